Background: an optimization exercise with open tools, aiming at small area. Do not read the settings as production practice. Function was checked by simulation only, so behaviour that the tests miss may differ from the original. The runs stand in the order in which they began. Some may have run side by side, so a run need not build on the results above it, and the first need not be the original design. The series may have gaps, and a smaller design here may also do less where the tests do not look. No driver is modelled on the clock port, so clocking that relies on it looks cheaper here than on a real chip.

$ cat flow/design.v
`timescale 1ns / 1ps
module DES_Core_Pipelined(
    input wire clk,
    input wire reset,  
    input wire [63:0] plaintext_i,
    input wire [63:0] key_i,
    output wire [63:0] ciphertext_o
    );
    reg [31:0] L [0:16];
    reg [31:0] R [0:16];
    reg [55:0] K [0:16];  
    wire [31:0] next_L [0:15];
    wire [31:0] next_R [0:15];
    wire [55:0] next_K [0:15];
    wire [47:0] subkey [0:15];
    wire [63:0] ip_out;
    function [63:0] func_ip;
        input [63:0] d;
        integer i;
        begin
            func_ip = {d[0], d[50], d[20], d[63:4]};  
            func_ip = d;  
        end
    endfunction
    assign ip_out = func_ip(plaintext_i);
    wire [55:0] key_pc1;
    assign key_pc1 = key_i[55:0]; 
    genvar i;
    generate
        for (i = 0; i < 16; i = i + 1) begin : STAGE
            wire [55:0] rotated_key;
            wire [47:0] round_subkey;
            assign rotated_key = {K[i][54:0], K[i][55]};  
            assign round_subkey = rotated_key[47:0];      
            wire [31:0] f_out;
            wire [47:0] e_expanded;
            wire [47:0] xor_out;
            assign e_expanded = {R[i][0], R[i], R[i][31], R[i][14:0]}; 
            assign xor_out = e_expanded ^ round_subkey;
            assign f_out = {xor_out[47:16] ^ xor_out[15:0]}; 
            assign next_L[i] = R[i];
            assign next_R[i] = L[i] ^ f_out;
            assign next_K[i] = rotated_key;
        end
    endgenerate
    integer j;
    always @(posedge clk) begin
        if (reset) begin
            for (j = 0; j <= 16; j = j + 1) begin
                L[j] <= 0;
                R[j] <= 0;
                K[j] <= 0;
            end
        end else begin
            L[0] <= ip_out[63:32];
            R[0] <= ip_out[31:0];
            K[0] <= key_pc1;
            for (j = 0; j < 16; j = j + 1) begin
                L[j+1] <= next_L[j];
                R[j+1] <= next_R[j];
                K[j+1] <= next_K[j];
            end
        end
    end
    wire [63:0] pre_fp;
    assign pre_fp = {R[16], L[16]};  
    function [63:0] func_fp;
        input [63:0] d;
        begin
            func_fp = d;  
        end
    endfunction
    assign ciphertext_o = func_fp(pre_fp);
endmodule
$ cat flow/constraint.sdc
create_clock -name core_clock -period 4.0 [get_ports {clk}]
set_input_delay 0.8000 -clock core_clock [delete_from_list [all_inputs] [get_ports {clk}]]
set_output_delay 0.8000 -clock core_clock [all_outputs]
set_load 0.01 [all_outputs]
$ cat flow/config.mk
export PLATFORM = sky130hd
export DESIGN_NAME = DES_Core_Pipelined
export DESIGN_NICKNAME = DES_Core_Pipelined
export VERILOG_FILES = /design/flow/design.v
export SDC_FILE = /design/flow/constraint.sdc
export NUM_CORES = 4
export LEC_CHECK = 0
export CAP_MARGIN = 20
export CORE_MARGIN = 2
export CORE_UTILIZATION = 40
export SLEW_MARGIN = 20
$ cat flow/run.sh
#!/bin/bash
# synth_recipe.tcl (not shown) runs the flow's synth.tcl, then flattens the netlist and writes it again
# the make line also repeats each setting of config.mk as NAME=value (left out here)
make -C /OpenROAD-flow-scripts/flow DESIGN_CONFIG=/design/flow/config.mk WORK_HOME=/design/flow/orfs CLKGATE_MAP_FILE= SYNTH_SCRIPT=/design/flow/synth_recipe.tcl finish
==> results of run 1 <==
-- path summary, 6_finish.rpt --
| kind | cells past startpoint | end | from |
|---|---|---|---|
| hold / removal | 1 | L[10][2] | R[9][2] |
| hold reg to reg | 1 | L[10][2] | R[9][2] |
| setup / recovery | 1 | ciphertext_o[33] | R[16][1] |
| setup reg to reg | 3 | R[9][15] | K[8][30] |
-- Yosys cell counts --
library cell	count	share of area, %
buf_2	76	0.63
xnor3_1	16	0.60
clkbuf_1	138	0.86
xor2_1	496	7.2
nor3_1	16	0.13
and2_1	16	0.17
buf_1	2	0.012
nor2b_1	1436	15
nor2_1	512	3.2
xnor2_1	512	7.5
dfxtp_1	1948	65
-- logic make-up after synthesis --
family / Yosys count / share of synthesized area (%)
simple gates: 1980 / 18.4
flops: 1948 / 64.8
xor+xnor: 1024 / 15.3
buf+inv: 216 / 1.51
-- per-layer routing --
layer	track usage [%]	routed length, µm	vias up
met3	2.72	3610	173
met2	16.5	34200	410
li1	-	-	15900
met5	0	0	-
met4	4.07	1980	0
met1	15.7	44100	12000
-- cell type report --
| type | count | share of cell area, % |
|---|---|---|
| clock inverter | 51 | 0.868 |
| timing repair buffer | 217 | 3.24 |
| multi-input combinational | 3004 | 28.8 |
| sequential | 1948 | 55.4 |
| tap | 2016 | 3.58 |
| clock buffer | 290 | 8.18 |
-- through the flow --
step	utilization, %	cell area (µm²)	std cells	setup WS, ns
final	47.1	70500	7526	1.57
after global routing	47.1	70500	7526	1.46
after CTS	47.1	70500	7526	1.47
after detailed placement	42.8	64100	7185	1.73
after global placement	42.8	64100	7185	1.74
after floorplan	-	60200	5168	2.37
-- registers in the layout (all words and copies together), names as in the netlist --
register	cells
K	860
L	544
R	544
-- cells in the final DEF (no fill, tap or decap) --
| cell | synthesis | routed |
|---|---|---|
| buf_16 | 0 | 1 |
| and2_1 | 16 | 16 |
| xnor3_1 | 16 | 16 |
| buf_4 | 0 | 18 |
| nor2_1 | 512 | 512 |
| clkbuf_1 | 138 | 40 |
| clkbuf_8 | 0 | 57 |
| dfxtp_1 | 1948 | 1948 |
| clkbuf_16 | 0 | 193 |
| clkinv_4 | 0 | 3 |
| xor2_1 | 496 | 496 |
| inv_6 | 0 | 6 |
| clkinv_8 | 0 | 2 |
| nor3_1 | 16 | 16 |
| xnor2_1 | 512 | 512 |
| clkinv_2 | 0 | 28 |
| clkdlybuf4s50_1 | 0 | 184 |
| nor2b_1 | 1436 | 1436 |
| buf_12 | 0 | 14 |
| bufinv_16 | 0 | 12 |
==> qor.yml, run 1 <==
status: "timing/DRC/antenna clean"
number_of_cts_inserted_buffers: 186
avgRoutedWirePerCell_um: 11.1
layout.area.seq_mm2: 0.0390
chipWidth_um: 392
holdWs_ns: 0.428
finalCriticalPeriod_ns: 2.43
dieArea_mm2: 0.154
rsz0062_at_grt: "false"
nNetsFinal: 5487
seq_total_area_yosys_pct: 64.8
core_region_area_mm2: 0.150
register_to_register_path_setup_slack_ns: 2.81
gr-total-overflow: 0
final_antenna_net_count: 0
cts-hold-fix-buffers: 0
drtIter0Drc: 963
timing.critical_path.arrival_ns: 1.63
hold_path.class: "register to register"
place_congestion: 0.711
postSynthRegisterBits: 1948
finalClockSkew_ns: 0.0228
io_port_bufs: 185
drive_above_1_share_pct: 6.06
grt_first_pass_wirelength_um: 142000
yosysUniqueCellTypes: 11
fp.dieH_um: 392
drv_cap: 0
synth_fp_nets: 5298
grt_pass1_vias: 28200
drt_wl_total_um: 83900
clk_pin_slew_ns: 0.06
max-clock-path-buffers: 3
post_cts_buffers: 0
setup_viol_count_final: 0
routed_vias: 28600
critPathLaunchType: "register"
clkSinkCount: 1948
worst_slew_margin_pct: 51.0
timing_worst_slew_pin_value_ns: 0.736
antenna_cells_inserted: 0
min_period_over_period_pct: 60.7
crit_family: "buffers and inverters"
dr.pass1.iters: 4
largest_net_degree_at_the_start_of_global_routing: 154
num_rows: 142
critical_path_cell_by_cell: "clkdlybuf4s50_1"
critPathCaptureType: "output pin"
syn-cell-area_mm2: 0.0602
slew_violations: 0
cts-htree-levels: 4
multiInputGateArea_mm2: 0.0203
finalSetupTns_ns: 0
critical_path_peak_fanout: 1
clock.fmax_mhz: 412
remaining_drc_errors: 0
post_cts_resize_count: 0
syn_to_final_growth_pct: 17.1
timing_hold_violations_final: 0
gr-usage-all-layers_pct: 11.1
tritoncts_clock_tree: "built"
syn_area_per_cell_um2: 11.6
criticalPathCategory: "register to output pin"
critical_path_required_ns: 3.20
num-fill-cells: 13800
ys_warn_count: 4
synthesis.instances: 5168
drt-vias-per-instance: 3.80
number_of_antenna_violations_at_the_first_check_in_global_routing: 0
detailed_place_hpwl_um: 57100
clk_latency_worst_skew_pair_ns: 0.78
worst_path_max_delay_cell: "clkdlybuf4s50_1"
critical_path.max_stage_delay_ns: 0.56
pin_count: 194
initial_core_util_pct: 40.2
worst_path_buffer_plus_inverter_count: 1
cts_root_buf: "clkbuf_16"
Power of run 1 is not shown: the default activity estimate is doubtful for this run.
==> run 2, diff against run 1 <==
==> flow/design.v (replaced) <==
`timescale 1ns / 1ps
module DES_Core_Pipelined(
    input wire clk,
    input wire reset,  
    input wire [63:0] plaintext_i,
    input wire [63:0] key_i,
    output wire [63:0] ciphertext_o
    );
    wire [63:0] c;
    wire x120 = key_i[6] ^ key_i[12];
    wire x121 = key_i[27] ^ key_i[30];
    wire x122 = key_i[3] ^ key_i[9];
    wire x123 = key_i[31] ^ key_i[34];
    wire x124 = key_i[29] ^ key_i[32];
    wire x125 = key_i[0] ^ x120;
    wire x126 = key_i[1] ^ x122;
    wire x127 = key_i[5] ^ key_i[55];
    wire x128 = key_i[7] ^ key_i[13];
    wire x129 = key_i[2] ^ x125;
    wire x130 = key_i[4] ^ key_i[10];
    wire x131 = key_i[14] ^ x129;
    wire x132 = key_i[11] ^ key_i[15];
    wire x133 = x126 ^ x128;
    wire x134 = key_i[8] ^ x131;
    wire x135 = x127 ^ x132;
    wire x136 = key_i[25] ^ key_i[28];
    wire x137 = key_i[16] ^ x130;
    wire x138 = x133 ^ x135;
    wire x139 = key_i[54] ^ x134;
    wire x140 = key_i[53] ^ x138;
    wire x141 = x137 ^ x139;
    wire x142 = key_i[33] ^ key_i[36];
    wire x143 = key_i[26] ^ x124;
    wire x144 = key_i[17] ^ key_i[19];
    wire x145 = key_i[24] ^ x121;
    wire x146 = key_i[37] ^ x123;
    wire x147 = key_i[18] ^ x141;
    wire x148 = key_i[35] ^ key_i[38];
    wire x149 = key_i[20] ^ key_i[22];
    wire x150 = key_i[51] ^ x140;
    wire x151 = key_i[21] ^ key_i[23];
    wire x152 = key_i[50] ^ key_i[52];
    wire x153 = key_i[49] ^ x150;
    wire x154 = key_i[39] ^ x142;
    wire x155 = key_i[48] ^ x152;
    wire x156 = key_i[40] ^ x146;
    wire x157 = x147 ^ x149;
    wire x158 = key_i[47] ^ x153;
    wire x159 = key_i[41] ^ x148;
    wire x160 = key_i[44] ^ key_i[46];
    wire x161 = key_i[22] ^ x136;
    wire x162 = x144 ^ x151;
    wire x163 = key_i[24] ^ x157;
    wire x164 = key_i[23] ^ x143;
    wire x165 = key_i[42] ^ x154;
    wire x166 = key_i[45] ^ x158;
    wire x167 = key_i[21] ^ x145;
    wire x168 = key_i[43] ^ x156;
    wire x169 = x155 ^ x160;
    wire x170 = key_i[25] ^ x162;
    wire x171 = x161 ^ x167;
    wire x172 = key_i[20] ^ x151;
    wire x173 = key_i[43] ^ x166;
    wire x174 = key_i[26] ^ x163;
    wire x175 = x136 ^ x149;
    wire x176 = x124 ^ x159;
    wire x177 = key_i[30] ^ x165;
    wire x178 = x145 ^ x172;
    wire x179 = x143 ^ x148;
    wire x180 = key_i[19] ^ key_i[31];
    wire x181 = key_i[26] ^ key_i[29];
    wire x182 = x143 ^ x178;
    wire x183 = key_i[27] ^ x170;
    wire x184 = key_i[28] ^ x156;
    wire x185 = key_i[18] ^ x171;
    wire x186 = key_i[32] ^ x159;
    wire x187 = x136 ^ x146;
    wire x188 = x142 ^ x145;
    wire x189 = key_i[42] ^ x169;
    wire x190 = x121 ^ x154;
    wire x191 = key_i[35] ^ x164;
    wire x192 = plaintext_i[29] ^ x177;
    wire x193 = plaintext_i[21] ^ x123;
    wire x194 = key_i[28] ^ x174;
    wire x195 = plaintext_i[26] ^ x190;
    wire x196 = x161 ^ x191;
    wire x197 = key_i[21] ^ x158;
    wire x198 = key_i[23] ^ x175;
    wire x199 = key_i[20] ^ x147;
    wire x200 = x147 ^ x169;
    wire x201 = plaintext_i[31] ^ key_i[45];
    wire x202 = x181 ^ x198;
    wire x203 = plaintext_i[25] ^ x179;
    wire x204 = plaintext_i[18] ^ x180;
    wire x205 = plaintext_i[20] ^ key_i[33];
    wire x206 = x144 ^ x197;
    wire x207 = x144 ^ x166;
    wire x208 = key_i[52] ^ x174;
    wire x209 = x155 ^ x199;
    wire x210 = x144 ^ x202;
    wire x211 = plaintext_i[28] ^ x176;
    wire x212 = key_i[41] ^ x173;
    wire x213 = key_i[17] ^ x173;
    wire x214 = plaintext_i[27] ^ x184;
    wire x215 = plaintext_i[30] ^ x168;
    wire x216 = key_i[46] ^ x209;
    wire x217 = x150 ^ x170;
    wire x218 = plaintext_i[63] ^ x160;
    wire x219 = key_i[17] ^ key_i[18];
    wire x220 = x141 ^ x189;
    wire x221 = plaintext_i[23] ^ x188;
    wire x222 = x152 ^ x163;
    wire x223 = x140 ^ x183;
    wire x224 = x153 ^ x162;
    wire x225 = key_i[44] ^ x186;
    wire x226 = plaintext_i[24] ^ x187;
    wire x227 = x155 ^ x157;
    wire x228 = x164 ^ x175;
    wire x229 = plaintext_i[32] ^ x212;
    wire x230 = plaintext_i[33] ^ x220;
    wire x231 = plaintext_i[34] ^ x213;
    wire x232 = plaintext_i[35] ^ x200;
    wire x233 = plaintext_i[36] ^ x207;
    wire x234 = plaintext_i[37] ^ x216;
    wire x235 = plaintext_i[38] ^ x206;
    wire x236 = plaintext_i[39] ^ x227;
    wire x237 = plaintext_i[40] ^ x224;
    wire x238 = plaintext_i[41] ^ x222;
    wire x239 = plaintext_i[42] ^ x217;
    wire x240 = plaintext_i[43] ^ x208;
    wire x241 = plaintext_i[44] ^ x223;
    wire x242 = plaintext_i[45] ^ x194;
    wire x243 = plaintext_i[46] ^ key_i[29];
    wire x244 = x138 ^ x183;
    wire x245 = x243 ^ x244;
    wire x246 = plaintext_i[15] ^ key_i[33];
    wire x247 = key_i[35] ^ key_i[39];
    wire x248 = key_i[41] ^ x125;
    wire x249 = x133 ^ x137;
    wire x250 = x201 ^ x210;
    wire x251 = x246 ^ x247;
    wire x252 = x248 ^ x249;
    wire x253 = x250 ^ x251;
    wire x254 = x252 ^ x253;
    wire x255 = plaintext_i[16] ^ x178;
    wire x256 = x181 ^ x219;
    wire x257 = x255 ^ x256;
    wire x258 = plaintext_i[17] ^ x180;
    wire x259 = x185 ^ x258;
    wire x260 = x204 ^ x228;
    wire x261 = plaintext_i[19] ^ key_i[33];
    wire x262 = x182 ^ x261;
    wire x263 = x123 ^ x171;
    wire x264 = x205 ^ x263;
    wire x265 = x193 ^ x196;
    wire x266 = plaintext_i[22] ^ x188;
    wire x267 = x191 ^ x266;
    wire x268 = x187 ^ x221;
    wire x269 = x179 ^ x226;
    wire x270 = x190 ^ x203;
    wire x271 = x184 ^ x195;
    wire x272 = x176 ^ x214;
    wire x273 = x177 ^ x211;
    wire x274 = x168 ^ x192;
    wire x275 = x215 ^ x225;
    wire x276 = x165 ^ x201;
    wire x277 = x225 ^ x276;
    wire x278 = plaintext_i[0] ^ key_i[40];
    wire x279 = x130 ^ x139;
    wire x280 = x189 ^ x278;
    wire x281 = x279 ^ x280;
    wire x282 = plaintext_i[1] ^ x212;
    wire x283 = plaintext_i[2] ^ x220;
    wire x284 = plaintext_i[3] ^ x213;
    wire x285 = plaintext_i[4] ^ x200;
    wire x286 = plaintext_i[5] ^ x207;
    wire x287 = plaintext_i[6] ^ x216;
    wire x288 = plaintext_i[7] ^ x206;
    wire x289 = plaintext_i[8] ^ x227;
    wire x290 = plaintext_i[9] ^ x224;
    wire x291 = plaintext_i[10] ^ x222;
    wire x292 = plaintext_i[11] ^ x217;
    wire x293 = plaintext_i[12] ^ x208;
    wire x294 = plaintext_i[13] ^ x223;
    wire x295 = plaintext_i[14] ^ x194;
    wire x296 = plaintext_i[15] ^ plaintext_i[47];
    wire x297 = key_i[16] ^ key_i[19];
    wire x298 = key_i[32] ^ key_i[34];
    wire x299 = key_i[38] ^ key_i[40];
    wire x300 = x122 ^ x134;
    wire x301 = x135 ^ x185;
    wire x302 = x218 ^ x296;
    wire x303 = x297 ^ x298;
    wire x304 = x299 ^ x300;
    wire x305 = x301 ^ x302;
    wire x306 = x303 ^ x304;
    wire x307 = x305 ^ x306;
    wire x308 = plaintext_i[16] ^ plaintext_i[48];
    wire x309 = key_i[16] ^ key_i[31];
    wire x310 = x210 ^ x308;
    wire x311 = x309 ^ x310;
    wire x312 = plaintext_i[17] ^ plaintext_i[49];
    wire x313 = x182 ^ x219;
    wire x314 = x312 ^ x313;
    wire x315 = plaintext_i[50] ^ key_i[33];
    wire x316 = x185 ^ x204;
    wire x317 = x315 ^ x316;
    wire x318 = plaintext_i[19] ^ plaintext_i[51];
    wire x319 = key_i[19] ^ x123;
    wire x320 = x228 ^ x318;
    wire x321 = x319 ^ x320;
    wire x322 = plaintext_i[52] ^ key_i[35];
    wire x323 = x182 ^ x205;
    wire x324 = x322 ^ x323;
    wire x325 = plaintext_i[53] ^ x142;
    wire x326 = x171 ^ x193;
    wire x327 = x325 ^ x326;
    wire x328 = plaintext_i[22] ^ plaintext_i[54];
    wire x329 = x146 ^ x196;
    wire x330 = x328 ^ x329;
    wire x331 = plaintext_i[55] ^ x148;
    wire x332 = x164 ^ x221;
    wire x333 = x331 ^ x332;
    wire x334 = plaintext_i[56] ^ x145;
    wire x335 = x154 ^ x226;
    wire x336 = x334 ^ x335;
    wire x337 = plaintext_i[57] ^ x136;
    wire x338 = x156 ^ x203;
    wire x339 = x337 ^ x338;
    wire x340 = plaintext_i[58] ^ x143;
    wire x341 = x159 ^ x195;
    wire x342 = x340 ^ x341;
    wire x343 = plaintext_i[59] ^ x121;
    wire x344 = x165 ^ x214;
    wire x345 = x343 ^ x344;
    wire x346 = plaintext_i[60] ^ key_i[28];
    wire x347 = x168 ^ x211;
    wire x348 = x346 ^ x347;
    wire x349 = plaintext_i[61] ^ key_i[44];
    wire x350 = x176 ^ x192;
    wire x351 = x349 ^ x350;
    wire x352 = plaintext_i[62] ^ key_i[45];
    wire x353 = x177 ^ x215;
    wire x354 = x352 ^ x353;
    wire x355 = plaintext_i[31] ^ x168;
    wire x356 = x186 ^ x218;
    wire x357 = x355 ^ x356;
    assign c = {x357, x354, x351, x348, x345, x342, x339, x336, x333, x330, x327, x324, x321, x317, x314, x311, x307, x295, x294, x293, x292, x291, x290, x289, x288, x287, x286, x285, x284, x283, x282, x281, x277, x275, x274, x273, x272, x271, x270, x269, x268, x267, x265, x264, x262, x260, x259, x257, x254, x245, x242, x241, x240, x239, x238, x237, x236, x235, x234, x233, x232, x231, x230, x229};
    reg [64*17-1:0] pipe_n;
    always @(posedge clk)
        pipe_n <= {pipe_n[64*16-1:0], ~c};
    reg [4:0] hold_cnt;
    always @(posedge clk) begin
        if (reset)
            hold_cnt <= 5'd17;
        else if (hold_cnt != 5'd0)
            hold_cnt <= hold_cnt - 5'd1;
    end
    wire flushed = (hold_cnt != 5'd0);
    assign ciphertext_o = ~(pipe_n[64*17-1:64*16] | {64{flushed}});
endmodule
==> run 2 against run 1 <==
Effect of this change: still clean; sequential share of layout area rose by 15 points; maximum frequency fell by 26%; core utilization rose by 3.6 points; global-route usage fell by 1.7 points; first-iteration DRC count fell by 62%; non-clock buffer count fell by 25; hold slack got worse by 0.11 ns; final cell count fell by 65%; highest routed layer unchanged.
==> qor.yml, run 2 <==
status: "timing/DRC/antenna clean"
finalClockSkew_ns: 0.0142
synth_fp_nets: 1560
post_cts_resize_count: 0
detailed_place_hpwl_um: 19700
avgRoutedWirePerCell_um: 11.5
criticalPathCategory: "register to output pin"
number_of_synthesized_flops_with_an_enable_pin: 0
final_antenna_net_count: 0
drt-vias-per-instance: 3.52
drive_above_1_share_pct: 9.65
ys_top_cells_by_count: "dfxtp_1 (1093), xnor2_1 (144), nor2_1 (67)"
pin_count: 194
tritoncts_clock_tree: "built"
post-synth-top-area-fraction_pct: 87.2
number_of_antenna_violations_at_the_first_check_in_global_routing: 0
max-clock-path-buffers: 3
synth_top_cells_by_area: "dfxtp_1 (87%), xnor2_1 (5.0%), xnor3_1 (2.6%), xor2_1 (1.6%), xor3_1 (1.0%)"
yosys.area.top_type: "dfxtp_1"
syn_to_final_growth_pct: 24.8
nNetsFinal: 1834
initial_core_util_pct: 40.6
timing_hold_violations_final: 0
yosys.cell_count.top_type: "dfxtp_1"
clk_pin_slew_ns: 0.06
largest_net_degree_at_the_start_of_global_routing: 38
top_register: "pipe_n"
finalSetupTns_ns: 0
registers_with_the_most_flip_flops: "pipe_n: 1088 flops, hold_cnt: 5 flops"
largest_register_ffs: 1088
io_port_bufs: 185
drt_wl_total_um: 30100
routed_vias: 9214
layout.cells.most_common: "dfxtp_1"
chipWidth_um: 254
core_region_area_mm2: 0.0618
number_of_cts_inserted_buffers: 96
drv_cap: 0
dieArea_mm2: 0.0648
slew_violations: 0
critPathCaptureType: "output pin"
min_period_over_period_pct: 81.6
remaining_drc_errors: 0
postSynth.asyncResetShare_pct: 0
gr-usage-all-layers_pct: 9.44
grt_first_pass_wirelength_um: 47700
clk_latency_worst_skew_pair_ns: 0.62
syn-cell-area_mm2: 0.0251
ys_warn_count: 1
drtIter0Drc: 368
cts_root_buf: "clkbuf_16"
cts-htree-levels: 3
fp.dieH_um: 254
timing.critical_path.arrival_ns: 2.46
seq_total_area_yosys_pct: 87.2
gr-total-overflow: 0
num-fill-cells: 5026
postSynthRegisterBits: 1093
grt_pass1_vias: 9223
setup_viol_count_final: 0
synth_top_flop_cell: "dfxtp_1"
yosysUniqueCellTypes: 23
critPathLaunchType: "register"
num_rows: 91
dr.pass1.iters: 4
critical_path_required_ns: 3.20
antenna_cells_inserted: 0
top_library_cells_by_usage_in_the_layout_fill_and_taps_aside: "dfxtp_1 (1093), clkdlybuf4s50_1 (185), xnor2_1 (144)"
finalCriticalPeriod_ns: 3.26
timing_worst_slew_pin_value_ns: 0.568
place_congestion: 0.804
worst_slew_margin_pct: 61.9
synthesis.instances: 1429
hold_path.class: "register to register"
clkSinkCount: 1093
post_cts_buffers: 0
cts-hold-fix-buffers: 0
rsz0062_at_grt: "false"
critical_path_peak_fanout: 37
syn_area_per_cell_um2: 17.6
clock.fmax_mhz: 306
## run 2: cell families after synthesis
| group | count (synthesis) | share of synthesized area, % |
|---|---|---|
| flops | 1093 | 87.2 |
| xor+xnor | 242 | 11.3 |
| simple gates | 73 | 1.13 |
| buf+inv | 18 | 0.294 |
| compound gates | 2 | 0.0599 |
| fa+ha+maj | 1 | 0.0498 |
## run 2: final timing paths
| kind | start | endpoint | slack, ns | cells past startpoint |
|---|---|---|---|---|
| min reg2reg | pipe_n[222] | pipe_n[286] | 0.31 | 0 |
| min | pipe_n[222] | pipe_n[286] | 0.31 | 0 |
| max | hold_cnt[0] | ciphertext_o[60] | 0.74 | 6 |
| max reg2reg | hold_cnt[0] | hold_cnt[1] | 2.43 | 6 |
## run 2: per-stage QoR
stage	hold slack (ns)	utilization [%]	setup WS [ns]	cells	area [µm²]
after floorplan	0.310	-	1.56	1429	25100
after global placement	0.310	45.3	0.805	2442	28000
after detailed placement	0.312	45.3	0.758	2442	28000
after CTS	0.315	50.7	0.636	2619	31300
after global routing	0.320	50.7	0.531	2619	31300
final	0.315	50.7	0.735	2619	31300
## run 2: routing by layer
| metal | up-vias | routed length [µm] | part of all wire [%] | global-route usage, % |
|---|---|---|---|---|
| met2 | 230 | 13600 | 45 | 14.9 |
| met4 | 0 | 1230 | 4.1 | 5.80 |
| li1 | 4982 | - | - | - |
| met3 | 84 | 1720 | 5.7 | 2.74 |
| met5 | - | 0 | 0 | 0 |
| met1 | 3918 | 13600 | 45 | 11.5 |
## run 2: cell type report
| type | count | area, µm² | area share [%] |
|---|---|---|---|
| multi-input combinational | 318 | 3140 | 10.0 |
| inverter | 2 | 7.51 | 0.0240 |
| tap | 837 | 1050 | 3.34 |
| timing repair buffer | 192 | 1900 | 6.08 |
| clock inverter | 30 | 430 | 1.37 |
| clock buffer | 147 | 2910 | 9.28 |
| sequential | 1093 | 21900 | 69.9 |
## run 2: worst max-delay path, cell delays in order, from the launching register on
cell and delay (ns):
dfxtp_1 0.37, inv_1 0.07, ha_1 0.24, nand3b_1 0.20, buf_4 0.37, nor2_1 0.09
clkdlybuf4s50_1 0.51
Power of run 2 is not shown: the default activity estimate is doubtful for this run.
==> run 3, diff against run 2 <==
--- a/flow/config.mk
+++ b/flow/config.mk
@@ -5,7 +5,10 @@
 export SDC_FILE = /design/flow/constraint.sdc
 export NUM_CORES = 4
 export LEC_CHECK = 0
+export ABC_AREA = 1
 export CAP_MARGIN = 20
 export CORE_MARGIN = 2
-export CORE_UTILIZATION = 40
+export CORE_UTILIZATION = 65
+export CTS_BUF_LIST = sky130_fd_sc_hd__clkbuf_2 sky130_fd_sc_hd__clkbuf_4 sky130_fd_sc_hd__clkbuf_8
+export CTS_CLUSTER_SIZE = 20
 export SLEW_MARGIN = 20
==> run 3 against run 2 <==
Effect of this change: synthesized cell count increased by 11%; clock skew increased by 0.011 ns; register-to-register slack got worse by 0.29 ns; routed wire length increased by 32%; still clean; first-iteration DRC count grew 31%; global-route usage rose by 11 points; via count is 20% higher; setup slack lost 0.53 ns; critical path depth grew 1; critical path type unchanged; core utilization is 30 points higher; maximum frequency is 14% lower; hold slack barely moved.
==> qor.yml, run 3 <==
status: "timing/DRC/antenna clean"
drive_above_1_share_pct: 14.8
rr_startpoint: "hold_cnt[0]"
synth_top_flop_cell: "dfxtp_1"
critical_path_required_ns: 3.20
drv_cap: 0
ff2ff_path_depth: 8
crit_path_end: "ciphertext_o[39]"
yosys.area.top_type: "dfxtp_1"
seq_total_area_yosys_pct: 87.2
syn-cell-area_mm2: 0.0251
place_congestion: 0.839
number_of_synthesized_flops_with_an_enable_pin: 0
io_port_bufs: 185
max-clock-path-buffers: 3
worst_setup_path_startpoint: "hold_cnt[0]"
finalCriticalPeriod_ns: 3.79
crit-reg2reg-capture: "hold_cnt[1]"
timing_hold_violations_final: 0
yosysUniqueCellTypes: 26
avgRoutedWirePerCell_um: 15.8
initial_core_util_pct: 66.3
routed_vias: 11000
hold_path.class: "register to register"
detailed_place_hpwl_um: 23500
remaining_drc_errors: 0
yosys.cell_count.top_type: "dfxtp_1"
grt_pass1_vias: 12300
top_register: "pipe_n"
register_to_register_path_setup_slack_ns: 2.14
slew_violations: 0
rsz0062_at_grt: "false"
routed.top_layer: "met5"
syn_to_final_growth_pct: 22.1
criticalPathCategory: "register to output pin"
core_region_area_mm2: 0.0378
critPathCaptureType: "output pin"
number_of_antenna_violations_at_the_first_check_in_global_routing: 1
clk_latency_worst_skew_pair_ns: 0.69
dieArea_mm2: 0.0402
syn_area_per_cell_um2: 15.9
final_antenna_net_count: 0
synth_top_cells_by_area: "dfxtp_1 (87%), xor2_1 (3.9%), xnor2_1 (2.4%), nand3_1 (1.3%), nand2_1 (1.0%)"
num-fill-cells: 1775
cts-htree-levels: 4
post-synth-top-area-fraction_pct: 87.2
gr-total-overflow: 0
number_of_cts_inserted_buffers: 146
layout.area.seq_mm2: 0.0219
critPathLaunchType: "register"
clk_pin_slew_ns: 0.06
routed-wl-met3_um: 2270
met1_layer_wirelength_in_the_final_routing_um: 16100
finalSetupTns_ns: 0
drt-vias-per-instance: 4.36
clock.fmax_mhz: 264
pin_count: 194
fp.dieH_um: 201
min_period_over_period_pct: 94.8
worst_slew_margin_pct: 59.7
timing.critical_path.arrival_ns: 2.99
synth_fp_nets: 1714
largest_net_degree_at_the_start_of_global_routing: 43
drt_wl_total_um: 39900
postSynth.asyncResetShare_pct: 0
dr.pass1.iters: 4
postSynthRegisterBits: 1093
num_rows: 71
critical_path_peak_fanout: 42
largest_register_ffs: 1088
registers_with_the_most_flip_flops: "pipe_n: 1088 flops, hold_cnt: 5 flops"
ys_warn_count: 1
multiInputGateArea_mm2: 0.00302
tritoncts_clock_tree: "built"
synthesis.instances: 1583
wl_met2_um: 20500
clkSinkCount: 1093
nNetsFinal: 2043
finalClockSkew_ns: 0.0254
cts_root_buf: "clkbuf_8"
drtIter0Drc: 481
timing_worst_slew_pin_value_ns: 0.603
layout.cells.most_common: "dfxtp_1"
gr-usage-all-layers_pct: 20.4
setup_viol_count_final: 0
top_library_cells_by_usage_in_the_layout_fill_and_taps_aside: "dfxtp_1 (1093), clkdlybuf4s50_1 (185), clkbuf_8 (176)"
chipWidth_um: 201
ys_top_cells_by_count: "dfxtp_1 (1093), xor2_1 (111), nand2_1 (70), nor2_1 (70), xnor2_1 (69)"
grt_first_pass_wirelength_um: 62500
-- run 3: cell types whose count changed after synthesis, moves of 29 or more --
cell     before  now
inv_1         2   42
nand2_1       1   70
nand3_1       0   64
xnor2_1     144   69
xnor3_1      29    0
xor2_1       47  111
-- run 3: cell families (layout without fill, tap and decap cells) --
kind of cell | Yosys count | in the layout | share of synthesized area (%)
other | 0 | 1 | 0
buffers and inverters | 55 | 486 | 0.842
xor gates and xnor gates | 199 | 199 | 7.69
and+or+nand+nor | 233 | 233 | 4.22
AOI/OAI and AO/OA | 2 | 2 | 0.0398
adders and majority gates | 1 | 1 | 0.0498
DFF | 1093 | 1093 | 87.2
-- run 3: worst min-delay path by stage --
| stage | to | slack, ns | cells after the start | from |
|---|---|---|---|---|
| after global placement | pipe_n[138] | 0.31 | 0 | pipe_n[74] |
| after CTS | pipe_n[782] | 0.31 | 0 | pipe_n[718] |
| after global routing | pipe_n[267] | 0.31 | 0 | pipe_n[203] |
| after detailed placement | pipe_n[1003] | 0.31 | 0 | pipe_n[939] |
| after floorplan | pipe_n[1000] | 0.31 | 0 | pipe_n[936] |
| final | pipe_n[158] | 0.31 | 0 | pipe_n[94] |
-- run 3: routing by layer --
metal / track usage (%) / vias up
li1: - / 5529
met1: 22.1 / 5120
met2: 36.4 / 298
met3: 6.62 / 76
met4: 8.99 / 2
met5: 0 / -
-- run 3: through the flow --
stage | util, % | instance area (µm²) | setup WS [ns] | std cells | hold WS [ns]
floorplan | - | 25100 | 1.61 | 1583 | 0.310
global placement | 72.9 | 27600 | 0.668 | 2275 | 0.310
detailed placement | 72.9 | 27600 | 0.590 | 2275 | 0.312
CTS | 81.0 | 30600 | 0.0722 | 2525 | 0.310
global route | 81.0 | 30600 | 0.0687 | 2525 | 0.306
finish | 81.0 | 30600 | 0.209 | 2526 | 0.315
-- run 3: layout make-up --
cell class / instances / share of cell area, %
clock buffer: 229 / 9.20
clock inverter: 21 / 0.731
sequential: 1093 / 71.4
timing repair buffer: 190 / 6.16
multi-input combinational: 435 / 9.84
antenna: 1 / 0.00816
tap: 511 / 2.09
inverter: 46 / 0.580
-- run 3: repair_timing --
action / CTS / global route
pin swaps: 0 / 0
setup endpoints to repair: 6 / 2
buffers inserted: 0 / 0
gates resized for setup: 1 / 2
hold buffers: 0 / 0
-- run 3: critical path, cell delays in order, from the launching register on --
cell,delay (ns)
dfxtp_1,0.34
inv_1,0.10
ha_1,0.23
nand2_1,0.13
nor2_2,0.24
inv_6,0.18
nor2_1,0.45
clkdlybuf4s50_1,0.64
Power of run 3 is not shown: the default activity estimate is doubtful for this run.
==> run 4, diff against run 3 <==
==> flow/design.v (replaced) <==
`timescale 1ns / 1ps
module DES_Core_Pipelined(
    input wire clk,
    input wire reset,  
    input wire [63:0] plaintext_i,
    input wire [63:0] key_i,
    output wire [63:0] ciphertext_o
    );
    wire [63:0] c_n;
    wire x120;
    fx_xor2 u120 (.a(key_i[32]), .b(key_i[35]), .y(x120));
    wire x121;
    fx_xor2 u121 (.a(key_i[27]), .b(key_i[30]), .y(x121));
    wire x122;
    fx_xor2 u122 (.a(key_i[2]), .b(key_i[14]), .y(x122));
    wire x123;
    fx_xor2 u123 (.a(key_i[6]), .b(key_i[12]), .y(x123));
    wire x124;
    fx_xor2 u124 (.a(key_i[3]), .b(key_i[9]), .y(x124));
    wire x125;
    fx_xor2 u125 (.a(key_i[31]), .b(key_i[34]), .y(x125));
    wire x126;
    fx_xor2 u126 (.a(key_i[0]), .b(x123), .y(x126));
    wire x127;
    fx_xor2 u127 (.a(key_i[11]), .b(key_i[55]), .y(x127));
    wire x128;
    fx_xor2 u128 (.a(key_i[8]), .b(x122), .y(x128));
    wire x129;
    fx_xor2 u129 (.a(key_i[15]), .b(x124), .y(x129));
    wire x130;
    fx_xor2 u130 (.a(key_i[1]), .b(key_i[7]), .y(x130));
    wire x131;
    fx_xor2 u131 (.a(key_i[13]), .b(x130), .y(x131));
    wire x132;
    fx_xor2 u132 (.a(key_i[4]), .b(key_i[10]), .y(x132));
    wire x133;
    fx_xor2 u133 (.a(x126), .b(x132), .y(x133));
    wire x134;
    fx_xor2 u134 (.a(key_i[26]), .b(key_i[29]), .y(x134));
    wire x135;
    fx_xor2 u135 (.a(key_i[5]), .b(x129), .y(x135));
    wire x136;
    fx_xor2 u136 (.a(x127), .b(x135), .y(x136));
    wire x137;
    fx_xor2 u137 (.a(x131), .b(x136), .y(x137));
    wire x138;
    fx_xor2 u138 (.a(key_i[16]), .b(x128), .y(x138));
    wire x139;
    fx_xor2 u139 (.a(key_i[25]), .b(key_i[28]), .y(x139));
    wire x140;
    fx_xor2 u140 (.a(key_i[54]), .b(x133), .y(x140));
    wire x141;
    fx_xor2 u141 (.a(key_i[33]), .b(key_i[36]), .y(x141));
    wire x142;
    fx_xor2 u142 (.a(key_i[53]), .b(x137), .y(x142));
    wire x143;
    fx_xor2 u143 (.a(x138), .b(x140), .y(x143));
    wire x144;
    fx_xor2 u144 (.a(key_i[17]), .b(key_i[19]), .y(x144));
    wire x145;
    fx_xor2 u145 (.a(key_i[24]), .b(x121), .y(x145));
    wire x146;
    fx_xor2 u146 (.a(key_i[37]), .b(x125), .y(x146));
    wire x147;
    fx_xor2 u147 (.a(key_i[23]), .b(x134), .y(x147));
    wire x148;
    fx_xor2 u148 (.a(key_i[38]), .b(x120), .y(x148));
    wire x149;
    fx_xor2 u149 (.a(key_i[20]), .b(key_i[22]), .y(x149));
    wire x150;
    fx_xor2 u150 (.a(key_i[18]), .b(x143), .y(x150));
    wire x151;
    fx_xor2 u151 (.a(key_i[51]), .b(x142), .y(x151));
    wire x152;
    fx_xor2 u152 (.a(key_i[50]), .b(key_i[52]), .y(x152));
    wire x153;
    fx_xor2 u153 (.a(key_i[39]), .b(x141), .y(x153));
    wire x154;
    fx_xor2 u154 (.a(key_i[49]), .b(x151), .y(x154));
    wire x155;
    fx_xor2 u155 (.a(key_i[21]), .b(x144), .y(x155));
    wire x156;
    fx_xor2 u156 (.a(key_i[21]), .b(x145), .y(x156));
    wire x157;
    fx_xor2 u157 (.a(key_i[48]), .b(x152), .y(x157));
    wire x158;
    fx_xor2 u158 (.a(key_i[40]), .b(x146), .y(x158));
    wire x159;
    fx_xor2 u159 (.a(key_i[41]), .b(x148), .y(x159));
    wire x160;
    fx_xor2 u160 (.a(x149), .b(x150), .y(x160));
    wire x161;
    fx_xor2 u161 (.a(key_i[47]), .b(x154), .y(x161));
    wire x162;
    fx_xor2 u162 (.a(key_i[46]), .b(x157), .y(x162));
    wire x163;
    fx_xor2 u163 (.a(key_i[22]), .b(x139), .y(x163));
    wire x164;
    fx_xor2 u164 (.a(key_i[42]), .b(x153), .y(x164));
    wire x165;
    fx_xor2 u165 (.a(key_i[23]), .b(x155), .y(x165));
    wire x166;
    fx_xor2 u166 (.a(key_i[24]), .b(x160), .y(x166));
    wire x167;
    fx_xor2 u167 (.a(key_i[45]), .b(x161), .y(x167));
    wire x168;
    fx_xor2 u168 (.a(key_i[25]), .b(x165), .y(x168));
    wire x169;
    fx_xor2 u169 (.a(key_i[18]), .b(x156), .y(x169));
    wire x170;
    fx_xor2 u170 (.a(key_i[44]), .b(x162), .y(x170));
    wire x171;
    fx_xor2 u171 (.a(key_i[43]), .b(x158), .y(x171));
    wire x172;
    fx_xor2 u172 (.a(key_i[44]), .b(x159), .y(x172));
    wire x173;
    fx_xor2 u173 (.a(x147), .b(x149), .y(x173));
    wire x174;
    fx_xor2 u174 (.a(key_i[20]), .b(x147), .y(x174));
    wire x175;
    fx_xor2 u175 (.a(key_i[43]), .b(x167), .y(x175));
    wire x176;
    fx_xor2 u176 (.a(key_i[30]), .b(x164), .y(x176));
    wire x177;
    fx_xor2 u177 (.a(x139), .b(x173), .y(x177));
    wire x178;
    fx_xor2 u178 (.a(key_i[26]), .b(x166), .y(x178));
    wire x179;
    fx_xor2 u179 (.a(x125), .b(x163), .y(x179));
    wire x180;
    fx_xor2 u180 (.a(key_i[33]), .b(x156), .y(x180));
    wire x181;
    fx_xor2 u181 (.a(key_i[27]), .b(x168), .y(x181));
    wire x182;
    fx_xor2 u182 (.a(x139), .b(x146), .y(x182));
    wire x183;
    fx_xor2 u183 (.a(key_i[19]), .b(x163), .y(x183));
    wire x184;
    fx_xor2 u184 (.a(key_i[42]), .b(x170), .y(x184));
    wire x185;
    fx_xor2 u185 (.a(x120), .b(x147), .y(x185));
    wire x186;
    fx_xor2 u186 (.a(x121), .b(x153), .y(x186));
    wire x187;
    fx_xor2 u187 (.a(key_i[29]), .b(x159), .y(x187));
    wire x188;
    fx_xor2 u188 (.a(x134), .b(x148), .y(x188));
    wire x189;
    fx_xor2 u189 (.a(x141), .b(x145), .y(x189));
    wire x190;
    fx_xor2 u190 (.a(key_i[28]), .b(x158), .y(x190));
    wire x191;
    fx_xor2 u191 (.a(x169), .b(x183), .y(x191));
    wire x192;
    fx_xor2 u192 (.a(x144), .b(x177), .y(x192));
    wire x193;
    fx_xor2 u193 (.a(key_i[28]), .b(x178), .y(x193));
    wire x194;
    fx_xor2 u194 (.a(key_i[41]), .b(x175), .y(x194));
    wire x195;
    fx_xor2 u195 (.a(x171), .b(x176), .y(x195));
    wire x196;
    fx_xor2 u196 (.a(x150), .b(x162), .y(x196));
    wire x197;
    fx_xor2 u197 (.a(key_i[17]), .b(x169), .y(x197));
    wire x198;
    fx_xor2 u198 (.a(plaintext_i[31]), .b(key_i[45]), .y(x198));
    wire x199;
    fx_xor2 u199 (.a(plaintext_i[24]), .b(x182), .y(x199));
    wire x200;
    fx_xor2 u200 (.a(plaintext_i[25]), .b(x188), .y(x200));
    wire x201;
    fx_xor2 u201 (.a(plaintext_i[27]), .b(x190), .y(x201));
    wire x202;
    fx_xor2 u202 (.a(plaintext_i[26]), .b(x186), .y(x202));
    wire x203;
    fx_xor2 u203 (.a(x152), .b(x166), .y(x203));
    wire x204;
    fx_xor2 u204 (.a(plaintext_i[22]), .b(x185), .y(x204));
    wire x205;
    fx_xor2 u205 (.a(key_i[32]), .b(x177), .y(x205));
    wire x206;
    fx_xor2 u206 (.a(key_i[16]), .b(x192), .y(x206));
    wire x207;
    fx_xor2 u207 (.a(x144), .b(x167), .y(x207));
    wire x208;
    fx_xor2 u208 (.a(x154), .b(x165), .y(x208));
    wire x209;
    fx_xor2 u209 (.a(x157), .b(x160), .y(x209));
    wire x210;
    fx_xor2 u210 (.a(x174), .b(x180), .y(x210));
    wire x211;
    fx_xor2 u211 (.a(x155), .b(x161), .y(x211));
    wire x212;
    fx_xor2 u212 (.a(plaintext_i[63]), .b(key_i[46]), .y(x212));
    wire x213;
    fx_xor2 u213 (.a(x142), .b(x181), .y(x213));
    wire x214;
    fx_xor2 u214 (.a(key_i[31]), .b(x191), .y(x214));
    wire x215;
    fx_xor2 u215 (.a(x151), .b(x168), .y(x215));
    wire x216;
    fx_xor2 u216 (.a(x174), .b(x197), .y(x216));
    wire x217;
    fx_xor2 u217 (.a(key_i[52]), .b(x178), .y(x217));
    wire x218;
    fx_xor2 u218 (.a(x143), .b(x184), .y(x218));
    wire x219;
    fx_xor2 u219 (.a(key_i[20]), .b(x196), .y(x219));
    wire x220;
    fx_xor2 u220 (.a(x150), .b(x170), .y(x220));
    wire x221;
    fx_xor2 u221 (.a(key_i[17]), .b(x175), .y(x221));
    wire x222;
    fx_xor2 u222 (.a(key_i[19]), .b(x205), .y(x222));
    wire x223;
    fx_xor2 u223 (.a(plaintext_i[21]), .b(x179), .y(x223));
    wire x224;
    fx_xor2 u224 (.a(x171), .b(x172), .y(x224));
    wire x225;
    fx_xor2 u225 (.a(plaintext_i[23]), .b(x189), .y(x225));
    wire x226;
    fx_xor2 u226 (.a(plaintext_i[28]), .b(x187), .y(x226));
    fx_xnor2 u227 (.a(plaintext_i[32]), .b(x194), .y(c_n[0]));
    fx_xnor2 u228 (.a(plaintext_i[33]), .b(x218), .y(c_n[1]));
    fx_xnor2 u229 (.a(plaintext_i[34]), .b(x221), .y(c_n[2]));
    fx_xnor2 u230 (.a(plaintext_i[35]), .b(x220), .y(c_n[3]));
    fx_xnor2 u231 (.a(plaintext_i[36]), .b(x207), .y(c_n[4]));
    fx_xnor2 u232 (.a(plaintext_i[37]), .b(x219), .y(c_n[5]));
    fx_xnor2 u233 (.a(plaintext_i[38]), .b(x211), .y(c_n[6]));
    fx_xnor2 u234 (.a(plaintext_i[39]), .b(x209), .y(c_n[7]));
    fx_xnor2 u235 (.a(plaintext_i[40]), .b(x208), .y(c_n[8]));
    fx_xnor2 u236 (.a(plaintext_i[41]), .b(x203), .y(c_n[9]));
    fx_xnor2 u237 (.a(plaintext_i[42]), .b(x215), .y(c_n[10]));
    fx_xnor2 u238 (.a(plaintext_i[43]), .b(x217), .y(c_n[11]));
    fx_xnor2 u239 (.a(plaintext_i[44]), .b(x213), .y(c_n[12]));
    fx_xnor2 u240 (.a(plaintext_i[45]), .b(x193), .y(c_n[13]));
    wire x241;
    fx_xor2 u241 (.a(plaintext_i[46]), .b(key_i[29]), .y(x241));
    wire x242;
    fx_xor2 u242 (.a(x137), .b(x181), .y(x242));
    fx_xnor2 u243 (.a(x241), .b(x242), .y(c_n[14]));
    wire x244;
    fx_xor2 u244 (.a(plaintext_i[15]), .b(key_i[33]), .y(x244));
    wire x245;
    fx_xor2 u245 (.a(key_i[35]), .b(key_i[39]), .y(x245));
    wire x246;
    fx_xor2 u246 (.a(key_i[41]), .b(x124), .y(x246));
    wire x247;
    fx_xor2 u247 (.a(x131), .b(x133), .y(x247));
    wire x248;
    fx_xor2 u248 (.a(x198), .b(x206), .y(x248));
    wire x249;
    fx_xor2 u249 (.a(x244), .b(x245), .y(x249));
    wire x250;
    fx_xor2 u250 (.a(x246), .b(x247), .y(x250));
    wire x251;
    fx_xor2 u251 (.a(x248), .b(x249), .y(x251));
    fx_xnor2 u252 (.a(x250), .b(x251), .y(c_n[15]));
    fx_xnor2 u253 (.a(plaintext_i[16]), .b(x216), .y(c_n[16]));
    fx_xnor2 u254 (.a(plaintext_i[17]), .b(x214), .y(c_n[17]));
    wire x255;
    fx_xor2 u255 (.a(plaintext_i[18]), .b(key_i[31]), .y(x255));
    fx_xnor2 u256 (.a(x222), .b(x255), .y(c_n[18]));
    wire x257;
    fx_xor2 u257 (.a(plaintext_i[19]), .b(key_i[32]), .y(x257));
    fx_xnor2 u258 (.a(x210), .b(x257), .y(c_n[19]));
    wire x259;
    fx_xor2 u259 (.a(plaintext_i[20]), .b(x179), .y(x259));
    fx_xnor2 u260 (.a(x180), .b(x259), .y(c_n[20]));
    fx_xnor2 u261 (.a(x185), .b(x223), .y(c_n[21]));
    fx_xnor2 u262 (.a(x189), .b(x204), .y(c_n[22]));
    fx_xnor2 u263 (.a(x182), .b(x225), .y(c_n[23]));
    fx_xnor2 u264 (.a(x188), .b(x199), .y(c_n[24]));
    fx_xnor2 u265 (.a(x186), .b(x200), .y(c_n[25]));
    fx_xnor2 u266 (.a(x190), .b(x202), .y(c_n[26]));
    fx_xnor2 u267 (.a(x187), .b(x201), .y(c_n[27]));
    fx_xnor2 u268 (.a(x176), .b(x226), .y(c_n[28]));
    fx_xnor2 u269 (.a(plaintext_i[29]), .b(x195), .y(c_n[29]));
    fx_xnor2 u270 (.a(plaintext_i[30]), .b(x224), .y(c_n[30]));
    wire x271;
    fx_xor2 u271 (.a(x164), .b(x172), .y(x271));
    fx_xnor2 u272 (.a(x198), .b(x271), .y(c_n[31]));
    wire x273;
    fx_xor2 u273 (.a(plaintext_i[0]), .b(key_i[40]), .y(x273));
    wire x274;
    fx_xor2 u274 (.a(x128), .b(x140), .y(x274));
    wire x275;
    fx_xor2 u275 (.a(x184), .b(x273), .y(x275));
    fx_xnor2 u276 (.a(x274), .b(x275), .y(c_n[32]));
    fx_xnor2 u277 (.a(plaintext_i[1]), .b(x194), .y(c_n[33]));
    fx_xnor2 u278 (.a(plaintext_i[2]), .b(x218), .y(c_n[34]));
    fx_xnor2 u279 (.a(plaintext_i[3]), .b(x221), .y(c_n[35]));
    fx_xnor2 u280 (.a(plaintext_i[4]), .b(x220), .y(c_n[36]));
    fx_xnor2 u281 (.a(plaintext_i[5]), .b(x207), .y(c_n[37]));
    fx_xnor2 u282 (.a(plaintext_i[6]), .b(x219), .y(c_n[38]));
    fx_xnor2 u283 (.a(plaintext_i[7]), .b(x211), .y(c_n[39]));
    fx_xnor2 u284 (.a(plaintext_i[8]), .b(x209), .y(c_n[40]));
    fx_xnor2 u285 (.a(plaintext_i[9]), .b(x208), .y(c_n[41]));
    fx_xnor2 u286 (.a(plaintext_i[10]), .b(x203), .y(c_n[42]));
    fx_xnor2 u287 (.a(plaintext_i[11]), .b(x215), .y(c_n[43]));
    fx_xnor2 u288 (.a(plaintext_i[12]), .b(x217), .y(c_n[44]));
    fx_xnor2 u289 (.a(plaintext_i[13]), .b(x213), .y(c_n[45]));
    fx_xnor2 u290 (.a(plaintext_i[14]), .b(x193), .y(c_n[46]));
    wire x291;
    fx_xor2 u291 (.a(plaintext_i[15]), .b(plaintext_i[47]), .y(x291));
    wire x292;
    fx_xor2 u292 (.a(key_i[32]), .b(key_i[34]), .y(x292));
    wire x293;
    fx_xor2 u293 (.a(key_i[38]), .b(key_i[40]), .y(x293));
    wire x294;
    fx_xor2 u294 (.a(key_i[44]), .b(x126), .y(x294));
    wire x295;
    fx_xor2 u295 (.a(x136), .b(x138), .y(x295));
    wire x296;
    fx_xor2 u296 (.a(x191), .b(x212), .y(x296));
    wire x297;
    fx_xor2 u297 (.a(x291), .b(x292), .y(x297));
    wire x298;
    fx_xor2 u298 (.a(x293), .b(x294), .y(x298));
    wire x299;
    fx_xor2 u299 (.a(x295), .b(x296), .y(x299));
    wire x300;
    fx_xor2 u300 (.a(x297), .b(x298), .y(x300));
    fx_xnor2 u301 (.a(x299), .b(x300), .y(c_n[47]));
    wire x302;
    fx_xor2 u302 (.a(plaintext_i[16]), .b(plaintext_i[48]), .y(x302));
    wire x303;
    fx_xor2 u303 (.a(key_i[31]), .b(x206), .y(x303));
    fx_xnor2 u304 (.a(x302), .b(x303), .y(c_n[48]));
    wire x305;
    fx_xor2 u305 (.a(plaintext_i[17]), .b(plaintext_i[49]), .y(x305));
    wire x306;
    fx_xor2 u306 (.a(key_i[32]), .b(x216), .y(x306));
    fx_xnor2 u307 (.a(x305), .b(x306), .y(c_n[49]));
    wire x308;
    fx_xor2 u308 (.a(plaintext_i[18]), .b(plaintext_i[50]), .y(x308));
    wire x309;
    fx_xor2 u309 (.a(key_i[33]), .b(x214), .y(x309));
    fx_xnor2 u310 (.a(x308), .b(x309), .y(c_n[50]));
    wire x311;
    fx_xor2 u311 (.a(plaintext_i[19]), .b(plaintext_i[51]), .y(x311));
    wire x312;
    fx_xor2 u312 (.a(x125), .b(x222), .y(x312));
    fx_xnor2 u313 (.a(x311), .b(x312), .y(c_n[51]));
    wire x314;
    fx_xor2 u314 (.a(plaintext_i[20]), .b(plaintext_i[52]), .y(x314));
    wire x315;
    fx_xor2 u315 (.a(x120), .b(x210), .y(x315));
    fx_xnor2 u316 (.a(x314), .b(x315), .y(c_n[52]));
    wire x317;
    fx_xor2 u317 (.a(plaintext_i[53]), .b(x141), .y(x317));
    wire x318;
    fx_xor2 u318 (.a(x156), .b(x223), .y(x318));
    fx_xnor2 u319 (.a(x317), .b(x318), .y(c_n[53]));
    wire x320;
    fx_xor2 u320 (.a(plaintext_i[54]), .b(x146), .y(x320));
    wire x321;
    fx_xor2 u321 (.a(x163), .b(x204), .y(x321));
    fx_xnor2 u322 (.a(x320), .b(x321), .y(c_n[54]));
    wire x323;
    fx_xor2 u323 (.a(plaintext_i[55]), .b(x147), .y(x323));
    wire x324;
    fx_xor2 u324 (.a(x148), .b(x225), .y(x324));
    fx_xnor2 u325 (.a(x323), .b(x324), .y(c_n[55]));
    wire x326;
    fx_xor2 u326 (.a(plaintext_i[56]), .b(x145), .y(x326));
    wire x327;
    fx_xor2 u327 (.a(x153), .b(x199), .y(x327));
    fx_xnor2 u328 (.a(x326), .b(x327), .y(c_n[56]));
    wire x329;
    fx_xor2 u329 (.a(plaintext_i[57]), .b(x139), .y(x329));
    wire x330;
    fx_xor2 u330 (.a(x158), .b(x200), .y(x330));
    fx_xnor2 u331 (.a(x329), .b(x330), .y(c_n[57]));
    wire x332;
    fx_xor2 u332 (.a(plaintext_i[58]), .b(x134), .y(x332));
    wire x333;
    fx_xor2 u333 (.a(x159), .b(x202), .y(x333));
    fx_xnor2 u334 (.a(x332), .b(x333), .y(c_n[58]));
    wire x335;
    fx_xor2 u335 (.a(plaintext_i[59]), .b(x121), .y(x335));
    wire x336;
    fx_xor2 u336 (.a(x164), .b(x201), .y(x336));
    fx_xnor2 u337 (.a(x335), .b(x336), .y(c_n[59]));
    wire x338;
    fx_xor2 u338 (.a(plaintext_i[60]), .b(key_i[28]), .y(x338));
    wire x339;
    fx_xor2 u339 (.a(x171), .b(x226), .y(x339));
    fx_xnor2 u340 (.a(x338), .b(x339), .y(c_n[60]));
    wire x341;
    fx_xor2 u341 (.a(plaintext_i[29]), .b(plaintext_i[61]), .y(x341));
    wire x342;
    fx_xor2 u342 (.a(key_i[29]), .b(x172), .y(x342));
    wire x343;
    fx_xor2 u343 (.a(x176), .b(x341), .y(x343));
    fx_xnor2 u344 (.a(x342), .b(x343), .y(c_n[61]));
    wire x345;
    fx_xor2 u345 (.a(plaintext_i[30]), .b(plaintext_i[62]), .y(x345));
    wire x346;
    fx_xor2 u346 (.a(key_i[45]), .b(x195), .y(x346));
    fx_xnor2 u347 (.a(x345), .b(x346), .y(c_n[62]));
    wire x348;
    fx_xor2 u348 (.a(plaintext_i[31]), .b(x212), .y(x348));
    fx_xnor2 u349 (.a(x224), .b(x348), .y(c_n[63]));
    reg [64*17-1:0] pipe_n;
    always @(posedge clk)
        pipe_n <= {pipe_n[64*16-1:0], c_n};
    reg [4:0] hold_cnt;
    always @(posedge clk) begin
        if (reset)
            hold_cnt <= 5'd17;
        else if (hold_cnt != 5'd0)
            hold_cnt <= hold_cnt - 5'd1;
    end
    wire flushed = (hold_cnt != 5'd0);
    genvar b;
    generate
        for (b = 0; b < 64; b = b + 1) begin : OUT
            fx_nor2 u_out (.a(pipe_n[64*16+b]), .b(flushed), .y(ciphertext_o[b]));
        end
    endgenerate
endmodule
module fx_xor2(input wire a, input wire b, output wire y);
    assign y = a ^ b;
endmodule
module fx_xnor2(input wire a, input wire b, output wire y);
    assign y = ~(a ^ b);
endmodule
module fx_nor2(input wire a, input wire b, output wire y);
    assign y = ~(a | b);
endmodule
==> flow/flow/run.sh (new file) <==
#!/bin/bash
# The standard layout (standard.sh: the standard flow's synthesis and ORFS steps), with two changes:
# ports get the smallest buffer cell, and the clock tree is built from clkbuf_8 sink
# clusters of at most 20 flip-flops, without dummy loads. All make output goes to
# standard_make.log; the ORFS step logs are under orfs/logs.
set -euo pipefail
CTS="-sink_clustering_enable -repair_clock_nets -dont_use_dummy_load"
CTS="$CTS -buf_list {sky130_fd_sc_hd__clkbuf_8}"
CTS="$CTS -sink_clustering_size 20 -sink_clustering_max_diameter 45"
bash standard.sh "BUFFER_PORTS_ARGS=-buffer_cell sky130_fd_sc_hd__buf_1" "CTS_ARGS=$CTS" finish > standard_make.log 2>&1
==> flow/standard.sh (new file) <==
#!/bin/bash
# synth_recipe.tcl (not shown) runs the flow's synth.tcl, then flattens the netlist and writes it again
# the make line also repeats each setting of config.mk as NAME=value (left out here)
make -C /OpenROAD-flow-scripts/flow DESIGN_CONFIG=/design/flow/config.mk WORK_HOME=/design/flow/orfs CLKGATE_MAP_FILE= SYNTH_SCRIPT=/design/flow/synth_recipe.tcl "${@:-finish}"
==> flow/config.mk (replaced) <==
export PLATFORM = sky130hd
export DESIGN_NAME = DES_Core_Pipelined
export DESIGN_NICKNAME = DES_Core_Pipelined
export VERILOG_FILES = /design/flow/design.v
export SDC_FILE = /design/flow/constraint.sdc
export NUM_CORES = 4
export LEC_CHECK = 0
export CAP_MARGIN = 20
export CORE_MARGIN = 2
export CORE_UTILIZATION = 65
export GPL_TIMING_DRIVEN = 0
export SLEW_MARGIN = 20
export SYNTH_HIERARCHICAL = 1
removed: flow/run.sh
==> run 4 against run 3 <==
Effect of this change: still clean on timing, DRC and antenna; via count is 17% lower; clock-buffer cell count down 161; routed wire length fell by 25%; setup slack improved by 0.021 ns; synthesized cell count fell by 11%; synthesized area is 3.1% lower; final area down 13%; critical path type is now input pin to register; critical endpoint is now pipe_n[2]; largest cell class unchanged.
==> qor.yml, run 4 <==
registers_with_the_most_flip_flops: "pipe_n: 1088 flops, hold_cnt: 5 flops"
place_congestion: 0.789
syn_to_final_growth_pct: 9.29
avgRoutedWirePerCell_um: 14.1
cts-hold-fix-buffers: 0
yosys.area.top_type: "dfxtp_1"
ys_top_cells_by_count: "dfxtp_1 (1093), xor2_1 (166), nor2_1 (67)"
worst_slew_margin_pct: 56.3
rsz0062_at_grt: "false"
layout.cells.most_common: "dfxtp_1"
postSynth.asyncResetShare_pct: 0
routed_vias: 9141
nNetsFinal: 1798
top_register: "pipe_n"
finalSetupTns_ns: 0
status: "timing/DRC/antenna clean"
post-synth-top-area-fraction_pct: 90.0
critical_path_required_ns: 4.49
detailed_place_hpwl_um: 19600
slew_violations: 0
finalCriticalPeriod_ns: 3.77
remaining_drc_errors: 0
tritoncts_clock_tree: "built"
syn-cell-area_mm2: 0.0243
holdPathStages: 0
critPathCaptureType: "register"
critical_path_peak_fanout: 2
clkSinkCount: 1093
top_library_cells_by_usage_in_the_layout_fill_and_taps_aside: "dfxtp_1 (1093), buf_1 (185), xor2_1 (165)"
yosysUniqueCellTypes: 17
gr-total-overflow: 0
timing_worst_slew_pin_value_ns: 0.654
max-clock-path-buffers: 3
dieArea_mm2: 0.0390
yosys.cell_count.top_type: "dfxtp_1"
cts-htree-levels: 3
holdWs_ns: 0.273
layout.cells.non_filler: 2132
dr.pass1.iters: 4
number_of_antenna_violations_at_the_first_check_in_global_routing: 2
criticalPathCategory: "input pin to register"
number_of_cts_inserted_buffers: 68
synthesis.instances: 1408
drt-vias-per-instance: 4.29
drtIter0Drc: 185
timing.critical_path.arrival_ns: 4.26
clk_pin_slew_ns: 0.10
synth_top_cells_by_area: "dfxtp_1 (90%), xor2_1 (6.0%), xnor2_1 (2.3%), nor2_1 (1.0%), ha_1 (0.10%)"
largest_register_ffs: 1088
chipWidth_um: 197
fp.dieH_um: 197
cts_root_buf: "clkbuf_8"
clock.fmax_mhz: 265
grt_pass1_vias: 9351
clk_latency_worst_skew_pair_ns: 0.61
dpl.cell_count: 2062
core_region_area_mm2: 0.0367
critPathLaunchType: "input pin"
antenna_cells_inserted: 0
finalClockSkew_ns: 0.0497
grt_first_pass_wirelength_um: 46500
ys_warn_count: 7
num-fill-cells: 2251
placedInstanceArea_mm2: 0.0256
largest_net_degree_at_the_start_of_global_routing: 46
drt_wl_total_um: 30000
setup_viol_count_final: 0
ff2ff_path_depth: 4
io_port_bufs: 185
min_period_over_period_pct: 94.3
number_of_synthesized_flops_with_an_enable_pin: 0
crit_path_frequent_cell: "xor2_1"
gr-usage-all-layers_pct: 15.9
critical_path_cell_by_cell: "buf_1 > xor2_2 > xor2_1 > xor2_1 > xor2_1 > xor2_1 > xor2_1 > xor2_1 > xor2_1 > xor2_1 > xor2_1 > xor2_1 > xor2_1 > xnor2_1"
final_antenna_net_count: 0
initial_core_util_pct: 66.3
drive_above_1_share_pct: 4.63
timing_hold_violations_final: 0
drv_cap: 0
post-route-cell-area_mm2: 0.0266
hold_path.class: "register to register"
syn_area_per_cell_um2: 17.3
pin_count: 194
synth_fp_nets: 1540
synth_top_flop_cell: "dfxtp_1"
critical_path.max_stage_delay_ns: 0.34
postSynthRegisterBits: 1093
worst_path_max_delay_cell: "xor2_1"
num_rows: 70
seq_total_area_yosys_pct: 90.0
[run 4: worst paths after layout]
check / startpoint / endpoint / slack (ns)
max: key_i[9] / pipe_n[2] / 0.23
min reg2reg: pipe_n[355] / pipe_n[419] / 0.27
max reg2reg: hold_cnt[0] / hold_cnt[1] / 2.51
min: pipe_n[355] / pipe_n[419] / 0.27
[run 4: logic make-up (layout without fill, tap and decap cells)]
logic type | Yosys count | count (layout) | share of synthesized area [%]
buf+inv | 3 | 259 | 0.0463
fa+ha+maj | 2 | 2 | 0.103
xor+xnor | 231 | 231 | 8.32
mux | 2 | 2 | 0.103
compound gates | 3 | 3 | 0.118
flops | 1093 | 1093 | 90.0
simple gates | 74 | 74 | 1.34
[run 4: critical path: cells and delay by family]
family                 cells  cell delay [ns]
buffers and inverters      1             0.12
XOR/XNOR                  13             3.31
[run 4: metal layers]
metal,track usage [%],wire (µm),vias to the layer above,share of wire [%]
li1,-,-,4772,-
met5,0,26,-,0.087
met2,27.1,14300,213,48
met3,4.40,1770,62,5.9
met1,19.0,13100,4090,44
met4,6.46,702,4,2.3
[run 4: layout make-up]
class | count | area (µm²) | area share [%]
sequential | 1093 | 21900 | 82.3
multi-input combinational | 312 | 2430 | 9.16
clock buffer | 68 | 936 | 3.52
timing repair buffer | 188 | 729 | 2.74
tap | 468 | 586 | 2.20
inverter | 3 | 11.3 | 0.0424
[run 4: modules after synthesis (local to each module, per instance)]
module / area [µm²] / cells inside / flops+latches
fx_xor2: 8.76 / 1 / 0
DES_Core_Pipelined: 22100 / 1114 / 1093
fx_nor2: 3.75 / 1 / 0
fx_xnor2: 8.76 / 1 / 0
[run 4: through the flow]
stage | utilization [%] | setup WS, ns
after floorplan | - | 0.165
final | 72.4 | 0.230
after global routing | 72.4 | 0.0105
after CTS | 72.4 | 0.147
after detailed placement | 69.8 | -0.530
after global placement | 69.8 | -0.557
[run 4: what timing repair did]
action,in CTS,in global routing
setup endpoints to repair,0,4
buffers inserted,0,2
hold endpoints to repair,0,0
gates resized for setup,0,1
Power of run 4 is not shown: the default activity estimate is doubtful for this run.
==> run 5, diff against run 4 <==
--- a/flow/design.v
+++ b/flow/design.v
@@ -406,14 +406,14 @@
     reg [64*17-1:0] pipe_n;
     always @(posedge clk)
         pipe_n <= {pipe_n[64*16-1:0], c_n};
-    reg [4:0] hold_cnt;
+    reg [4:0] flush_s;
     always @(posedge clk) begin
         if (reset)
-            hold_cnt <= 5'd17;
-        else if (hold_cnt != 5'd0)
-            hold_cnt <= hold_cnt - 5'd1;
+            flush_s <= 5'b01111;
+        else
+            flush_s <= {flush_s[3:0], flush_s[3] & flush_s[4]};
     end
-    wire flushed = (hold_cnt != 5'd0);
+    wire flushed = |flush_s;
     genvar b;
     generate
         for (b = 0; b < 64; b = b + 1) begin : OUT
--- a/flow/flow/run.sh
+++ b/flow/flow/run.sh
@@ -5,6 +5,6 @@
 # standard_make.log; the ORFS step logs are under orfs/logs.
 set -euo pipefail
 CTS="-sink_clustering_enable -repair_clock_nets -dont_use_dummy_load"
-CTS="$CTS -buf_list {sky130_fd_sc_hd__clkbuf_8}"
-CTS="$CTS -sink_clustering_size 20 -sink_clustering_max_diameter 45"
+CTS="$CTS -buf_list {sky130_fd_sc_hd__clkbuf_16}"
+CTS="$CTS -sink_clustering_size 32 -sink_clustering_max_diameter 50"
 bash standard.sh "BUFFER_PORTS_ARGS=-buffer_cell sky130_fd_sc_hd__buf_1" "CTS_ARGS=$CTS" finish > standard_make.log 2>&1
--- a/flow/config.mk
+++ b/flow/config.mk
@@ -7,7 +7,7 @@
 export LEC_CHECK = 0
 export CAP_MARGIN = 20
 export CORE_MARGIN = 2
-export CORE_UTILIZATION = 65
+export CORE_UTILIZATION = 75
 export GPL_TIMING_DRIVEN = 0
 export SLEW_MARGIN = 20
 export SYNTH_HIERARCHICAL = 1
==> run 5 against run 4 <==
Effect of this change: global-route usage up 11 points; hold slack better by 0.0056 ns; non-clock buffer count unchanged; setup slack worse by 0.061 ns; sequential share of layout area down 0.19 points; via count up 7.8%; final area up 0.24%; sequential cell count unchanged; largest cell class unchanged.
==> qor.yml, run 5 <==
grt_first_pass_wirelength_um: 65100
critPathCaptureType: "register"
crit_family: "XOR/XNOR gates"
clk_latency_worst_skew_pair_ns: 0.56
place_congestion: 0.793
synth_fp_nets: 1525
remaining_drc_errors: 0
yosys.area_share.simple_pct: 1.15
clk_pin_slew_ns: 0.11
min_period_over_period_pct: 95.8
top_library_cells_by_usage_in_the_layout_fill_and_taps_aside: "dfxtp_1 (1093), buf_1 (185), xor2_1 (154)"
holdWs_ns: 0.279
synth_top_flop_cell: "dfxtp_1"
ys_top_cells_by_count: "dfxtp_1 (1093), xor2_1 (166), nor2_1 (65)"
ys_warn_count: 7
max-clock-path-buffers: 3
critical_path_required_ns: 4.42
io_port_bufs: 185
worst_slew_margin_pct: 44.4
hold_path.class: "register to register"
avgRoutedWirePerCell_um: 21.8
number_of_antenna_violations_at_the_first_check_in_global_routing: 2
timing.critical_path.arrival_ns: 4.25
num-fill-cells: 1225
crit_path_frequent_cell: "xor2_2"
synth_top_cells_by_area: "dfxtp_1 (90%), xor2_1 (6.0%), xnor2_1 (2.3%), nor2_1 (1.0%), or2_1 (0.078%)"
layout.cells.most_common: "dfxtp_1"
gr-total-overflow: 0
drt_wl_total_um: 44400
routed_vias: 9852
xor_and_xnor_area_share_after_synthesis_pct: 8.33
critical_path_cell_by_cell: "buf_1 > xor2_1 > xor2_1 > xor2_1 > xor2_2 > xor2_2 > xor2_2 > xor2_2 > xor2_2 > xor2_2 > xor2_2 > xor2_2 > xor2_1 > xnor2_1"
final_core_utilization_pct: 84.2
drt-vias-per-instance: 4.85
finalClockSkew_ns: 0.0544
synth_top_family_by_area: "XOR/XNOR gates"
core_region_area_mm2: 0.0316
timing_worst_slew_pin_value_ns: 0.832
yosys.area.top_type: "dfxtp_1"
critical_path.max_stage_delay_ns: 0.31
detailed_place_hpwl_um: 25700
grt_pass1_vias: 11200
critical_path_peak_fanout: 2
largest_register_ffs: 1088
drive_above_1_share_pct: 3.81
final_antenna_net_count: 0
nNetsFinal: 1760
number_of_synthesized_flops_with_an_enable_pin: 0
worst_path_buffer_plus_inverter_count: 1
fp.dieH_um: 184
seq_total_area_yosys_pct: 90.5
pin_count: 194
status: "timing/DRC/antenna clean"
yosysUniqueCellTypes: 9
syn_area_per_cell_um2: 17.3
postSynthRegisterBits: 1093
gr-usage-all-layers_pct: 26.5
rsz0062_at_grt: "false"
top_register: "pipe_n"
chipWidth_um: 184
post-synth-top-area-fraction_pct: 90.5
cts_root_buf: "clkbuf_16"
finalCriticalPeriod_ns: 3.83
yosys.cell_count.top_type: "dfxtp_1"
drtIter0Drc: 477
placedInstanceArea_mm2: 0.0254
slew_violations: 0
antenna_cells_inserted: 0
criticalPathCategory: "input pin to register"
postSynth.asyncResetShare_pct: 0
met2_resource_use_gr_pct: 50.6
number_of_cts_inserted_buffers: 45
cts-htree-levels: 2
yosys.area_share.adder_pct: 0
clkSinkCount: 1093
num_rows: 65
dieArea_mm2: 0.0337
grt-busiest-layer: "met2"
critPathLaunchType: "input pin"
worst_path_max_delay_cell: "xor2_2"
setup_viol_count_final: 0
initial_core_util_pct: 76.4
dr.pass1.iters: 5
largest_net_degree_at_the_start_of_global_routing: 36
syn-cell-area_mm2: 0.0242
drv_cap: 0
use_met3_pct: 5.43
clock.fmax_mhz: 261
synthMuxAreaShare_pct: 0
syn_to_final_growth_pct: 10.2
post-route-cell-area_mm2: 0.0266
timing_hold_violations_final: 0
tritoncts_clock_tree: "built"
synthesis.instances: 1395
synth_compound_area_share_pct: 0.0362
registers_with_the_most_flip_flops: "pipe_n: 1088 flops, flush_s: 5 flops"
groute.layer.met1.usage_pct: 28.8
## run 5: cell count changes in the layout (fill, tap and decap cells not counted), sizes merged, moves of 2 or more
cell / before / now
nor2: 67 / 65
ha: 2 / 0
or2: 0 / 3
inv: 3 / 0
clkbuf: 68 / 45
## run 5: timing repair
item	CTS	global route
setup endpoints to repair	4	10
buffers inserted	1	1
resized for setup	3	9
hold buffers	0	0
pin swaps	1	3
## run 5: path summary, 6_finish.rpt
check | from | end | slack (ns) | cells past startpoint
setup / recovery | key_i[3] | pipe_n[2] | 0.17 | 14
hold / removal | pipe_n[170] | pipe_n[234] | 0.28 | 0
setup reg to reg | flush_s[2] | flush_s[3] | 3.33 | 1
hold reg to reg | pipe_n[170] | pipe_n[234] | 0.28 | 0
## run 5: area by class of cell
cell class                      count  area [µm²]  share of cell area [%]
Sequential cell                  1093       21900                    82.1
Multi-Input combinational cell    302        2390                    8.98
Clock buffer                       45        1130                    4.23
Timing Repair Buffer              188         737                    2.77
Tap cell                          402         503                    1.89
## run 5: logic make-up after synthesis
family / count (synthesis)
DFF: 1093
xor gates and xnor gates: 230
and+or+nand+nor: 71
AOI/OAI and AO/OA: 1
## run 5: layer usage
layer / wire length, µm / up-vias
met3: 2720 / 99
met1: 16200 / 4735
li1: - / 4664
met2: 23800 / 352
met4: 1650 / 2
met5: 13 / -
## run 5: through the flow
stage | std cells | setup TNS [ns] | setup WS (ns)
finish | 2030 | 0 | 0.169
floorplan | 1395 | 0 | 0.165
CTS | 2029 | 0 | 0.0467
global placement | 1982 | -4.47 | -0.509
detailed placement | 1983 | -5.60 | -0.644
global route | 2030 | 0 | 0.00551
## run 5: modules after synthesis (local to each module, per instance)
module              times used  flops+latches  area (µm²)
fx_xor2                    166              0        8.76
fx_xnor2                    64              0        8.76
fx_nor2                     64              0        3.75
DES_Core_Pipelined           1           1093       21900
Power of run 5 is not shown: the default activity estimate is doubtful for this run.
==> run 6, diff against run 5 <==
--- a/flow/flow/run.sh
+++ b/flow/flow/run.sh
@@ -5,6 +5,6 @@
 # standard_make.log; the ORFS step logs are under orfs/logs.
 set -euo pipefail
 CTS="-sink_clustering_enable -repair_clock_nets -dont_use_dummy_load"
-CTS="$CTS -buf_list {sky130_fd_sc_hd__clkbuf_16}"
-CTS="$CTS -sink_clustering_size 32 -sink_clustering_max_diameter 50"
+CTS="$CTS -buf_list {sky130_fd_sc_hd__clkbuf_8}"
+CTS="$CTS -sink_clustering_size 20 -sink_clustering_max_diameter 45"
 bash standard.sh "BUFFER_PORTS_ARGS=-buffer_cell sky130_fd_sc_hd__buf_1" "CTS_ARGS=$CTS" finish > standard_make.log 2>&1
==> run 6 against run 5 <==
Effect of this change: still clean; clock skew up 0.016 ns; synthesized cell count did not move; core utilization is 0.95 points lower; first-iteration DRC count decreased by 17%; synthesized area unchanged; clock-buffer cell count is 16 higher; sequential cell count is the same; critical endpoint is now pipe_n[0]; largest cell class unchanged.
==> qor.yml, run 6 <==
status: "timing/DRC/antenna clean"
worst_setup_path_startpoint: "key_i[3]"
synth_fp_nets: 1525
postSynthRegisterBits: 1093
critPathLaunchType: "input pin"
chipWidth_um: 184
gr-total-overflow: 0
grt_first_pass_wirelength_um: 59200
critPathCaptureType: "register"
slew_violations: 0
grt_pass1_vias: 10900
remaining_drc_errors: 0
seq_total_area_yosys_pct: 90.5
worstHoldStart: "pipe_n[114]"
synthesis.instances: 1395
tritoncts_clock_tree: "built"
ys_top_cells_by_count: "dfxtp_1 (1093), xor2_1 (166), nor2_1 (65)"
yosys.cell_count.top_type: "dfxtp_1"
yosys.area.top_type: "dfxtp_1"
min_period_over_period_pct: 95.3
post-synth-top-area-fraction_pct: 90.5
final_core_utilization_pct: 83.3
holdWs_ns: 0.295
routed_vias: 9601
finalSetupTns_ns: 0
registers_with_the_most_flip_flops: "pipe_n: 1088 flops, flush_s: 5 flops"
largest_net_degree_at_the_start_of_global_routing: 36
finalClockSkew_ns: 0.0704
num-fill-cells: 1290
pin_count: 194
syn_area_per_cell_um2: 17.3
synth_top_cells_by_area: "dfxtp_1 (90%), xor2_1 (6.0%), xnor2_1 (2.3%), nor2_1 (1.0%), or2_1 (0.078%)"
io_port_bufs: 185
antenna_cells_inserted: 0
worst_slew_margin_pct: 44.7
number_of_antenna_violations_at_the_first_check_in_global_routing: 1
place_congestion: 0.793
drt_wl_total_um: 40000
dpl.cell_count: 1983
finalCriticalPeriod_ns: 3.81
number_of_cts_inserted_buffers: 61
largest_register_ffs: 1088
timing.critical_path.arrival_ns: 4.34
top_register: "pipe_n"
postSynth.asyncResetShare_pct: 0
dr.pass1.iters: 6
ys_warn_count: 7
core_region_area_mm2: 0.0316
layout.cells.most_common: "dfxtp_1"
max-clock-path-buffers: 3
gr-usage-all-layers_pct: 24.0
timing_worst_slew_pin_value_ns: 0.827
synth_top_flop_cell: "dfxtp_1"
nNetsFinal: 1774
detailed_place_hpwl_um: 25700
clk_pin_slew_ns: 0.11
critical_path_peak_fanout: 2
rr_startpoint: "flush_s[0]"
drive_above_1_share_pct: 4.63
cts_root_buf: "clkbuf_8"
drv_cap: 0
timing_hold_violations_final: 0
drt-vias-per-instance: 4.70
dieArea_mm2: 0.0337
num_rows: 65
top_library_cells_by_usage_in_the_layout_fill_and_taps_aside: "dfxtp_1 (1093), buf_1 (185), xor2_1 (154)"
critical_path_required_ns: 4.53
syn_to_final_growth_pct: 8.92
avgRoutedWirePerCell_um: 19.6
post_cts_buffers: 0
criticalPathCategory: "input pin to register"
fp.dieH_um: 184
layout.cells.non_filler: 2044
number_of_synthesized_flops_with_an_enable_pin: 0
syn-cell-area_mm2: 0.0242
setup_viol_count_final: 0
clkSinkCount: 1093
initial_core_util_pct: 76.4
cts-htree-levels: 2
drtIter0Drc: 397
clock.fmax_mhz: 262
clk_latency_worst_skew_pair_ns: 0.64
final_antenna_net_count: 0
yosysUniqueCellTypes: 9
hold_path.class: "register to register"
## run 6: per-module statistics from Yosys (local to each module, per instance)
module              cells inside  area (µm²)  copies in the design
DES_Core_Pipelined          1101       21900                     1
fx_xnor2                       1        8.76                    64
fx_xor2                        1        8.76                   166
fx_nor2                        1        3.75                    64
## run 6: metal layers
layer  wire (µm)  part of all wire [%]  global-route usage, %
met4        1330                   3.3                   9.31
met2       21800                    54                   46.9
met1       14700                    37                   25.0
met3        2150                   5.4                   4.66
met5           0                     0                      0
## run 6: cell families after synthesis
kind of cell              Yosys count  share of synthesized area, %
DFF                              1093                          90.5
xor gates and xnor gates          230                          8.33
and+or+nand+nor                    71                          1.15
AOI/OAI and AO/OA                   1                        0.0362
## run 6: path summary, 6_finish.rpt
check,endpoint,slack [ns],depth (start not counted)
max,pipe_n[0],0.19,14
min,pipe_n[178],0.30,0
max reg2reg,flush_s[1],3.31,1
min reg2reg,pipe_n[178],0.30,0
## run 6: timing repair
action	in CTS	in global routing
hold endpoints to repair	0	0
hold buffers	0	0
resized for setup	2	10
pin swaps	2	4
endpoints found under the setup margin	4	10
## run 6: critical path, cell delays in order
cell and delay (ns):
buf_1 0.09, xor2_1 0.29, xor2_1 0.21, xor2_1 0.27, xor2_2 0.28, xor2_1 0.35
xor2_2 0.25, xor2_2 0.25, xor2_2 0.24, xor2_2 0.30, xor2_2 0.29, xor2_2 0.31
xor2_2 0.25, xnor2_1 0.15
## run 6: layout make-up
class	instances	area [µm²]	share of cell area, %
repair buffers	186	722	2.74
multi-input cells	302	2390	9.09
well taps	402	503	1.91
flip-flops and latches	1093	21900	83.1
clock buffers	61	840	3.19
## run 6: metrics by stage
stage               area (µm²)  worst slack, ns
floorplan                24200            0.165
finish                   26300            0.189
CTS                      26300           0.0270
detailed placement       25400           -0.644
global placement         25400           -0.509
global route             26300          -0.0170
Power of run 6 is not shown: the default activity estimate is doubtful for this run.
==> run 7, diff against run 6 <==
==> flow/design.v (replaced) <==
`timescale 1ns / 1ps
module DES_Core_Pipelined(
    input wire clk,
    input wire reset,  
    input wire [63:0] plaintext_i,
    input wire [63:0] key_i,
    output wire [63:0] ciphertext_o
    );
    wire [63:0] c_n;
    wire x120;
    fx_xor2 u120 (.a(key_i[0]), .b(key_i[12]), .y(x120));
    wire x121;
    fx_xor2 u121 (.a(key_i[29]), .b(key_i[32]), .y(x121));
    wire x122;
    fx_xor2 u122 (.a(key_i[6]), .b(x120), .y(x122));
    wire x123;
    fx_xor2 u123 (.a(key_i[27]), .b(key_i[30]), .y(x123));
    wire x124;
    fx_xor2 u124 (.a(key_i[31]), .b(key_i[34]), .y(x124));
    wire x125;
    fx_xor2 u125 (.a(key_i[3]), .b(key_i[9]), .y(x125));
    wire x126;
    fx_xor2 u126 (.a(key_i[5]), .b(key_i[55]), .y(x126));
    wire x127;
    fx_xor2 u127 (.a(key_i[1]), .b(key_i[7]), .y(x127));
    wire x128;
    fx_xor2 u128 (.a(key_i[11]), .b(key_i[15]), .y(x128));
    wire x129;
    fx_xor2 u129 (.a(key_i[16]), .b(x122), .y(x129));
    wire x130;
    fx_xor2 u130 (.a(x126), .b(x128), .y(x130));
    wire x131;
    fx_xor2 u131 (.a(x125), .b(x130), .y(x131));
    wire x132;
    fx_xor2 u132 (.a(key_i[2]), .b(key_i[14]), .y(x132));
    wire x133;
    fx_xor2 u133 (.a(key_i[8]), .b(x132), .y(x133));
    wire x134;
    fx_xor2 u134 (.a(key_i[13]), .b(x127), .y(x134));
    wire x135;
    fx_xor2 u135 (.a(key_i[4]), .b(key_i[10]), .y(x135));
    wire x136;
    fx_xor2 u136 (.a(x131), .b(x134), .y(x136));
    wire x137;
    fx_xor2 u137 (.a(key_i[54]), .b(x135), .y(x137));
    wire x138;
    fx_xor2 u138 (.a(key_i[25]), .b(key_i[28]), .y(x138));
    wire x139;
    fx_xor2 u139 (.a(key_i[53]), .b(x136), .y(x139));
    wire x140;
    fx_xor2 u140 (.a(x129), .b(x133), .y(x140));
    wire x141;
    fx_xor2 u141 (.a(x137), .b(x140), .y(x141));
    wire x142;
    fx_xor2 u142 (.a(key_i[33]), .b(key_i[36]), .y(x142));
    wire x143;
    fx_xor2 u143 (.a(key_i[35]), .b(x121), .y(x143));
    wire x144;
    fx_xor2 u144 (.a(key_i[17]), .b(key_i[19]), .y(x144));
    wire x145;
    fx_xor2 u145 (.a(key_i[37]), .b(x124), .y(x145));
    wire x146;
    fx_xor2 u146 (.a(key_i[24]), .b(x123), .y(x146));
    wire x147;
    fx_xor2 u147 (.a(key_i[51]), .b(x139), .y(x147));
    wire x148;
    fx_xor2 u148 (.a(key_i[23]), .b(key_i[26]), .y(x148));
    wire x149;
    fx_xor2 u149 (.a(key_i[18]), .b(x141), .y(x149));
    wire x150;
    fx_xor2 u150 (.a(key_i[22]), .b(x138), .y(x150));
    wire x151;
    fx_xor2 u151 (.a(key_i[50]), .b(key_i[52]), .y(x151));
    wire x152;
    fx_xor2 u152 (.a(key_i[49]), .b(x147), .y(x152));
    wire x153;
    fx_xor2 u153 (.a(key_i[20]), .b(x149), .y(x153));
    wire x154;
    fx_xor2 u154 (.a(key_i[39]), .b(x142), .y(x154));
    wire x155;
    fx_xor2 u155 (.a(key_i[21]), .b(x144), .y(x155));
    wire x156;
    fx_xor2 u156 (.a(key_i[40]), .b(x145), .y(x156));
    wire x157;
    fx_xor2 u157 (.a(key_i[38]), .b(x143), .y(x157));
    wire x158;
    fx_xor2 u158 (.a(key_i[21]), .b(x146), .y(x158));
    wire x159;
    fx_xor2 u159 (.a(key_i[48]), .b(x151), .y(x159));
    wire x160;
    fx_xor2 u160 (.a(key_i[47]), .b(x152), .y(x160));
    wire x161;
    fx_xor2 u161 (.a(key_i[20]), .b(x148), .y(x161));
    wire x162;
    fx_xor2 u162 (.a(key_i[22]), .b(x153), .y(x162));
    wire x163;
    fx_xor2 u163 (.a(key_i[46]), .b(x159), .y(x163));
    wire x164;
    fx_xor2 u164 (.a(key_i[23]), .b(x155), .y(x164));
    wire x165;
    fx_xor2 u165 (.a(key_i[45]), .b(x160), .y(x165));
    wire x166;
    fx_xor2 u166 (.a(key_i[42]), .b(x154), .y(x166));
    wire x167;
    fx_xor2 u167 (.a(key_i[24]), .b(x162), .y(x167));
    wire x168;
    fx_xor2 u168 (.a(key_i[41]), .b(key_i[43]), .y(x168));
    wire x169;
    fx_xor2 u169 (.a(key_i[44]), .b(x163), .y(x169));
    wire x170;
    fx_xor2 u170 (.a(key_i[19]), .b(x150), .y(x170));
    wire x171;
    fx_xor2 u171 (.a(x121), .b(x161), .y(x171));
    wire x172;
    fx_xor2 u172 (.a(key_i[25]), .b(x164), .y(x172));
    wire x173;
    fx_xor2 u173 (.a(key_i[18]), .b(x158), .y(x173));
    wire x174;
    fx_xor2 u174 (.a(key_i[41]), .b(x157), .y(x174));
    wire x175;
    fx_xor2 u175 (.a(key_i[30]), .b(x166), .y(x175));
    wire x176;
    fx_xor2 u176 (.a(key_i[28]), .b(x156), .y(x176));
    wire x177;
    fx_xor2 u177 (.a(key_i[32]), .b(key_i[44]), .y(x177));
    wire x178;
    fx_xor2 u178 (.a(key_i[38]), .b(x177), .y(x178));
    wire x179;
    fx_xor2 u179 (.a(key_i[26]), .b(x167), .y(x179));
    wire x180;
    fx_xor2 u180 (.a(key_i[33]), .b(x158), .y(x180));
    wire x181;
    fx_xor2 u181 (.a(x124), .b(x150), .y(x181));
    wire x182;
    fx_xor2 u182 (.a(key_i[31]), .b(x170), .y(x182));
    wire x183;
    fx_xor2 u183 (.a(x143), .b(x148), .y(x183));
    wire x184;
    fx_xor2 u184 (.a(key_i[35]), .b(x178), .y(x184));
    wire x185;
    fx_xor2 u185 (.a(key_i[29]), .b(x161), .y(x185));
    wire x186;
    fx_xor2 u186 (.a(key_i[26]), .b(x157), .y(x186));
    wire x187;
    fx_xor2 u187 (.a(x142), .b(x146), .y(x187));
    wire x188;
    fx_xor2 u188 (.a(key_i[27]), .b(x172), .y(x188));
    wire x189;
    fx_xor2 u189 (.a(key_i[42]), .b(x169), .y(x189));
    wire x190;
    fx_xor2 u190 (.a(x123), .b(x154), .y(x190));
    wire x191;
    fx_xor2 u191 (.a(x138), .b(x145), .y(x191));
    wire x192;
    fx_xor2 u192 (.a(x141), .b(x189), .y(x192));
    wire x193;
    fx_xor2 u193 (.a(plaintext_i[26]), .b(x190), .y(x193));
    wire x194;
    fx_xor2 u194 (.a(plaintext_i[20]), .b(x180), .y(x194));
    wire x195;
    fx_xor2 u195 (.a(plaintext_i[24]), .b(x191), .y(x195));
    wire x196;
    fx_xor2 u196 (.a(plaintext_i[31]), .b(key_i[41]), .y(x196));
    wire x197;
    fx_xor2 u197 (.a(x147), .b(x172), .y(x197));
    wire x198;
    fx_xor2 u198 (.a(plaintext_i[23]), .b(x187), .y(x198));
    wire x199;
    fx_xor2 u199 (.a(key_i[43]), .b(x175), .y(x199));
    wire x200;
    fx_xor2 u200 (.a(x155), .b(x160), .y(x200));
    wire x201;
    fx_xor2 u201 (.a(x156), .b(x199), .y(x201));
    wire x202;
    fx_xor2 u202 (.a(key_i[17]), .b(x173), .y(x202));
    wire x203;
    fx_xor2 u203 (.a(x144), .b(x185), .y(x203));
    wire x204;
    fx_xor2 u204 (.a(x165), .b(x168), .y(x204));
    wire x205;
    fx_xor2 u205 (.a(x150), .b(x203), .y(x205));
    wire x206;
    fx_xor2 u206 (.a(plaintext_i[18]), .b(x182), .y(x206));
    wire x207;
    fx_xor2 u207 (.a(key_i[17]), .b(key_i[43]), .y(x207));
    wire x208;
    fx_xor2 u208 (.a(plaintext_i[19]), .b(x171), .y(x208));
    wire x209;
    fx_xor2 u209 (.a(x174), .b(x175), .y(x209));
    wire x210;
    fx_xor2 u210 (.a(plaintext_i[21]), .b(x181), .y(x210));
    wire x211;
    fx_xor2 u211 (.a(x168), .b(x184), .y(x211));
    wire x212;
    fx_xor2 u212 (.a(x139), .b(x188), .y(x212));
    wire x213;
    fx_xor2 u213 (.a(x149), .b(x169), .y(x213));
    wire x214;
    fx_xor2 u214 (.a(x144), .b(x165), .y(x214));
    wire x215;
    fx_xor2 u215 (.a(plaintext_i[22]), .b(x183), .y(x215));
    wire x216;
    fx_xor2 u216 (.a(x165), .b(x207), .y(x216));
    wire x217;
    fx_xor2 u217 (.a(plaintext_i[25]), .b(x186), .y(x217));
    wire x218;
    fx_xor2 u218 (.a(x159), .b(x162), .y(x218));
    wire x219;
    fx_xor2 u219 (.a(x153), .b(x163), .y(x219));
    wire x220;
    fx_xor2 u220 (.a(x152), .b(x164), .y(x220));
    wire x221;
    fx_xor2 u221 (.a(x156), .b(x211), .y(x221));
    wire x222;
    fx_xor2 u222 (.a(plaintext_i[63]), .b(key_i[46]), .y(x222));
    wire x223;
    fx_xor2 u223 (.a(plaintext_i[27]), .b(x176), .y(x223));
    wire x224;
    fx_xor2 u224 (.a(x151), .b(x167), .y(x224));
    wire x225;
    fx_xor2 u225 (.a(key_i[45]), .b(x196), .y(x225));
    fx_xnor2 u226 (.a(plaintext_i[32]), .b(x204), .y(c_n[0]));
    fx_xnor2 u227 (.a(plaintext_i[33]), .b(x192), .y(c_n[1]));
    fx_xnor2 u228 (.a(plaintext_i[34]), .b(x216), .y(c_n[2]));
    fx_xnor2 u229 (.a(plaintext_i[35]), .b(x213), .y(c_n[3]));
    fx_xnor2 u230 (.a(plaintext_i[36]), .b(x214), .y(c_n[4]));
    fx_xnor2 u231 (.a(plaintext_i[37]), .b(x219), .y(c_n[5]));
    fx_xnor2 u232 (.a(plaintext_i[38]), .b(x200), .y(c_n[6]));
    fx_xnor2 u233 (.a(plaintext_i[39]), .b(x218), .y(c_n[7]));
    fx_xnor2 u234 (.a(plaintext_i[40]), .b(x220), .y(c_n[8]));
    fx_xnor2 u235 (.a(plaintext_i[41]), .b(x224), .y(c_n[9]));
    fx_xnor2 u236 (.a(plaintext_i[42]), .b(x197), .y(c_n[10]));
    wire x237;
    fx_xor2 u237 (.a(plaintext_i[43]), .b(key_i[52]), .y(x237));
    fx_xnor2 u238 (.a(x237), .b(x179), .y(c_n[11]));
    fx_xnor2 u239 (.a(plaintext_i[44]), .b(x212), .y(c_n[12]));
    wire x240;
    fx_xor2 u240 (.a(plaintext_i[45]), .b(key_i[28]), .y(x240));
    fx_xnor2 u241 (.a(x240), .b(x179), .y(c_n[13]));
    wire x242;
    fx_xor2 u242 (.a(plaintext_i[46]), .b(key_i[29]), .y(x242));
    wire x243;
    fx_xor2 u243 (.a(x242), .b(x136), .y(x243));
    fx_xnor2 u244 (.a(x188), .b(x243), .y(c_n[14]));
    wire x245;
    fx_xor2 u245 (.a(plaintext_i[15]), .b(key_i[33]), .y(x245));
    wire x246;
    fx_xor2 u246 (.a(key_i[35]), .b(key_i[39]), .y(x246));
    wire x247;
    fx_xor2 u247 (.a(x125), .b(x135), .y(x247));
    wire x248;
    fx_xor2 u248 (.a(x245), .b(x246), .y(x248));
    wire x249;
    fx_xor2 u249 (.a(x134), .b(x225), .y(x249));
    wire x250;
    fx_xor2 u250 (.a(x247), .b(x248), .y(x250));
    wire x251;
    fx_xor2 u251 (.a(x129), .b(x249), .y(x251));
    wire x252;
    fx_xor2 u252 (.a(x250), .b(x251), .y(x252));
    fx_xnor2 u253 (.a(x205), .b(x252), .y(c_n[15]));
    wire x254;
    fx_xor2 u254 (.a(plaintext_i[16]), .b(x185), .y(x254));
    fx_xnor2 u255 (.a(x254), .b(x202), .y(c_n[16]));
    wire x256;
    fx_xor2 u256 (.a(plaintext_i[17]), .b(x173), .y(x256));
    fx_xnor2 u257 (.a(x182), .b(x256), .y(c_n[17]));
    fx_xnor2 u258 (.a(x171), .b(x206), .y(c_n[18]));
    fx_xnor2 u259 (.a(x180), .b(x208), .y(c_n[19]));
    fx_xnor2 u260 (.a(x181), .b(x194), .y(c_n[20]));
    fx_xnor2 u261 (.a(x183), .b(x210), .y(c_n[21]));
    fx_xnor2 u262 (.a(x187), .b(x215), .y(c_n[22]));
    fx_xnor2 u263 (.a(x191), .b(x198), .y(c_n[23]));
    fx_xnor2 u264 (.a(x186), .b(x195), .y(c_n[24]));
    fx_xnor2 u265 (.a(x190), .b(x217), .y(c_n[25]));
    fx_xnor2 u266 (.a(x176), .b(x193), .y(c_n[26]));
    fx_xnor2 u267 (.a(x174), .b(x223), .y(c_n[27]));
    fx_xnor2 u268 (.a(plaintext_i[28]), .b(x209), .y(c_n[28]));
    fx_xnor2 u269 (.a(plaintext_i[29]), .b(x201), .y(c_n[29]));
    fx_xnor2 u270 (.a(plaintext_i[30]), .b(x221), .y(c_n[30]));
    wire x271;
    fx_xor2 u271 (.a(x225), .b(x166), .y(x271));
    fx_xnor2 u272 (.a(x184), .b(x271), .y(c_n[31]));
    wire x273;
    fx_xor2 u273 (.a(plaintext_i[0]), .b(key_i[40]), .y(x273));
    wire x274;
    fx_xor2 u274 (.a(x273), .b(x122), .y(x274));
    wire x275;
    fx_xor2 u275 (.a(x133), .b(x137), .y(x275));
    wire x276;
    fx_xor2 u276 (.a(x274), .b(x275), .y(x276));
    fx_xnor2 u277 (.a(x276), .b(x189), .y(c_n[32]));
    fx_xnor2 u278 (.a(plaintext_i[1]), .b(x204), .y(c_n[33]));
    fx_xnor2 u279 (.a(plaintext_i[2]), .b(x192), .y(c_n[34]));
    fx_xnor2 u280 (.a(plaintext_i[3]), .b(x216), .y(c_n[35]));
    fx_xnor2 u281 (.a(plaintext_i[4]), .b(x213), .y(c_n[36]));
    fx_xnor2 u282 (.a(plaintext_i[5]), .b(x214), .y(c_n[37]));
    fx_xnor2 u283 (.a(plaintext_i[6]), .b(x219), .y(c_n[38]));
    fx_xnor2 u284 (.a(plaintext_i[7]), .b(x200), .y(c_n[39]));
    fx_xnor2 u285 (.a(plaintext_i[8]), .b(x218), .y(c_n[40]));
    fx_xnor2 u286 (.a(plaintext_i[9]), .b(x220), .y(c_n[41]));
    fx_xnor2 u287 (.a(plaintext_i[10]), .b(x224), .y(c_n[42]));
    fx_xnor2 u288 (.a(plaintext_i[11]), .b(x197), .y(c_n[43]));
    wire x289;
    fx_xor2 u289 (.a(plaintext_i[12]), .b(key_i[52]), .y(x289));
    fx_xnor2 u290 (.a(x289), .b(x179), .y(c_n[44]));
    fx_xnor2 u291 (.a(plaintext_i[13]), .b(x212), .y(c_n[45]));
    wire x292;
    fx_xor2 u292 (.a(plaintext_i[14]), .b(key_i[28]), .y(x292));
    fx_xnor2 u293 (.a(x292), .b(x179), .y(c_n[46]));
    wire x294;
    fx_xor2 u294 (.a(plaintext_i[15]), .b(plaintext_i[47]), .y(x294));
    wire x295;
    fx_xor2 u295 (.a(key_i[34]), .b(key_i[40]), .y(x295));
    wire x296;
    fx_xor2 u296 (.a(x222), .b(x294), .y(x296));
    wire x297;
    fx_xor2 u297 (.a(x295), .b(x178), .y(x297));
    wire x298;
    fx_xor2 u298 (.a(x296), .b(x131), .y(x298));
    wire x299;
    fx_xor2 u299 (.a(x170), .b(x297), .y(x299));
    wire x300;
    fx_xor2 u300 (.a(x140), .b(x173), .y(x300));
    wire x301;
    fx_xor2 u301 (.a(x298), .b(x299), .y(x301));
    fx_xnor2 u302 (.a(x300), .b(x301), .y(c_n[47]));
    wire x303;
    fx_xor2 u303 (.a(plaintext_i[16]), .b(plaintext_i[48]), .y(x303));
    wire x304;
    fx_xor2 u304 (.a(key_i[16]), .b(key_i[31]), .y(x304));
    wire x305;
    fx_xor2 u305 (.a(x303), .b(x304), .y(x305));
    fx_xnor2 u306 (.a(x305), .b(x205), .y(c_n[48]));
    wire x307;
    fx_xor2 u307 (.a(plaintext_i[17]), .b(plaintext_i[49]), .y(x307));
    wire x308;
    fx_xor2 u308 (.a(x307), .b(x171), .y(x308));
    fx_xnor2 u309 (.a(x308), .b(x202), .y(c_n[49]));
    wire x310;
    fx_xor2 u310 (.a(plaintext_i[50]), .b(key_i[33]), .y(x310));
    wire x311;
    fx_xor2 u311 (.a(x310), .b(x173), .y(x311));
    fx_xnor2 u312 (.a(x206), .b(x311), .y(c_n[50]));
    wire x313;
    fx_xor2 u313 (.a(plaintext_i[51]), .b(x124), .y(x313));
    wire x314;
    fx_xor2 u314 (.a(x313), .b(x170), .y(x314));
    fx_xnor2 u315 (.a(x208), .b(x314), .y(c_n[51]));
    wire x316;
    fx_xor2 u316 (.a(plaintext_i[52]), .b(x143), .y(x316));
    wire x317;
    fx_xor2 u317 (.a(x161), .b(x316), .y(x317));
    fx_xnor2 u318 (.a(x317), .b(x194), .y(c_n[52]));
    wire x319;
    fx_xor2 u319 (.a(plaintext_i[53]), .b(x142), .y(x319));
    wire x320;
    fx_xor2 u320 (.a(x319), .b(x158), .y(x320));
    fx_xnor2 u321 (.a(x210), .b(x320), .y(c_n[53]));
    wire x322;
    fx_xor2 u322 (.a(plaintext_i[54]), .b(x145), .y(x322));
    wire x323;
    fx_xor2 u323 (.a(x150), .b(x322), .y(x323));
    fx_xnor2 u324 (.a(x215), .b(x323), .y(c_n[54]));
    wire x325;
    fx_xor2 u325 (.a(plaintext_i[55]), .b(x148), .y(x325));
    wire x326;
    fx_xor2 u326 (.a(x325), .b(x157), .y(x326));
    fx_xnor2 u327 (.a(x198), .b(x326), .y(c_n[55]));
    wire x328;
    fx_xor2 u328 (.a(plaintext_i[56]), .b(x146), .y(x328));
    wire x329;
    fx_xor2 u329 (.a(x154), .b(x328), .y(x329));
    fx_xnor2 u330 (.a(x195), .b(x329), .y(c_n[56]));
    wire x331;
    fx_xor2 u331 (.a(plaintext_i[57]), .b(x138), .y(x331));
    wire x332;
    fx_xor2 u332 (.a(x331), .b(x156), .y(x332));
    fx_xnor2 u333 (.a(x332), .b(x217), .y(c_n[57]));
    wire x334;
    fx_xor2 u334 (.a(plaintext_i[58]), .b(key_i[26]), .y(x334));
    wire x335;
    fx_xor2 u335 (.a(x334), .b(x174), .y(x335));
    fx_xnor2 u336 (.a(x193), .b(x335), .y(c_n[58]));
    wire x337;
    fx_xor2 u337 (.a(plaintext_i[59]), .b(x123), .y(x337));
    wire x338;
    fx_xor2 u338 (.a(x337), .b(x166), .y(x338));
    fx_xnor2 u339 (.a(x338), .b(x223), .y(c_n[59]));
    wire x340;
    fx_xor2 u340 (.a(plaintext_i[28]), .b(plaintext_i[60]), .y(x340));
    wire x341;
    fx_xor2 u341 (.a(x168), .b(x340), .y(x341));
    wire x342;
    fx_xor2 u342 (.a(x341), .b(x157), .y(x342));
    fx_xnor2 u343 (.a(x176), .b(x342), .y(c_n[60]));
    wire x344;
    fx_xor2 u344 (.a(plaintext_i[29]), .b(plaintext_i[61]), .y(x344));
    wire x345;
    fx_xor2 u345 (.a(key_i[44]), .b(x344), .y(x345));
    fx_xnor2 u346 (.a(x345), .b(x209), .y(c_n[61]));
    wire x347;
    fx_xor2 u347 (.a(plaintext_i[30]), .b(plaintext_i[62]), .y(x347));
    wire x348;
    fx_xor2 u348 (.a(key_i[45]), .b(x347), .y(x348));
    fx_xnor2 u349 (.a(x348), .b(x201), .y(c_n[62]));
    wire x350;
    fx_xor2 u350 (.a(plaintext_i[31]), .b(x222), .y(x350));
    fx_xnor2 u351 (.a(x350), .b(x221), .y(c_n[63]));
    reg [64*17-1:0] pipe_n;
    always @(posedge clk)
        pipe_n <= {pipe_n[64*16-1:0], c_n};
    reg [4:0] flush_s;
    always @(posedge clk) begin
        if (reset)
            flush_s <= 5'b01111;
        else
            flush_s <= {flush_s[3:0], flush_s[3] & flush_s[4]};
    end
    wire flushed = |flush_s;
    genvar b;
    generate
        for (b = 0; b < 64; b = b + 1) begin : OUT
            fx_nor2 u_out (.a(pipe_n[64*16+b]), .b(flushed), .y(ciphertext_o[b]));
        end
    endgenerate
endmodule
module fx_xor2(input wire a, input wire b, output wire y);
    assign y = a ^ b;
endmodule
module fx_xnor2(input wire a, input wire b, output wire y);
    assign y = ~(a ^ b);
endmodule
module fx_nor2(input wire a, input wire b, output wire y);
    assign y = ~(a | b);
endmodule
--- a/flow/flow/run.sh
+++ b/flow/flow/run.sh
@@ -6,5 +6,5 @@
 set -euo pipefail
 CTS="-sink_clustering_enable -repair_clock_nets -dont_use_dummy_load"
 CTS="$CTS -buf_list {sky130_fd_sc_hd__clkbuf_8}"
-CTS="$CTS -sink_clustering_size 20 -sink_clustering_max_diameter 45"
+CTS="$CTS -sink_clustering_size 21 -sink_clustering_max_diameter 55"
 bash standard.sh "BUFFER_PORTS_ARGS=-buffer_cell sky130_fd_sc_hd__buf_1" "CTS_ARGS=$CTS" finish > standard_make.log 2>&1
==> run 7 against run 6 <==
Effect of this change: still clean on timing, DRC and antenna; maximum frequency rose by 2.3%; synthesized cell count rose by 0.14%; via count fell by 0.41%; final area fell by 0.39%; die area barely moved; core utilization fell by 0.32 points; non-clock buffer count did not move; critical path type unchanged; critical endpoint is now pipe_n[13]; highest routed layer is now met5.
==> qor.yml, run 7 <==
status: "timing/DRC/antenna clean"
worst_slew_margin_pct: 48.6
syn-cell-area_mm2: 0.0242
timing_worst_slew_pin_value_ns: 0.768
post-route-cell-area_mm2: 0.0262
ys_warn_count: 7
top_library_cells_by_usage_in_the_layout_fill_and_taps_aside: "dfxtp_1 (1093), buf_1 (185), xor2_1 (168)"
placedInstanceArea_mm2: 0.0254
initial_core_util_pct: 76.5
hold_path.class: "register to register"
num-fill-cells: 1301
cts-hold-fix-buffers: 0
register_to_register_path_setup_slack_ns: 3.31
yosysUniqueCellTypes: 9
avgRoutedWirePerCell_um: 19.6
clk_latency_worst_skew_pair_ns: 0.63
yosys.cell_count.top_type: "dfxtp_1"
criticalPathCategory: "input pin to register"
setup_viol_count_final: 0
synth_top_cells_by_area: "dfxtp_1 (90%), xor2_1 (6.1%), xnor2_1 (2.3%), nor2_1 (1.0%), or2_1 (0.078%)"
critPathLaunchType: "input pin"
io_port_bufs: 185
layout.cells.most_common: "dfxtp_1"
dp_worst_setup_slack_ns: -0.270
post-synth-top-area-fraction_pct: 90.4
dieArea_mm2: 0.0337
tritoncts_clock_tree: "built"
timing.critical_path.arrival_ns: 4.18
final_antenna_net_count: 0
syn_area_per_cell_um2: 17.3
finalCriticalPeriod_ns: 3.73
slew_violations: 0
number_of_cts_inserted_buffers: 59
min_period_over_period_pct: 93.2
critical_path_peak_fanout: 4
drt_wl_total_um: 40000
chipWidth_um: 184
clock.fmax_mhz: 268
cts-htree-levels: 2
holdWs_ns: 0.251
largest_register_ffs: 1088
rsz0062_at_grt: "false"
number_of_synthesized_flops_with_an_enable_pin: 0
ys_top_cells_by_count: "dfxtp_1 (1093), xor2_1 (168), nor2_1 (65)"
detailed_place_hpwl_um: 25200
cts_root_buf: "clkbuf_8"
finalClockSkew_ns: 0.0831
synth_top_flop_cell: "dfxtp_1"
syn_to_final_growth_pct: 8.42
timing_hold_violations_final: 0
fp.dieH_um: 184
grt_pass1_vias: 10700
post_cts_resize_count: 0
nNetsFinal: 1774
drive_above_1_share_pct: 3.78
max-clock-path-buffers: 3
registers_with_the_most_flip_flops: "pipe_n: 1088 flops, flush_s: 5 flops"
postSynth.asyncResetShare_pct: 0
synthesis.instances: 1397
routed_vias: 9562
pin_count: 194
core_region_area_mm2: 0.0316
drt-vias-per-instance: 4.67
place_congestion: 0.798
drv_cap: 0
gr-total-overflow: 0
post_cts_buffers: 0
layout.area.seq_mm2: 0.0219
largest_net_degree_at_the_start_of_global_routing: 43
synth_fp_nets: 1527
remaining_drc_errors: 0
yosys.area.top_type: "dfxtp_1"
multiInputGateArea_mm2: 0.00232
critPathCaptureType: "register"
num_rows: 65
gr-usage-all-layers_pct: 24.0
clk_pin_slew_ns: 0.12
postSynthRegisterBits: 1093
grt_first_pass_wirelength_um: 59200
critical_path_required_ns: 4.45
drtIter0Drc: 396
dr.pass1.iters: 4
clkSinkCount: 1093
top_register: "pipe_n"
final_setup_slack_of_the_worst_path_ns: 0.273
seq_total_area_yosys_pct: 90.4
number_of_antenna_violations_at_the_first_check_in_global_routing: 4
-- run 7: cell types whose count changed in the layout (fill, tap and decap cells not counted), sizes merged --
cell / change
clkbuf: -2
diode: +2
xor2: +2
-- run 7: through the flow --
stage	util, %	setup TNS [ns]	cells
2_1_floorplan	-	0	1397
3_3_place_gp	80.3	-1.28	1984
3_5_place_dp	80.3	-1.67	1985
4_1_cts	82.9	0	2044
5_1_grt	82.9	0	2044
6_report	82.9	0	2046
-- run 7: layer usage --
metal | track usage (%) | part of all wire [%] | wire length (µm)
met1 | 25.6 | 37 | 15000
met3 | 4.87 | 5.7 | 2280
met2 | 47.6 | 55 | 21800
met4 | 6.72 | 2.3 | 932
met5 | 0 | 0.065 | 26
-- run 7: Yosys stat by module (local to each module, per instance) --
| module | flip-flops and latches | area [µm²] | times used | cells |
|---|---|---|---|---|
| DES_Core_Pipelined | 1093 | 21900 | 1 | 1101 |
| fx_xor2 | 0 | 8.76 | 168 | 1 |
| fx_xnor2 | 0 | 8.76 | 64 | 1 |
| fx_nor2 | 0 | 3.75 | 64 | 1 |
-- run 7: area by class of cell --
| cell class | count | share of cell area [%] |
|---|---|---|
| Clock buffer | 59 | 3.10 |
| Tap cell | 402 | 1.92 |
| Timing Repair Buffer | 186 | 2.72 |
| Sequential cell | 1093 | 83.4 |
| Multi-Input combinational cell | 304 | 8.85 |
| Antenna cell | 2 | 0.0191 |
-- run 7: cell families after synthesis --
| group | share of synthesized area (%) |
|---|---|
| xor gates and xnor gates | 8.40 |
| AOI/OAI and AO/OA | 0.0362 |
| DFF | 90.4 |
| and+or+nand+nor | 1.15 |
-- run 7: critical path, stage by stage --
cell and delay [ns]:
buf_1 0.10, xor2_1 0.22, xor2_1 0.29, xor2_1 0.28, xor2_1 0.33, xor2_1 0.29, xor2_1 0.31, xor2_1 0.34
xor2_1 0.34, xor2_1 0.29, xor2_1 0.44, xnor2_1 0.13
-- run 7: worst paths after layout --
check / start / cells after the start / to
worst max-delay path: key_i[0] / 12 / pipe_n[13]
worst min-delay path: pipe_n[52] / 0 / pipe_n[116]
worst max register to register: flush_s[1] / 1 / flush_s[2]
worst min register to register: pipe_n[52] / 0 / pipe_n[116]
Power of run 7 is not shown: the default activity estimate is doubtful for this run.
==> run 8, diff against run 7 <==
--- a/flow/flow/run.sh
+++ b/flow/flow/run.sh
@@ -1,7 +1,7 @@
 #!/bin/bash
 # The standard layout (standard.sh: the standard flow's synthesis and ORFS steps), with two changes:
 # ports get the smallest buffer cell, and the clock tree is built from clkbuf_8 sink
-# clusters of at most 20 flip-flops, without dummy loads. All make output goes to
+# clusters of at most 21 flip-flops, without dummy loads. All make output goes to
 # standard_make.log; the ORFS step logs are under orfs/logs.
 set -euo pipefail
 CTS="-sink_clustering_enable -repair_clock_nets -dont_use_dummy_load"
==> run 8 against run 7 <==
Effect of this change: largest cell class unchanged; critical endpoint unchanged; critical path type unchanged; still clean; maximum frequency stayed put; via count stayed put; final area stayed put; die area stayed put.
==> qor.yml, run 8 <==
drive_above_1_share_pct: 3.78
fp.dieH_um: 184
number_of_cts_inserted_buffers: 59
core_region_area_mm2: 0.0316
critPathLaunchType: "input pin"
ys_warn_count: 7
final_setup_slack_of_the_worst_path_ns: 0.273
critical_path_cell_by_cell: "buf_1 > xor2_1 > xor2_1 > xor2_1 > xor2_1 > xor2_1 > xor2_1 > xor2_1 > xor2_1 > xor2_1 > xor2_1 > xnor2_1"
timing_worst_slew_pin_value_ns: 0.768
post-route-cell-area_mm2: 0.0262
yosys.cell_count.top_type: "dfxtp_1"
synth_top_flop_cell: "dfxtp_1"
multiInputGateArea_mm2: 0.00232
syn-cell-area_mm2: 0.0242
largest_register_ffs: 1088
status: "timing/DRC/antenna clean"
clock.fmax_mhz: 268
num_rows: 65
top_library_cells_by_usage_in_the_layout_fill_and_taps_aside: "dfxtp_1 (1093), buf_1 (185), xor2_1 (168)"
setup_viol_count_final: 0
num-fill-cells: 1301
nNetsFinal: 1774
syn_area_per_cell_um2: 17.3
place_congestion: 0.798
registers_with_the_most_flip_flops: "pipe_n: 1088 flops, flush_s: 5 flops"
holdPathStages: 0
final_antenna_net_count: 0
met2_resource_use_gr_pct: 47.6
layout.cells.most_common: "dfxtp_1"
grt-busiest-layer: "met2"
tritoncts_clock_tree: "built"
dpl.cell_count: 1985
critical_path_peak_fanout: 4
crit_family: "XOR/XNOR gates"
worst_path_max_delay_cell: "xor2_1"
post-synth-top-area-fraction_pct: 90.4
clk_latency_worst_skew_pair_ns: 0.63
critPathCaptureType: "register"
post_cts_buffers: 0
drt_wl_total_um: 40000
cts_root_buf: "clkbuf_8"
min_period_over_period_pct: 93.2
io_port_bufs: 185
gr-usage-all-layers_pct: 24.0
largest_net_degree_at_the_start_of_global_routing: 43
detailed_place_hpwl_um: 25200
postSynthRegisterBits: 1093
ff2ff_path_depth: 1
critical_path.max_stage_delay_ns: 0.44
placedInstanceArea_mm2: 0.0254
clkSinkCount: 1093
pin_count: 194
drv_cap: 0
synthesis.instances: 1397
layout.cells.non_filler: 2046
use_met3_pct: 4.87
ys_top_cells_by_count: "dfxtp_1 (1093), xor2_1 (168), nor2_1 (65)"
remaining_drc_errors: 0
groute.layer.met1.usage_pct: 25.6
grt_first_pass_wirelength_um: 59200
dp_worst_setup_slack_ns: -0.270
postSynth.asyncResetShare_pct: 0
rsz0062_at_grt: "false"
gr-total-overflow: 0
timing.critical_path.arrival_ns: 4.18
synth_top_cells_by_area: "dfxtp_1 (90%), xor2_1 (6.1%), xnor2_1 (2.3%), nor2_1 (1.0%), or2_1 (0.078%)"
routed_vias: 9562
layout.area.seq_mm2: 0.0219
yosysUniqueCellTypes: 9
avgRoutedWirePerCell_um: 19.6
timing_hold_violations_final: 0
number_of_antenna_violations_at_the_first_check_in_global_routing: 4
post_cts_resize_count: 0
syn_to_final_growth_pct: 8.42
initial_core_util_pct: 76.5
worst_slew_margin_pct: 48.6
yosys.area.top_type: "dfxtp_1"
criticalPathCategory: "input pin to register"
crit_path_frequent_cell: "xor2_1"
worst_path_buffer_plus_inverter_count: 1
drtIter0Drc: 396
max-clock-path-buffers: 3
critical_path_required_ns: 4.45
drt-vias-per-instance: 4.67
dr.pass1.iters: 4
grt_pass1_vias: 10700
clk_pin_slew_ns: 0.12
slew_violations: 0
hold_path.class: "register to register"
cts-htree-levels: 2
synth_fp_nets: 1527
top_register: "pipe_n"
chipWidth_um: 184
cts-hold-fix-buffers: 0
finalClockSkew_ns: 0.0831
worstSetupPathDepth: 12
dieArea_mm2: 0.0337
number_of_synthesized_flops_with_an_enable_pin: 0
seq_total_area_yosys_pct: 90.4
finalCriticalPeriod_ns: 3.73
==> run 8: path summary, 6_finish.rpt <==
path                 end        from  slack [ns]
max           pipe_n[13]    key_i[0]        0.27
min          pipe_n[116]  pipe_n[52]        0.25
max reg2reg   flush_s[2]  flush_s[1]        3.31
min reg2reg  pipe_n[116]  pipe_n[52]        0.25
==> run 8: area by class of cell <==
| cell class | count | area share [%] |
|---|---|---|
| sequential | 1093 | 83.4 |
| multi-input combinational | 304 | 8.85 |
| clock buffer | 59 | 3.10 |
| timing repair buffer | 186 | 2.72 |
| tap | 402 | 1.92 |
| antenna | 2 | 0.0191 |
==> run 8: metal layers <==
layer	vias up	part of all wire (%)
met1	4474	37
met5	-	0.065
met4	4	2.3
met2	302	55
li1	4704	-
met3	78	5.7
==> run 8: cells by family (layout without fill, tap and decap cells) <==
family / Yosys count / count (layout) / synth area share (%)
flops: 1093 / 1093 / 90.4
simple gates: 71 / 71 / 1.15
xor+xnor: 232 / 232 / 8.40
buf+inv: 0 / 245 / 0
other cells: 0 / 2 / 0
compound gates: 1 / 1 / 0.0362
==> run 8: per-module statistics from Yosys (local to each module, per instance) <==
module,flops+latches,cell area [µm²]
DES_Core_Pipelined,1093,21900
fx_xor2,0,8.76
fx_nor2,0,3.75
fx_xnor2,0,8.76
==> run 8: metrics by stage <==
stage	hold slack (ns)	TNS, ns	utilization [%]
2_1_floorplan	0.310	0	-
3_3_place_gp	0.309	-1.28	80.3
3_5_place_dp	0.312	-1.67	80.3
4_1_cts	0.246	0	82.9
5_1_grt	0.231	0	82.9
6_report	0.251	0	82.9
Power of run 8 is not shown: the default activity estimate is doubtful for this run.
==> run 9, diff against run 8 <==
==> flow/flow/run.sh (replaced) <==
#!/bin/bash
# The standard layout (standard.sh: the standard flow's synthesis and ORFS steps) with three changes:
#  - ports get the smallest buffer cell (buf_1);
#  - the clock tree is built from clkbuf_8 sink clusters of at most 22 flip-flops, without
#    dummy loads;
#  - after CTS, fix_clk.tcl resizes leaf clock buffers: one whose flip-flop clock pins would see
#    a slew over 112 ps (placement parasitics) is upsized, a lightly loaded one (under 85 ps) is
#    downsized while its slew stays under 100 ps.
# Each tool's output goes to its own log here: make_cts.log, fix_clk.log, make_finish.log
# (the ORFS step logs are under orfs/logs).
set -euo pipefail
CTS="-sink_clustering_enable -repair_clock_nets -dont_use_dummy_load"
CTS="$CTS -buf_list {sky130_fd_sc_hd__clkbuf_8}"
CTS="$CTS -sink_clustering_size 22 -sink_clustering_max_diameter 55"
ARGS=("BUFFER_PORTS_ARGS=-buffer_cell sky130_fd_sc_hd__buf_1" "CTS_ARGS=$CTS")
bash standard.sh "${ARGS[@]}" cts > make_cts.log 2>&1
R=orfs/results/$FLOW_PLATFORM/DES_Core_Pipelined/base
PLATFORM_DIR=$FLOW_HOME/platforms/$FLOW_PLATFORM CTS_ODB=$R/4_1_cts.odb CTS_SDC=$R/4_cts.sdc \
  FIX_HI=0.112 FIX_LO=0.085 FIX_DOWN_MAX=0.10 \
  openroad -no_init -exit flow/fix_clk.tcl > fix_clk.log 2>&1
cp $R/4_1_cts.odb $R/4_cts.odb
touch $R/4_cts.sdc
bash standard.sh "${ARGS[@]}" finish > make_finish.log 2>&1
==> flow/flow/fix_clk.tcl (new file) <==
set P $::env(PLATFORM_DIR)
read_liberty $P/lib/sky130_fd_sc_hd__tt_025C_1v80.lib
read_db $::env(CTS_ODB)
read_sdc $::env(CTS_SDC)
source $P/setRC.tcl
set_propagated_clock [all_clocks]
estimate_parasitics -placement
set hi $::env(FIX_HI)
set lo $::env(FIX_LO)
set downmax $::env(FIX_DOWN_MAX)
set sizes {sky130_fd_sc_hd__clkbuf_2 sky130_fd_sc_hd__clkbuf_4 sky130_fd_sc_hd__clkbuf_8 sky130_fd_sc_hd__clkbuf_16}

proc leaf_slew {net} {
  set s 0
  foreach p [get_pins -of_objects $net -filter "direction==input"] {
    set v [get_property $p slew_max]
    if {$v > $s} {set s $v}
  }
  return $s
}
proc drives_flops {net} {
  foreach p [get_pins -of_objects $net -filter "direction==input"] {
    if {[string match *dfxtp* [get_property [get_cells -of_objects $p] ref_name]]} { return 1 }
  }
  return 0
}
# Leaf buffers: {name net}
set leaves {}
foreach inst [[ord::get_db_block] getInsts] {
  if {[lsearch $::sizes [[$inst getMaster] getName]] < 0} continue
  set name [$inst getName]
  set net [get_nets -of_objects [get_pins $name/X]]
  if {[drives_flops $net]} { lappend leaves [list $name $net] }
}
puts "FIX [llength $leaves] leaf buffers"

proc resize_round {round allow_down} {
  set changed 0
  foreach l $::leaves {
    lassign $l name net
    set m [get_property [get_cells $name] ref_name]
    set k [lsearch $::sizes $m]
    set s [leaf_slew $net]
    set n [llength [get_pins -of_objects $net -filter "direction==input"]]
    set new $k
    if {$s > $::hi && $k < [llength $::sizes] - 1} {
      set new [expr {$k + 1}]
      replace_cell $name [lindex $::sizes $new]
      estimate_parasitics -placement
    } elseif {$allow_down && $s < $::lo} {
      # step down while the slew stays under FIX_DOWN_MAX
      while {$new > 0} {
        replace_cell $name [lindex $::sizes [expr {$new - 1}]]
        estimate_parasitics -placement
        if {[leaf_slew $net] > $::downmax} {
          replace_cell $name [lindex $::sizes $new]
          estimate_parasitics -placement
          break
        }
        incr new -1
      }
    }
    if {$new != $k} {
      incr changed
      puts [format "FIX round %d: %s %s n=%d slew=%.4f -> %s slew=%.4f" $round $name $m $n $s [lindex $::sizes $new] [leaf_slew $net]]
    }
  }
  return $changed
}
proc report_leaves {tag} {
  set worst 0
  foreach l $::leaves {
    set s [leaf_slew [lindex $l 1]]
    if {$s > $worst} { set worst $s }
  }
  puts [format "FIX %s: worst leaf slew %.4f" $tag $worst]
  return $worst
}
report_leaves "before"
set any 0
for {set round 1} {$round <= 3} {incr round} {
  set c [resize_round $round [expr {$round == 1}]]
  if {$c == 0} break
  set any 1
  detailed_placement
  check_placement -verbose
  estimate_parasitics -placement
  if {[report_leaves "after round $round"] <= $hi} break
}
if {$any} { write_db $::env(CTS_ODB) }
--- a/flow/config.mk
+++ b/flow/config.mk
@@ -7,7 +7,7 @@
 export LEC_CHECK = 0
 export CAP_MARGIN = 20
 export CORE_MARGIN = 2
-export CORE_UTILIZATION = 75
+export CORE_UTILIZATION = 65
 export GPL_TIMING_DRIVEN = 0
 export SLEW_MARGIN = 20
 export SYNTH_HIERARCHICAL = 1
==> run 9 against run 8 <==
Effect of this change: global-route usage shrank 8.3 points; clock skew grew 0.075 ns; hold slack lost 0.077 ns; clock-buffer cell count shrank 3; synthesized area is the same; first-iteration DRC count shrank 46%; final area grew 2.2%; maximum frequency grew 4.7%; final cell count grew 3.0%; routed wire length shrank 25%; critical path type unchanged.
==> qor.yml, run 9 <==
number_of_cts_inserted_buffers: 56
worst_slew_margin_pct: 56.5
multiInputGateArea_mm2: 0.00232
worstHoldStart: "pipe_n[241]"
timing.critical_path.arrival_ns: 4.05
synth_top_flop_cell: "dfxtp_1"
drtIter0Drc: 212
holdPathStages: 0
registers_with_the_most_flip_flops: "pipe_n: 1088 flops, flush_s: 5 flops"
routed_vias: 8935
seq_total_area_yosys_pct: 90.4
postSynth.asyncResetShare_pct: 0
synth_top_family_by_area: "XOR/XNOR gates"
top_library_cells_by_usage_in_the_layout_fill_and_taps_aside: "dfxtp_1 (1093), buf_1 (185), xor2_1 (168)"
slew_violations: 0
place_congestion: 0.805
met2_resource_use_gr_pct: 27.9
largest_register_ffs: 1088
synthMuxAreaShare_pct: 0
finalCriticalPeriod_ns: 3.56
cts-htree-levels: 2
post-synth-top-area-fraction_pct: 90.4
largest_net_degree_at_the_start_of_global_routing: 43
io_port_bufs: 185
register_to_register_path_setup_slack_ns: 3.37
gr-usage-all-layers_pct: 15.7
syn_area_per_cell_um2: 17.3
initial_core_util_pct: 66.1
timing.hold.worst_endpoint: "pipe_n[305]"
grt_first_pass_wirelength_um: 46500
clk_latency_worst_skew_pair_ns: 0.76
clk_pin_slew_ns: 0.08
clock.fmax_mhz: 281
dieArea_mm2: 0.0388
drt_wl_total_um: 29800
nNetsFinal: 1771
hold_path.class: "register to register"
yosysUniqueCellTypes: 9
setup_viol_count_final: 0
layout.cells.non_filler: 2107
ff2ff_path_depth: 1
crit-reg2reg-capture: "flush_s[3]"
yosys.area_share.simple_pct: 1.15
xor_and_xnor_area_share_after_synthesis_pct: 8.40
yosys.area_share.adder_pct: 0
grt_pass1_vias: 9192
post_cts_buffers: 0
postSynthRegisterBits: 1093
synth_fp_nets: 1527
synthesis.instances: 1397
yosys.area.top_type: "dfxtp_1"
dr.pass1.iters: 4
num_rows: 70
gr-total-overflow: 0
critPathLaunchType: "input pin"
finalClockSkew_ns: 0.159
cts_root_buf: "clkbuf_8"
avgRoutedWirePerCell_um: 14.2
layout.area.seq_mm2: 0.0219
number_of_synthesized_flops_with_an_enable_pin: 0
groute.layer.met1.usage_pct: 18.6
drive_above_1_share_pct: 3.60
drv_cap: 0
drt-vias-per-instance: 4.24
timing_worst_slew_pin_value_ns: 0.651
chipWidth_um: 197
rsz0062_at_grt: "false"
cts-hold-fix-buffers: 0
post_cts_resize_count: 0
critPathCaptureType: "register"
use_met3_pct: 4.65
grt-busiest-layer: "met2"
top_register: "pipe_n"
rr_startpoint: "flush_s[2]"
synth_top_cells_by_area: "dfxtp_1 (90%), xor2_1 (6.1%), xnor2_1 (2.3%), nor2_1 (1.0%), or2_1 (0.078%)"
number_of_antenna_violations_at_the_first_check_in_global_routing: 4
synth_compound_area_share_pct: 0.0362
syn-cell-area_mm2: 0.0242
status: "timing/DRC/antenna clean"
remaining_drc_errors: 0
min_period_over_period_pct: 89.0
critical_path_peak_fanout: 3
final_antenna_net_count: 0
timing_hold_violations_final: 0
clkSinkCount: 1093
syn_to_final_growth_pct: 10.8
core_region_area_mm2: 0.0366
ys_top_cells_by_count: "dfxtp_1 (1093), xor2_1 (168), nor2_1 (65)"
ys_warn_count: 7
layout.cells.most_common: "dfxtp_1"
num-fill-cells: 2232
detailed_place_hpwl_um: 17900
tritoncts_clock_tree: "built"
yosys.cell_count.top_type: "dfxtp_1"
post-route-cell-area_mm2: 0.0268
dpl.cell_count: 2051
critical_path_required_ns: 4.49
criticalPathCategory: "input pin to register"
fp.dieH_um: 197
max-clock-path-buffers: 3
pin_count: 194
antenna_cells_inserted: 0
placedInstanceArea_mm2: 0.0255
-- run 9: cell counts after synthesis --
No cell type changed its count.
-- run 9: per-layer routing --
metal  up-vias  part of all wire (%)  wire [µm]
li1       4707                     -          -
met1      3962                    43      12900
met2       202                    49      14500
met3        56                   5.8       1740
met4         8                   2.0        588
met5         -                  0.16         48
-- run 9: area by class of cell --
type | instances | share of cell area, %
flip-flops and latches | 1093 | 81.6
multi-input cells | 304 | 8.66
clock buffers | 56 | 4.87
repair buffers | 186 | 2.67
well taps | 468 | 2.18
-- run 9: cell families after synthesis --
kind of cell / Yosys count
AOI/OAI and AO/OA: 1
xor gates and xnor gates: 232
DFF: 1093
and+or+nand+nor: 71
-- run 9: worst max path at each step --
stage	start	to	slack, ns	depth (start not counted)
after floorplan	key_i[12]	pipe_n[11]	0.44	11
after detailed placement	key_i[55]	pipe_n[33]	-0.26	12
after CTS	key_i[55]	pipe_n[33]	0.40	12
after global routing	key_i[0]	pipe_n[46]	0.20	12
after global placement	key_i[55]	pipe_n[33]	-0.35	12
final	key_i[55]	pipe_n[0]	0.44	12
-- run 9: Yosys stat by module (local to each module, per instance) --
| module | flops+latches | area (µm²) | cells inside | times used |
|---|---|---|---|---|
| DES_Core_Pipelined | 1093 | 21900 | 1101 | 1 |
| fx_nor2 | 0 | 3.75 | 1 | 64 |
| fx_xor2 | 0 | 8.76 | 1 | 168 |
| fx_xnor2 | 0 | 8.76 | 1 | 64 |
-- run 9: critical path, cell delays in order --
cell	delay, ns
buf_1	0.15
xor2_1	0.20
xor2_1	0.19
xor2_1	0.25
xor2_1	0.38
xor2_1	0.29
xor2_1	0.32
xor2_1	0.28
xor2_1	0.29
xor2_1	0.39
xor2_1	0.37
xnor2_1	0.12
-- run 9: stage by stage --
| stage | setup slack, ns | utilization, % | hold WS [ns] | setup TNS [ns] |
|---|---|---|---|---|
| after global routing | 0.196 | 73.2 | 0.170 | 0 |
| final | 0.439 | 73.2 | 0.173 | 0 |
| after detailed placement | -0.263 | 69.7 | 0.312 | -2.26 |
| after CTS | 0.400 | 71.8 | 0.210 | 0 |
| after floorplan | 0.437 | - | 0.310 | 0 |
| after global placement | -0.349 | 69.6 | 0.309 | -2.77 |
Power of run 9 is not shown: the default activity estimate is doubtful for this run.
==> run 10, diff against run 9 <==
==> flow/flow/run.sh (replaced) <==
#!/bin/bash
# The standard layout (standard.sh: the standard flow's synthesis and ORFS steps) with three changes:
#  - ports get the smallest buffer cell (buf_1);
#  - the clock tree is built from clkbuf_8 sink clusters of at most 21 flip-flops, without
#    dummy loads;
#  - after CTS, fix_clk.tcl downsizes lightly loaded leaf clock buffers (flip-flop clock pin
#    slew under 85 ps with placement parasitics) while their slew stays under 100 ps.
# Each tool's output goes to its own log here: make_cts.log, fix_clk.log, make_finish.log
# (the ORFS step logs are under orfs/logs).
set -euo pipefail
CTS="-sink_clustering_enable -repair_clock_nets -dont_use_dummy_load"
CTS="$CTS -buf_list {sky130_fd_sc_hd__clkbuf_8}"
CTS="$CTS -sink_clustering_size 21 -sink_clustering_max_diameter 55"
ARGS=("BUFFER_PORTS_ARGS=-buffer_cell sky130_fd_sc_hd__buf_1" "CTS_ARGS=$CTS")
bash standard.sh "${ARGS[@]}" cts > make_cts.log 2>&1
R=orfs/results/$FLOW_PLATFORM/DES_Core_Pipelined/base
PLATFORM_DIR=$FLOW_HOME/platforms/$FLOW_PLATFORM CTS_ODB=$R/4_1_cts.odb CTS_SDC=$R/4_cts.sdc \
  FIX_HI=1.0 FIX_LO=0.085 FIX_DOWN_MAX=0.10 \
  openroad -no_init -exit flow/fix_clk.tcl > fix_clk.log 2>&1
cp $R/4_1_cts.odb $R/4_cts.odb
touch $R/4_cts.sdc
bash standard.sh "${ARGS[@]}" finish > make_finish.log 2>&1
--- a/flow/flow/fix_clk.tcl
+++ b/flow/flow/fix_clk.tcl
@@ -34,6 +34,7 @@
 }
 puts "FIX [llength $leaves] leaf buffers"
 
+set grew 0
 proc resize_round {round allow_down} {
   set changed 0
   foreach l $::leaves {
@@ -45,6 +46,7 @@
     set new $k
     if {$s > $::hi && $k < [llength $::sizes] - 1} {
       set new [expr {$k + 1}]
+      set ::grew 1
       replace_cell $name [lindex $::sizes $new]
       estimate_parasitics -placement
     } elseif {$allow_down && $s < $::lo} {
@@ -82,7 +84,8 @@
   set c [resize_round $round [expr {$round == 1}]]
   if {$c == 0} break
   set any 1
-  detailed_placement
+  # a smaller cell stays legal where it is; only a larger one needs legalizing
+  if {$grew} { detailed_placement }
   check_placement -verbose
   estimate_parasitics -placement
   if {[report_leaves "after round $round"] <= $hi} break
--- a/flow/config.mk
+++ b/flow/config.mk
@@ -7,7 +7,7 @@
 export LEC_CHECK = 0
 export CAP_MARGIN = 20
 export CORE_MARGIN = 2
-export CORE_UTILIZATION = 65
+export CORE_UTILIZATION = 75
 export GPL_TIMING_DRIVEN = 0
 export SLEW_MARGIN = 20
 export SYNTH_HIERARCHICAL = 1
==> run 10 against run 9 <==
Effect of this change: still clean; sequential cell count did not move; final cell count shrank 2.9%; maximum frequency fell by 3.4%; clock-buffer cell count rose by 3; final area decreased by 2.2%; routed wire length is 34% higher; die area down 13%; non-clock buffer count unchanged; register-to-register slack got worse by 0.06 ns; sequential share of layout area grew 1.8 points; critical endpoint is now pipe_n[13]; largest cell class unchanged.
==> qor.yml, run 10 <==
largest_register_ffs: 1088
crit_path_frequent_cell: "xor2_1"
slew_violations: 0
critical_path_cell_by_cell: "buf_1 > xor2_1 > xor2_1 > xor2_1 > xor2_1 > xor2_1 > xor2_1 > xor2_1 > xor2_1 > xor2_1 > xor2_1 > xnor2_1"
setup_viol_count_final: 0
fp.dieH_um: 184
post-synth-top-area-fraction_pct: 90.4
syn_area_per_cell_um2: 17.3
worst_setup_path_startpoint: "key_i[0]"
nNetsFinal: 1774
top_library_cells_by_usage_in_the_layout_fill_and_taps_aside: "dfxtp_1 (1093), buf_1 (185), xor2_1 (168)"
synth_top_flop_cell: "dfxtp_1"
largest_net_degree_at_the_start_of_global_routing: 43
crit-reg2reg-capture: "flush_s[2]"
register_to_register_path_setup_slack_ns: 3.31
rsz0062_at_grt: "false"
num-fill-cells: 1306
holdWs_ns: 0.271
routed-wl-met3_um: 2430
postSynthRegisterBits: 1093
synth_fp_nets: 1527
criticalPathCategory: "input pin to register"
hold_path.class: "register to register"
clkSinkCount: 1093
avgRoutedWirePerCell_um: 19.6
io_port_bufs: 185
dr.pass1.iters: 4
cts-hold-fix-buffers: 0
ff2ff_path_depth: 1
post_cts_buffers: 0
multiInputGateArea_mm2: 0.00232
rr_startpoint: "flush_s[1]"
drtIter0Drc: 439
registers_with_the_most_flip_flops: "pipe_n: 1088 flops, flush_s: 5 flops"
tritoncts_clock_tree: "built"
clk_pin_slew_ns: 0.12
worst_slew_margin_pct: 49.4
seq_total_area_yosys_pct: 90.4
post_cts_resize_count: 0
drive_above_1_share_pct: 3.78
ys_warn_count: 7
critical_path_peak_fanout: 4
gr-usage-all-layers_pct: 24.0
routed.top_layer: "met5"
layout.cells.most_common: "dfxtp_1"
yosysUniqueCellTypes: 9
min_period_over_period_pct: 92.1
met1_layer_wirelength_in_the_final_routing_um: 14800
ys_top_cells_by_count: "dfxtp_1 (1093), xor2_1 (168), nor2_1 (65)"
grt_pass1_vias: 10700
cts_root_buf: "clkbuf_8"
pin_count: 194
number_of_antenna_violations_at_the_first_check_in_global_routing: 4
dieArea_mm2: 0.0337
clk_latency_worst_skew_pair_ns: 0.63
final_antenna_net_count: 0
timing.critical_path.arrival_ns: 4.17
core_region_area_mm2: 0.0316
postSynth.asyncResetShare_pct: 0
syn_to_final_growth_pct: 8.36
timing_worst_slew_pin_value_ns: 0.757
synthesis.instances: 1397
cts-htree-levels: 2
clock.fmax_mhz: 271
status: "timing/DRC/antenna clean"
syn-cell-area_mm2: 0.0242
top_register: "pipe_n"
finalClockSkew_ns: 0.0766
drv_cap: 0
drt-vias-per-instance: 4.68
number_of_cts_inserted_buffers: 59
yosys.cell_count.top_type: "dfxtp_1"
routed_vias: 9574
finalSetupTns_ns: 0
wl_met2_um: 21800
worst_path_max_delay_cell: "xor2_1"
drt_wl_total_um: 40000
grt_first_pass_wirelength_um: 59200
place_congestion: 0.798
max-clock-path-buffers: 3
crit_path_end: "pipe_n[13]"
timing_hold_violations_final: 0
num_rows: 65
critPathLaunchType: "input pin"
finalCriticalPeriod_ns: 3.69
number_of_synthesized_flops_with_an_enable_pin: 0
yosys.area.top_type: "dfxtp_1"
synth_top_cells_by_area: "dfxtp_1 (90%), xor2_1 (6.1%), xnor2_1 (2.3%), nor2_1 (1.0%), or2_1 (0.078%)"
chipWidth_um: 184
remaining_drc_errors: 0
initial_core_util_pct: 76.5
layout.area.seq_mm2: 0.0219
critPathCaptureType: "register"
critical_path.max_stage_delay_ns: 0.44
gr-total-overflow: 0
detailed_place_hpwl_um: 25200
critical_path_required_ns: 4.48
run 10: cell count changes in the layout (fill, tap and decap cells not counted), sizes merged:
cell	previous run	this run
clkbuf	56	59
diode	0	2
run 10: area by class of cell:
type / instances / area share (%)
Antenna cell: 2 / 0.0191
Clock buffer: 59 / 3.04
Multi-Input combinational cell: 304 / 8.85
Sequential cell: 1093 / 83.4
Tap cell: 402 / 1.92
Timing Repair Buffer: 186 / 2.72
run 10: per-layer routing:
layer | vias up | global-route usage [%]
met5 | - | 0
met4 | 4 | 6.72
met3 | 82 | 4.87
met2 | 306 | 47.6
met1 | 4474 | 25.6
li1 | 4708 | -
run 10: worst min-delay path by stage:
| stage | depth (start not counted) | from | end | slack (ns) |
|---|---|---|---|---|
| 2_1_floorplan | 0 | pipe_n[936] | pipe_n[1000] | 0.31 |
| 3_3_place_gp | 0 | pipe_n[756] | pipe_n[820] | 0.31 |
| 3_5_place_dp | 0 | pipe_n[75] | pipe_n[139] | 0.31 |
| 4_1_cts | 0 | pipe_n[181] | pipe_n[245] | 0.25 |
| 5_1_grt | 0 | pipe_n[181] | pipe_n[245] | 0.25 |
| 6_report | 0 | pipe_n[52] | pipe_n[116] | 0.27 |
run 10: Yosys stat by module, one instance, submodules excluded:
module	flip-flops and latches	copies in the design	cells inside
fx_xnor2	0	64	1
fx_xor2	0	168	1
DES_Core_Pipelined	1093	1	1101
fx_nor2	0	64	1
run 10: logic make-up (layout without fill, tap and decap cells):
| family | after synthesis | in the layout | share of synthesized area, % |
|---|---|---|---|
| buf+inv | 0 | 245 | 0 |
| compound gates | 1 | 1 | 0.0362 |
| simple gates | 71 | 71 | 1.15 |
| other cells | 0 | 2 | 0 |
| flops | 1093 | 1093 | 90.4 |
| xor+xnor | 232 | 232 | 8.40 |
run 10: critical path: cells and delay by family:
kind,cells,cell delay [ns]
XOR/XNOR,11,3.27
buffers and inverters,1,0.10
run 10: metrics by stage:
step                      worst slack (ns)  utilization [%]  cells  area, µm²
after floorplan                      0.437                -   1397      24200
after CTS                            0.350             82.9   2044      26200
after global routing                 0.119             82.9   2044      26200
after detailed placement            -0.270             80.3   1985      25400
final                                0.314             82.9   2046      26200
after global placement              -0.264             80.3   1984      25400
Power of run 10 is not shown: the default activity estimate is doubtful for this run.
==> run 11, diff against run 10 <==
--- a/flow/flow/run.sh
+++ b/flow/flow/run.sh
@@ -10,7 +10,7 @@
 set -euo pipefail
 CTS="-sink_clustering_enable -repair_clock_nets -dont_use_dummy_load"
 CTS="$CTS -buf_list {sky130_fd_sc_hd__clkbuf_8}"
-CTS="$CTS -sink_clustering_size 21 -sink_clustering_max_diameter 55"
+CTS="$CTS -sink_clustering_size 20 -sink_clustering_max_diameter 65"
 ARGS=("BUFFER_PORTS_ARGS=-buffer_cell sky130_fd_sc_hd__buf_1" "CTS_ARGS=$CTS")
 bash standard.sh "${ARGS[@]}" cts > make_cts.log 2>&1
 R=orfs/results/$FLOW_PLATFORM/DES_Core_Pipelined/base
==> run 11 against run 10 <==
Effect of this change: clock skew decreased by 0.039 ns; clock-buffer cell count increased by 1; first-iteration DRC count decreased by 5.2%; synthesized area unchanged; maximum frequency increased by 1.6%; critical path depth unchanged; via count decreased by 0.61%; setup slack improved by 0.059 ns; hold slack improved by 0.032 ns; critical endpoint is now pipe_n[11]; register-to-register slack got worse by 0.03 ns; highest routed layer unchanged; non-clock buffer count unchanged.
==> qor.yml, run 11 <==
finalSetupTns_ns: 0
synthesis.instances: 1397
detailed_place_hpwl_um: 25200
hold_path.class: "register to register"
yosys.cell_count.top_type: "dfxtp_1"
number_of_synthesized_flops_with_an_enable_pin: 0
number_of_antenna_violations_at_the_first_check_in_global_routing: 5
yosys.area.top_type: "dfxtp_1"
clkSinkCount: 1093
drv_cap: 0
synth_fp_nets: 1527
place_congestion: 0.798
gr-usage-all-layers_pct: 23.4
finalCriticalPeriod_ns: 3.63
core_region_area_mm2: 0.0316
drtIter0Drc: 416
xor_and_xnor_area_share_after_synthesis_pct: 8.40
ys_top_cells_by_count: "dfxtp_1 (1093), xor2_1 (168), nor2_1 (65)"
cts-hold-fix-buffers: 0
initial_core_util_pct: 76.5
drt_wl_total_um: 38900
io_port_bufs: 185
final_antenna_net_count: 0
yosys.area_share.simple_pct: 1.15
num_rows: 65
postSynthRegisterBits: 1093
worst_slew_margin_pct: 50.4
layout.cells.non_filler: 2046
cts_root_buf: "clkbuf_8"
holdPathStages: 0
critical_path_required_ns: 4.49
tritoncts_clock_tree: "built"
largest_register_ffs: 1088
pin_count: 194
post_cts_resize_count: 0
holdWs_ns: 0.304
crit_path_frequent_cell: "xor2_1"
grt_pass1_vias: 10700
rr_startpoint: "flush_s[1]"
seq_total_area_yosys_pct: 90.4
ys_warn_count: 7
worst_setup_path_startpoint: "key_i[0]"
grt_first_pass_wirelength_um: 58000
clk_latency_worst_skew_pair_ns: 0.62
synthMuxAreaShare_pct: 0
synth_top_flop_cell: "dfxtp_1"
critical_path_peak_fanout: 4
remaining_drc_errors: 0
setup_viol_count_final: 0
postSynth.asyncResetShare_pct: 0
post_cts_buffers: 0
critPathLaunchType: "input pin"
critPathCaptureType: "register"
slew_violations: 0
nNetsFinal: 1775
routed_vias: 9516
syn-cell-area_mm2: 0.0242
worstHoldStart: "pipe_n[303]"
critical_path_cell_by_cell: "buf_1 > xor2_1 > xor2_1 > xor2_1 > xor2_1 > xor2_1 > xor2_1 > xor2_1 > xor2_1 > xor2_1 > xor2_1 > xnor2_1"
max-clock-path-buffers: 3
clk_pin_slew_ns: 0.11
cts-htree-levels: 2
synth_compound_area_share_pct: 0.0362
top_register: "pipe_n"
finalClockSkew_ns: 0.0372
timing_hold_violations_final: 0
worst_path_max_delay_cell: "xor2_1"
post-route-cell-area_mm2: 0.0262
syn_to_final_growth_pct: 8.46
min_period_over_period_pct: 90.7
synth_top_cells_by_area: "dfxtp_1 (90%), xor2_1 (6.1%), xnor2_1 (2.3%), nor2_1 (1.0%), or2_1 (0.078%)"
largest_net_degree_at_the_start_of_global_routing: 43
placedInstanceArea_mm2: 0.0254
drt-vias-per-instance: 4.65
criticalPathCategory: "input pin to register"
chipWidth_um: 184
synth_top_family_by_area: "XOR/XNOR gates"
top_library_cells_by_usage_in_the_layout_fill_and_taps_aside: "dfxtp_1 (1093), buf_1 (185), xor2_1 (168)"
yosysUniqueCellTypes: 9
fp.dieH_um: 184
drive_above_1_share_pct: 3.83
clock.fmax_mhz: 276
status: "timing/DRC/antenna clean"
timing_worst_slew_pin_value_ns: 0.742
dr.pass1.iters: 4
number_of_cts_inserted_buffers: 60
dieArea_mm2: 0.0337
gr-total-overflow: 0
post-synth-top-area-fraction_pct: 90.4
yosys.area_share.adder_pct: 0
registers_with_the_most_flip_flops: "pipe_n: 1088 flops, flush_s: 5 flops"
critical_path.max_stage_delay_ns: 0.45
syn_area_per_cell_um2: 17.3
dpl.cell_count: 1985
ff2ff_path_depth: 1
timing.critical_path.arrival_ns: 4.11
rsz0062_at_grt: "false"
avgRoutedWirePerCell_um: 19.0
layout.cells.most_common: "dfxtp_1"
[run 11: through the flow]
stage	utilization, %	worst slack, ns
after floorplan	-	0.437
after global placement	80.3	-0.264
after detailed placement	80.3	-0.270
after CTS	83.0	0.413
after global routing	83.0	0.123
final	83.0	0.373
[run 11: critical path: cells and delay by family]
family                 cells  cell delay (ns)
buffers and inverters      1             0.10
XOR/XNOR                  11             3.21
[run 11: worst paths after layout]
kind / slack (ns) / end
max: 0.37 / pipe_n[11]
min: 0.30 / pipe_n[367]
max reg2reg: 3.28 / flush_s[2]
min reg2reg: 0.30 / pipe_n[367]
[run 11: kinds of logic after synthesis]
kind of cell	Yosys count
DFF	1093
AOI/OAI and AO/OA	1
xor gates and xnor gates	232
and+or+nand+nor	71
[run 11: Yosys stat by module (local to each module, per instance)]
module              cells inside  flip-flops and latches  cell area (µm²)  times used
DES_Core_Pipelined          1101                    1093            21900           1
fx_xor2                        1                       0             8.76         168
fx_xnor2                       1                       0             8.76          64
fx_nor2                        1                       0             3.75          64
[run 11: area by class of cell]
type	count	area, µm²
well taps	402	503
multi-input cells	304	2320
fillers	1303	5390
diodes	1	2.50
flip-flops and latches	1093	21900
repair buffers	186	714
clock buffers	60	826
[run 11: routing by layer]
layer / global-route usage (%) / vias up / wire length, µm
met1: 25.2 / 4443 / 14700
li1: - / 4698 / -
met5: 0 / - / 44
met3: 5.31 / 75 / 2240
met2: 45.3 / 294 / 21100
met4: 6.75 / 6 / 831
Power of run 11 is not shown: the default activity estimate is doubtful for this run.

port drivers added, routing unchanged:
Ports are ideal in the flow. The routed layouts listed here were re-timed in OpenROAD. Step 1 (the two cells are an assumption about what drives the block):
set clk [get_ports {clk}]
set_driving_cell -lib_cell sky130_fd_sc_hd__clkbuf_16 $clk
set_driving_cell -lib_cell sky130_fd_sc_hd__buf_2 [delete_from_list [all_inputs] $clk]
Step 2 times the ports against the registers' clock, not the clock port: input delays grow and output delays shrink by t, the midpoint of the rising clock arrivals with the driver on. a / b / c = ideal ports / drivers / drivers and shift; a / b = the first two.
run | t (ns) | setup WS [ns] | hold slack, ns | clock arrival spread, ns | slew at the worst register clock pin (ns)
run 1 | 0.837 | 1.571 / 1.501 / 1.646 | 0.428 / 0.428 / 0.428 | 0.024 / 0.025 | 0.06 / 0.06
run 2 | 0.663 | 0.735 / 0.682 / 0.787 | 0.315 / 0.315 / 0.315 | 0.023 / 0.023 | 0.07 / 0.07
run 3 | 0.729 | 0.209 / 0.159 / 0.636 | 0.315 / 0.315 / 0.315 | 0.033 / 0.034 | 0.08 / 0.08
run 4 | 0.643 | 0.230 / 0.257 / -0.386 | 0.273 / 0.273 / 0.273 | 0.076 / 0.076 | 0.11 / 0.11
run 5 | 0.591 | 0.169 / 0.183 / -0.408 | 0.279 / 0.279 / 0.279 | 0.070 / 0.070 | 0.12 / 0.12
run 6 | 0.655 | 0.189 / 0.190 / -0.466 | 0.295 / 0.295 / 0.295 | 0.077 / 0.077 | 0.12 / 0.12
run 7 | 0.642 | 0.273 / 0.296 / -0.346 | 0.251 / 0.251 / 0.251 | 0.091 / 0.092 | 0.12 / 0.12
run 8 | 0.642 | 0.273 / 0.296 / -0.346 | 0.251 / 0.251 / 0.251 | 0.091 / 0.092 | 0.12 / 0.12
run 9 | 0.733 | 0.439 / 0.462 / -0.271 | 0.173 / 0.173 / 0.173 | 0.164 / 0.164 | 0.09 / 0.09
run 10 | 0.642 | 0.314 / 0.337 / -0.305 | 0.271 / 0.271 / 0.271 | 0.087 / 0.088 | 0.12 / 0.12
run 11 | 0.652 | 0.373 / 0.396 / -0.256 | 0.304 / 0.304 / 0.304 | 0.051 / 0.050 | 0.12 / 0.12
With both steps, setup timing fails in 8 of these runs, where it was met with ideal ports. For run 9, which loses most, drivers alone change the setup slack by +0.023 ns; drivers and shift together by -0.710 ns.
